Context: an optimization exercise on an open-source flow, tuned for small area and a short achievable clock period. The choices shown serve that exercise and are no tape-out recipe. In this exercise RTL edits were held to simulation tests only and were not proved equivalent to the original. Runs are listed by start time; runs that overlapped did not see each other's results, and the first one shown may already differ from the original design. The series may have gaps, and a smaller design here may also do less where the tests do not look. Power figures rest on the tool's default switching activity, not on a simulated workload.

==> flow/design.v <==
module alu #(parameter N = 16)
(
    input  [N-1:0] OPA, OPB,
    input CIN, CLK, RST, CE, MODE,
    input [3:0] CMD,
    input [1:0] INP_VALID,
    output reg COUT,
    output reg OFLOW,
    output reg G,
    output reg L,
    output reg E,
    output reg ERR,
    output reg overflow,
    output reg [2*N:0]RES);
    reg [N-1:0] OPA_temp, OPB_temp;
    reg [3:0] CMD_temp;
    reg [1:0] INP_VALID_temp;
    reg MODE_temp, CIN_temp;
    reg [1:0] mul_counter;
    reg mult_in_progress;
    reg [2*N:0]mul_result;
    reg signed [N-1:0] sa, sb;
    reg signed [N:0] sr;
always @(posedge CLK or posedge RST) begin
    if (RST) begin
        OPA_temp <= 0; OPB_temp <= 0; CMD_temp <= 0;
        INP_VALID_temp <= 0; MODE_temp <= 0; CIN_temp <= 0;
end else if (CE) begin
        OPA_temp <= OPA;
        OPB_temp <= OPB;
        CMD_temp <= CMD;
        INP_VALID_temp <= INP_VALID;
        MODE_temp <= MODE;
        CIN_temp <= CIN;
    end
end
always @(posedge CLK or posedge RST) begin
    if (RST) begin
        RES = 0;
        COUT = 0;
        OFLOW = 0;
        G = 0; L = 0; E = 0; ERR = 0;
        overflow = 0;
        mul_counter = 0;
        mult_in_progress = 0;
    end else if (CE) begin
        COUT = 0;
        OFLOW = 0;
        G = 0; L = 0; E = 0; ERR = 0;
        overflow = 0;  
if (mult_in_progress) begin
            mul_counter = mul_counter + 1;
            if (mul_counter == 1) begin   
                RES = mul_result;
                mult_in_progress = 0;
                mul_counter = 0;
            end
 end else if (MODE_temp) begin   
            if (INP_VALID_temp == 2'b11) begin
                case (CMD_temp)
                    4'b0000: begin  
                        RES[N:0] = OPA_temp + OPB_temp;
                        COUT = RES[N];
                    end
                        4'b0001: begin  
                        RES = OPA_temp - OPB_temp;
                        OFLOW = (OPA_temp < OPB_temp);
                    end
                    4'b0010: begin  
                        {COUT, RES} = OPA_temp + OPB_temp + CIN_temp;
                    end
                    4'b0011: begin  
                        RES = OPA_temp - OPB_temp - CIN_temp;
                        OFLOW = (OPA_temp < (OPB_temp + CIN_temp));
                    end
                   4'b1000: begin  
                        RES = {N+1{1'b0}};
                        if (OPA_temp == OPB_temp) begin E = 1; end
                        else if (OPA_temp > OPB_temp) begin G = 1; end
                        else L = 1;
                    end
                    4'b1001: begin  
                        mul_result = (OPA_temp + 1) * (OPB_temp + 1);
                        mult_in_progress = 1;
                        mul_counter = 0;
                    end
                    4'b1010: begin  
                        mul_result = (OPA_temp << 1) * OPB_temp;
                        mult_in_progress = 1;
                        mul_counter = 0;
                    end
                    4'b1011: begin  
                        sa = OPA_temp; sb = OPB_temp; sr = sa + sb;
                        RES = sr;
                        overflow = (sa[N-1] == sb[N-1]) && (sr[N-1] != sa[N-1]);
                        if (sa == sb) E = 1;
                        else if (sa > sb) G = 1;
                        else L = 1;
                    end
                    4'b1100: begin  
                        sa = OPA_temp; sb = OPB_temp; sr = sa - sb;
                        RES = sr;
                        overflow = (sa[N-1] != sb[N-1]) && (sr[N-1] != sa[N-1]);
                        if (sa == sb) E = 1;
                        else if (sa > sb) G = 1;
                        else L = 1;
                    end
                    default: begin
                        RES = 0; ERR = 1;
                    end
                endcase
 end else if (INP_VALID_temp == 2'b01) begin
                case (CMD_temp)
                    4'b0110:  
                    begin
                    if(OPB_temp == {N{1'b1}})begin
                    RES = 0;
                    COUT =0;
                    ERR =1;
                    end else begin
                   RES = OPB_temp + 1;
                    COUT = 0;
                    ERR = 0;
                    end
                    end
                    4'b0111:   
                    begin
                    if(OPB_temp == 0)begin
                    RES = {N{1'b1}};
                    OFLOW = 1;
                    ERR =0;
                    end else begin
                   RES = OPB_temp - 1;
                    OFLOW = 0;
                    ERR = 0;
                    end
                    end
                    default: begin RES = 0; ERR = 1; end
                endcase
            end else if (INP_VALID_temp == 2'b10) begin
                case (CMD_temp)
                    4'b0100:   begin   
                    if(OPA_temp == {N{1'b1}})begin
                    RES = 0;
                    COUT =0;
                    ERR =1;
                    end else begin
                   RES = OPA_temp + 1;
                    COUT = 0;
                    ERR = 0;
                    end
                    end
                    4'b0101:    begin     
                    if(OPA_temp == 0)begin
                    RES = {N{1'b1}};
                    OFLOW = 1;
                    ERR =1;
                    end else begin
                   RES = OPA_temp - 1;
                    OFLOW = 0;
                    ERR = 0;
                    end
                    end
                    default: begin RES = 0; ERR = 1; end
                endcase
            end
        end else begin   
            if (INP_VALID_temp == 2'b11) begin
                case (CMD_temp)
                    4'b0000: RES = (OPA_temp & OPB_temp);  
                    4'b0001: RES = {1'b0,~(OPA_temp & OPB_temp)}; 
                    4'b0010: RES = OPA_temp | OPB_temp; 
                    4'b0011: RES ={1'b0,~(OPA_temp | OPB_temp)}; 
                    4'b0100: RES = OPA_temp ^ OPB_temp;  
                    4'b0101: RES = {1'b0,~(OPA_temp ^ OPB_temp)}; 
                    4'b1100: begin   
                        if (OPB_temp >= N) begin RES = 0; ERR = 1; end
                        else begin
                        RES = {1'b0, ((OPA_temp << OPB_temp) | (OPA_temp >> (N - OPB_temp))) & ((1 << N) - 1)};
                        ERR =0;
                        end
                    end
                    4'b1101: begin   
                        if (OPB_temp >= N) begin RES = 0; ERR = 1; end
                        else begin
                        RES = {1'b0, ((OPA_temp >> OPB_temp) | (OPA_temp << (N - OPB_temp))) & ((1 << N) - 1)};
                        ERR = 0;
                        end
                    end
                    default: begin RES = 0; ERR = 1; end
                endcase
            end else if (INP_VALID_temp == 2'b01) begin
                case (CMD_temp)
                    4'b0111: RES ={1'b0, ~(OPB_temp)}; 
                    4'b1010: RES = OPB_temp >> 1; 
                    4'b1011: RES = OPB_temp << 1; 
                    default: begin RES = 0; ERR = 1; end
                endcase
            end else if (INP_VALID_temp == 2'b10) begin
                case (CMD_temp)
                    4'b0110: RES ={1'b0, ~(OPA_temp)}; 
                    4'b1000: RES = OPA_temp >> 1;
                    4'b1001: RES = OPA_temp << 1;
                    default: begin RES = 0; ERR = 1; end
                endcase
            end
        end
    end
end
endmodule
==> flow/run.sh <==
#!/bin/bash
# synth_recipe.tcl (not shown) runs the flow's synth.tcl, then flattens the netlist and writes it again
# the make line also repeats each setting of config.mk as NAME=value (left out here)
make -C /OpenROAD-flow-scripts/flow DESIGN_CONFIG=/design/flow/config.mk WORK_HOME=/design/flow/orfs CLKGATE_MAP_FILE= SYNTH_SCRIPT=/design/flow/synth_recipe.tcl finish
==> flow/config.mk <==
export PLATFORM = sky130hd
export DESIGN_NAME = alu
export DESIGN_NICKNAME = alu
export VERILOG_FILES = /design/flow/design.v
export SDC_FILE = /design/flow/constraint.sdc
export NUM_CORES = 4
export LEC_CHECK = 0
export CAP_MARGIN = 20
export CORE_MARGIN = 2
export CORE_UTILIZATION = 40
export SLEW_MARGIN = 20
==> flow/constraint.sdc <==
create_clock -name core_clock -period 10.0 [get_ports {CLK}]
set_input_delay 2.0000 -clock core_clock [delete_from_list [all_inputs] [get_ports {CLK}]]
set_output_delay 2.0000 -clock core_clock [all_outputs]
set_load 0.01 [all_outputs]
==> results of run 1 <==
[through the flow]
step | area [um^2] | total power, mW | hold slack, ns | setup WS [ns] | std cells
2_1_floorplan | 32500 | 8.00 | 0.466 | 1.72 | 4074
3_3_place_gp | 34600 | 11.9 | 0.475 | 1.48 | 5081
3_5_place_dp | 34600 | 11.9 | 0.473 | 1.31 | 5081
4_1_cts | 35200 | 12.7 | 0.490 | 1.31 | 5113
5_1_grt | 35200 | 13.9 | 0.503 | 0.848 | 5114
6_report | 35200 | 12.7 | 0.481 | 1.23 | 5117
[state kept, by name (all words and copies together), names as in the netlist]
| register | count |
|---|---|
| RES | 33 |
| CMD_temp | 4 |
| ERR | 1 |
| INP_VALID_temp | 2 |
| COUT | 1 |
| mul_result | 33 |
| OPA_temp | 16 |
| L | 1 |
| mult_in_progress | 1 |
| mul_counter | 2 |
| CIN_temp | 1 |
| overflow | 1 |
| G | 1 |
| OPB_temp | 16 |
| OFLOW | 1 |
| E | 1 |
| MODE_temp | 1 |
[path summary, 6_finish.rpt]
check / slack (ns) / startpoint / endpoint
max reg2reg: 1.23 / OPB_temp[6]$_DFFE_PP0P_ / mul_result[26]$_DFFE_PP_
min reg2reg: 0.48 / ERR$_DFFE_PP0P_ / ERR$_DFFE_PP0P_
max in group asynchronous: 6.77 / RST / OPB_temp[0]$_DFFE_PP0P_
min in group asynchronous: 1.90 / RST / CMD_temp[3]$_DFFE_PP0P_
max: 1.23 / OPB_temp[6]$_DFFE_PP0P_ / mul_result[26]$_DFFE_PP_
min: 0.48 / ERR$_DFFE_PP0P_ / ERR$_DFFE_PP0P_
[logic make-up (layout without fill, tap and decap cells)]
| logic type | after synthesis | in the layout | share of synthesized area [%] |
|---|---|---|---|
| other | 0 | 3 | 0 |
| multiplexers | 83 | 83 | 3.81 |
| AND/OR/NAND/NOR | 1302 | 1302 | 17.7 |
| AO/OA/AOI/OAI | 838 | 838 | 17.1 |
| buffers and inverters | 842 | 822 | 9.92 |
| XOR/XNOR | 189 | 189 | 5.10 |
| adder cells (fa/ha/maj) | 704 | 704 | 36.8 |
| flip-flops | 116 | 116 | 9.44 |
[critical path, delay by kind of cell (launching register included)]
family | cells | cell delay, ns
compound gates | 7 | 1.24
xor+xnor | 2 | 0.53
fa+ha+maj | 7 | 3.60
buf+inv | 4 | 0.49
flops | 1 | 0.33
simple gates | 6 | 2.26
[report_power, final]
group | internal, mW | total [mW] | switching, mW
clock network | 0.352 | 0.647 | 0.296
logic | 3.97 | 11.2 | 7.20
registers | 0.778 | 0.852 | 0.0742
[layout by cell type (no fill, tap or decap), types with 41 or more instances in the layout]
| master | instances |
|---|---|
| a21o_1 | 41 |
| a21oi_1 | 193 |
| buf_4 | 125 |
| clkdlybuf4s50_1 | 81 |
| dfrtp_1 | 78 |
| fa_1 | 421 |
| ha_1 | 282 |
| inv_1 | 561 |
| nand2_1 | 556 |
| nand3_1 | 67 |
| nor2_1 | 389 |
| nor3_1 | 64 |
| o21ai_0 | 187 |
| o22ai_1 | 64 |
| xnor2_1 | 153 |
[metal layers]
| layer | global-route usage, % | vias up |
|---|---|---|
| met5 | 0 | - |
| met4 | 21.1 | 8 |
| met3 | 9.66 | 510 |
| met2 | 50.7 | 2001 |
| met1 | 44.9 | 15500 |
| li1 | - | 13500 |
[final cells by class]
type / instances / area, um^2 / area share, %
timing repair buffer: 207 / 1750 / 4.99
sequential: 116 / 3080 / 8.75
tap: 1060 / 1330 / 3.77
multi-input combinational: 3116 / 26200 / 74.6
clock buffer: 17 / 425 / 1.21
inverter: 583 / 2190 / 6.23
antenna: 3 / 7.51 / 0.0213
clock inverter: 15 / 158 / 0.448
==> metrics.md, run 1 <==
| Metric | Value |
|---|---|
| Status | `complete, no violations` |
| Seq/Total Area, Yosys | `9.44%` |
| GRT Util Overall | `34.5%` |
| Final TNS setup | `0 ns` |
| Clock Skew | `0.0170 ns` |
| PwrDens | `360 mW/mm^2` |
| Std-Cell Rows | `104` |
| CTS Hold Bufs | `0` |
| Flops & latches, synth | `116` |
| Most frequent cell after synthesis | `inv_1` |
| Synth area leader | `fa_1` |
| Reg2Reg Depth | `26` |
| Largest net degree at the start of global routing | `76` |
| Max Cap Violations | `0` |
| Core area | `0.0804 mm^2` |
| H-tree depth | `4` |
| Max clock buf depth | `2` |
| RD Place Congestion | `1.03` |
| DR WL met2 | `59400 um` |
| Drt drc | `0` |
| CTS tree | `yes` |
| Leakage | `15.8 nW` |
| Period Utilization, post-route | `87.7%` |
| Skew-Pair Late Insertion Delay | `0.49 ns` |
| Critical Path Start Type | `flip-flop` |
| Final #Nets | `4788` |
| Ys async rst share | `71.6%` |
| CP dominant cell by count | `fa_1` |
| Top_reg_cell synth | `dfrtp_1` |
| Final Hold Viols | `0` |
| Synth Warn # | `1` |
| M1 wire length | `55400 um` |
| Synthesized area per cell | `7.97 um^2` |
| CP required | `10.21 ns` |
| Synthesized instance count | `4074` |
| Post CTS Setup Buffer Count | `0` |
| DR WL/cell | `27.8 um` |
| Top sig layer | `met5` |
| Critical Path AT | `8.97 ns` |
| Critical path capture point type | `flip-flop` |
| Slowest cell on crit path | `nor3_1` |
| Height of the die | `289 um` |
| CP max stage delay | `0.85 ns` |
| CTS buffer count | `17` |
| Worst slew margin | `9.15%` |
| RSZ-0062 raised after global routing | `no` |
| Yosys top cell area share | `25.9%` |
| Die area | `0.0835 mm^2` |
| Root buffer cell | `clkbuf_16` |
| Final count of negative-setup-slack endpoints | `0` |
| Cell variety after synth | `103` |
| Initial Util | `40.4%` |
| Fill count | `8213` |
| DRT Pass-1 Iters | `7` |
| Grt total ovfl | `0` |
| CP max FO | `24` |
| Post-synth EDFFs | `33` |
| Final min period | `8.77 ns` |
| Port bufs | `82` |
| Syn_nets | `4821` |
| IO Pins | `83` |
| Commonest cells post-synth | `inv_1 (562), nand2_1 (557), fa_1 (421), nor2_1 (391), ha_1 (283)` |
| Max Slew Vio Count | `0` |
| Routed wire length | `142000 um` |
| Cell Area, Synth | `0.0325 mm^2` |
| Fmax | `0.114 GHz` |
| Via density per instance | `6.15` |
| Share of layout cells above drive strength 1 | `6.76%` |
| Vias in the first global route | `31100` |
| Clk sinks | `116` |
| CP Class | `reg -> reg` |
| Synth top area cells | `fa_1 (26%), ha_1 (11%), inv_1 (6.5%), nand2_1 (6.4%), dfrtp_1 (6.4%)` |
| Final ANT Viol Nets | `0` |
| Synth-to-layout area growth | `8.29%` |
| Worst VDD drop | `0.000546 V` |
| Worst Max-Slew Pin Slew | `1.35 ns` |
| Util after Layout | `43.7%` |
| Vias | `31500` |
| Worst Hold Depth | `1` |
| Routed met3 length | `16500 um` |
| Post-DP HPWL | `107000 um` |
| Post-CTS Resized | `0` |
| Clk slew on worst S/H paths | `0.06 ns` |
| Die Wd | `289 um` |
| First-pass GRT wire length | `211000 um` |
| DRT iter0 DRCs | `4193` |
| Worst Hold Class | `reg -> reg` |
| Antenna violations before repair | `9` |
==> run 2: changes to the inputs <==
==> flow/design.v (replaced) <==
module alu #(parameter N = 16)
(
    input  [N-1:0] OPA, OPB,
    input CIN, CLK, RST, CE, MODE,
    input [3:0] CMD,
    input [1:0] INP_VALID,
    output reg COUT,
    output reg OFLOW,
    output reg G,
    output reg L,
    output reg E,
    output reg ERR,
    output reg overflow,
    output reg [2*N:0] RES);
    reg [15:0] a, b;
    reg [3:0]  cmd;
    reg        mode, cin;
    reg [1:0]  iv;
    reg        mip;
    reg [24:0] acc;
    wire v11 = (iv == 2'b11);
    wire v01 = (iv == 2'b01);
    wire v10 = (iv == 2'b10);
    wire is_mul = mode & v11 & ((cmd == 4'd9) | (cmd == 4'd10));
    wire start = ~mip & is_mul;
    always @(posedge CLK or posedge RST) begin
        if (RST) iv <= 2'b00;
        else if (CE & ~start) iv <= INP_VALID;
    end
    always @(posedge CLK) begin
        if (CE & ~start) begin
            a <= OPA; b <= OPB; cmd <= CMD; mode <= MODE; cin <= CIN;
        end
    end
    wire op9 = cmd[0];
    wire [7:0]  msel = mip ? b[15:8] : b[7:0];
    wire [16:0] rowa = mip ? acc[24:8] : (op9 ? {1'b0, a} : 17'd0);
    wire [15:0] rowb = (~mip & op9) ? b : 16'd0;
    wire        mc   = ~mip & op9;
    wire [24:0] x = a * msel + rowa + rowb + mc;
    always @(posedge CLK) begin
        if (~mip) acc <= x;
    end
    wire [32:0] prod = {x, acc[7:0]};
    wire incdec = ~v11;                  
    wire dec = cmd[0];                   
    wire sgn = (cmd == 4'd11) | (cmd == 4'd12);  
    wire sub = v11 & (cmd[3] ? cmd[2] : cmd[0]);  
    wire [15:0] xo = v01 ? b : a;
    wire [16:0] xs = {sgn & a[15], xo};
    wire [16:0] yb = {sgn & b[15], b};
    wire [16:0] ys = incdec ? {17{dec}} : (sub ? ~yb : yb);
    wire        cs = incdec ? ~dec :
                     (cmd[1] & ~cmd[3]) ? (cin ^ cmd[0]) : sub;
    wire [16:0] s = xs + ys + cs;
    wire [15:0] ca = {a[15] ^ sgn, a[14:0]};
    wire [15:0] cb = {b[15] ^ sgn, b[14:0]};
    wire eq = (a == b);
    wire lt = (ca < cb);
    wire a_one = &a, b_one = &b, a_zero = ~|a, b_zero = ~|b;
    wire [3:0] ramt = cmd[0] ? b[3:0] : (4'd0 - b[3:0]);
    wire [31:0] rr = {a, a} >> ramt;
    wire [15:0] rot = rr[15:0];
    wire big = |b[15:4];
    reg [32:0] rn;
    reg cn, on, gn, ln, en, errn, ovn;
    always @* begin
        rn = 33'd0; cn = 1'b0; on = 1'b0; gn = 1'b0; ln = 1'b0; en = 1'b0; errn = 1'b0; ovn = 1'b0;
        if (mip) begin
            rn = op9 ? prod : {prod[31:0], 1'b0};
        end else if (iv == 2'b00) begin
            rn = RES;
        end else if (mode) begin
            if (v11) begin
                case (cmd)
                    4'd0: begin rn = {RES[32:17], s}; cn = s[16]; end
                    4'd1: begin rn = {{16{s[16]}}, s}; on = lt; end
                    4'd2: rn = {16'd0, s};
                    4'd3: begin rn = {{16{s[16]}}, s}; on = s[16] & ~(cin & b_one); end
                    4'd8: begin en = eq; gn = ~eq & ~lt; ln = lt; end
                    4'd9, 4'd10: rn = RES;
                    4'd11: begin rn = {{16{s[16]}}, s}; ovn = (a[15] == b[15]) & (s[15] != a[15]);
                                 en = eq; gn = ~eq & ~lt; ln = lt; end
                    4'd12: begin rn = {{16{s[16]}}, s}; ovn = (a[15] != b[15]) & (s[15] != a[15]);
                                 en = eq; gn = ~eq & ~lt; ln = lt; end
                    default: errn = 1'b1;
                endcase
            end else if (v01) begin
                case (cmd)
                    4'd6: begin rn = {17'd0, s[15:0]}; errn = b_one; end
                    4'd7: begin rn = {17'd0, s[15:0]}; on = b_zero; end
                    default: errn = 1'b1;
                endcase
            end else begin
                case (cmd)
                    4'd4: begin rn = {17'd0, s[15:0]}; errn = a_one; end
                    4'd5: begin rn = {17'd0, s[15:0]}; on = a_zero; errn = a_zero; end
                    default: errn = 1'b1;
                endcase
            end
        end else begin
            if (v11) begin
                case (cmd)
                    4'd0: rn = {17'd0, a & b};
                    4'd1: rn = {17'd0, ~(a & b)};
                    4'd2: rn = {17'd0, a | b};
                    4'd3: rn = {17'd0, ~(a | b)};
                    4'd4: rn = {17'd0, a ^ b};
                    4'd5: rn = {17'd0, ~(a ^ b)};
                    4'd12, 4'd13: begin rn = big ? 33'd0 : {17'd0, rot}; errn = big; end
                    default: errn = 1'b1;
                endcase
            end else if (v01) begin
                case (cmd)
                    4'd7:  rn = {17'd0, ~b};
                    4'd10: rn = {18'd0, b[15:1]};
                    4'd11: rn = {16'd0, b, 1'b0};
                    default: errn = 1'b1;
                endcase
            end else begin
                case (cmd)
                    4'd6: rn = {17'd0, ~a};
                    4'd8: rn = {18'd0, a[15:1]};
                    4'd9: rn = {16'd0, a, 1'b0};
                    default: errn = 1'b1;
                endcase
            end
        end
    end
    always @(posedge CLK or posedge RST) begin
        if (RST) begin
            RES <= 0; COUT <= 0; OFLOW <= 0; G <= 0; L <= 0; E <= 0; ERR <= 0; overflow <= 0;
            mip <= 0;
        end else if (CE) begin
            RES <= rn; COUT <= cn; OFLOW <= on; G <= gn; L <= ln; E <= en; ERR <= errn; overflow <= ovn;
            mip <= start;
        end
    end
endmodule
==> run 2 against run 1 <==
Net effect:
- worst setup slack improved by 1.9 ns
- flip-flop and latch count is 10 lower
- largest power group unchanged
- first-iteration DRC count fell by 68%
- count of clock-buffer cells in the layout shrank 6
- sequential share of layout area grew 9.9 points
- die area decreased by 55%
- critical path type unchanged
- synthesized area decreased by 55%
==> metrics.md, run 2 <==
| Metric | Value |
|---|---|
| Worst Hold Class | `reg -> reg` |
| Vias in the first global route | `13100 (-58%)` |
| Reg2Reg Depth | `22 (-15%)` |
| Via density per instance | `5.96 (-3.0%)` |
| Post-CTS Resized | `0 (unchanged)` |
| Critical Path Start Type | `flip-flop` |
| Commonest non-fill, non-tap cells in the layout | `nor2_1 (199), nand2_1 (179), inv_1 (153)` |
| Sw Pwr | `2.32 mW (-69%)` |
| Register area | `0.00297 mm^2 (-3.5%)` |
| Max clock buf depth | `2 (unchanged)` |
| Cell Area, Synth | `0.0145 mm^2 (-55%)` |
| Std-Cell Rows | `69 (-34%)` |
| Worst slew margin | `29.2% (+20 points)` |
| RSZ-0062 raised after global routing | `no` |
| H-tree depth | `3 (-1)` |
| Drt drc | `0 (unchanged)` |
| Fmax | `0.146 GHz (+28%)` |
| Register-to-register setup slack | `3.16 ns (+1.93 ns)` |
| Root buffer cell | `clkbuf_16` |
| Terminus of the critical flop-to-flop path | `acc[24]$_DFFE_PN_` |
| Share of layout cells above drive strength 1 | `6.56% (-0.20 points)` |
| Max Cap Violations | `0 (unchanged)` |
| DRT iter0 DRCs | `1335 (-68%)` |
| Die area | `0.0377 mm^2 (-55%)` |
| Syn_nets | `1979 (-59%)` |
| Synth Warn # | `1 (unchanged)` |
| CTS tree | `yes` |
| Max Slew Vio Count | `0 (unchanged)` |
| IO Pins | `83 (unchanged)` |
| Final min period | `6.84 ns (-1.93 ns)` |
| Most common cell after layout, fill and taps aside | `nor2_1` |
| Period Utilization, post-route | `68.4% (-19 points)` |
| Grt total ovfl | `0 (unchanged)` |
| # placed instances | `2153 (-58%)` |
| Final Hold Viols | `0 (unchanged)` |
| Fill count | `3546 (-57%)` |
| Post-DP HPWL | `36600 um (-66%)` |
| Synth top area cells | `fa_1 (16%), edfxtp_1 (13%), ha_1 (11%), dfrtp_1 (7.4%), nor2_1 (5.2%)` |
| Multi-input gate area | `0.0104 mm^2 (-60%)` |
| # diodes | `0 (-3)` |
| Antenna violations before repair | `0 (-9)` |
| Flops & latches, synth | `106 (-8.6%)` |
| Yosys top cell area share | `16.3% (-9.6 points)` |
| Synth area leader | `fa_1` |
| Top_reg_cell synth | `edfxtp_1` |
| Fraction of power consumed by the clock network | `7.6% (+2.5 points)` |
| CP Class | `reg -> reg` |
| DRT Pass-1 Iters | `8 (+1)` |
| Util after Layout | `44.8% (+1.1 points)` |
| Final count of negative-setup-slack endpoints | `0 (unchanged)` |
| Ys async rst share | `40.6% (-31 points)` |
| Leakage | `6.90 nW (-56%)` |
| Skew-Pair Late Insertion Delay | `0.39 ns (-0.10 ns)` |
| CP max FO | `18 (-25%)` |
| Initial Util | `40.7% (+0.26 points)` |
| DR WL/cell | `22.6 um (-19%)` |
| Critical Path AT | `6.98 ns (-1.99 ns)` |
| Synthesized area per cell | `8.54 um^2 (+7.1%)` |
| Clk slew on worst S/H paths | `0.07 ns (about the same)` |
| Port bufs | `82 (unchanged)` |
| Routed wire length | `49000 um (-66%)` |
| Final ANT Viol Nets | `0 (unchanged)` |
| Core area | `0.0356 mm^2 (-56%)` |
| PwrDens | `298 mW/mm^2 (-17%)` |
| Synthesized instance count | `1693 (-58%)` |
| Post-synth EDFFs | `63 (+91%)` |
| CTS buffer count | `9 (-8)` |
| Most frequent cell after synthesis | `nor2_1` |
| Commonest cells post-synth | `nor2_1 (199), nand2_1 (179), inv_1 (154), ha_1 (125), fa_1 (118)` |
| Worst Setup EP | `acc[24]$_DFFE_PN_` |
| First-pass GRT wire length | `77100 um (-63%)` |
| GRT Util Overall | `26.4% (-8.0 points)` |
| R2r startpoint | `b[0]$_DFFE_PP_` |
| Max reg flops | `33` |
| Combinational share of power | `75.4% (-13 points)` |
| Clock Skew | `0.00975 ns (-0.00721 ns)` |
| Post CTS Setup Buffer Count | `0 (unchanged)` |
| Placed Area | `0.0156 mm^2 (-55%)` |
| Worst Hold Depth | `2 (+1)` |
| Largest net degree at the start of global routing | `64 (-16%)` |
| Worst Max-Slew Pin Slew | `1.06 ns (-0.297 ns)` |
| Worst setup startpoint | `b[0]$_DFFE_PP_` |
| Critical path capture point type | `flip-flop` |
| Final TNS setup | `0 ns (unchanged)` |
| Cell variety after synth | `81 (-21%)` |
| Clk sinks | `106 (-8.6%)` |
| Height of the die | `194 um (-33%)` |
| Final instance area | `0.0159 mm^2 (-55%)` |
| Die Wd | `194 um (-33%)` |
| Worst VDD drop | `0.000334 V (-39%)` |
| Status | `complete, no violations` |
| CTS Hold Bufs | `0 (unchanged)` |
| Reg with most FFs | `RES` |
| Internal cell power | `2.43 mW (-52%)` |
| Sw Share | `48.8% (-11 points)` |
| Vias | `12900 (-59%)` |
| Sequential share of power | `17.0% (+10 points)` |
| RD Place Congestion | `1.00 (-3.1%)` |
| Seq/Total Area, Yosys | `20.5% (+11 points)` |
| Synth-to-layout area growth | `10.2%` |
| CP required | `10.14 ns (-0.07 ns)` |
| Final #Nets | `1989 (-58%)` |
| Finished Layout Cells | `2169 (-58%)` |
-- run 2: cell count changes after synthesis, moves of 90 or more --
cell      delta
inv_1      -408
nor2_1     -192
ha_1       -158
nand2_1    -378
clkbuf_1   -100
fa_1       -303
o21ai_0    -103
a21oi_1     -90
-- run 2: worst min path at each step --
stage                       start                 end  slack, ns
6_report       RES[7]$_DFFE_PP0P_  RES[7]$_DFFE_PP0P_       0.50
5_1_grt        RES[7]$_DFFE_PP0P_  RES[7]$_DFFE_PP0P_       0.53
4_1_cts        RES[7]$_DFFE_PP0P_  RES[7]$_DFFE_PP0P_       0.51
3_5_place_dp   RES[7]$_DFFE_PP0P_  RES[7]$_DFFE_PP0P_       0.48
3_3_place_gp   RES[7]$_DFFE_PP0P_  RES[7]$_DFFE_PP0P_       0.49
2_1_floorplan  RES[7]$_DFFE_PP0P_  RES[7]$_DFFE_PP0P_       0.52
-- run 2: kinds of logic (layout without fill, tap and decap cells) --
| family | count (synthesis) | count (layout) | synth area share (%) |
|---|---|---|---|
| buffers and inverters | 283 | 298 | 7.77 |
| and+or+nand+nor | 532 | 532 | 16.3 |
| adders and majority gates | 243 | 243 | 27.2 |
| muxes | 61 | 61 | 5.75 |
| xor gates and xnor gates | 86 | 86 | 5.39 |
| AOI/OAI and AO/OA | 382 | 382 | 17.2 |
| DFF | 106 | 106 | 20.5 |
-- run 2: final cells by class --
cell class	count	share of cell area, %
multi-input combinational	1304	65.2
sequential	106	18.6
timing repair buffer	120	6.94
inverter	162	3.82
tap	461	3.62
clock buffer	11	1.52
clock inverter	5	0.228
-- run 2: power groups by stage --
| stage | clock (mW) | combinational [mW] | sequential, mW |
|---|---|---|---|
| 2_1_floorplan | 0 | 2.70 | 0.787 |
| 6_report | 0.360 | 3.59 | 0.807 |
| 3_3_place_gp | 0 | 3.51 | 0.815 |
| 4_1_cts | 0.372 | 3.58 | 0.808 |
| 3_5_place_dp | 0 | 3.56 | 0.815 |
| 5_1_grt | 0.388 | 4.09 | 0.819 |
-- run 2: metrics by stage --
step | hold WS (ns) | total power, mW | setup slack (ns)
floorplan | 0.517 | 3.49 | 3.45
global placement | 0.490 | 4.33 | 3.27
detailed placement | 0.484 | 4.37 | 3.20
CTS | 0.505 | 4.76 | 3.18
global route | 0.532 | 5.30 | 2.64
finish | 0.495 | 4.75 | 3.16
-- run 2: metal layers --
| metal | vias to the layer above | GRT usage, % | wire (um) |
|---|---|---|---|
| met1 | 6380 | 34.0 | 19900 |
| met3 | 115 | 4.47 | 3870 |
| met4 | 0 | 12.2 | 2090 |
| met5 | - | 0 | 0 |
| met2 | 616 | 43.5 | 23100 |
| li1 | 5825 | - | - |
-- run 2: worst max-delay path: stages, from the launching register on --
cell       delay (ns)
edfxtp_1         0.94
inv_2            0.31
o21ai_1          0.20
buf_4            0.26
nand2_1          0.11
fa_1             0.54
inv_1            0.05
fa_1             0.48
fa_1             0.51
fa_1             0.49
inv_1            0.05
fa_1             0.48
inv_1            0.04
ha_1             0.37
a21oi_1          0.19
o211ai_1         0.13
a22o_1           0.28
o21a_1           0.21
a2111oi_4        0.39
o21ai_1          0.10
a21o_1           0.20
xnor2_1          0.17
inv_1            0.07
==> run 3: changes to the inputs <==
==> flow/design.v (replaced) <==
module alu #(parameter N = 16)
(
    input  [N-1:0] OPA, OPB,
    input CIN, CLK, RST, CE, MODE,
    input [3:0] CMD,
    input [1:0] INP_VALID,
    output reg COUT,
    output reg OFLOW,
    output reg G,
    output reg L,
    output reg E,
    output reg ERR,
    output reg overflow,
    output reg [2*N:0] RES);
    reg [15:0] a, b;
    reg [3:0]  cmd;
    reg        mode, cin;
    reg [1:0]  iv;
    reg        mip;
    reg [24:0] acc;
    wire v11 = (iv == 2'b11);
    wire v01 = (iv == 2'b01);
    wire v10 = (iv == 2'b10);
    wire is_mul = mode & v11 & ((cmd == 4'd9) | (cmd == 4'd10));
    wire start = ~mip & is_mul;
    always @(posedge CLK or posedge RST) begin
        if (RST) iv <= 2'b00;
        else if (CE & ~start) iv <= INP_VALID;
    end
    always @(posedge CLK) begin
        if (CE) begin
            if (start) begin
                b[7:0] <= b[15:8];
            end else begin
                a <= OPA; b <= OPB; cmd <= CMD; mode <= MODE; cin <= CIN;
            end
        end
    end
    wire op9 = cmd[0];
    wire m9 = ~mip & op9;
    wire [7:0] sel = b[7:0];
    wire [16:0] a0 = {1'b0, a};
    wire [16:0] a1 = {a, 1'b0};
    wire [16:0] r0 = m9 ? (sel[0] ? a1 : a0) : (sel[0] ? a0 : 17'd0);
    wire [15:0] pp1 = sel[1] ? a : 16'd0;
    wire [15:0] pp2 = sel[2] ? a : 16'd0;
    wire [15:0] pp3 = sel[3] ? a : 16'd0;
    wire [15:0] pp4 = sel[4] ? a : 16'd0;
    wire [15:0] pp5 = sel[5] ? a : 16'd0;
    wire [15:0] pp6 = sel[6] ? a : 16'd0;
    wire [15:0] pp7 = sel[7] ? a : 16'd0;
    wire [16:0] r8 = mip ? acc[24:8] : (op9 ? {1'b0, b} : 17'd0);
    wire mc = m9;
    wire hs1 = r0[5] ^ pp1[4];
    wire hc2 = r0[5] & pp1[4];
    wire fs3 = r0[6] ^ pp1[5] ^ pp2[4];
    wire fc4 = (r0[6] & pp1[5]) | (r0[6] & pp2[4]) | (pp1[5] & pp2[4]);
    wire hs5 = pp3[3] ^ pp4[2];
    wire hc6 = pp3[3] & pp4[2];
    wire fs7 = r0[7] ^ pp1[6] ^ pp2[5];
    wire fc8 = (r0[7] & pp1[6]) | (r0[7] & pp2[5]) | (pp1[6] & pp2[5]);
    wire fs9 = pp3[4] ^ pp4[3] ^ pp5[2];
    wire fc10 = (pp3[4] & pp4[3]) | (pp3[4] & pp5[2]) | (pp4[3] & pp5[2]);
    wire hs11 = pp6[1] ^ pp7[0];
    wire hc12 = pp6[1] & pp7[0];
    wire fs13 = r0[8] ^ pp1[7] ^ pp2[6];
    wire fc14 = (r0[8] & pp1[7]) | (r0[8] & pp2[6]) | (pp1[7] & pp2[6]);
    wire fs15 = pp3[5] ^ pp4[4] ^ pp5[3];
    wire fc16 = (pp3[5] & pp4[4]) | (pp3[5] & pp5[3]) | (pp4[4] & pp5[3]);
    wire fs17 = pp6[2] ^ pp7[1] ^ r8[8];
    wire fc18 = (pp6[2] & pp7[1]) | (pp6[2] & r8[8]) | (pp7[1] & r8[8]);
    wire fs19 = r0[9] ^ pp1[8] ^ pp2[7];
    wire fc20 = (r0[9] & pp1[8]) | (r0[9] & pp2[7]) | (pp1[8] & pp2[7]);
    wire fs21 = pp3[6] ^ pp4[5] ^ pp5[4];
    wire fc22 = (pp3[6] & pp4[5]) | (pp3[6] & pp5[4]) | (pp4[5] & pp5[4]);
    wire fs23 = pp6[3] ^ pp7[2] ^ r8[9];
    wire fc24 = (pp6[3] & pp7[2]) | (pp6[3] & r8[9]) | (pp7[2] & r8[9]);
    wire fs25 = r0[10] ^ pp1[9] ^ pp2[8];
    wire fc26 = (r0[10] & pp1[9]) | (r0[10] & pp2[8]) | (pp1[9] & pp2[8]);
    wire fs27 = pp3[7] ^ pp4[6] ^ pp5[5];
    wire fc28 = (pp3[7] & pp4[6]) | (pp3[7] & pp5[5]) | (pp4[6] & pp5[5]);
    wire fs29 = pp6[4] ^ pp7[3] ^ r8[10];
    wire fc30 = (pp6[4] & pp7[3]) | (pp6[4] & r8[10]) | (pp7[3] & r8[10]);
    wire fs31 = r0[11] ^ pp1[10] ^ pp2[9];
    wire fc32 = (r0[11] & pp1[10]) | (r0[11] & pp2[9]) | (pp1[10] & pp2[9]);
    wire fs33 = pp3[8] ^ pp4[7] ^ pp5[6];
    wire fc34 = (pp3[8] & pp4[7]) | (pp3[8] & pp5[6]) | (pp4[7] & pp5[6]);
    wire fs35 = pp6[5] ^ pp7[4] ^ r8[11];
    wire fc36 = (pp6[5] & pp7[4]) | (pp6[5] & r8[11]) | (pp7[4] & r8[11]);
    wire fs37 = r0[12] ^ pp1[11] ^ pp2[10];
    wire fc38 = (r0[12] & pp1[11]) | (r0[12] & pp2[10]) | (pp1[11] & pp2[10]);
    wire fs39 = pp3[9] ^ pp4[8] ^ pp5[7];
    wire fc40 = (pp3[9] & pp4[8]) | (pp3[9] & pp5[7]) | (pp4[8] & pp5[7]);
    wire fs41 = pp6[6] ^ pp7[5] ^ r8[12];
    wire fc42 = (pp6[6] & pp7[5]) | (pp6[6] & r8[12]) | (pp7[5] & r8[12]);
    wire fs43 = r0[13] ^ pp1[12] ^ pp2[11];
    wire fc44 = (r0[13] & pp1[12]) | (r0[13] & pp2[11]) | (pp1[12] & pp2[11]);
    wire fs45 = pp3[10] ^ pp4[9] ^ pp5[8];
    wire fc46 = (pp3[10] & pp4[9]) | (pp3[10] & pp5[8]) | (pp4[9] & pp5[8]);
    wire fs47 = pp6[7] ^ pp7[6] ^ r8[13];
    wire fc48 = (pp6[7] & pp7[6]) | (pp6[7] & r8[13]) | (pp7[6] & r8[13]);
    wire fs49 = r0[14] ^ pp1[13] ^ pp2[12];
    wire fc50 = (r0[14] & pp1[13]) | (r0[14] & pp2[12]) | (pp1[13] & pp2[12]);
    wire fs51 = pp3[11] ^ pp4[10] ^ pp5[9];
    wire fc52 = (pp3[11] & pp4[10]) | (pp3[11] & pp5[9]) | (pp4[10] & pp5[9]);
    wire fs53 = pp6[8] ^ pp7[7] ^ r8[14];
    wire fc54 = (pp6[8] & pp7[7]) | (pp6[8] & r8[14]) | (pp7[7] & r8[14]);
    wire fs55 = r0[15] ^ pp1[14] ^ pp2[13];
    wire fc56 = (r0[15] & pp1[14]) | (r0[15] & pp2[13]) | (pp1[14] & pp2[13]);
    wire fs57 = pp3[12] ^ pp4[11] ^ pp5[10];
    wire fc58 = (pp3[12] & pp4[11]) | (pp3[12] & pp5[10]) | (pp4[11] & pp5[10]);
    wire fs59 = pp6[9] ^ pp7[8] ^ r8[15];
    wire fc60 = (pp6[9] & pp7[8]) | (pp6[9] & r8[15]) | (pp7[8] & r8[15]);
    wire fs61 = r0[16] ^ pp1[15] ^ pp2[14];
    wire fc62 = (r0[16] & pp1[15]) | (r0[16] & pp2[14]) | (pp1[15] & pp2[14]);
    wire fs63 = pp3[13] ^ pp4[12] ^ pp5[11];
    wire fc64 = (pp3[13] & pp4[12]) | (pp3[13] & pp5[11]) | (pp4[12] & pp5[11]);
    wire fs65 = pp6[10] ^ pp7[9] ^ r8[16];
    wire fc66 = (pp6[10] & pp7[9]) | (pp6[10] & r8[16]) | (pp7[9] & r8[16]);
    wire fs67 = pp2[15] ^ pp3[14] ^ pp4[13];
    wire fc68 = (pp2[15] & pp3[14]) | (pp2[15] & pp4[13]) | (pp3[14] & pp4[13]);
    wire hs69 = pp5[12] ^ pp6[11];
    wire hc70 = pp5[12] & pp6[11];
    wire hs71 = pp3[15] ^ pp4[14];
    wire hc72 = pp3[15] & pp4[14];
    wire hs73 = r0[3] ^ pp1[2];
    wire hc74 = r0[3] & pp1[2];
    wire fs75 = r0[4] ^ pp1[3] ^ pp2[2];
    wire fc76 = (r0[4] & pp1[3]) | (r0[4] & pp2[2]) | (pp1[3] & pp2[2]);
    wire hs77 = pp3[1] ^ pp4[0];
    wire hc78 = pp3[1] & pp4[0];
    wire fs79 = hs1 ^ pp2[3] ^ pp3[2];
    wire fc80 = (hs1 & pp2[3]) | (hs1 & pp3[2]) | (pp2[3] & pp3[2]);
    wire fs81 = pp4[1] ^ pp5[0] ^ r8[5];
    wire fc82 = (pp4[1] & pp5[0]) | (pp4[1] & r8[5]) | (pp5[0] & r8[5]);
    wire fs83 = hc2 ^ fs3 ^ hs5;
    wire fc84 = (hc2 & fs3) | (hc2 & hs5) | (fs3 & hs5);
    wire fs85 = pp5[1] ^ pp6[0] ^ r8[6];
    wire fc86 = (pp5[1] & pp6[0]) | (pp5[1] & r8[6]) | (pp6[0] & r8[6]);
    wire fs87 = fc4 ^ hc6 ^ fs7;
    wire fc88 = (fc4 & hc6) | (fc4 & fs7) | (hc6 & fs7);
    wire fs89 = fs9 ^ hs11 ^ r8[7];
    wire fc90 = (fs9 & hs11) | (fs9 & r8[7]) | (hs11 & r8[7]);
    wire fs91 = fc8 ^ fc10 ^ hc12;
    wire fc92 = (fc8 & fc10) | (fc8 & hc12) | (fc10 & hc12);
    wire fs93 = fs13 ^ fs15 ^ fs17;
    wire fc94 = (fs13 & fs15) | (fs13 & fs17) | (fs15 & fs17);
    wire fs95 = fc14 ^ fc16 ^ fc18;
    wire fc96 = (fc14 & fc16) | (fc14 & fc18) | (fc16 & fc18);
    wire fs97 = fs19 ^ fs21 ^ fs23;
    wire fc98 = (fs19 & fs21) | (fs19 & fs23) | (fs21 & fs23);
    wire fs99 = fc20 ^ fc22 ^ fc24;
    wire fc100 = (fc20 & fc22) | (fc20 & fc24) | (fc22 & fc24);
    wire fs101 = fs25 ^ fs27 ^ fs29;
    wire fc102 = (fs25 & fs27) | (fs25 & fs29) | (fs27 & fs29);
    wire fs103 = fc26 ^ fc28 ^ fc30;
    wire fc104 = (fc26 & fc28) | (fc26 & fc30) | (fc28 & fc30);
    wire fs105 = fs31 ^ fs33 ^ fs35;
    wire fc106 = (fs31 & fs33) | (fs31 & fs35) | (fs33 & fs35);
    wire fs107 = fc32 ^ fc34 ^ fc36;
    wire fc108 = (fc32 & fc34) | (fc32 & fc36) | (fc34 & fc36);
    wire fs109 = fs37 ^ fs39 ^ fs41;
    wire fc110 = (fs37 & fs39) | (fs37 & fs41) | (fs39 & fs41);
    wire fs111 = fc38 ^ fc40 ^ fc42;
    wire fc112 = (fc38 & fc40) | (fc38 & fc42) | (fc40 & fc42);
    wire fs113 = fs43 ^ fs45 ^ fs47;
    wire fc114 = (fs43 & fs45) | (fs43 & fs47) | (fs45 & fs47);
    wire fs115 = fc44 ^ fc46 ^ fc48;
    wire fc116 = (fc44 & fc46) | (fc44 & fc48) | (fc46 & fc48);
    wire fs117 = fs49 ^ fs51 ^ fs53;
    wire fc118 = (fs49 & fs51) | (fs49 & fs53) | (fs51 & fs53);
    wire fs119 = fc50 ^ fc52 ^ fc54;
    wire fc120 = (fc50 & fc52) | (fc50 & fc54) | (fc52 & fc54);
    wire fs121 = fs55 ^ fs57 ^ fs59;
    wire fc122 = (fs55 & fs57) | (fs55 & fs59) | (fs57 & fs59);
    wire fs123 = fc56 ^ fc58 ^ fc60;
    wire fc124 = (fc56 & fc58) | (fc56 & fc60) | (fc58 & fc60);
    wire fs125 = fs61 ^ fs63 ^ fs65;
    wire fc126 = (fs61 & fs63) | (fs61 & fs65) | (fs63 & fs65);
    wire fs127 = fc62 ^ fc64 ^ fc66;
    wire fc128 = (fc62 & fc64) | (fc62 & fc66) | (fc64 & fc66);
    wire fs129 = fs67 ^ hs69 ^ pp7[10];
    wire fc130 = (fs67 & hs69) | (fs67 & pp7[10]) | (hs69 & pp7[10]);
    wire fs131 = fc68 ^ hc70 ^ hs71;
    wire fc132 = (fc68 & hc70) | (fc68 & hs71) | (hc70 & hs71);
    wire fs133 = pp5[13] ^ pp6[12] ^ pp7[11];
    wire fc134 = (pp5[13] & pp6[12]) | (pp5[13] & pp7[11]) | (pp6[12] & pp7[11]);
    wire fs135 = hc72 ^ pp4[15] ^ pp5[14];
    wire fc136 = (hc72 & pp4[15]) | (hc72 & pp5[14]) | (pp4[15] & pp5[14]);
    wire hs137 = pp6[13] ^ pp7[12];
    wire hc138 = pp6[13] & pp7[12];
    wire hs139 = pp5[15] ^ pp6[14];
    wire hc140 = pp5[15] & pp6[14];
    wire hs141 = r0[2] ^ pp1[1];
    wire hc142 = r0[2] & pp1[1];
    wire fs143 = hs73 ^ pp2[1] ^ pp3[0];
    wire fc144 = (hs73 & pp2[1]) | (hs73 & pp3[0]) | (pp2[1] & pp3[0]);
    wire fs145 = hc74 ^ fs75 ^ hs77;
    wire fc146 = (hc74 & fs75) | (hc74 & hs77) | (fs75 & hs77);
    wire fs147 = fc76 ^ hc78 ^ fs79;
    wire fc148 = (fc76 & hc78) | (fc76 & fs79) | (hc78 & fs79);
    wire fs149 = fc80 ^ fc82 ^ fs83;
    wire fc150 = (fc80 & fc82) | (fc80 & fs83) | (fc82 & fs83);
    wire fs151 = fc84 ^ fc86 ^ fs87;
    wire fc152 = (fc84 & fc86) | (fc84 & fs87) | (fc86 & fs87);
    wire fs153 = fc88 ^ fc90 ^ fs91;
    wire fc154 = (fc88 & fc90) | (fc88 & fs91) | (fc90 & fs91);
    wire fs155 = fc92 ^ fc94 ^ fs95;
    wire fc156 = (fc92 & fc94) | (fc92 & fs95) | (fc94 & fs95);
    wire fs157 = fc96 ^ fc98 ^ fs99;
    wire fc158 = (fc96 & fc98) | (fc96 & fs99) | (fc98 & fs99);
    wire fs159 = fc100 ^ fc102 ^ fs103;
    wire fc160 = (fc100 & fc102) | (fc100 & fs103) | (fc102 & fs103);
    wire fs161 = fc104 ^ fc106 ^ fs107;
    wire fc162 = (fc104 & fc106) | (fc104 & fs107) | (fc106 & fs107);
    wire fs163 = fc108 ^ fc110 ^ fs111;
    wire fc164 = (fc108 & fc110) | (fc108 & fs111) | (fc110 & fs111);
    wire fs165 = fc112 ^ fc114 ^ fs115;
    wire fc166 = (fc112 & fc114) | (fc112 & fs115) | (fc114 & fs115);
    wire fs167 = fc116 ^ fc118 ^ fs119;
    wire fc168 = (fc116 & fc118) | (fc116 & fs119) | (fc118 & fs119);
    wire fs169 = fc120 ^ fc122 ^ fs123;
    wire fc170 = (fc120 & fc122) | (fc120 & fs123) | (fc122 & fs123);
    wire fs171 = fc124 ^ fc126 ^ fs127;
    wire fc172 = (fc124 & fc126) | (fc124 & fs127) | (fc126 & fs127);
    wire fs173 = fc128 ^ fc130 ^ fs131;
    wire fc174 = (fc128 & fc130) | (fc128 & fs131) | (fc130 & fs131);
    wire fs175 = fc132 ^ fc134 ^ fs135;
    wire fc176 = (fc132 & fc134) | (fc132 & fs135) | (fc134 & fs135);
    wire fs177 = fc136 ^ hc138 ^ hs139;
    wire fc178 = (fc136 & hc138) | (fc136 & hs139) | (hc138 & hs139);
    wire hs179 = hc140 ^ pp6[15];
    wire hc180 = hc140 & pp6[15];
    wire hs181 = r0[0] ^ r8[0];
    wire hc182 = r0[0] & r8[0];
    wire fs183 = r0[1] ^ pp1[0] ^ r8[1];
    wire fc184 = (r0[1] & pp1[0]) | (r0[1] & r8[1]) | (pp1[0] & r8[1]);
    wire fs185 = hs141 ^ pp2[0] ^ r8[2];
    wire fc186 = (hs141 & pp2[0]) | (hs141 & r8[2]) | (pp2[0] & r8[2]);
    wire fs187 = hc142 ^ fs143 ^ r8[3];
    wire fc188 = (hc142 & fs143) | (hc142 & r8[3]) | (fs143 & r8[3]);
    wire fs189 = fc144 ^ fs145 ^ r8[4];
    wire fc190 = (fc144 & fs145) | (fc144 & r8[4]) | (fs145 & r8[4]);
    wire fs191 = fc146 ^ fs147 ^ fs81;
    wire fc192 = (fc146 & fs147) | (fc146 & fs81) | (fs147 & fs81);
    wire fs193 = fc148 ^ fs149 ^ fs85;
    wire fc194 = (fc148 & fs149) | (fc148 & fs85) | (fs149 & fs85);
    wire fs195 = fc150 ^ fs151 ^ fs89;
    wire fc196 = (fc150 & fs151) | (fc150 & fs89) | (fs151 & fs89);
    wire fs197 = fc152 ^ fs153 ^ fs93;
    wire fc198 = (fc152 & fs153) | (fc152 & fs93) | (fs153 & fs93);
    wire fs199 = fc154 ^ fs155 ^ fs97;
    wire fc200 = (fc154 & fs155) | (fc154 & fs97) | (fs155 & fs97);
    wire fs201 = fc156 ^ fs157 ^ fs101;
    wire fc202 = (fc156 & fs157) | (fc156 & fs101) | (fs157 & fs101);
    wire fs203 = fc158 ^ fs159 ^ fs105;
    wire fc204 = (fc158 & fs159) | (fc158 & fs105) | (fs159 & fs105);
    wire fs205 = fc160 ^ fs161 ^ fs109;
    wire fc206 = (fc160 & fs161) | (fc160 & fs109) | (fs161 & fs109);
    wire fs207 = fc162 ^ fs163 ^ fs113;
    wire fc208 = (fc162 & fs163) | (fc162 & fs113) | (fs163 & fs113);
    wire fs209 = fc164 ^ fs165 ^ fs117;
    wire fc210 = (fc164 & fs165) | (fc164 & fs117) | (fs165 & fs117);
    wire fs211 = fc166 ^ fs167 ^ fs121;
    wire fc212 = (fc166 & fs167) | (fc166 & fs121) | (fs167 & fs121);
    wire fs213 = fc168 ^ fs169 ^ fs125;
    wire fc214 = (fc168 & fs169) | (fc168 & fs125) | (fs169 & fs125);
    wire fs215 = fc170 ^ fs171 ^ fs129;
    wire fc216 = (fc170 & fs171) | (fc170 & fs129) | (fs171 & fs129);
    wire fs217 = fc172 ^ fs173 ^ fs133;
    wire fc218 = (fc172 & fs173) | (fc172 & fs133) | (fs173 & fs133);
    wire fs219 = fc174 ^ fs175 ^ hs137;
    wire fc220 = (fc174 & fs175) | (fc174 & hs137) | (fs175 & hs137);
    wire fs221 = fc176 ^ fs177 ^ pp7[13];
    wire fc222 = (fc176 & fs177) | (fc176 & pp7[13]) | (fs177 & pp7[13]);
    wire fs223 = fc178 ^ hs179 ^ pp7[14];
    wire fc224 = (fc178 & hs179) | (fc178 & pp7[14]) | (hs179 & pp7[14]);
    wire hs225 = hc180 ^ pp7[15];
    wire hc226 = hc180 & pp7[15];
    wire [24:0] xa = {1'b0, hc226, fc224, fc222, fc220, fc218, fc216, fc214, fc212, fc210, fc208, fc206, fc204, fc202, fc200, fc198, fc196, fc194, fc192, fc190, fc188, fc186, fc184, hc182, hs181};
    wire [24:0] xb = {1'b0, 1'b0, hs225, fs223, fs221, fs219, fs217, fs215, fs213, fs211, fs209, fs207, fs205, fs203, fs201, fs199, fs197, fs195, fs193, fs191, fs189, fs187, fs185, fs183, mc};
    wire [24:0] x = xa + xb;
    always @(posedge CLK) begin
        if (~mip) acc <= x;
    end
    wire incdec = ~v11;                        
    wire dec = cmd[0];                         
    wire sgn = (cmd == 4'd11) | (cmd == 4'd12);
    wire sub = (cmd == 4'd1) | (cmd == 4'd3) | (cmd == 4'd12);
    wire [15:0] xo = v01 ? b : a;
    wire [16:0] xs = {sgn & a[15], xo};
    wire [16:0] yb = {sgn & b[15], b};
    wire [16:0] ys = incdec ? {17{dec}} : (sub ? ~yb : yb);
    wire cs = incdec ? ~dec : (cmd == 4'd2) ? cin : (cmd == 4'd3) ? ~cin : sub;
    wire [17:0] s1 = {xs, 1'b1} + {ys, cs};    
    wire [16:0] s = s1[17:1];
    wire [15:0] ca = {a[15] ^ sgn, a[14:0]};
    wire [15:0] cb = {b[15] ^ sgn, b[14:0]};
    wire eq = (a == b);
    wire lt = (ca < cb);
    wire b_one = &b;
    reg [3:0] lut;
    always @* begin
        lut = 4'b0000;
        if (~mode) begin
            if (v11) begin
                case (cmd)
                    4'd0: lut = 4'b1000;
                    4'd1: lut = 4'b0111;
                    4'd2: lut = 4'b1110;
                    4'd3: lut = 4'b0001;
                    4'd4: lut = 4'b0110;
                    4'd5: lut = 4'b1001;
                    default: lut = 4'b0000;
                endcase
            end else if (v01) begin
                if (cmd == 4'd7) lut = 4'b0101;    
            end else if (v10) begin
                if (cmd == 4'd6) lut = 4'b0011;    
            end
        end
    end
    wire [15:0] lg = (a & b & {16{lut[3]}}) | (a & ~b & {16{lut[2]}}) |
                     (~a & b & {16{lut[1]}}) | (~a & ~b & {16{lut[0]}});
    wire rotop = v11;                          
    wire [3:0] ramt = cmd[0] ? (rotop ? b[3:0] : 4'd15) : (rotop ? (4'd0 - b[3:0]) : 4'd1);
    wire [15:0] r1 = ramt[0] ? {xo[0], xo[15:1]} : xo;
    wire [15:0] r2 = ramt[1] ? {r1[1:0], r1[15:2]} : r1;
    wire [15:0] r3 = ramt[2] ? {r2[3:0], r2[15:4]} : r2;
    wire [15:0] rot = ramt[3] ? {r3[7:0], r3[15:8]} : r3;
    wire big = |b[15:4];
    reg selS, selS16, selExt, holdLo, holdHi, selRot, selShr, selShl;
    reg cn, on, gn, ln, en, errn, ovn;
    always @* begin
        selS = 0; selS16 = 0; selExt = 0; holdLo = 0; holdHi = 0;
        selRot = 0; selShr = 0; selShl = 0;
        cn = 0; on = 0; gn = 0; ln = 0; en = 0; errn = 0; ovn = 0;
        if (mip) begin
        end else if (iv == 2'b00) begin
            holdLo = 1; holdHi = 1;
        end else if (mode) begin
            if (v11) begin
                case (cmd)
                    4'd0: begin selS = 1; selS16 = 1; holdHi = 1; cn = s[16]; end
                    4'd1: begin selS = 1; selS16 = 1; selExt = 1; on = s[16]; end
                    4'd2: begin selS = 1; selS16 = 1; end
                    4'd3: begin selS = 1; selS16 = 1; selExt = 1; on = s[16] & ~(cin & b_one); end
                    4'd8: begin en = eq; gn = ~eq & ~lt; ln = lt; end
                    4'd9, 4'd10: begin holdLo = 1; holdHi = 1; end
                    4'd11: begin selS = 1; selS16 = 1; selExt = 1;
                                 ovn = ~(a[15] ^ b[15]) & (s[15] ^ a[15]);
                                 en = eq; gn = ~eq & ~lt; ln = lt; end
                    4'd12: begin selS = 1; selS16 = 1; selExt = 1;
                                 ovn = (a[15] ^ b[15]) & (s[15] ^ a[15]);
                                 en = eq; gn = ~eq & ~lt; ln = lt; end
                    default: errn = 1;
                endcase
            end else if (v01) begin
                case (cmd)
                    4'd6: begin selS = 1; errn = s[16]; end
                    4'd7: begin selS = 1; on = s[16]; end
                    default: errn = 1;
                endcase
            end else begin
                case (cmd)
                    4'd4: begin selS = 1; errn = s[16]; end
                    4'd5: begin selS = 1; on = s[16]; errn = s[16]; end
                    default: errn = 1;
                endcase
            end
        end else begin
            if (v11) begin
                case (cmd)
                    4'd0, 4'd1, 4'd2, 4'd3, 4'd4, 4'd5: ;
                    4'd12, 4'd13: begin selRot = ~big; errn = big; end
                    default: errn = 1;
                endcase
            end else if (v01) begin
                case (cmd)
                    4'd7: ;
                    4'd10: selShr = 1;
                    4'd11: selShl = 1;
                    default: errn = 1;
                endcase
            end else begin
                case (cmd)
                    4'd6: ;
                    4'd8: selShr = 1;
                    4'd9: selShl = 1;
                    default: errn = 1;
                endcase
            end
        end
    end
    wire [15:0] rsel = {selRot | selShl, {14{selRot | selShl | selShr}}, selRot | selShr};
    wire [32:0] y = {{16{selExt & s[16]}},
                     (selS16 & s[16]) | (selShl & xo[15]),
                     ({16{selS}} & s[15:0]) | lg | (rsel & rot)};
    wire [32:0] prod = op9 ? {x, acc[7:0]} : {x[23:0], acc[7:0], 1'b0};
    wire enLo = CE & (mip | ~holdLo);
    wire enHi = CE & (mip | ~holdHi);
    wire [32:0] rn = mip ? prod : y;
    always @(posedge CLK or posedge RST) begin
        if (RST) RES[16:0] <= 0;
        else if (enLo) RES[16:0] <= rn[16:0];
    end
    always @(posedge CLK or posedge RST) begin
        if (RST) RES[32:17] <= 0;
        else if (enHi) RES[32:17] <= rn[32:17];
    end
    always @(posedge CLK or posedge RST) begin
        if (RST) begin
            COUT <= 0; OFLOW <= 0; G <= 0; L <= 0; E <= 0; ERR <= 0; overflow <= 0;
            mip <= 0;
        end else if (CE) begin
            COUT <= cn; OFLOW <= on; G <= gn; L <= ln; E <= en; ERR <= errn; overflow <= ovn;
            mip <= start;
        end
    end
endmodule
--- a/flow/config.mk
+++ b/flow/config.mk
@@ -5,6 +5,7 @@
 export SDC_FILE = /design/flow/constraint.sdc
 export NUM_CORES = 4
 export LEC_CHECK = 0
+export ABC_AREA = 1
 export CAP_MARGIN = 20
 export CORE_MARGIN = 2
 export CORE_UTILIZATION = 40
==> run 3 against run 2 <==
Net effect:
- maximum frequency down 8.2%
- routed wire length down 6.5%
- clock skew up 0.0051 ns
==> metrics.md, run 3 <==
| Metric | Value |
|---|---|
| Status | `complete, no violations` |
| Yosys top cell area share | `15.0% (-1.3 points)` |
| Final Hold Viols | `0 (unchanged)` |
| Initial Util | `40.6% (-0.079 points)` |
| Flops & latches, synth | `106 (unchanged)` |
| DRT iter0 DRCs | `1305 (-2.2%)` |
| Max reg flops | `33 (unchanged)` |
| Synthesized area per cell | `7.42 um^2 (-13%)` |
| Combinational share of power | `69.2% (-6.2 points)` |
| Max Cap Violations | `0 (unchanged)` |
| Worst Max-Slew Pin Slew | `1.13 ns (+0.0721 ns)` |
| Skew-Pair Late Insertion Delay | `0.39 ns (about the same)` |
| DR WL/cell | `19.8 um (-12%)` |
| Largest net degree at the start of global routing | `49 (-23%)` |
| Sw Pwr | `2.00 mW (-14%)` |
| Critical Path Start Type | `flip-flop` |
| Root buffer cell | `clkbuf_16` |
| CP required | `10.31 ns (+0.17 ns)` |
| Grt total ovfl | `0 (unchanged)` |
| RSZ-0062 raised after global routing | `no` |
| Synth top area cells | `fa_1 (15%), edfxtp_1 (14%), nand2_1 (12%), ha_1 (11%), inv_1 (9.5%)` |
| Vias in the first global route | `12100 (-7.4%)` |
| Core area | `0.0335 mm^2 (-5.7%)` |
| Synthesized instance count | `1833 (+8.3%)` |
| Final worst slack | `2.55 ns (-0.614 ns)` |
| Fill count | `3404 (-4.0%)` |
| Clock Skew | `0.0149 ns (+0.00514 ns)` |
| DRT Pass-1 Iters | `7 (-1)` |
| Via density per instance | `5.42 (-9.1%)` |
| Leakage | `7.52 nW (+9.0%)` |
| Critical path capture point type | `flip-flop` |
| Final instance area | `0.0150 mm^2 (-5.8%)` |
| Util after Layout | `44.8% (about the same)` |
| Worst slew margin | `24.8% (-4.4 points)` |
| Most common cell after layout, fill and taps aside | `nand2_1` |
| Finished Layout Cells | `2315 (+6.7%)` |
| Register-to-register setup slack | `2.55 ns (-0.61 ns)` |
| Max Slew Vio Count | `0 (unchanged)` |
| Ys async rst share | `40.6% (unchanged)` |
| Post-synth EDFFs | `63 (unchanged)` |
| Worst VDD drop | `0.000181 V (-46%)` |
| Final min period | `7.45 ns (+0.614 ns)` |
| Fmax | `0.134 GHz (-8.2%)` |
| Fraction of power consumed by the clock network | `10.0% (+2.4 points)` |
| RD Place Congestion | `1.04 (+3.6%)` |
| Reg with most FFs | `RES` |
| Total Power | `3.73 mW (-21%)` |
| First-pass GRT wire length | `71100 um (-7.7%)` |
| CTS tree | `yes` |
| Top_reg_cell synth | `edfxtp_1` |
| H-tree depth | `3 (unchanged)` |
| Pre-CTS setup slack | `2.67 ns (-0.529 ns)` |
| Final #Nets | `2128 (+7.0%)` |
| Max clock buf depth | `2 (unchanged)` |
| Crit path buf inv count | `8 (+2)` |
| Commonest cells post-synth | `nand2_1 (430), inv_1 (343), ha_1 (121), nand3_1 (117), o21ai_0 (106)` |
| Min Hold Slack | `0.486 ns (-0.00965 ns)` |
| Drt drc | `0 (unchanged)` |
| Post-DP HPWL | `36700 um (+0.25%)` |
| Top delay family on crit path | `adder cells` |
| Height of the die | `188 um (-2.9%)` |
| Most frequent cell after synthesis | `nand2_1` |
| Final count of negative-setup-slack endpoints | `0 (unchanged)` |
| Share of layout cells above drive strength 1 | `4.02% (-2.5 points)` |
| # diodes | `0 (unchanged)` |
| Syn_nets | `2099 (+6.1%)` |
| # placed instances | `2298 (+6.7%)` |
| CP dominant cell by count | `nand2_1` |
| Std-Cell Rows | `67 (-2.9%)` |
| Seq/Total Area, Yosys | `21.8% (+1.3 points)` |
| Sw Share | `53.6% (+4.8 points)` |
| GRT Util Overall | `26.5% (about the same)` |
| Placed Area | `0.0147 mm^2 (-6.1%)` |
| CP max stage delay | `0.70 ns (-0.24 ns)` |
| Routed wire length | `45800 um (-6.5%)` |
| Internal cell power | `1.73 mW (-29%)` |
| IO Pins | `83 (unchanged)` |
| Cell Area, Synth | `0.0136 mm^2 (-5.9%)` |
| Synth Warn # | `1 (unchanged)` |
| Worst Hold Class | `reg -> reg` |
| Clk sinks | `106 (unchanged)` |
| Final TNS setup | `0 ns (unchanged)` |
| CTS buffer count | `9 (unchanged)` |
| Clk slew on worst S/H paths | `0.07 ns (about the same)` |
| Die area | `0.0355 mm^2 (-5.8%)` |
| Critical Path AT | `7.77 ns (+0.79 ns)` |
| Post CTS Setup Buffer Count | `0 (unchanged)` |
| Post-CTS Resized | `0 (unchanged)` |
| Final ANT Viol Nets | `0 (unchanged)` |
| Antenna violations before repair | `0 (unchanged)` |
| Period Utilization, post-route | `74.5% (+6.1 points)` |
| Slowest cell on crit path | `edfxtp_1` |
| Sequential share of power | `20.8% (+3.8 points)` |
| Commonest non-fill, non-tap cells in the layout | `nand2_1 (430), inv_1 (342), ha_1 (121)` |
| Die Wd | `188 um (-2.9%)` |
| Cell variety after synth | `59 (-27%)` |
| CTS Hold Bufs | `0 (unchanged)` |
| Synth-to-layout area growth | `10.3%` |
| CP Class | `reg -> reg` |
| PwrDens | `249 mW/mm^2 (-17%)` |
| Vias | `12600 (-3.0%)` |
| CP max FO | `17 (-1)` |
| Synth area leader | `fa_1` |
| Port bufs | `82 (unchanged)` |
run 3: cell count changes after synthesis, moves of 41 or more:
cell,before,now
inv_1,154,343
clkbuf_1,78,37
nor2_1,199,97
nand2_1,179,430
xnor2_1,77,5
nand3_1,40,117
run 3: final timing paths:
| kind | from | cells past startpoint | endpoint |
|---|---|---|---|
| min in group asynchronous | RST | 2 | RES[14]$_DFFE_PP0P_ |
| max in group asynchronous | RST | 2 | mip$_DFFE_PP0P_ |
| max | cmd[0]$_DFFE_PP_ | 29 | RES[21]$_DFFE_PP0P_ |
| min reg2reg | OFLOW$_DFFE_PP0P_ | 2 | OFLOW$_DFFE_PP0P_ |
| min | OFLOW$_DFFE_PP0P_ | 2 | OFLOW$_DFFE_PP0P_ |
| max reg2reg | cmd[0]$_DFFE_PP_ | 29 | RES[21]$_DFFE_PP0P_ |
run 3: kinds of logic after synthesis:
family / Yosys count / synth area share [%]
and+or+nand+nor: 719 / 22.3
buffers and inverters: 432 / 12.5
AOI/OAI and AO/OA: 309 / 14.0
adders and majority gates: 223 / 26.1
DFF: 106 / 21.8
xor gates and xnor gates: 29 / 2.06
muxes: 15 / 1.10
run 3: final cells by class:
cell class,count,area [um^2],share of cell area (%)
Sequential cell,106,2970,19.8
Clock inverter,4,32.5,0.217
Timing Repair Buffer,87,878,5.85
Inverter,363,1370,9.13
Clock buffer,12,268,1.78
Multi-Input combinational cell,1295,8930,59.5
Tap cell,448,561,3.73
run 3: power groups by stage:
stage / registers [mW] / clock network, mW / logic [mW]
after floorplan: 0.746 / 0 / 1.71
after global routing: 0.789 / 0.397 / 2.88
after CTS: 0.779 / 0.379 / 2.53
final: 0.778 / 0.373 / 2.58
after detailed placement: 0.784 / 0 / 2.52
after global placement: 0.790 / 0 / 2.51
run 3: metal layers:
layer  track usage (%)  wire length [um]  vias up
met3              5.12              3650       73
met5                 0                 0        -
met4              10.0              1590        0
li1                  -                 -     5952
met1              38.2             21200     6006
met2              39.2             19400      519
run 3: tightest hold or removal path, cell delays in order (launching register included):
cell,delay (ns)
dfrtp_1,0.35
nand2_1,0.06
nand2_1,0.05
==> run 4: changes to the inputs <==
--- a/flow/design.v
+++ b/flow/design.v
@@ -36,12 +36,15 @@
             end
         end
     end
+    reg m9;
+    always @(posedge CLK) begin
+        if (CE) m9 <= ~start & CMD[0];
+    end
     wire op9 = cmd[0];
-    wire m9 = ~mip & op9;
     wire [7:0] sel = b[7:0];
-    wire [16:0] a0 = {1'b0, a};
-    wire [16:0] a1 = {a, 1'b0};
-    wire [16:0] r0 = m9 ? (sel[0] ? a1 : a0) : (sel[0] ? a0 : 17'd0);
+    wire k1 = m9 ^ sel[0];
+    wire k2 = m9 & sel[0];
+    wire [16:0] r0 = ({17{k1}} & {1'b0, a}) | ({17{k2}} & {a, 1'b0});
     wire [15:0] pp1 = sel[1] ? a : 16'd0;
     wire [15:0] pp2 = sel[2] ? a : 16'd0;
     wire [15:0] pp3 = sel[3] ? a : 16'd0;
@@ -49,7 +52,7 @@
     wire [15:0] pp5 = sel[5] ? a : 16'd0;
     wire [15:0] pp6 = sel[6] ? a : 16'd0;
     wire [15:0] pp7 = sel[7] ? a : 16'd0;
-    wire [16:0] r8 = mip ? acc[24:8] : (op9 ? {1'b0, b} : 17'd0);
+    wire [16:0] r8 = ({17{mip}} & acc[24:8]) | ({17{m9}} & {1'b0, b});
     wire mc = m9;
     wire hs1 = r0[5] ^ pp1[4];
     wire hc2 = r0[5] & pp1[4];
@@ -396,17 +399,20 @@
     wire [32:0] y = {{16{selExt & s[16]}},
                      (selS16 & s[16]) | (selShl & xo[15]),
                      ({16{selS}} & s[15:0]) | lg | (rsel & rot)};
-    wire [32:0] prod = op9 ? {x, acc[7:0]} : {x[23:0], acc[7:0], 1'b0};
-    wire enLo = CE & (mip | ~holdLo);
-    wire enHi = CE & (mip | ~holdHi);
-    wire [32:0] rn = mip ? prod : y;
-    always @(posedge CLK or posedge RST) begin
-        if (RST) RES[16:0] <= 0;
-        else if (enLo) RES[16:0] <= rn[16:0];
-    end
+    wire [32:0] prod9 = {x, acc[7:0]};
+    wire [32:0] prod10 = {x[23:0], acc[7:0], 1'b0};
+    wire p9 = CE & mip & op9;
+    wire p10 = CE & mip & ~op9;
+    wire ldLo = CE & ~mip & ~holdLo;
+    wire ldHi = CE & ~mip & ~holdHi;
+    wire [32:0] rn;
+    assign rn[16:0] = ({17{p9}} & prod9[16:0]) | ({17{p10}} & prod10[16:0]) |
+                      ({17{ldLo}} & y[16:0]) | ({17{~(p9 | p10 | ldLo)}} & RES[16:0]);
+    assign rn[32:17] = ({16{p9}} & prod9[32:17]) | ({16{p10}} & prod10[32:17]) |
+                       ({16{ldHi}} & y[32:17]) | ({16{~(p9 | p10 | ldHi)}} & RES[32:17]);
     always @(posedge CLK or posedge RST) begin
-        if (RST) RES[32:17] <= 0;
-        else if (enHi) RES[32:17] <= rn[32:17];
+        if (RST) RES <= 0;
+        else RES <= rn;
     end
     always @(posedge CLK or posedge RST) begin
         if (RST) begin
--- a/flow/config.mk
+++ b/flow/config.mk
@@ -9,4 +9,5 @@
 export CAP_MARGIN = 20
 export CORE_MARGIN = 2
 export CORE_UTILIZATION = 40
+export SETUP_SLACK_MARGIN = 5
 export SLEW_MARGIN = 20
==> run 4 against run 3 <==
Net effect:
- largest power group unchanged
- register-to-register slack better by 2.5 ns
- first-iteration DRC count is 16% lower
- highest routed layer unchanged
- clock skew is 0.0012 ns higher
- synthesized area is 1.4% lower
- synthesized cell count is 0.65% higher
- global-route usage is 1.2 points higher
- core utilization is 2.5 points higher
- routed wire length is 5.6% higher
- sequential power is 4.1% lower
- cell count is 2.3% higher
- sequential share of layout area is 0.70 points lower
- still clean on timing, DRC and antenna
- die area is 1.3% lower
==> metrics.md, run 4 <==
| Metric | Value |
|---|---|
| Yosys top cell area share | `15.2% (+0.21 points)` |
| Max Slew Vio Count | `0 (unchanged)` |
| GRT Util Overall | `27.7% (+1.2 points)` |
| Drt drc | `0 (unchanged)` |
| Std-Cell Rows | `67 (unchanged)` |
| Flops & latches, synth | `107 (+0.94%)` |
| Clk slew on worst S/H paths | `0.09 ns (+0.02 ns)` |
| Clk sinks | `107 (+0.94%)` |
| Cell Area, Synth | `0.0134 mm^2 (-1.4%)` |
| Adder-cell share of the synthesized area | `26.6% (+0.45 points)` |
| Skew-Pair Late Insertion Delay | `0.38 ns (about the same)` |
| Top delay family on crit path | `adder cells` |
| Reg with most FFs | `RES` |
| Synthesized instance count | `1845 (+0.65%)` |
| H-tree depth | `3 (unchanged)` |
| Seq/Total Area, Yosys | `22.3% (+0.52 points)` |
| Util after Layout | `47.2% (+2.5 points)` |
| Clock Skew | `0.0161 ns (+0.00123 ns)` |
| Final TNS setup | `0 ns (unchanged)` |
| DRT iter0 DRCs | `1098 (-16%)` |
| Fmax | `0.202 GHz (+51%)` |
| Post-synth EDFFs | `64 (+1.6%)` |
| Hold path startpoint | `G$_DFFE_PP0P_` |
| Most frequent cell after synthesis | `nand2_1` |
| Commonest cells post-synth | `nand2_1 (507), inv_1 (342), nand3_1 (135), ha_1 (122), fa_1 (102)` |
| Post-DP HPWL | `37100 um (+1.1%)` |
| Port bufs | `82 (unchanged)` |
| Grt total ovfl | `0 (unchanged)` |
| Met2 usage | `45.0% (+5.9 points)` |
| Most common cell after layout, fill and taps aside | `nand2_1` |
| CTS tree | `yes` |
| Worst Max-Slew Pin Slew | `1.02 ns (-0.110 ns)` |
| Final #Nets | `2182 (+2.5%)` |
| PwrDens | `276 mW/mm^2 (+11%)` |
| Max clock buf depth | `2 (unchanged)` |
| Critical Path AT | `5.09 ns (-2.68 ns)` |
| Cell variety after synth | `47 (-20%)` |
| Mux share of post-synthesis cell area | `0.746% (-0.36 points)` |
| Final Hold Viols | `0 (unchanged)` |
| R2r startpoint | `m9$_DFFE_PP_` |
| Worst setup startpoint | `m9$_DFFE_PP_` |
| Top Usage Layer GRT | `met2` |
| DRT Pass-1 Iters | `7 (unchanged)` |
| Total Power | `4.34 mW (+16%)` |
| Simple-gate share of the synthesized area | `25.0% (+2.7 points)` |
| Worst VDD drop | `0.000217 V (+19%)` |
| First-pass GRT wire length | `73900 um (+3.9%)` |
| # diodes | `0 (unchanged)` |
| Synthesized area per cell | `7.27 um^2 (-2.0%)` |
| CP required | `10.14 ns (-0.17 ns)` |
| Critical Path Start Type | `flip-flop` |
| Largest net degree at the start of global routing | `44 (-10%)` |
| Max Cap Violations | `0 (unchanged)` |
| Top_reg_cell synth | `edfxtp_1` |
| Status | `complete, no violations` |
| Compound-Gate Fraction of Synth Area | `11.7% (-2.4 points)` |
| Critical path capture point type | `flip-flop` |
| Core area | `0.0333 mm^2 (-0.75%)` |
| Commonest non-fill, non-tap cells in the layout | `nand2_1 (494), inv_1 (329), nand3_1 (128)` |
| Die area | `0.0350 mm^2 (-1.3%)` |
| Final min period | `4.95 ns (-2.51 ns)` |
| Period Utilization, post-route | `49.5% (-25 points)` |
| Root buffer cell | `clkbuf_16` |
| Vias | `12800 (+2.1%)` |
| Worst Hold Class | `reg -> reg` |
| Syn_nets | `2112 (+0.62%)` |
| DR WL/cell | `20.4 um (+3.2%)` |
| Vias in the first global route | `12600 (+4.2%)` |
| Die Wd | `187 um (-0.67%)` |
| Max reg flops | `33 (unchanged)` |
| Crit path cell chain | `ha_4, clkinvlp_4, buf_6, o22ai_4, inv_2, fa_2, fa_1, inv_2, fa_1, inv_1, fa_1, inv_2, ha_4, a21o_1, o21bai_1, o21bai_4, a21oi_2, inv_1, nand2_1, nand3b_1, and2_4` |
| GRT met3 Usage | `3.83% (-1.3 points)` |
| CTS buffer count | `9 (unchanged)` |
| Slowest cell on crit path | `fa_1` |
| Synth-to-layout area growth | `17.2%` |
| Synth Warn # | `1 (unchanged)` |
| Synth area leader | `fa_1` |
| Largest family of logic cells by synthesized area | `adder cells` |
| Via density per instance | `5.41 (-0.15%)` |
| CP max stage delay | `0.53 ns (-0.17 ns)` |
| IO Pins | `83 (unchanged)` |
| Initial Util | `40.3% (-0.25 points)` |
| CP max FO | `6 (-11)` |
| Ys async rst share | `40.2% (-0.38 points)` |
| Share of layout cells above drive strength 1 | `8.96% (+4.9 points)` |
| Synth top area cells | `fa_1 (15%), edfxtp_1 (14%), nand2_1 (14%), ha_1 (11%), inv_1 (9.6%)` |
| Final ANT Viol Nets | `0 (unchanged)` |
| CTS Hold Bufs | `0 (unchanged)` |
| Final count of negative-setup-slack endpoints | `0 (unchanged)` |
| Routed wire length | `48300 um (+5.6%)` |
| Leakage | `7.89 nW (+5.0%)` |
| RD Place Congestion | `0.985 (-5.0%)` |
| CP Class | `reg -> reg` |
| Antenna violations before repair | `0 (unchanged)` |
| RSZ-0062 raised after global routing | `yes` |
| Worst slew margin | `32.1% (+7.4 points)` |
| Post-Synth XOR/XNOR Area | `1.68% (-0.38 points)` |
| Crit path buf inv count | `7 (-1)` |
| Height of the die | `187 um (-0.67%)` |
| GRT met1 Usage | `37.3% (-0.82 points)` |
run 4: cell count changes after synthesis, sizes merged, moves of 7 or more:
cell	change
a2bb2oi	-10
a221oi	-11
nand4	+8
nand3	+16
nand2	+75
o22a	-7
a21oi	+15
o21ai	-23
inv	-14
nor2	-13
run 4: layout make-up:
type	instances	area, um^2
clock buffer	11	254
clock inverter	5	42.5
fill	3345	17600
inverter	348	1320
multi-input combinational	1324	9350
sequential	107	3000
tap	448	561
timing repair buffer	124	1190
timing repair inverter	1	7.51
run 4: worst reg2reg max path: stages, from the launching register on:
cell and delay (ns):
edfxtp_1 0.45, ha_4 0.33, clkinvlp_4 0.19, buf_6 0.18, o22ai_4 0.15, inv_2 0.06
fa_2 0.36, fa_1 0.53, inv_2 0.04, fa_1 0.47, inv_1 0.05, fa_1 0.49
inv_2 0.05, ha_4 0.26, a21o_1 0.21, o21bai_1 0.16, o21bai_4 0.18, a21oi_2 0.15
inv_1 0.07, nand2_1 0.07, nand3b_1 0.12, and2_4 0.16
run 4: kinds of logic (layout without fill, tap and decap cells):
family / after synthesis / after routing
simple gates: 798 / 798
flops: 107 / 107
fa+ha+maj: 224 / 224
buf+inv: 414 / 489
mux: 10 / 10
compound gates: 268 / 268
xor+xnor: 24 / 24
run 4: metrics by stage:
| stage | setup WS (ns) | cells | hold WS [ns] | area (um^2) |
|---|---|---|---|---|
| final | 5.05 | 2368 | 0.490 | 15700 |
| after global routing | 4.89 | 2368 | 0.523 | 15700 |
| after CTS | 5.01 | 2349 | 0.489 | 15200 |
| after detailed placement | 4.52 | 2314 | 0.470 | 14500 |
| after global placement | 4.54 | 2314 | 0.468 | 14500 |
| after floorplan | 5.03 | 1845 | 0.468 | 13400 |
run 4: routing by layer:
layer / routed length, um / vias up
met2: 22400 / 516
met1: 20900 / 6180
li1: - / 6023
met3: 3300 / 99
met4: 1750 / 0
met5: 0 / -
run 4: power by group:
part / total, mW / internal (mW) / switching (mW)
sequential: 0.746 / 0.667 / 0.0788
combinational: 3.22 / 1.28 / 1.94
clock: 0.374 / 0.188 / 0.186
total: 4.34 / 2.14 / 2.21
run 4: final timing paths:
kind	endpoint	slack (ns)	cells past startpoint
hold reg to reg	G$_DFFE_PP0P_	0.49	2
setup reg to reg	acc[17]$_DFFE_PN_	5.05	21
hold / removal	G$_DFFE_PP0P_	0.49	2
max in group asynchronous	E$_DFFE_PP0P_	7.37	2
setup / recovery	acc[17]$_DFFE_PN_	5.05	21
min in group asynchronous	RES[13]$_DFF_PP0_	2.10	2
run 4: repair_timing:
action | 4_1_cts | 5_1_grt
pin swaps | 4 | 37
resized for setup | 31 | 89
cloned | 1 | 0
endpoints found under the hold margin | 0 | 0
setup endpoints to repair | 33 | 40
setup buffers | 18 | 18
==> run 5: changes to the inputs <==
--- a/flow/design.v
+++ b/flow/design.v
@@ -17,7 +17,7 @@
     reg        mode, cin;
     reg [1:0]  iv;
     reg        mip;
-    reg [24:0] acc;
+    reg [24:8] acc;      
     wire v11 = (iv == 2'b11);
     wire v01 = (iv == 2'b01);
     wire v10 = (iv == 2'b10);
@@ -31,6 +31,7 @@
         if (CE) begin
             if (start) begin
                 b[7:0] <= b[15:8];
+                b[15:8] <= x[7:0];
             end else begin
                 a <= OPA; b <= OPB; cmd <= CMD; mode <= MODE; cin <= CIN;
             end
@@ -284,7 +285,7 @@
     wire [24:0] xb = {1'b0, 1'b0, hs225, fs223, fs221, fs219, fs217, fs215, fs213, fs211, fs209, fs207, fs205, fs203, fs201, fs199, fs197, fs195, fs193, fs191, fs189, fs187, fs185, fs183, mc};
     wire [24:0] x = xa + xb;
     always @(posedge CLK) begin
-        if (~mip) acc <= x;
+        if (~mip) acc <= x[24:8];
     end
     wire incdec = ~v11;                        
     wire dec = cmd[0];                         
@@ -399,20 +400,20 @@
     wire [32:0] y = {{16{selExt & s[16]}},
                      (selS16 & s[16]) | (selShl & xo[15]),
                      ({16{selS}} & s[15:0]) | lg | (rsel & rot)};
-    wire [32:0] prod9 = {x, acc[7:0]};
-    wire [32:0] prod10 = {x[23:0], acc[7:0], 1'b0};
-    wire p9 = CE & mip & op9;
-    wire p10 = CE & mip & ~op9;
-    wire ldLo = CE & ~mip & ~holdLo;
-    wire ldHi = CE & ~mip & ~holdHi;
+    wire [32:0] prod9 = {x, b[15:8]};
+    wire [32:0] prod10 = {x[23:0], b[15:8], 1'b0};
+    wire p9 = mip & op9;
+    wire p10 = mip & ~op9;
+    wire ldLo = ~mip & ~holdLo;
+    wire ldHi = ~mip & ~holdHi;
     wire [32:0] rn;
     assign rn[16:0] = ({17{p9}} & prod9[16:0]) | ({17{p10}} & prod10[16:0]) |
-                      ({17{ldLo}} & y[16:0]) | ({17{~(p9 | p10 | ldLo)}} & RES[16:0]);
+                      ({17{ldLo}} & y[16:0]) | ({17{~(mip | ldLo)}} & RES[16:0]);
     assign rn[32:17] = ({16{p9}} & prod9[32:17]) | ({16{p10}} & prod10[32:17]) |
-                       ({16{ldHi}} & y[32:17]) | ({16{~(p9 | p10 | ldHi)}} & RES[32:17]);
+                       ({16{ldHi}} & y[32:17]) | ({16{~(mip | ldHi)}} & RES[32:17]);
     always @(posedge CLK or posedge RST) begin
         if (RST) RES <= 0;
-        else RES <= rn;
+        else if (CE) RES <= rn;
     end
     always @(posedge CLK or posedge RST) begin
         if (RST) begin
--- a/flow/config.mk
+++ b/flow/config.mk
@@ -5,7 +5,6 @@
 export SDC_FILE = /design/flow/constraint.sdc
 export NUM_CORES = 4
 export LEC_CHECK = 0
-export ABC_AREA = 1
 export CAP_MARGIN = 20
 export CORE_MARGIN = 2
 export CORE_UTILIZATION = 40
==> run 5 against run 4 <==
Net effect:
- clock skew is 0.0050 ns higher
- critical path depth is 4 lower
- hold slack better by 0.0071 ns
- sequential share of layout area is 1.2 points lower
- combinational power is 12% lower
- via count is 3.4% lower
- synthesized area is 3.8% lower
- routed wire length is 3.9% higher
- first-iteration DRC count is 63% higher
- highest routed layer unchanged
==> metrics.md, run 5 <==
| Metric | Value |
|---|---|
| Status | `complete, no violations` |
| Cell Area, Synth | `0.0129 mm^2 (-3.8%)` |
| Largest family of logic cells by synthesized area | `adder cells` |
| Grt total ovfl | `0 (unchanged)` |
| Compound-Gate Fraction of Synth Area | `20.0% (+8.3 points)` |
| RSZ-0062 raised after global routing | `yes` |
| CP max FO | `8 (+2)` |
| Largest net degree at the start of global routing | `58 (+32%)` |
| DR WL/cell | `24.8 um (+22%)` |
| Final TNS setup | `0 ns (unchanged)` |
| Register-to-register setup slack | `4.93 ns (-0.12 ns)` |
| Synthesized area per cell | `8.59 um^2 (+18%)` |
| Final Hold Viols | `0 (unchanged)` |
| RD Place Congestion | `1.02 (+4.0%)` |
| Std-Cell Rows | `65 (-3.0%)` |
| Most common cell after layout, fill and taps aside | `nand2_1` |
| DRT Pass-1 Iters | `10 (+3)` |
| Critical Path AT | `5.34 ns (+0.25 ns)` |
| Syn_nets | `1770 (-16%)` |
| Final count of negative-setup-slack endpoints | `0 (unchanged)` |
| # diodes | `0 (unchanged)` |
| CP max stage delay | `0.60 ns (+0.07 ns)` |
| Simple-gate share of the synthesized area | `14.6% (-10 points)` |
| Leakage | `6.90 nW (-12%)` |
| Reg with most FFs | `RES` |
| Commonest non-fill, non-tap cells in the layout | `nand2_1 (197), inv_1 (151), nor2_1 (127)` |
| Height of the die | `184 um (-1.9%)` |
| Post-synth EDFFs | `56 (-13%)` |
| Worst Max-Slew Pin Slew | `0.995 ns (-0.0231 ns)` |
| Final #Nets | `1884 (-14%)` |
| Post-Synth XOR/XNOR Area | `3.80% (+2.1 points)` |
| Seq/Total Area, Yosys | `21.4% (-0.98 points)` |
| Synthesized instance count | `1503 (-19%)` |
| Final ANT Viol Nets | `0 (unchanged)` |
| CP required | `10.27 ns (+0.13 ns)` |
| Fmax | `0.197 GHz (-2.4%)` |
| Clock Skew | `0.0211 ns (+0.00502 ns)` |
| Share of layout cells above drive strength 1 | `15.1% (+6.1 points)` |
| Synth area leader | `fa_1` |
| Clk sinks | `99 (-7.5%)` |
| Most frequent cell after synthesis | `nand2_1` |
| Post-DP HPWL | `36100 um (-2.7%)` |
| Max Cap Violations | `0 (unchanged)` |
| Period Utilization, post-route | `50.7% (+1.2 points)` |
| H-tree depth | `3 (unchanged)` |
| Critical Path Start Type | `flip-flop` |
| Top_reg_cell synth | `edfxtp_1` |
| Antenna violations before repair | `0 (unchanged)` |
| Routed wire length | `50200 um (+3.9%)` |
| Mux share of post-synthesis cell area | `4.83% (+4.1 points)` |
| Vias in the first global route | `12100 (-4.4%)` |
| Clk slew on worst S/H paths | `0.07 ns (-0.02 ns)` |
| Max Slew Vio Count | `0 (unchanged)` |
| CTS tree | `yes` |
| Slowest cell on crit path | `fa_1` |
| Worst VDD drop | `0.000225 V (+4.0%)` |
| IO Pins | `83 (unchanged)` |
| Flops & latches, synth | `99 (-7.5%)` |
| CTS Hold Bufs | `0 (unchanged)` |
| Port bufs | `82 (unchanged)` |
| Worst slew margin | `33.6% (+1.5 points)` |
| Commonest cells post-synth | `nand2_1 (197), inv_1 (165), nor2_1 (128), ha_1 (122), fa_1 (102)` |
| Drt drc | `0 (unchanged)` |
| Finished Layout Cells | `2024 (-15%)` |
| Die area | `0.0337 mm^2 (-3.7%)` |
| Die Wd | `184 um (-1.9%)` |
| Critical path capture point type | `flip-flop` |
| Initial Util | `40.8% (+0.48 points)` |
| Synth Warn # | `1 (unchanged)` |
| Core area | `0.0316 mm^2 (-4.9%)` |
| Total Power | `3.85 mW (-11%)` |
| # placed instances | `1923 (-17%)` |
| Root buffer cell | `clkbuf_16` |
| Final min period | `5.07 ns (+0.120 ns)` |
| Skew-Pair Late Insertion Delay | `0.40 ns (+0.02 ns)` |
| Fill count | `3017 (-9.8%)` |
| Via density per instance | `6.12 (+13%)` |
| Worst Hold Class | `reg -> reg` |
| Synth-to-layout area growth | `20.0%` |
| Max clock buf depth | `2 (unchanged)` |
| First-pass GRT wire length | `74500 um (+0.76%)` |
| Adder-cell share of the synthesized area | `27.6% (+1.1 points)` |
| Yosys top cell area share | `15.8% (+0.60 points)` |
| CTS buffer count | `9 (unchanged)` |
| PwrDens | `248 mW/mm^2 (-10%)` |
| Max reg flops | `33 (unchanged)` |
| CP Class | `reg -> reg` |
| DRT iter0 DRCs | `1785 (+63%)` |
| Cell variety after synth | `78 (+66%)` |
| GRT Util Overall | `29.9% (+2.2 points)` |
| Synth top area cells | `fa_1 (16%), edfxtp_1 (13%), ha_1 (12%), dfrtp_1 (8.3%), nand2_1 (5.7%)` |
| CP dominant cell by count | `fa_1` |
| Ys async rst share | `43.4% (+3.2 points)` |
| Crit path cell chain | `ha_4, buf_2, a22o_1, fa_1, inv_1, fa_1, inv_1, fa_1, fa_1, ha_4, and2_1, a221o_1, buf_4, a31oi_4, o211ai_1, buf_4, a221o_1` |
| Vias | `12400 (-3.4%)` |
==> run 5: changes by cell type in the layout (fill, tap and decap cells not counted), sizes merged, moves of 12 or more <==
cell    before  now
a21o         3   17
nand2      514  197
xnor2        6   42
a21oi       88   60
a211oi       5   17
nand3      135   22
nor2        87  129
a22o         0   22
buf         42  110
nand4       25   12
inv        346  163
mux2i       10   51
==> run 5: metal layers <==
metal | wire (um) | global-route usage [%] | vias to the layer above
met1 | 20500 | 41.1 | 6044
met2 | 21700 | 45.0 | 781
met3 | 5760 | 6.70 | 135
li1 | - | - | 5426
met5 | 0 | 0 | -
met4 | 2240 | 12.8 | 0
==> run 5: critical path: cells and delay by family, from the launching register on <==
family,cells,cell delay (ns)
adders and majority gates,6,2.36
AOI/OAI and AO/OA,5,1.22
buffers and inverters,5,0.68
DFF,1,0.48
and+or+nand+nor,1,0.21
==> run 5: final timing paths <==
check                         startpoint                    to  depth (start not counted)
setup reg to reg            m9$_DFFE_PP_   RES[28]$_DFFE_PP0P_                         17
hold reg to reg            G$_DFFE_PP0P_         G$_DFFE_PP0P_                          1
max in group asynchronous            RST       mip$_DFFE_PP0P_                          3
min in group asynchronous            RST  overflow$_DFFE_PP0P_                          3
hold / removal             G$_DFFE_PP0P_         G$_DFFE_PP0P_                          1
setup / recovery            m9$_DFFE_PP_   RES[28]$_DFFE_PP0P_                         17
==> run 5: logic make-up (layout without fill, tap and decap cells) <==
family / after synthesis / count (layout)
xor gates and xnor gates: 56 / 56
buffers and inverters: 260 / 379
DFF: 99 / 99
adders and majority gates: 224 / 224
and+or+nand+nor: 430 / 430
AOI/OAI and AO/OA: 373 / 373
muxes: 61 / 61
==> run 5: metrics by stage <==
step                util (%)  setup slack [ns]  cell area [um^2]  hold WS [ns]
floorplan                  -              4.81             13000         0.516
global placement        44.7              4.24             14100         0.474
detailed placement      44.7              4.16             14100         0.477
CTS                     47.5              4.93             15000         0.503
global route            49.0              4.82             15500         0.522
finish                  49.0              4.93             15500         0.497
==> run 5: report_power, final <==
part | internal [mW] | total [mW] | switching (mW)
combinational | 1.19 | 2.83 | 1.65
clock | 0.197 | 0.383 | 0.187
sequential | 0.561 | 0.630 | 0.0686
total | 1.94 | 3.85 | 1.90
==> run 5: cell type report <==
| class | instances | area [um^2] | share of cell area (%) |
|---|---|---|---|
| Timing Repair Buffer | 192 | 1710 | 11.1 |
| Sequential cell | 99 | 2760 | 17.8 |
| Inverter | 171 | 668 | 4.31 |
| Tap cell | 402 | 503 | 3.25 |
| Clock inverter | 5 | 61.3 | 0.396 |
| Multi-Input combinational cell | 1144 | 9550 | 61.7 |
| Clock buffer | 11 | 233 | 1.50 |
==> run 5: repair_timing <==
| action | CTS | global route |
|---|---|---|
| pin swaps | 12 | 35 |
| endpoints found under the hold margin | 0 | 0 |
| endpoints found under the setup margin | 39 | 27 |
| gates resized for setup | 38 | 55 |
| setup buffers | 51 | 34 |
==> run 6: changes to the inputs <==
==> flow/flow/run.sh (new file) <==
#!/bin/bash
# The standard layout, with one netlist clean-up between synthesis and
# floorplan: fixinv.py flips full adders that Yosys left with inverted inputs
# or outputs (a full adder is self-dual), so the inverters around them go.
# Registers and everything else in the netlist stay as the standard synthesis
# made them.
set -euo pipefail
W=$(pwd)
R=$W/orfs/results/$FLOW_PLATFORM/alu/base
bash standard.sh "$R/1_2_yosys.v" > synth.log 2>&1
cp "$R/1_2_yosys.v" 1_2_yosys.standard.v
python3 flow/fixinv.py "$R/1_2_yosys.v" > fixinv.log 2>&1
bash standard.sh > layout.log 2>&1
==> flow/flow/fixinv.py (new file) <==
#!/usr/bin/env python3
"""Removes inverters around full adders in a flat sky130 netlist.

A full adder is self-dual: FA(~a, ~b, ~c) = (~sum, ~cout).  Yosys's extract_fa
leaves many full adders with inverted inputs or outputs; flipping such an adder
(feeding it the complemented inputs and complementing its outputs) lets the
inverters around it go.  Only combinational inverters and full adders change;
every register stays as it is.
usage: fixinv.py netlist.v [out.v]"""
import re, sys

src = open(sys.argv[1]).read()
out = sys.argv[2] if len(sys.argv) > 2 else sys.argv[1]
cell_re = re.compile(r'^  (sky130_fd_sc_hd__\w+) (\S+)\s+\((.*?)\n  \);\n', re.S | re.M)
first = cell_re.search(src)
head = src[:first.start()]
tail = src[src.rindex('endmodule'):]
cells = {}
order = []
for m in cell_re.finditer(src):
    typ, name, body = m.group(1), m.group(2), m.group(3)
    pins = dict((k, v.strip()) for k, v in re.findall(r'\.(\w+)\(([^()]*)\)', body))
    cells[name] = [typ, pins]
    order.append(name)
assert src[first.start():src.rindex('endmodule')].count(';') == len(order), "unparsed text"
OUTP = {'X', 'Y', 'SUM', 'COUT', 'Q', 'Q_N', 'HI', 'LO'}
INV = re.compile(r'sky130_fd_sc_hd__(inv|clkinv)_\d+$')
ports = set()
for m in re.finditer(r'^\s*(input|output)\s+(\[\d+:\d+\]\s+)?(\S+);', head, re.M):
    ports.add(m.group(3))
def portnet(n):
    return n.split('[')[0] in ports

def rebuild():
    global drv, loads
    drv, loads = {}, {}
    for name, (typ, pins) in cells.items():
        for p, n in pins.items():
            if p in OUTP:
                drv[n] = (name, p)
            else:
                loads.setdefault(n, []).append((name, p))
rebuild()
def is_inv(name):
    return name in cells and INV.match(cells[name][0])

cnt = [0]
def newnet():
    cnt[0] += 1
    return f"_fixinv{cnt[0]}_"
def newinv(a, y):
    cnt[0] += 1
    nm = f"_fixinv_cell{cnt[0]}_"
    cells[nm] = ['sky130_fd_sc_hd__inv_1', {'A': a, 'Y': y}]
    order.append(nm)
newnets = []

def gain(f):
    typ, pins = cells[f]
    g = 0
    for p in ('A', 'B', 'CIN'):
        n = pins[p]
        d = drv.get(n)
        if d and is_inv(d[0]):
            if len(loads.get(n, [])) == 1 and not portnet(n):
                g += 1
        else:
            if not any(is_inv(c) for c, _ in loads.get(n, [])):
                g -= 1
    for p in ('SUM', 'COUT'):
        n = pins[p]
        if portnet(n):
            return -99
        ls = loads.get(n, [])
        invs = [c for c, _ in ls if is_inv(c) and not portnet(cells[c][1]['Y'])]
        g += len(invs)
        if len(invs) < len(ls):
            g -= 1
    return g

def flip(f):
    typ, pins = cells[f]
    for p in ('A', 'B', 'CIN'):
        n = pins[p]
        d = drv.get(n)
        if d and is_inv(d[0]):
            pins[p] = cells[d[0]][1]['A']
        else:
            inv = [c for c, _ in loads.get(n, []) if is_inv(c)]
            if inv:
                pins[p] = cells[inv[0]][1]['Y']
            else:
                y = newnet(); newnets.append(y); newinv(n, y); pins[p] = y
    for p in ('SUM', 'COUT'):
        n = pins[p]
        n2 = newnet(); newnets.append(n2)
        pins[p] = n2
        rest = []
        for c, cp in loads.get(n, []):
            if is_inv(c) and not portnet(cells[c][1]['Y']):
                k = cells[c][1]['Y']
                for c2, p2 in loads.get(k, []):
                    cells[c2][1][p2] = n2
                del cells[c]
            else:
                rest.append((c, cp))
        if rest:
            newinv(n2, n)
    # drop inverters left without loads
    rebuild()
    changed = True
    while changed:
        changed = False
        for c in list(cells):
            if is_inv(c):
                y = cells[c][1]['Y']
                if not loads.get(y) and not portnet(y):
                    del cells[c]; changed = True
        if changed:
            rebuild()

def ninv():
    return sum(1 for c in cells if is_inv(c))
before = ninv()
while True:
    best = None
    for f, (typ, pins) in cells.items():
        if typ.startswith('sky130_fd_sc_hd__fa_'):
            g = gain(f)
            if g > 0 and (best is None or g > best[0]):
                best = (g, f)
    if best is None:
        break
    n0 = ninv()
    flip(best[1])
    assert ninv() < n0, (best, n0, ninv())
after = ninv()
order = [c for c in order if c in cells]
with open(out, 'w') as fo:
    fo.write(head)
    for n in newnets:
        fo.write(f"  wire {n};\n")
    for c in order:
        typ, pins = cells[c]
        fo.write(f"  {typ} {c} (\n" + ",\n".join(f"    .{p}({n}{' ' if n.startswith(chr(92)) else ''})" for p, n in pins.items()) + "\n  );\n")
    fo.write(tail)
print(f"fixinv: inverters {before} -> {after}", file=sys.stderr)
==> flow/standard.sh (new file) <==
#!/bin/bash
# synth_recipe.tcl (not shown) runs the flow's synth.tcl, then flattens the netlist and writes it again
# the make line also repeats each setting of config.mk as NAME=value (left out here)
make -C /OpenROAD-flow-scripts/flow DESIGN_CONFIG=/design/flow/config.mk WORK_HOME=/design/flow/orfs CLKGATE_MAP_FILE= SYNTH_SCRIPT=/design/flow/synth_recipe.tcl "${@:-finish}"
removed: flow/run.sh
==> run 6 against run 5 <==
Net effect:
- via count shrank 2.5%
- clock skew grew 0.0029 ns
- largest power group unchanged
- hold slack gained 0.0069 ns
- synthesized area shrank 2.0%
- core utilization shrank 0.64 points
- die area shrank 2.0%
- routed wire length shrank 2.6%
- first-iteration DRC count shrank 15%
- flip-flop and latch count is the same
- worst setup slack gained 0.00081 ns
- sequential share of layout area grew 0.40 points
==> metrics.md, run 6 <==
| Metric | Value |
|---|---|
| GRT met3 Usage | `7.10% (+0.40 points)` |
| Die Wd | `182 um (-1.0%)` |
| CTS buffer count | `9 (unchanged)` |
| CP max FO | `11 (+3)` |
| Via density per instance | `6.24 (+1.9%)` |
| Terminus of the critical flop-to-flop path | `RES[28]$_DFFE_PP0P_` |
| PwrDens | `257 mW/mm^2 (+3.4%)` |
| Final #Nets | `1796 (-4.7%)` |
| Final min period | `5.07 ns (-0.000810 ns)` |
| Worst Hold Depth | `1 (unchanged)` |
| CP max stage delay | `0.57 ns (-0.03 ns)` |
| Worst VDD drop | `0.000286 V (+27%)` |
| Reg2Reg Depth | `15 (-2)` |
| Syn_nets | `1700 (-4.0%)` |
| IO Pins | `83 (unchanged)` |
| Worst Setup EP | `RES[28]$_DFFE_PP0P_` |
| # diodes | `0 (unchanged)` |
| Vias in the first global route | `11900 (-0.99%)` |
| Crit path cell chain | `buf_8, buf_4, a22o_1, fa_1, fa_1, fa_1, fa_1, ha_4, a21o_1, a221o_1, buf_4, a31oi_4, o211ai_1, buf_4, a221o_1` |
| Cell Area, Synth | `0.0126 mm^2 (-2.0%)` |
| Antenna violations before repair | `0 (unchanged)` |
| Std-Cell Rows | `65 (unchanged)` |
| Clock Skew | `0.0241 ns (+0.00295 ns)` |
| Post-DP HPWL | `35600 um (-1.4%)` |
| Skew-Pair Late Insertion Delay | `0.40 ns (about the same)` |
| GRT Util Overall | `29.7% (-0.16 points)` |
| Clk sinks | `99 (unchanged)` |
| Grt total ovfl | `0 (unchanged)` |
| Worst Hold Class | `reg -> reg` |
| Root buffer cell | `clkbuf_16` |
| CP dominant cell by count | `fa_1` |
| Final TNS setup | `0 ns (unchanged)` |
| Most common cell after layout, fill and taps aside | `nand2_1` |
| Top delay family on crit path | `adder cells` |
| DRT Pass-1 Iters | `12 (+2)` |
| Final ANT Viol Nets | `0 (unchanged)` |
| Routed wire length | `48900 um (-2.6%)` |
| Slowest cell on crit path | `fa_1` |
| Initial Util | `40.4% (-0.42 points)` |
| Core area | `0.0313 mm^2 (-1.0%)` |
| Max Slew Vio Count | `0 (unchanged)` |
| Critical path capture point type | `flip-flop` |
| Fmax | `0.197 GHz (about the same)` |
| Worst Max-Slew Pin Slew | `1.04 ns (+0.0452 ns)` |
| Register-to-register setup slack | `4.93 ns (about the same)` |
| Final count of negative-setup-slack endpoints | `0 (unchanged)` |
| Clk slew on worst S/H paths | `0.08 ns (about the same)` |
| Period Utilization, post-route | `50.7% (about the same)` |
| Fill count | `2938 (-2.6%)` |
| CTS Hold Bufs | `0 (unchanged)` |
| CP required | `10.27 ns (about the same)` |
| GRT met1 Usage | `40.0% (-1.1 points)` |
| Synth-to-layout area growth | `19.7%` |
| Commonest non-fill, non-tap cells in the layout | `nand2_1 (197), nor2_1 (128), ha_1 (109)` |
| Worst setup startpoint | `m9$_DFFE_PP_` |
| Critical Path Start Type | `flip-flop` |
| Top Usage Layer GRT | `met2` |
| Height of the die | `182 um (-1.0%)` |
| RD Place Congestion | `0.994 (-2.9%)` |
| Total Power | `3.89 mW (+1.0%)` |
| CTS tree | `yes` |
| Worst slew margin | `30.6% (-3.0 points)` |
| Critical Path AT | `5.33 ns (about the same)` |
| Max reg flops | `33 (unchanged)` |
| R2r startpoint | `m9$_DFFE_PP_` |
| H-tree depth | `3 (unchanged)` |
| Die area | `0.0330 mm^2 (-2.0%)` |
| Max Cap Violations | `0 (unchanged)` |
| RSZ-0062 raised after global routing | `yes` |
| Max clock buf depth | `2 (unchanged)` |
| Reg with most FFs | `RES` |
| DRT iter0 DRCs | `1522 (-15%)` |
| Synthesized instance count | `1433 (-4.7%)` |
| Crit path buf inv count | `4 (-1)` |
| Port bufs | `82 (unchanged)` |
| Synthesized area per cell | `8.82 um^2 (+2.7%)` |
| CP Class | `reg -> reg` |
| Logic depth of the worst path, buffers included | `15 (-2)` |
| Met2 usage | `46.0% (+1.0 points)` |
| Final Hold Viols | `0 (unchanged)` |
| First-pass GRT wire length | `73400 um (-1.4%)` |
| Largest net degree at the start of global routing | `58 (unchanged)` |
| Share of layout cells above drive strength 1 | `14.1% (-1.0 points)` |
| Drt drc | `0 (unchanged)` |
| Leakage | `6.55 nW (-5.1%)` |
| Status | `complete, no violations` |
| Synth Warn # | `1 (unchanged)` |
| Vias | `12100 (-2.5%)` |
| DR WL/cell | `25.3 um (+1.9%)` |
==> run 6: how the worst min path moves through the flow <==
stage                             start                   to  slack, ns
CTS                       G$_DFFE_PP0P_        G$_DFFE_PP0P_       0.51
global route              G$_DFFE_PP0P_        G$_DFFE_PP0P_       0.52
finish                    G$_DFFE_PP0P_        G$_DFFE_PP0P_       0.50
floorplan           RES[19]$_DFFE_PP0P_  RES[19]$_DFFE_PP0P_       0.52
global placement       COUT$_DFFE_PP0P_     COUT$_DFFE_PP0P_       0.47
detailed placement  RES[11]$_DFFE_PP0P_  RES[11]$_DFFE_PP0P_       0.47
==> run 6: per-stage QoR <==
stage	instances	hold WS, ns	instance area, um^2	util (%)	setup WS (ns)
after global placement	1850	0.474	13900	44.3	4.16
after detailed placement	1850	0.475	13900	44.3	4.20
after floorplan	1433	0.516	12700	-	5.03
after global routing	1936	0.523	15100	48.3	4.79
final	1936	0.504	15100	48.3	4.93
after CTS	1918	0.508	14800	47.2	4.98
==> run 6: cell type report <==
type / count / area [um^2] / share of cell area, %
Tap cell: 402 / 503 / 3.32
Inverter: 101 / 414 / 2.74
Timing Repair Buffer: 174 / 1570 / 10.4
Clock inverter: 7 / 114 / 0.752
Multi-Input combinational cell: 1144 / 9550 / 63.1
Sequential cell: 99 / 2760 / 18.2
Clock buffer: 9 / 225 / 1.49
==> run 6: worst register-to-register path, cell delays in order, from the launching register on <==
cell,delay (ns)
edfxtp_1,0.51
buf_8,0.20
buf_4,0.16
a22o_1,0.22
fa_1,0.45
fa_1,0.52
fa_1,0.49
fa_1,0.57
ha_4,0.25
a21o_1,0.22
a221o_1,0.36
buf_4,0.15
a31oi_4,0.17
o211ai_1,0.19
buf_4,0.18
a221o_1,0.30
==> run 6: per-layer routing <==
metal / part of all wire [%] / wire, um / vias up
met3: 11 / 5270 / 146
li1: - / - / 5264
met5: 0 / 0 / -
met2: 44 / 21600 / 749
met1: 41 / 20100 / 5912
met4: 4.1 / 2000 / 0
==> run 6: timing repair <==
action                                  4_1_cts  5_1_grt
setup buffers                                52       18
pin swaps                                    10       22
endpoints found under the setup margin       40       26
endpoints found under the hold margin         0        0
gates resized for setup                      34       40
==> run 6: power breakdown <==
| group | internal (mW) | total (mW) | switching, mW |
|---|---|---|---|
| combinational | 1.20 | 2.83 | 1.64 |
| sequential | 0.561 | 0.627 | 0.0661 |
| clock | 0.227 | 0.426 | 0.200 |
| total | 1.98 | 3.89 | 1.90 |
==> run 7: changes to the inputs <==
--- a/flow/design.v
+++ b/flow/design.v
@@ -37,14 +37,16 @@
             end
         end
     end
-    reg m9;
+    reg m9, k1, k2;
     always @(posedge CLK) begin
-        if (CE) m9 <= ~start & CMD[0];
+        if (CE) begin
+            m9 <= ~start & CMD[0];
+            k1 <= start ? b[8] : CMD[0] ^ OPB[0];
+            k2 <= ~start & CMD[0] & OPB[0];
+        end
     end
     wire op9 = cmd[0];
     wire [7:0] sel = b[7:0];
-    wire k1 = m9 ^ sel[0];
-    wire k2 = m9 & sel[0];
     wire [16:0] r0 = ({17{k1}} & {1'b0, a}) | ({17{k2}} & {a, 1'b0});
     wire [15:0] pp1 = sel[1] ? a : 16'd0;
     wire [15:0] pp2 = sel[2] ? a : 16'd0;
==> flow/flow/run.sh (replaced) <==
#!/bin/bash
# The standard layout with two changes:
# - between synthesis and floorplan, fixinv.py flips full adders that Yosys
#   left with inverted inputs or outputs (a full adder is self-dual), so the
#   inverters around them go; registers and all else stay as synthesized;
# - the port buffers that placement inserts on every input and output are
#   buf_1 cells instead of the default delay buffer.
set -euo pipefail
W=$(pwd)
R=$W/orfs/results/$FLOW_PLATFORM/alu/base
bash standard.sh "$R/1_2_yosys.v" > synth.log 2>&1
cp "$R/1_2_yosys.v" 1_2_yosys.standard.v
python3 flow/fixinv.py "$R/1_2_yosys.v" > fixinv.log 2>&1
bash standard.sh "BUFFER_PORTS_ARGS=-buffer_cell sky130_fd_sc_hd__buf_1" finish > layout.log 2>&1
--- a/flow/config.mk
+++ b/flow/config.mk
@@ -5,6 +5,7 @@
 export SDC_FILE = /design/flow/constraint.sdc
 export NUM_CORES = 4
 export LEC_CHECK = 0
+export ABC_AREA = 1
 export CAP_MARGIN = 20
 export CORE_MARGIN = 2
 export CORE_UTILIZATION = 40
==> run 7 against run 6 <==
Net effect:
- count of clock-buffer cells in the layout up 1
- die area up 4.9%
- clock power down 12%
- hold slack worse by 0.018 ns
- first-iteration DRC count up 0.72%
- critical path type unchanged
==> metrics.md, run 7 <==
| Metric | Value |
|---|---|
| Status | `complete, no violations` |
| Antenna violations before repair | `0 (unchanged)` |
| Die Wd | `186 um (+2.4%)` |
| Routed wire length | `49400 um (+0.88%)` |
| Synth Warn # | `1 (unchanged)` |
| Clock Skew | `0.0281 ns (+0.00403 ns)` |
| Critical path capture point type | `flip-flop` |
| Reg2Reg Depth | `20 (+5)` |
| Port bufs | `82 (unchanged)` |
| Via density per instance | `5.63 (-9.7%)` |
| Worst VDD drop | `0.000249 V (-13%)` |
| DRT Pass-1 Iters | `6 (-6)` |
| CP required | `10.27 ns (about the same)` |
| Worst Max-Slew Pin Slew | `0.996 ns (-0.0434 ns)` |
| RD Place Congestion | `0.979 (-1.6%)` |
| H-tree depth | `3 (unchanged)` |
| DR WL/cell | `21.0 um (-17%)` |
| Cell Area, Synth | `0.0133 mm^2 (+5.0%)` |
| Syn_nets | `2080 (+22%)` |
| Vias | `13200 (+9.6%)` |
| R2r startpoint | `k2$_DFFE_PP_` |
| Sequential share of power | `16.6% (+0.5 points)` |
| CP Class | `reg -> reg` |
| Hold EP | `ERR$_DFFE_PP0P_` |
| Skew-Pair Late Insertion Delay | `0.39 ns (about the same)` |
| Final count of negative-setup-slack endpoints | `0 (unchanged)` |
| Sw Share | `53.1% (+4.1 points)` |
| CTS tree | `yes` |
| Register-to-register setup slack | `5.15 ns (+0.21 ns)` |
| Internal cell power | `1.88 mW (-5.4%)` |
| Sw Pwr | `2.12 mW (+12%)` |
| Max Cap Violations | `0 (unchanged)` |
| RSZ-0062 raised after global routing | `yes` |
| Initial Util | `40.7% (+0.31 points)` |
| Worst slew margin | `33.4% (+2.8 points)` |
| Synth-to-layout area growth | `13.4%` |
| PwrDens | `266 mW/mm^2 (+3.4%)` |
| Final min period | `4.85 ns (-0.214 ns)` |
| Std-Cell Rows | `66 (+1.5%)` |
| Root buffer cell | `clkbuf_16` |
| Critical Path AT | `5.12 ns (-0.21 ns)` |
| Final TNS setup | `0 ns (unchanged)` |
| First-pass GRT wire length | `75000 um (+2.1%)` |
| CP max FO | `6 (-5)` |
| Post-DP HPWL | `37700 um (+5.9%)` |
| Grt total ovfl | `0 (unchanged)` |
| CTS buffer count | `9 (unchanged)` |
| Critical Path Start Type | `flip-flop` |
| Reg with most FFs | `RES` |
| Min Hold Slack | `0.486 ns (-0.0179 ns)` |
| Max clock buf depth | `2 (unchanged)` |
| Height of the die | `186 um (+2.4%)` |
| Vias in the first global route | `12700 (+6.2%)` |
| Worst Hold Class | `reg -> reg` |
| Drt drc | `0 (unchanged)` |
| Synthesized instance count | `1814 (+27%)` |
| Hold path startpoint | `ERR$_DFFE_PP0P_` |
| GRT Util Overall | `29.0% (-0.68 points)` |
| Final ANT Viol Nets | `0 (unchanged)` |
| Core area | `0.0326 mm^2 (+4.2%)` |
| Largest net degree at the start of global routing | `53 (-8.6%)` |
| Fmax | `0.206 GHz (+4.4%)` |
| Clk slew on worst S/H paths | `0.10 ns (+0.02 ns)` |
| Combinational share of power | `74.0% (+1.1 points)` |
| Period Utilization, post-route | `48.5% (-2.1 points)` |
| DRT iter0 DRCs | `1533 (+0.72%)` |
| Synthesized area per cell | `7.32 um^2 (-17%)` |
| Max Slew Vio Count | `0 (unchanged)` |
| Clk sinks | `101 (+2.0%)` |
| CTS Hold Bufs | `0 (unchanged)` |
| Leakage | `7.24 nW (+11%)` |
| Worst Hold Depth | `2 (+1)` |
| Final Hold Viols | `0 (unchanged)` |
| Fraction of power consumed by the clock network | `9.4% (-1.6 points)` |
| Die area | `0.0347 mm^2 (+4.9%)` |
| # diodes | `0 (unchanged)` |
| Final #Nets | `2171 (+21%)` |
| Most common cell after layout, fill and taps aside | `nand2_1` |
| Terminus of the critical flop-to-flop path | `RES[32]$_DFFE_PP0P_` |
| Max reg flops | `33 (unchanged)` |
| Fill count | `3337 (+14%)` |
| Commonest non-fill, non-tap cells in the layout | `nand2_1 (541), inv_1 (218), nand3_1 (154)` |
| IO Pins | `83 (unchanged)` |
| Share of layout cells above drive strength 1 | `10.7% (-3.4 points)` |
run 7: cell count changes in the layout (fill, tap and decap cells not counted), sizes merged, moves of 22 or more:
cell,delta
o21ai,+38
inv,+141
clkdlybuf4s50,-82
a21oi,+44
a22o,-22
nand2,+362
buf,+61
xnor2,-36
nor2,-60
nand3,+143
mux2i,-46
run 7: area by class of cell:
class,count,area [um^2],share of cell area (%)
well taps,442,553,3.67
repair buffers,153,893,5.93
clock inverters,6,62.6,0.416
clock buffers,10,239,1.59
multi-input cells,1399,9550,63.4
flip-flops and latches,101,2820,18.7
repair inverters,1,7.51,0.0499
inverters,240,936,6.22
run 7: power by group through the flow:
stage	Sequential [mW]	Combinational [mW]	Clock [mW]
5_1_grt	0.672	3.26	0.391
2_1_floorplan	0.663	1.69	0
3_5_place_dp	0.685	2.36	0
4_1_cts	0.666	2.42	0.377
6_report	0.664	2.96	0.374
3_3_place_gp	0.688	2.35	0
run 7: worst max-delay path, stage by stage (launching register included):
cell	delay (ns)
edfxtp_1	0.48
clkinvlp_4	0.21
buf_4	0.20
o22ai_2	0.24
inv_1	0.09
fa_1	0.39
fa_1	0.47
fa_1	0.45
fa_1	0.52
inv_1	0.05
ha_2	0.43
nand2_2	0.15
nor4_4	0.32
nand3_1	0.13
nand3_1	0.09
nand2_1	0.05
and2_1	0.17
nand2_1	0.07
nand3_1	0.08
nand2_1	0.07
nand2_1	0.06
run 7: what timing repair did:
action / in CTS / in global routing
pin swaps: 0 / 12
buffers inserted: 36 / 27
gates resized for setup: 11 / 81
endpoints found under the setup margin: 29 / 30
hold endpoints to repair: 0 / 0
gates cloned: 0 / 1
run 7: metrics by stage:
stage                     cells  worst slack, ns  instance area [um^2]  power, mW  util, %
after detailed placement   2272             4.63                 13800       3.04     42.4
after global placement     2272             4.69                 13800       3.04     42.4
after floorplan            1814             5.19                 13300       2.35        -
after global routing       2352             4.96                 15100       4.32     46.2
final                      2352             5.15                 15100       4.00     46.2
after CTS                  2324             5.02                 14500       3.47     44.3
run 7: how the worst max path moves through the flow:
stage                          from             endpoint  slack (ns)  cells past startpoint
finish                 k2$_DFFE_PP_  RES[32]$_DFFE_PP0P_        5.15                     20
global route           k2$_DFFE_PP_  RES[22]$_DFFE_PP0P_        4.96                     19
CTS                  b[8]$_DFFE_PP_  RES[21]$_DFFE_PP0P_        5.02                     18
detailed placement   b[4]$_DFFE_PP_  RES[21]$_DFFE_PP0P_        4.63                     17
global placement     b[4]$_DFFE_PP_  RES[21]$_DFFE_PP0P_        4.69                     17
floorplan           mip$_DFFE_PP0P_  RES[31]$_DFFE_PP0P_        5.19                     22
run 7: layer usage:
layer	global-route usage, %	share of wire (%)	vias up
met4	9.26	3.1	0
met5	0	0	-
met1	40.4	43	6315
met2	44.1	44	722
li1	-	-	6089
met3	7.59	10	109
==> run 8: changes to the inputs <==
==> flow/design.v: back to that of run 4 <==
--- a/flow/flow/run.sh
+++ b/flow/flow/run.sh
@@ -1,5 +1,7 @@
 #!/bin/bash
-# The standard layout with two changes:
+# The standard layout with these changes:
+# - synthesis maps no half adders (ha cells are added to the don't-use list),
+#   so Yosys extracts full adders only and ABC maps the rest;
 # - between synthesis and floorplan, fixinv.py flips full adders that Yosys
 #   left with inverted inputs or outputs (a full adder is self-dual), so the
 #   inverters around them go; registers and all else stay as synthesized;
@@ -8,6 +10,8 @@
 set -euo pipefail
 W=$(pwd)
 R=$W/orfs/results/$FLOW_PLATFORM/alu/base
+# the platform's config.mk appends its own list to this one
+export DONT_USE_CELLS="sky130_fd_sc_hd__ha_1 sky130_fd_sc_hd__ha_2 sky130_fd_sc_hd__ha_4"
 bash standard.sh "$R/1_2_yosys.v" > synth.log 2>&1
 cp "$R/1_2_yosys.v" 1_2_yosys.standard.v
 python3 flow/fixinv.py "$R/1_2_yosys.v" > fixinv.log 2>&1
--- a/flow/config.mk
+++ b/flow/config.mk
@@ -11,3 +11,4 @@
 export CORE_UTILIZATION = 40
 export SETUP_SLACK_MARGIN = 5
 export SLEW_MARGIN = 20
+export TNS_END_PERCENT = 0
==> run 8 against run 7 <==
Net effect:
- register-to-register slack got worse by 0.08 ns
- non-clock buffer count decreased by 34
- still clean on timing, DRC and antenna
- worst setup slack worse by 0.078 ns
- highest routed layer unchanged
==> metrics.md, run 8 <==
| Metric | Value |
|---|---|
| Status | `complete, no violations` |
| Multi-input gate area | `0.00917 mm^2 (-3.9%)` |
| Fill count | `3273 (-1.9%)` |
| Final TNS setup | `0 ns (unchanged)` |
| Cell Area, Synth | `0.0130 mm^2 (-1.7%)` |
| CTS tree | `yes` |
| Height of the die | `185 um (-0.85%)` |
| # diodes | `0 (unchanged)` |
| DRT Pass-1 Iters | `5 (-1)` |
| Synthesized area per cell | `7.47 um^2 (+2.2%)` |
| Commonest non-fill, non-tap cells in the layout | `nand2_1 (497), inv_1 (238), nand3_1 (134)` |
| Critical Path AT | `5.08 ns (-0.04 ns)` |
| RD Place Congestion | `0.958 (-2.2%)` |
| Antenna violations before repair | `0 (unchanged)` |
| CP dominant cell by count | `fa_1` |
| Largest net degree at the start of global routing | `44 (-17%)` |
| Internal cell power | `1.86 mW (-0.61%)` |
| Finished Layout Cells | `2257 (-4.0%)` |
| Logic depth of the worst path, buffers included | `19 (-5.0%)` |
| Fraction of power consumed by the clock network | `9.8% (+0.4 points)` |
| Total Power | `3.91 mW (-2.3%)` |
| Slowest cell on crit path | `fa_1` |
| Worst Max-Slew Pin Slew | `0.966 ns (-0.0303 ns)` |
| Top delay family on crit path | `adder cells` |
| Final worst slack | `5.07 ns (-0.0776 ns)` |
| Vias in the first global route | `12100 (-4.7%)` |
| DRT iter0 DRCs | `1311 (-14%)` |
| Crit path buf inv count | `5 (+1)` |
| Die Wd | `185 um (-0.85%)` |
| Vias | `12400 (-6.7%)` |
| Max Slew Vio Count | `0 (unchanged)` |
| Max clock buf depth | `2 (unchanged)` |
| IO Pins | `83 (unchanged)` |
| Sw Pwr | `2.04 mW (-3.8%)` |
| Max reg flops | `33 (unchanged)` |
| Share of layout cells above drive strength 1 | `7.49% (-3.2 points)` |
| Worst Hold Class | `reg -> reg` |
| CTS Hold Bufs | `0 (unchanged)` |
| Routed wire length | `45900 um (-7.1%)` |
| Most common cell after layout, fill and taps aside | `nand2_1` |
| Synthesized instance count | `1745 (-3.8%)` |
| Fmax | `0.203 GHz (-1.6%)` |
| Register area | `0.00300 mm^2 (+6.4%)` |
| Final #Nets | `2077 (-4.3%)` |
| CTS buffer count | `9 (unchanged)` |
| Initial Util | `40.4% (-0.29 points)` |
| PwrDens | `268 mW/mm^2 (+0.77%)` |
| Skew-Pair Late Insertion Delay | `0.39 ns (about the same)` |
| RSZ-0062 raised after global routing | `yes` |
| Synth-to-layout area growth | `11.9%` |
| Sequential share of power | `19.2% (+2.6 points)` |
| Sw Share | `52.3% (-0.82 points)` |
| Syn_nets | `2012 (-3.3%)` |
| GRT Util Overall | `27.5% (-1.5 points)` |
| Combinational share of power | `71.0% (-3.0 points)` |
| First-pass GRT wire length | `70300 um (-6.2%)` |
| Critical Path Start Type | `flip-flop` |
| Worst VDD drop | `0.000216 V (-13%)` |
| Max Cap Violations | `0 (unchanged)` |
| Grt total ovfl | `0 (unchanged)` |
| Worst Hold Depth | `2 (unchanged)` |
| Die area | `0.0341 mm^2 (-1.7%)` |
| Reg2Reg Depth | `19 (-5.0%)` |
| Core area | `0.0323 mm^2 (-1.0%)` |
| Crit path cell chain | `ha_4, clkinvlp_4, buf_4, o22ai_1, inv_1, fa_1, fa_1, fa_1, fa_1, inv_1, ha_2, a21o_1, o21bai_1, o21bai_2, a21oi_2, inv_1, nand2_1, nand3b_1, and2_1` |
| Reg with most FFs | `RES` |
| Std-Cell Rows | `66 (unchanged)` |
| CP Class | `reg -> reg` |
| Root buffer cell | `clkbuf_16` |
| Final count of negative-setup-slack endpoints | `0 (unchanged)` |
| Final min period | `4.93 ns (+0.0776 ns)` |
| Min Hold Slack | `0.485 ns (-0.00138 ns)` |
| # placed instances | `2209 (-2.8%)` |
| Final ANT Viol Nets | `0 (unchanged)` |
| Leakage | `7.01 nW (-3.2%)` |
| Post-DP HPWL | `35900 um (-4.7%)` |
| Clk sinks | `107 (+5.9%)` |
| Via density per instance | `5.47 (-2.7%)` |
| H-tree depth | `3 (unchanged)` |
| Period Utilization, post-route | `49.3% (+0.78 points)` |
| CP max stage delay | `0.55 ns (+0.03 ns)` |
| Worst slew margin | `35.6% (+2.2 points)` |
| CP required | `10.15 ns (-0.12 ns)` |
| Clock Skew | `0.0201 ns (-0.00805 ns)` |
| Clk slew on worst S/H paths | `0.09 ns (about the same)` |
| Critical path capture point type | `flip-flop` |
| CP max FO | `8 (+2)` |
| DR WL/cell | `20.3 um (-3.1%)` |
| Final Hold Viols | `0 (unchanged)` |
| Synth Warn # | `1 (unchanged)` |
| Drt drc | `0 (unchanged)` |
| Pre-CTS setup slack | `4.60 ns (-0.0229 ns)` |
| Port bufs | `82 (unchanged)` |
run 8: worst reg2reg max path, delay by kind of cell, from the launching register on:
kind                     cells  cell delay, ns
adder cells (fa/ha/maj)      6            2.44
AO/OA/AOI/OAI                5            0.84
buffers and inverters        5            0.58
flip-flops                   1            0.48
AND/OR/NAND/NOR              3            0.36
run 8: per-stage QoR:
stage,instance area (um^2),utilization (%)
6_report,14600,45.2
5_1_grt,14600,45.2
4_1_cts,14200,43.9
3_5_place_dp,13700,42.4
3_3_place_gp,13700,42.3
2_1_floorplan,13000,-
run 8: final cells by class:
type	count	area share [%]
flip-flops and latches	107	20.5
clock inverters	7	0.549
repair buffers	119	4.24
clock buffers	9	1.54
well taps	442	3.79
multi-input cells	1324	62.9
repair inverters	1	0.0343
inverters	248	6.46
run 8: power groups by stage:
stage	combinational (mW)	clock, mW	sequential [mW]
2_1_floorplan	1.63	0	0.744
3_3_place_gp	2.30	0	0.763
3_5_place_dp	2.30	0	0.764
4_1_cts	2.45	0.392	0.753
5_1_grt	3.07	0.407	0.760
6_report	2.77	0.384	0.750
run 8: per-layer routing:
metal	part of all wire (%)	track usage (%)	wire (um)	vias up
met5	0	0	0	-
met4	4.8	13.8	2190	0
met3	5.8	2.87	2640	85
met2	47	45.8	21600	471
met1	42	35.4	19500	5972
li1	-	-	-	5824
run 8: final timing paths:
kind	start	to	slack (ns)
max	m9$_DFFE_PP_	acc[17]$_DFFE_PN_	5.07
min	ERR$_DFFE_PP0P_	ERR$_DFFE_PP0P_	0.48
max reg2reg	m9$_DFFE_PP_	acc[17]$_DFFE_PN_	5.07
min reg2reg	ERR$_DFFE_PP0P_	ERR$_DFFE_PP0P_	0.48
max in group asynchronous	RST	iv[0]$_DFFE_PP0P_	7.60
min in group asynchronous	RST	RES[23]$_DFF_PP0_	1.80
run 8: what timing repair did:
action / CTS / global route
pin swaps: 2 / 20
setup buffers: 14 / 17
gates resized for setup: 17 / 50
gates cloned: 0 / 1
endpoints found under the setup margin: 34 / 38
==> run 9: changes to the inputs <==
--- a/flow/design.v
+++ b/flow/design.v
@@ -17,7 +17,7 @@
     reg        mode, cin;
     reg [1:0]  iv;
     reg        mip;
-    reg [24:0] acc;
+    reg [24:8] acc;      
     wire v11 = (iv == 2'b11);
     wire v01 = (iv == 2'b01);
     wire v10 = (iv == 2'b10);
@@ -31,6 +31,7 @@
         if (CE) begin
             if (start) begin
                 b[7:0] <= b[15:8];
+                b[15:8] <= x[7:0];
             end else begin
                 a <= OPA; b <= OPB; cmd <= CMD; mode <= MODE; cin <= CIN;
             end
@@ -284,7 +285,7 @@
     wire [24:0] xb = {1'b0, 1'b0, hs225, fs223, fs221, fs219, fs217, fs215, fs213, fs211, fs209, fs207, fs205, fs203, fs201, fs199, fs197, fs195, fs193, fs191, fs189, fs187, fs185, fs183, mc};
     wire [24:0] x = xa + xb;
     always @(posedge CLK) begin
-        if (~mip) acc <= x;
+        if (~mip) acc <= x[24:8];
     end
     wire incdec = ~v11;                        
     wire dec = cmd[0];                         
@@ -399,8 +400,8 @@
     wire [32:0] y = {{16{selExt & s[16]}},
                      (selS16 & s[16]) | (selShl & xo[15]),
                      ({16{selS}} & s[15:0]) | lg | (rsel & rot)};
-    wire [32:0] prod9 = {x, acc[7:0]};
-    wire [32:0] prod10 = {x[23:0], acc[7:0], 1'b0};
+    wire [32:0] prod9 = {x, b[15:8]};
+    wire [32:0] prod10 = {x[23:0], b[15:8], 1'b0};
     wire p9 = CE & mip & op9;
     wire p10 = CE & mip & ~op9;
     wire ldLo = CE & ~mip & ~holdLo;
==> run 9 against run 8 <==
Net effect:
- highest routed layer unchanged
- core utilization grew 0.56 points
- sequential share of layout area shrank 1.6 points
- power rose by 3.5%
- largest cell class unchanged
- clock power decreased by 3%
==> metrics.md, run 9 <==
| Metric | Value |
|---|---|
| Commonest non-fill, non-tap cells in the layout | `nand2_1 (517), inv_1 (225), nand3_1 (139)` |
| Clock Skew | `0.0175 ns (-0.00261 ns)` |
| Worst setup startpoint | `m9$_DFFE_PP_` |
| DRT Pass-1 Iters | `6 (+1)` |
| Vias | `13000 (+5.0%)` |
| GRT Util Overall | `29.6% (+2.2 points)` |
| Period Utilization, post-route | `50.3% (+1.0 points)` |
| Die area | `0.0339 mm^2 (-0.41%)` |
| CTS Hold Bufs | `0 (unchanged)` |
| # placed instances | `2246 (+1.7%)` |
| Multi-input gate area | `0.00932 mm^2 (+1.6%)` |
| Critical path capture point type | `flip-flop` |
| Final ANT Viol Nets | `0 (unchanged)` |
| Worst Max-Slew Pin Slew | `0.969 ns (+0.00288 ns)` |
| R2r startpoint | `m9$_DFFE_PP_` |
| Fill count | `3253 (-0.61%)` |
| Height of the die | `184 um (-0.21%)` |
| Core area | `0.0318 mm^2 (-1.5%)` |
| RSZ-0062 raised after global routing | `yes` |
| Grt total ovfl | `0 (unchanged)` |
| Fmax | `0.199 GHz (-2.0%)` |
| Most common cell after layout, fill and taps aside | `nand2_1` |
| Status | `complete, no violations` |
| Critical Path Start Type | `flip-flop` |
| Routed wire length | `49300 um (+7.5%)` |
| Synthesized instance count | `1789 (+2.5%)` |
| Max Cap Violations | `0 (unchanged)` |
| Std-Cell Rows | `65 (-1.5%)` |
| Critical Path AT | `5.28 ns (+0.20 ns)` |
| CP Class | `reg -> reg` |
| Synthesized area per cell | `7.26 um^2 (-2.9%)` |
| Worst slew margin | `35.4% (-0.19 points)` |
| Worst VDD drop | `0.000261 V (+21%)` |
| Synth-to-layout area growth | `12.0%` |
| Die Wd | `184 um (-0.21%)` |
| H-tree depth | `3 (unchanged)` |
| Register area | `0.00276 mm^2 (-8.0%)` |
| DR WL/cell | `21.5 um (+5.6%)` |
| Max Slew Vio Count | `0 (unchanged)` |
| Post-DP HPWL | `38700 um (+7.9%)` |
| Max clock buf depth | `2 (unchanged)` |
| Largest net degree at the start of global routing | `44 (unchanged)` |
| Final min period | `5.03 ns (+0.103 ns)` |
| Final #Nets | `2125 (+2.3%)` |
| PwrDens | `278 mW/mm^2 (+3.8%)` |
| Clk sinks | `99 (-7.5%)` |
| Finished Layout Cells | `2298 (+1.8%)` |
| DRT iter0 DRCs | `1213 (-7.5%)` |
| Cell Area, Synth | `0.0130 mm^2 (-0.42%)` |
| Total Power | `4.04 mW (+3.5%)` |
| First-pass GRT wire length | `75500 um (+7.3%)` |
| Initial Util | `40.8% (+0.45 points)` |
| Syn_nets | `2056 (+2.2%)` |
| CTS buffer count | `9 (unchanged)` |
| Via density per instance | `5.64 (+3.1%)` |
| Hold path startpoint | `overflow$_DFFE_PP0P_` |
| Clk slew on worst S/H paths | `0.08 ns (about the same)` |
| Final Hold Viols | `0 (unchanged)` |
| Root buffer cell | `clkbuf_16` |
| Synth Warn # | `1 (unchanged)` |
| CP max FO | `4 (-4)` |
| Reg with most FFs | `RES` |
| IO Pins | `83 (unchanged)` |
| # diodes | `0 (unchanged)` |
| Port bufs | `82 (unchanged)` |
| Vias in the first global route | `12700 (+5.1%)` |
| Drt drc | `0 (unchanged)` |
| Max reg flops | `33 (unchanged)` |
| CTS tree | `yes` |
| CP required | `10.25 ns (+0.10 ns)` |
| RD Place Congestion | `0.976 (+2.0%)` |
| Antenna violations before repair | `0 (unchanged)` |
| Final count of negative-setup-slack endpoints | `0 (unchanged)` |
| Final TNS setup | `0 ns (unchanged)` |
| Leakage | `6.92 nW (-1.3%)` |
| Worst Hold Class | `reg -> reg` |
| Share of layout cells above drive strength 1 | `8.53% (+1.0 points)` |
| Skew-Pair Late Insertion Delay | `0.38 ns (about the same)` |
run 9: where the power goes:
part           switching [mW]  internal [mW]  leakage (nW)
Combinational            1.87           1.13          5.66
Clock                   0.194          0.177         0.147
Sequential             0.0809          0.592          1.12
run 9: layer usage:
layer | vias up | track usage [%] | wire length, um
met3 | 130 | 3.93 | 3520
li1 | 5950 | - | -
met1 | 6310 | 37.6 | 19700
met5 | - | 0 | 0
met2 | 576 | 50.1 | 23700
met4 | 0 | 14.1 | 2450
run 9: final timing paths:
kind                                        endpoint  slack [ns]  cells past startpoint
worst max-delay path               RES[25]$_DFF_PP0_        4.97                     20
worst min-delay path            overflow$_DFFE_PP0P_        0.49                      2
worst max register to register     RES[25]$_DFF_PP0_        4.97                     20
worst min register to register  overflow$_DFFE_PP0P_        0.49                      2
max in group asynchronous            mip$_DFFE_PP0P_        7.50                      2
min in group asynchronous          RES[20]$_DFF_PP0_        1.81                      2
run 9: through the flow:
| stage | cell area, um^2 | hold slack (ns) | util, % | setup slack [ns] |
|---|---|---|---|---|
| 4_1_cts | 14000 | 0.491 | 44.2 | 4.92 |
| 2_1_floorplan | 13000 | 0.515 | - | 5.05 |
| 6_report | 14600 | 0.485 | 45.8 | 4.97 |
| 3_3_place_gp | 13600 | 0.466 | 42.7 | 4.42 |
| 3_5_place_dp | 13600 | 0.474 | 42.7 | 4.42 |
| 5_1_grt | 14600 | 0.518 | 45.8 | 4.89 |
run 9: timing repair:
| item | 4_1_cts | 5_1_grt |
|---|---|---|
| resized for setup | 10 | 77 |
| setup buffers | 15 | 21 |
| pin swaps | 0 | 27 |
| setup endpoints to repair | 35 | 35 |
run 9: final cells by class:
class / count / share of cell area, %
multi-input combinational: 1373 / 64.0
clock buffer: 9 / 1.55
clock inverter: 7 / 0.482
sequential: 99 / 19.0
timing repair buffer: 128 / 4.70
inverter: 247 / 6.52
tap: 435 / 3.74
run 9: worst max-delay path, stage by stage, from the launching register on:
cell and delay [ns]:
edfxtp_1 0.52, ha_4 0.34, clkinvlp_4 0.13, o22ai_1 0.14, inv_1 0.07, fa_1 0.52, fa_1 0.47, fa_1 0.56
inv_1 0.05, fa_1 0.51, ha_4 0.32, nand2_1 0.10, o21ai_0 0.28, nand2_1 0.14, nand3_2 0.12, a21oi_4 0.05
nor2_1 0.14, o21ai_1 0.12, and2_1 0.20, nand2_1 0.06, nand3b_1 0.07
==> run 10: changes to the inputs <==
--- a/flow/design.v
+++ b/flow/design.v
@@ -17,7 +17,7 @@
     reg        mode, cin;
     reg [1:0]  iv;
     reg        mip;
-    reg [24:8] acc;      
+    reg [24:0] acc;
     wire v11 = (iv == 2'b11);
     wire v01 = (iv == 2'b01);
     wire v10 = (iv == 2'b10);
@@ -31,7 +31,6 @@
         if (CE) begin
             if (start) begin
                 b[7:0] <= b[15:8];
-                b[15:8] <= x[7:0];
             end else begin
                 a <= OPA; b <= OPB; cmd <= CMD; mode <= MODE; cin <= CIN;
             end
@@ -285,7 +284,7 @@
     wire [24:0] xb = {1'b0, 1'b0, hs225, fs223, fs221, fs219, fs217, fs215, fs213, fs211, fs209, fs207, fs205, fs203, fs201, fs199, fs197, fs195, fs193, fs191, fs189, fs187, fs185, fs183, mc};
     wire [24:0] x = xa + xb;
     always @(posedge CLK) begin
-        if (~mip) acc <= x[24:8];
+        if (~mip) acc <= x;
     end
     wire incdec = ~v11;                        
     wire dec = cmd[0];                         
@@ -400,8 +399,8 @@
     wire [32:0] y = {{16{selExt & s[16]}},
                      (selS16 & s[16]) | (selShl & xo[15]),
                      ({16{selS}} & s[15:0]) | lg | (rsel & rot)};
-    wire [32:0] prod9 = {x, b[15:8]};
-    wire [32:0] prod10 = {x[23:0], b[15:8], 1'b0};
+    wire [32:0] prod9 = {x, acc[7:0]};
+    wire [32:0] prod10 = {x[23:0], acc[7:0], 1'b0};
     wire p9 = CE & mip & op9;
     wire p10 = CE & mip & ~op9;
     wire ldLo = CE & ~mip & ~holdLo;
==> flow/flow/run.sh (replaced) <==
#!/bin/bash
# The standard layout with these changes:
# - synthesis maps no half adders (ha cells are added to the platform's
#   don't-use list), so Yosys extracts full adders only and ABC maps the rest;
# - between synthesis and floorplan, fixinv.py flips full adders that Yosys
#   left with inverted inputs or outputs (a full adder is self-dual), so the
#   inverters around them go; registers and all else stay as synthesized;
# - the port buffers that placement inserts on every input and output are
#   buf_1 cells instead of the default delay buffer.
set -euo pipefail
W=$(pwd)
R=$W/orfs/results/$FLOW_PLATFORM/alu/base
# the platform's own don't-use list, plus the half adders
PLAT=$(awk '/^export DONT_USE_CELLS/{on=1; next} on && /^[^ \t]/{on=0} on' \
       "$FLOW_HOME/platforms/$FLOW_PLATFORM/config.mk" | tr -d '\\' | xargs)
DU="DONT_USE_CELLS=$PLAT sky130_fd_sc_hd__ha_1 sky130_fd_sc_hd__ha_2 sky130_fd_sc_hd__ha_4"
echo "$DU" > dont_use.log
bash standard.sh "$DU" "$R/1_2_yosys.v" > synth.log 2>&1
cp "$R/1_2_yosys.v" 1_2_yosys.synth.v
python3 flow/fixinv.py "$R/1_2_yosys.v" > fixinv.log 2>&1
bash standard.sh "$DU" "BUFFER_PORTS_ARGS=-buffer_cell sky130_fd_sc_hd__buf_1" finish > layout.log 2>&1
==> run 10 against run 9 <==
Net effect:
- power shrank 12%
- combinational power shrank 17%
- routed wire length shrank 5.0%
- critical path type unchanged
- register-to-register slack gained 0.24 ns
- clock skew shrank 0.0017 ns
- still clean on timing, DRC and antenna
- hold slack is essentially flat
- synthesized area shrank 1.5%
- count of clock-buffer cells in the layout grew 1
- final area shrank 1.5%
- die area shrank 1.4%
- critical path depth grew 7
- cell count grew 0.78%
==> metrics.md, run 10 <==
| Metric | Value |
|---|---|
| Initial Util | `40.6% (-0.29 points)` |
| Clock Skew | `0.0158 ns (-0.00167 ns)` |
| GRT Util Overall | `28.5% (-1.1 points)` |
| DRT iter0 DRCs | `1338 (+10%)` |
| PwrDens | `249 mW/mm^2 (-10%)` |
| Fmax | `0.209 GHz (+5.0%)` |
| Grt total ovfl | `0 (unchanged)` |
| Std-Cell Rows | `65 (unchanged)` |
| Core area | `0.0316 mm^2 (-0.77%)` |
| Cell Area, Synth | `0.0128 mm^2 (-1.5%)` |
| Most common cell after layout, fill and taps aside | `nand2_1` |
| DRT Pass-1 Iters | `5 (-1)` |
| Syn_nets | `1965 (-4.4%)` |
| Reg2Reg Depth | `27 (+35%)` |
| Final #Nets | `2053 (-3.4%)` |
| Root buffer cell | `clkbuf_16` |
| DR WL/cell | `20.2 um (-5.7%)` |
| Worst slew margin | `36.9% (+1.5 points)` |
| Die area | `0.0334 mm^2 (-1.4%)` |
| Min Hold Slack | `0.485 ns (+0.0000930 ns)` |
| CP max stage delay | `0.52 ns (-0.04 ns)` |
| Synth Warn # | `1 (unchanged)` |
| Vias in the first global route | `12400 (-2.7%)` |
| Post-DP HPWL | `37000 um (-4.5%)` |
| Status | `complete, no violations` |
| Final instance area | `0.0143 mm^2 (-1.5%)` |
| Critical Path AT | `5.05 ns (-0.23 ns)` |
| Final ANT Viol Nets | `0 (unchanged)` |
| Synthesized area per cell | `7.03 um^2 (-3.1%)` |
| First-pass GRT wire length | `72100 um (-4.5%)` |
| RD Place Congestion | `1.01 (+3.5%)` |
| Reg with most FFs | `RES` |
| Height of the die | `183 um (-0.72%)` |
| Worst Max-Slew Pin Slew | `0.945 ns (-0.0236 ns)` |
| Worst Hold Class | `reg -> reg` |
| Drt drc | `0 (unchanged)` |
| Synthesized instance count | `1820 (+1.7%)` |
| Routed wire length | `46900 um (-5.0%)` |
| Period Utilization, post-route | `47.9% (-2.4 points)` |
| Final min period | `4.79 ns (-0.239 ns)` |
| Final TNS setup | `0 ns (unchanged)` |
| Worst VDD drop | `0.000166 V (-36%)` |
| Leakage | `6.63 nW (-4.2%)` |
| CP max FO | `14 (+10)` |
| Skew-Pair Late Insertion Delay | `0.39 ns (about the same)` |
| CP required | `10.25 ns (about the same)` |
| Largest net degree at the start of global routing | `44 (unchanged)` |
| Max Slew Vio Count | `0 (unchanged)` |
| Finished Layout Cells | `2316 (+0.78%)` |
| CTS buffer count | `9 (unchanged)` |
| CTS tree | `yes` |
| Commonest non-fill, non-tap cells in the layout | `nand2_1 (547), inv_1 (238), nand3_1 (129)` |
| Max clock buf depth | `2 (unchanged)` |
| Antenna violations before repair | `0 (unchanged)` |
| Max Cap Violations | `0 (unchanged)` |
| Placed Area | `0.0133 mm^2 (-2.1%)` |
| Via density per instance | `5.58 (-1.1%)` |
| CP dominant cell by count | `nand2_1` |
| Pre-CTS setup slack | `4.06 ns (-0.358 ns)` |
| Final count of negative-setup-slack endpoints | `0 (unchanged)` |
| Vias | `12900 (-0.32%)` |
| Synth-to-layout area growth | `12.0% (about the same)` |
| Port bufs | `82 (unchanged)` |
| Util after Layout | `45.4% (-0.32 points)` |
| Slowest cell on crit path | `fa_1` |
| Final Hold Viols | `0 (unchanged)` |
| CP Class | `reg -> reg` |
| H-tree depth | `3 (unchanged)` |
| Clk sinks | `107 (+8.1%)` |
| Share of layout cells above drive strength 1 | `12.4% (+3.9 points)` |
| Final worst slack | `5.21 ns (+0.239 ns)` |
| Total Power | `3.58 mW (-12%)` |
| RSZ-0062 raised after global routing | `yes` |
| IO Pins | `83 (unchanged)` |
| Critical Path Start Type | `flip-flop` |
| Max reg flops | `33 (unchanged)` |
| Critical path capture point type | `flip-flop` |
| # placed instances | `2241 (-0.22%)` |
| Die Wd | `183 um (-0.72%)` |
| Clk slew on worst S/H paths | `0.09 ns (about the same)` |
| Worst Hold Depth | `2 (unchanged)` |
==> run 10: cell count changes in the layout (fill, tap and decap cells not counted), sizes merged, moves of 22 or more <==
| cell | previous run | this run |
|---|---|---|
| a21oi | 82 | 50 |
| buf | 128 | 150 |
| ha | 122 | 0 |
| mux2i | 0 | 24 |
| nand2 | 533 | 582 |
| nor2 | 93 | 159 |
==> run 10: timing repair <==
action,CTS,global route
pin swaps,1,29
hold buffers,0,0
hold endpoints to repair,0,0
endpoints found under the setup margin,36,35
buffers inserted,12,46
resized for setup,8,91
==> run 10: final timing paths <==
path	slack (ns)	startpoint	end
max	5.21	m9$_DFFE_PP_	RES[26]$_DFF_PP0_
min reg2reg	0.49	G$_DFFE_PP0P_	G$_DFFE_PP0P_
max in group asynchronous	7.56	RST	mip$_DFFE_PP0P_
min in group asynchronous	1.80	RST	RES[22]$_DFF_PP0_
min	0.49	G$_DFFE_PP0P_	G$_DFFE_PP0P_
max reg2reg	5.21	m9$_DFFE_PP_	RES[26]$_DFF_PP0_
==> run 10: routing by layer <==
layer | vias up | part of all wire (%) | track usage [%]
li1 | 6059 | - | -
met1 | 6165 | 41 | 37.0
met2 | 574 | 47 | 47.5
met3 | 126 | 6.6 | 3.81
met4 | 0 | 4.9 | 13.0
met5 | - | 0 | 0
==> run 10: power by group <==
| group | internal, mW | leakage (nW) | switching, mW | total (mW) |
|---|---|---|---|---|
| clock network | 0.175 | 0.137 | 0.188 | 0.362 |
| logic | 0.854 | 5.30 | 1.63 | 2.48 |
| registers | 0.657 | 1.19 | 0.0746 | 0.732 |
| total | 1.69 | 6.63 | 1.89 | 3.58 |
==> run 10: area by class of cell <==
cell class                      count  area, um^2
Sequential cell                   107        3000
Fill cell                        3323       17200
Antenna cell                        1        2.50
Tap cell                          402         503
Inverter                          256         980
Clock inverter                      6        58.8
Multi-Input combinational cell   1383        8690
Clock buffer                       10         229
Timing Repair Buffer              151         876
==> run 10: critical path: cells and delay by family, from the launching register on <==
family                   cells  cell delay, ns
AND/OR/NAND/NOR             17            1.65
buffers and inverters        5            0.47
flip-flops                   1            0.47
adder cells (fa/ha/maj)      4            1.92
AO/OA/AOI/OAI                1            0.14
==> run 11: changes to the inputs <==
--- a/flow/design.v
+++ b/flow/design.v
@@ -17,7 +17,7 @@
     reg        mode, cin;
     reg [1:0]  iv;
     reg        mip;
-    reg [24:0] acc;
+    reg [24:8] acc;      
     wire v11 = (iv == 2'b11);
     wire v01 = (iv == 2'b01);
     wire v10 = (iv == 2'b10);
@@ -31,6 +31,7 @@
         if (CE) begin
             if (start) begin
                 b[7:0] <= b[15:8];
+                b[15:8] <= x[7:0];
             end else begin
                 a <= OPA; b <= OPB; cmd <= CMD; mode <= MODE; cin <= CIN;
             end
@@ -284,7 +285,7 @@
     wire [24:0] xb = {1'b0, 1'b0, hs225, fs223, fs221, fs219, fs217, fs215, fs213, fs211, fs209, fs207, fs205, fs203, fs201, fs199, fs197, fs195, fs193, fs191, fs189, fs187, fs185, fs183, mc};
     wire [24:0] x = xa + xb;
     always @(posedge CLK) begin
-        if (~mip) acc <= x;
+        if (~mip) acc <= x[24:8];
     end
     wire incdec = ~v11;                        
     wire dec = cmd[0];                         
@@ -399,8 +400,8 @@
     wire [32:0] y = {{16{selExt & s[16]}},
                      (selS16 & s[16]) | (selShl & xo[15]),
                      ({16{selS}} & s[15:0]) | lg | (rsel & rot)};
-    wire [32:0] prod9 = {x, acc[7:0]};
-    wire [32:0] prod10 = {x[23:0], acc[7:0], 1'b0};
+    wire [32:0] prod9 = {x, b[15:8]};
+    wire [32:0] prod10 = {x[23:0], b[15:8], 1'b0};
     wire p9 = CE & mip & op9;
     wire p10 = CE & mip & ~op9;
     wire ldLo = CE & ~mip & ~holdLo;
==> run 11 against run 10 <==
Net effect:
- maximum frequency down 0.44%
- die area down 0.39%
- cell count down 0.35%
- largest cell class unchanged
- highest routed layer unchanged
- clock skew about the same
- global-route usage up 2.1 points
- largest power group unchanged
- via count up 0.84%
==> metrics.md, run 11 <==
| Metric | Value |
|---|---|
| Status | `complete, no violations` |
| Vias | `13000 (+0.84%)` |
| Core area | `0.0315 mm^2 (-0.26%)` |
| Reg with most FFs | `RES` |
| Leakage | `6.68 nW (+0.67%)` |
| Reg2Reg Depth | `17 (-37%)` |
| PwrDens | `247 mW/mm^2 (-1.0%)` |
| Max Cap Violations | `0 (unchanged)` |
| Final #Nets | `2046 (-0.34%)` |
| Antenna violations before repair | `0 (unchanged)` |
| DR WL/cell | `21.9 um (+8.1%)` |
| CP Class | `reg -> reg` |
| CTS tree | `yes` |
| Initial Util | `40.5% (-0.058 points)` |
| Die Wd | `183 um (-0.20%)` |
| Routed wire length | `50500 um (+7.8%)` |
| Met2 usage | `50.9% (+3.4 points)` |
| Synth-to-layout area growth | `12.6%` |
| Height of the die | `183 um (-0.20%)` |
| R2r startpoint | `b[10]$_DFFE_PP_` |
| Clk sinks | `99 (-7.5%)` |
| IO Pins | `83 (unchanged)` |
| Via density per instance | `5.65 (+1.2%)` |
| Largest net degree at the start of global routing | `44 (unchanged)` |
| Synth Warn # | `1 (unchanged)` |
| Worst Max-Slew Pin Slew | `0.892 ns (-0.0534 ns)` |
| GRT met1 Usage | `38.4% (+1.3 points)` |
| Period Utilization, post-route | `48.1% (+0.21 points)` |
| Port bufs | `82 (unchanged)` |
| Fmax | `0.208 GHz (-0.44%)` |
| Most common cell after layout, fill and taps aside | `nand2_1` |
| H-tree depth | `3 (unchanged)` |
| CP required | `10.14 ns (-0.11 ns)` |
| DRT Pass-1 Iters | `5 (unchanged)` |
| Placed Area | `0.0132 mm^2 (-0.71%)` |
| Final count of negative-setup-slack endpoints | `0 (unchanged)` |
| Final ANT Viol Nets | `0 (unchanged)` |
| Post-DP HPWL | `38400 um (+3.9%)` |
| # diodes | `0 (-1)` |
| Clk slew on worst S/H paths | `0.09 ns (about the same)` |
| Final min period | `4.81 ns (+0.0210 ns)` |
| Drt drc | `0 (unchanged)` |
| Synthesized instance count | `1812 (-0.44%)` |
| GRT Util Overall | `30.6% (+2.1 points)` |
| Share of layout cells above drive strength 1 | `14.0% (+1.6 points)` |
| GRT met3 Usage | `4.39% (+0.58 points)` |
| Critical Path AT | `4.96 ns (-0.09 ns)` |
| Critical Path Start Type | `flip-flop` |
| DRT iter0 DRCs | `1272 (-4.9%)` |
| Commonest non-fill, non-tap cells in the layout | `nand2_1 (536), inv_1 (232), nand3_1 (128)` |
| # placed instances | `2234 (-0.31%)` |
| Worst Hold Depth | `2 (unchanged)` |
| RD Place Congestion | `0.996 (-1.5%)` |
| CTS buffer count | `9 (unchanged)` |
| Final TNS setup | `0 ns (unchanged)` |
| Final instance area | `0.0144 mm^2 (+0.15%)` |
| Terminus of the critical flop-to-flop path | `acc[22]$_DFFE_PN_` |
| Max clock buf depth | `2 (unchanged)` |
| Vias in the first global route | `12800 (+3.3%)` |
| Critical path capture point type | `flip-flop` |
| Max reg flops | `33 (unchanged)` |
| Die area | `0.0333 mm^2 (-0.39%)` |
| Top Usage Layer GRT | `met2` |
| Cell Area, Synth | `0.0127 mm^2 (-0.40%)` |
| Std-Cell Rows | `65 (unchanged)` |
| Final Hold Viols | `0 (unchanged)` |
| Hold path startpoint | `overflow$_DFFE_PP0P_` |
| Synthesized area per cell | `7.03 um^2 (about the same)` |
| Clock Skew | `0.0162 ns (+0.000452 ns)` |
| Finished Layout Cells | `2308 (-0.35%)` |
| Skew-Pair Late Insertion Delay | `0.38 ns (about the same)` |
| Grt total ovfl | `0 (unchanged)` |
| Root buffer cell | `clkbuf_16` |
| Syn_nets | `1957 (-0.41%)` |
| Worst VDD drop | `0.000225 V (+36%)` |
| CP max FO | `6 (-8)` |
| RSZ-0062 raised after global routing | `yes` |
| Register-to-register setup slack | `5.19 ns (-0.02 ns)` |
| Hold EP | `overflow$_DFFE_PP0P_` |
| First-pass GRT wire length | `76800 um (+6.5%)` |
| Worst Hold Class | `reg -> reg` |
| Max Slew Vio Count | `0 (unchanged)` |
| Worst slew margin | `40.5% (+3.6 points)` |
[run 11: per-stage QoR]
stage               utilization [%]  hold slack [ns]  power, mW  worst slack (ns)
detailed placement             41.9            0.480       2.76              4.28
global placement               41.9            0.467       2.77              4.25
CTS                            43.8            0.501       3.25              4.98
finish                         45.6            0.488       3.54              5.19
global route                   45.6            0.521       3.80              4.96
floorplan                         -            0.515       2.14              5.19
[run 11: what timing repair did]
action                                  4_1_cts  5_1_grt
cloned                                        0        2
endpoints found under the setup margin       35       30
gates resized for setup                      19       90
hold buffers                                  0        0
pin swaps                                     2       37
hold endpoints to repair                      0        0
setup buffers                                25       30
[run 11: area by class of cell]
| cell class | instances | area (um^2) |
|---|---|---|
| Fill cell | 3232 | 17100 |
| Clock buffer | 9 | 225 |
| Inverter | 257 | 985 |
| Sequential cell | 99 | 2760 |
| Multi-Input combinational cell | 1381 | 8900 |
| Clock inverter | 7 | 91.3 |
| Timing Repair Buffer | 153 | 896 |
| Tap cell | 402 | 503 |
[run 11: how the worst max path moves through the flow]
stage | startpoint | endpoint | slack, ns | cells after the start
2_1_floorplan | mip$_DFFE_PP0P_ | acc[22]$_DFFE_PN_ | 5.19 | 23
3_3_place_gp | b[0]$_DFFE_PP_ | RES[26]$_DFF_PP0_ | 4.25 | 20
3_5_place_dp | b[0]$_DFFE_PP_ | RES[26]$_DFF_PP0_ | 4.28 | 20
4_1_cts | b[15]$_DFFE_PP_ | acc[22]$_DFFE_PN_ | 4.98 | 21
5_1_grt | m9$_DFFE_PP_ | acc[22]$_DFFE_PN_ | 4.96 | 23
6_report | b[10]$_DFFE_PP_ | acc[22]$_DFFE_PN_ | 5.19 | 17
[run 11: critical path, cell delays in order (launching register included)]
cell and delay (ns):
edfxtp_1 0.46, inv_1 0.39, o21ai_0 0.14, inv_1 0.17, fa_2 0.46, fa_1 0.45
fa_1 0.49, fa_1 0.56, nand2_1 0.10, a21oi_1 0.27, o21ai_0 0.18, a31oi_1 0.22
nand3_2 0.12, nand3_1 0.09, nand2_2 0.07, nand2_1 0.10, nand3_1 0.11, and2_1 0.18
[run 11: routing by layer]
layer | up-vias | part of all wire (%)
li1 | 6040 | -
met1 | 6194 | 39
met2 | 642 | 47
met3 | 156 | 7.4
met4 | 0 | 6.6
met5 | - | 0
[run 11: power breakdown]
part	total (mW)	switching (mW)	internal [mW]
Clock	0.400	0.219	0.181
Combinational	2.50	1.64	0.862
Sequential	0.643	0.0576	0.585

## separate check: timing with driven ports
How much do the figures lean on ideal ports? The routed layouts below were timed once more, with nothing changed but the port constraints.
Step 1, drivers: a clkbuf_16 drives CLK and a buf_2 each remaining input, both assumed.
Step 2 adds t to the input delays and takes it off the output delays; t is the mean of the earliest and latest rising clock arrival at the registers after step 1. Input paths then give back, and output paths get back, about the clock's delay inside the block.
a / b / c = no drivers / after step 1 / after step 2; a / b = the first two.
run	t, ns	slack for setup (ns)	worst setup path after step 2	worst data-port slew with drivers (ns)
run 1	0.554	1.232 / 1.232 / 1.232	register to register	0.06
run 2	0.436	3.160 / 3.160 / 3.160	register to register	0.05
run 3	0.429	2.546 / 2.546 / 2.546	register to register	0.05
run 4	0.421	5.053 / 5.053 / 5.053	register to register	0.08
run 5	0.445	4.932 / 4.932 / 4.932	register to register	0.04
run 6	0.440	4.933 / 4.933 / 4.933	register to register	0.04
run 7	0.436	5.148 / 5.148 / 5.148	register to register	0.04
run 8	0.424	5.070 / 5.070 / 4.981	input to register	0.04
run 9	0.420	4.967 / 4.967 / 4.967	register to register	0.05
run 10	0.428	5.207 / 5.207 / 5.207	register to register	0.03
run 11	0.430	5.186 / 5.186 / 5.186	register to register	0.04
After both steps every run listed still meets setup and hold. The setup slack of run 8, which loses most, moves by 0.000 ns with the drivers and by -0.089 ns with both steps.
